This is an optimization exercise on Yosys and OpenROAD, whose aim is a short achievable clock period and few clock cycles, not a production implementation. RTL that was checked went through simulation tests only; none was proved equivalent to the original. Order is by start time. A run may have started before the one above it ended, and the first run may already hold edits. The series may have gaps, and a smaller design here may also do less where the tests do not look. The RTL of runs 2, 3, 7 to 10, 17 and 20 was laid out without a check of its function. The clock cells of runs 7 to 20 come from the design's own scripts or RTL, not from TritonCTS. The clock port is modelled as an ideal driver, which makes a skipped or thinned clock tree look cheaper than it is; a real chip needs a root buffer or a tree. Power figures rest on the tool's default switching activity, not on a simulated workload.

### run.sh
#!/bin/bash
# synth_recipe.tcl (not shown) runs the flow's synth.tcl, then flattens the netlist and writes it again
# the make line also repeats each setting of config.mk as NAME=value (left out here)
make -C /OpenROAD-flow-scripts/flow DESIGN_CONFIG=/design/flow/config.mk WORK_HOME=/design/flow/orfs CLKGATE_MAP_FILE= SYNTH_SCRIPT=/design/flow/synth_recipe.tcl finish
### config.mk
export PLATFORM = sky130hd
export DESIGN_NAME = mover
export DESIGN_NICKNAME = mover
export VERILOG_FILES = /design/flow/design.v
export SDC_FILE = /design/flow/constraint.sdc
export NUM_CORES = 4
export LEC_CHECK = 0
export CAP_MARGIN = 20
export CORE_AREA = 6 6 234 234
export DIE_AREA = 0 0 240 240
export SLEW_MARGIN = 20
### constraint.sdc
create_clock -name core_clock -period 5.0 [get_ports {ACLK}]
set_input_delay 1.0000 -clock core_clock [delete_from_list [all_inputs] [get_ports {ACLK}]]
set_output_delay 1.0000 -clock core_clock [all_outputs]
set_load 0.01 [all_outputs]
### design.v
module mover(
    input MOVE_START,
    input[7:0] MOVE_NUM,
    input[31:0] SOURCE_ADDR,
    input[31:0] DEST_ADDR,
    output MOVE_DONE,
    output reg RD_START,
    output reg [31:0] RD_ADDR,
    input[127:0] RD_DATA,
    input RD_DONE,
    output reg WR_START,
    output reg [31:0] WR_ADDR,
    output reg [127:0] WR_DATA,
    input WR_DONE,
    input ACLK,
    input ARESETN
);
    localparam [2:0] IDLE       = 3'd0;
    localparam [2:0] READ_CMD   = 3'd1;
    localparam [2:0] READ_WAIT  = 3'd2;
    localparam [2:0] WRITE_CMD  = 3'd3;
    localparam [2:0] WRITE_WAIT = 3'd4;
    localparam [2:0] DONE       = 3'd5;
    reg [2:0] current_state, next_state;
    reg [7:0] move_cnt;
    reg [127:0] data_buffer;
    always @(posedge ACLK or negedge ARESETN) begin
        if (!ARESETN) begin
            current_state <= IDLE;
        end else begin
            current_state <= next_state;
        end
    end
    always @(*) begin
        case (current_state)
            IDLE: begin
                if (MOVE_START)
                    next_state = READ_CMD;
                else
                    next_state = IDLE;
            end
            READ_CMD: begin
                next_state = READ_WAIT;
            end
            READ_WAIT: begin
                if (RD_DONE)
                    next_state = WRITE_CMD;
                else
                    next_state = READ_WAIT;
            end
            WRITE_CMD: begin
                next_state = WRITE_WAIT;
            end
            WRITE_WAIT: begin
                if (WR_DONE) begin
                    if (move_cnt == MOVE_NUM - 1)
                        next_state = DONE;
                    else
                        next_state = READ_CMD;
                end else begin
                    next_state = WRITE_WAIT;
                end
            end
            DONE: begin
                next_state = IDLE;
            end
            default: next_state = IDLE;
        endcase
    end
    always @(posedge ACLK or negedge ARESETN) begin
        if (!ARESETN) begin
            RD_START    <= 1'b0;
            RD_ADDR     <= 32'd0;
            WR_START    <= 1'b0;
            WR_ADDR     <= 32'd0;
            WR_DATA     <= 128'd0;
            move_cnt    <= 8'd0;
            data_buffer <= 128'd0;
        end else begin
            RD_START <= 1'b0;
            WR_START <= 1'b0;
            case (current_state)
                IDLE: begin
                    move_cnt <= 8'd0;
                    if (MOVE_START) begin
                        RD_ADDR <= SOURCE_ADDR;
                        WR_ADDR <= DEST_ADDR;
                    end
                end
                READ_CMD: begin
                    RD_START <= 1'b1;
                end
                READ_WAIT: begin
                    if (RD_DONE) begin
                        data_buffer <= RD_DATA;  
                    end
                end
                WRITE_CMD: begin
                    WR_START <= 1'b1;
                    WR_DATA  <= data_buffer;
                end
                WRITE_WAIT: begin
                    if (WR_DONE) begin
                        if (move_cnt < MOVE_NUM - 1) begin
                            move_cnt <= move_cnt + 1'b1;
                            RD_ADDR  <= RD_ADDR + 32'd16;
                            WR_ADDR  <= WR_ADDR + 32'd16;
                        end
                    end
                end
                DONE: begin
                end
            endcase
        end
    end
    assign MOVE_DONE = (current_state == DONE);
endmodule
==> results.cfg, run 1 <==
[status]
status = finished clean

[place]
routabilityCongestion = 0.822
dp_hpwl_um = 32400
portBuffers = 399
place_ws_ps = 679

[clocking]
root_buffer = clkbuf_16
cts_hold_buf = 0
cts.sinks = 333
cts.repair.resized = 0
clk_latency_ps = 560
htreeDepth = 2
numCtsBuffers = 41
cts_tree = done
cts_setup_buffers = 0
path_clk_slew_ps = 60
clockBufferDepth = 3

[logic_synthesis]
synth_edf_count = 0
ys.flop_type = dfrtp_1
synthAdderAreaFrac = 0.0105
synth_async_sr_flop_share = 1.00
ys_ff_latch = 333
synth_compound_area_frac = 0.0982
netlist_instances = 1384
synth_top_cells_by_area = dfrtp_1 (58%), nand2_1 (12%), mux2_2 (11%), a21oi_1 (2.7%), o21ai_0 (1.9%)
synth_most_common_cell = nand2_1
yosysUniqueCellTypes = 54
synth_top_family_by_area = simple AND/OR/NAND/NOR gates
postSynthAreaPerCell_sq_um = 10.3
yosys.area.top_type = dfrtp_1
syn_area_sq_um = 14300
synth-simple-area-share = 0.167
synth.net_count = 1601
yosys.area_share.xor_xnor = 0.00491
synth_top_cell_area_share = 0.584
ys_seq_area_frac = 0.584
synthTopCellsByCount = nand2_1 (443), dfrtp_1 (333), mux2_2 (136), a21oi_1 (76), o21ai_0 (54)
ys_warn_count = 1
synthMuxAreaShare = 0.107

[global_routing]
grt_first_pass_wirelength_um = 71100
grt_overflow_total = 0
grt_max_degree = 119
track_usage = 0.154
grt_pass1_vias = 12200
antenna_found_initial = 8

[worst_setup_path]
cp-start-kind = primary input
required_ps = 5430
r2r_slack_ps = 2140
worstPathMaxFanout = 24
cp.arrival_ps = 4260
worstSetupEndpointType = flip-flop
critPathKind = in2reg

[floorplan]
start_util = 0.278
die_y_um = 240
io_pins = 400
die_w_um = 240
core-area_sq_um = 51300
die_area_sq_um = 57600
num_rows = 83

[min_path]
hp-class = reg2reg

[detailed_routing]
drt_iter0_drc = 724
viasPerCell = 4.77
post_drt_wl_per_cell_um = 18.7
dr.pass1.iters = 8
vias = 11800
drc = 0
postRouteAntennaNets = 0
drt_wl_total_um = 46300

[power]
pwr-share-clk = 0.238
power_density_nw_per_um2 = 652
power.internal_w = 0.00865
swShare = 0.352
combPwrFrac = 0.391
p_sw_w = 0.00471
pwr-share-seq = 0.371
vdd_drop_max_mv = 0.368
total_power_w = 0.0134
power_leakage_nw = 8.80

[sta]
finalSetupViolCount = 0
fmax_mhz = 261
maxSlewViolCount = 0
final.setup.tns_ps = 0
rsz0062_at_grt = no
holdWs_ps = 457
clock_skew_ps = 20.3
layout_setup_ws_ps = 1170
finalCritPeriodShare = 0.766
tightest_slew_ps = 920
finalHoldViolations = 0
relSlewSlack = 0.387
fin_crit_ps = 3830

[run]
max_cap_viol_count = 0

[finish]
drive_above_1_share = 0.136
finalNetCount = 1983
fin_util = 0.400
syn2layout_area_growth_pct = 43.5
==> cells by family after synthesis <==
logic type | Yosys count
AOI/OAI and AO/OA | 232
xor gates and xnor gates | 8
adders and majority gates | 12
buffers and inverters | 93
DFF | 333
muxes | 136
and+or+nand+nor | 570
==> area by class of cell <==
cell class	count	area, sq um
diodes	2	5.00
clock buffers	61	1240
clock inverters	14	231
fillers	4983	30800
inverters	15	58.8
multi-input cells	958	5570
flip-flops and latches	333	8330
well taps	680	851
repair buffers	417	4210
==> per-layer routing <==
metal	global-route usage	routed length, um	up-vias
met5	0	64	-
met4	0.0394	868	10
met3	0.0650	4910	70
met2	0.255	22000	454
met1	0.186	18400	5786
li1	-	-	5518
==> critical path, cell delays in order <==
cell             delay (ps)
clkdlybuf4s50_1         490
inv_1                    80
ha_1                    240
nand3_1                 160
xor2_1                  180
ha_1                    270
o21ai_1                 200
o21ai_1                 130
a2111oi_4               400
or2_1                   200
buf_4                   290
nand2_2                 210
o41ai_1                 410
==> sequential cells by signal, summed over array words and instances, names as in the netlist <==
register,flops
move_cnt,8
RD_ADDR,32
data_buffer,128
WR_ADDR,32
current_state,3
WR_DATA,128
RD_START,1
WR_START,1
==> power groups by stage <==
stage	Sequential (W)	Clock (W)	Combinational (W)
after floorplan	0.00506	0	0.00250
after global placement	0.00492	0	0.00521
after detailed placement	0.00498	0	0.00531
after CTS	0.00496	0.00330	0.00533
after global routing	0.00513	0.00339	0.00573
final	0.00496	0.00318	0.00522
==> cell usage in the layout (no fill, tap or decap), types with 6 or more instances in the layout <==
cell / instances
buf_12: 6
mux2_2: 136
nand2_1: 443
nand4_1: 14
a21oi_1: 76
clkbuf_8: 12
dfrtp_1: 333
clkdlybuf4s50_1: 398
and4_1: 9
a31oi_1: 35
o21ai_0: 54
ha_1: 12
nand3_1: 32
inv_1: 14
nor2_1: 26
or3_1: 6
buf_4: 12
clkbuf_16: 42
o22ai_1: 21
clkbuf_1: 7
o31ai_1: 8
==> per-stage QoR <==
step / std cells / cell area (sq um)
6_report: 2480 / 20500
5_1_grt: 2479 / 20500
4_1_cts: 2478 / 20500
3_5_place_dp: 2403 / 19000
3_3_place_gp: 2403 / 19000
2_1_floorplan: 1384 / 14300
==> final timing paths <==
| path | startpoint | to | depth (start not counted) |
|---|---|---|---|
| setup / recovery | MOVE_NUM[0] | WR_ADDR[23]$_DFFE_PN0P_ | 13 |
| hold / removal | data_buffer[83]$_DFFE_PN0P_ | WR_DATA[83]$_DFFE_PN0P_ | 2 |
| setup reg to reg | move_cnt[5]$_DFFE_PN0P_ | WR_ADDR[23]$_DFFE_PN0P_ | 8 |
| hold reg to reg | data_buffer[83]$_DFFE_PN0P_ | WR_DATA[83]$_DFFE_PN0P_ | 2 |
| max in group asynchronous | ARESETN | RD_ADDR[27]$_DFFE_PN0P_ | 2 |
| min in group asynchronous | ARESETN | data_buffer[0]$_DFFE_PN0P_ | 1 |
Testbench counts, summed over its fixed seeds: cycles 200,146.
==> run 2, diff against run 1 <==
==> design.v (replaced) <==
module mover(
    input MOVE_START,
    input[7:0] MOVE_NUM,
    input[31:0] SOURCE_ADDR,
    input[31:0] DEST_ADDR,
    output MOVE_DONE,
    output reg RD_START,
    output reg [31:0] RD_ADDR,
    input[127:0] RD_DATA,
    input RD_DONE,
    output reg WR_START,
    output reg [31:0] WR_ADDR,
    output reg [127:0] WR_DATA,
    input WR_DONE,
    input ACLK,
    input ARESETN
);
    localparam integer CAP = 4;
    localparam integer N   = CAP + 1;
    reg [127:0] mem [0:N-1];
    reg [N-1:0] wsel;           
    reg [N-1:0] rsel;           
    reg         nonempty;       
    reg [7:0]   occ;            
    reg [7:0]   rd_left;        
    reg         rd_wait;        
    reg         wr_wait;        
    reg [7:0]   wr_left;        
    reg         wr_last;        
    reg         done_r;
    assign MOVE_DONE = done_r;
    reg [127:0] head;
    integer i;
    always @(*) begin
        head = 128'd0;
        for (i = 0; i < N; i = i + 1)
            head = head | (mem[i] & {128{rsel[i]}});
    end
    wire rd_free  = ~RD_START & (~rd_wait | RD_DONE);
    wire wr_free  = ~WR_START & (~wr_wait | WR_DONE);
    wire [7:0] rd_left_now = rd_left - {7'd0, RD_START};
    wire [7:0] occ_now     = occ + {7'd0, RD_START} - {7'd0, WR_START};
    wire rd_go = MOVE_START | (rd_free & (rd_left_now != 8'd0) & (occ_now < CAP));
    wire wr_go = wr_free & (nonempty | RD_DONE);
    always @(posedge ACLK) begin
        for (i = 0; i < N; i = i + 1)
            if (wsel[i]) mem[i] <= RD_DATA;
        WR_DATA <= nonempty ? head : RD_DATA;
    end
    always @(posedge ACLK or negedge ARESETN) begin
        if (!ARESETN) begin
            RD_START <= 1'b0;
            WR_START <= 1'b0;
            done_r   <= 1'b0;
            wsel     <= {{(N-1){1'b0}}, 1'b1};
            rsel     <= {{(N-1){1'b0}}, 1'b1};
            nonempty <= 1'b0;
            occ      <= 8'd0;
            rd_left  <= 8'd0;
            rd_wait  <= 1'b0;
            wr_wait  <= 1'b0;
            wr_left  <= 8'd0;
            wr_last  <= 1'b0;
        end else begin
            RD_START <= rd_go;
            WR_START <= wr_go;
            done_r   <= WR_DONE & wr_last;
            rd_wait  <= RD_START | (rd_wait & ~RD_DONE);
            wr_wait  <= WR_START | (wr_wait & ~WR_DONE);
            occ      <= occ_now;
            rd_left  <= MOVE_START ? MOVE_NUM : rd_left_now;
            if (MOVE_START) begin
                wr_left <= MOVE_NUM;
                wr_last <= (MOVE_NUM == 8'd1);
            end else if (WR_DONE) begin
                wr_left <= wr_left - 8'd1;
                wr_last <= (wr_left == 8'd2);
            end
            if (RD_DONE) wsel <= {wsel[N-2:0], wsel[N-1]};
            if (wr_go)   rsel <= {rsel[N-2:0], rsel[N-1]};
            if (RD_DONE & ~wr_go)
                nonempty <= 1'b1;
            else if (wr_go & ~RD_DONE)
                nonempty <= (wsel != {rsel[N-2:0], rsel[N-1]});
        end
    end
    always @(posedge ACLK) begin
        if (MOVE_START) begin
            RD_ADDR <= SOURCE_ADDR;
            WR_ADDR <= DEST_ADDR;
        end else begin
            if (RD_START) RD_ADDR[31:4] <= RD_ADDR[31:4] + 28'd1;
            if (WR_START) WR_ADDR[31:4] <= WR_ADDR[31:4] + 28'd1;
        end
    end
endmodule
--- a/config.mk
+++ b/config.mk
@@ -10,2 +10,3 @@
 export DIE_AREA = 0 0 240 240
+export SETUP_SLACK_MARGIN = 3.2
 export SLEW_MARGIN = 20
==> run 2 against run 1 <==
Against the previous run:
- combinational power is 39% higher
- routed wire length is 85% higher
- largest power group is now sequential cells
- first-iteration DRC count grew to 3.1 times the previous value
- sequential power is 120% higher
- flip-flop and latch count is 540 higher
==> results.cfg, run 2 <==
[sta]
final.setup.tns_ps = 0
fmax_mhz = 376
clock_skew_ps = 23.9
rsz0062_at_grt = yes
finalCritPeriodShare = 0.531
maxSlewViolCount = 0
fin_crit_ps = 2660
finalSetupViolCount = 0
tightest_slew_ps = 947
finalHoldViolations = 0
relSlewSlack = 0.368

[clocking]
cts_hold_buf = 0
clk_latency_ps = 640
path_clk_slew_ps = 60
htreeDepth = 3
root_buffer = clkbuf_16
numCtsBuffers = 85
clockBufferDepth = 3
cts_tree = done
cts.sinks = 873

[global_routing]
grt_pass1_vias = 20200
grt_overflow_total = 0
grt_max_degree = 103
grt_first_pass_wirelength_um = 123000
antenna_found_initial = 15
track_usage = 0.280

[power]
power_density_nw_per_um2 = 602
power_leakage_nw = 14.4
vdd_drop_max_mv = 0.445

[detailed_routing]
viasPerCell = 6.27
drt_wl_total_um = 85700
vias = 20300
highest_layer = met5
met3_length_um = 8370
postRouteAntennaNets = 0
dr.pass1.iters = 9
drc = 0
drt-met1-wl_um = 31900
wl_met2_um = 43300
drt_iter0_drc = 2275
post_drt_wl_per_cell_um = 26.5

[logic_synthesis]
postSynthAreaPerCell_sq_um = 16.1
synth_async_sr_flop_share = 0.0470
ys_ff_latch = 873
synthAdderAreaFrac = 0.00659
synth_top_family_by_area = compound AO/OA/AOI/OAI gates
synthMuxAreaShare = 0.00457
synthTopCellsByCount = edfxtp_1 (704), nor2_1 (156), a222oi_1 (129)
ys_warn_count = 2
synth_compound_area_frac = 0.114
synth_most_common_cell = edfxtp_1
yosysUniqueCellTypes = 62
yosys.area.top_type = edfxtp_1
ys_seq_area_frac = 0.785
synth_top_cells_by_area = edfxtp_1 (67%), dfxtp_1 (8.1%), a222oi_1 (4.1%), dfrtp_1 (3.1%), a22oi_1 (3.0%)
syn_area_sq_um = 31500
yosys.area_share.xor_xnor = 0.0200
synth-simple-area-share = 0.0496
synth.net_count = 2178
synth_top_cell_area_share = 0.671
netlist_instances = 1957
ys.flop_type = edfxtp_1
synth_edf_count = 704

[worst_setup_path]
required_ps = 5510
worstSetupEndpointType = flip-flop
worstPathMaxFanout = 2
cp-start-kind = flip-flop
cp.arrival_ps = 3170
critPathKind = reg2reg

[finish]
fin_util = 0.802
reg_top3 = mem x640, WR_DATA x128
final_cell_mix = edfxtp_1 (704), clkdlybuf4s50_1 (200), buf_6 (160), nor2_1 (151), a222oi_1 (129)
regMostFlops = mem
final_common_cell = edfxtp_1
largest_register_ffs = 640
finalNetCount = 2696
syn2layout_area_growth_pct = 30.6
fillers = 2768
drive_above_1_share = 0.281

[min_path]
hp-class = reg2reg

[floorplan]
die_y_um = 240
start_util = 0.614
die_w_um = 240
die_area_sq_um = 57600
io_pins = 400
num_rows = 83
core-area_sq_um = 51300

[place]
portBuffers = 399
routabilityCongestion = 0.829
dp_hpwl_um = 42100

[status]
status = finished clean

[run]
max_cap_viol_count = 0
==> run 2: cell types whose count changed after synthesis, sizes merged, moves of 125 or more <==
cell	before	now
dfrtp	333	39
edfxtp	0	704
nor2	30	156
mux2	136	11
a222oi	0	129
a22oi	0	128
nand2	444	89
dfxtp	0	128
==> run 2: final cells by class <==
cell class	instances	area, sq um	area share
multi-input cells	924	6840	0.166
flip-flops and latches	873	24900	0.606
inverters	36	138	0.00334
clock buffers	121	2420	0.0589
clock inverters	37	415	0.0101
well taps	680	851	0.0207
repair buffers	555	5550	0.135
diodes	6	15.0	0.000365
==> run 2: kinds of logic after synthesis <==
group,count (synthesis)
xor gates and xnor gates,72
and+or+nand+nor,340
buffers and inverters,162
adders and majority gates,16
AOI/OAI and AO/OA,481
DFF,873
muxes,13
==> run 2: timing repair <==
| item | 4_1_cts | 5_1_grt |
|---|---|---|
| pin swaps | 18 | 47 |
| buffers inserted | 96 | 43 |
| resized for setup | 1081 | 146 |
| gates cloned | 1 | 3 |
| endpoints found under the setup margin | 854 | 331 |
==> run 2: per-layer routing <==
layer	global-route usage	vias to the layer above
met5	0	-
met4	0.0742	18
met3	0.0683	147
met2	0.470	1028
met1	0.372	10200
li1	-	8902
==> run 2: critical path, stage by stage, from the launching register on <==
cell,delay (ps)
dfrtp_1,390
inv_2,80
ha_4,210
inv_4,50
ha_4,130
inv_2,40
fa_2,370
xnor2_2,160
or3b_4,410
nor4b_4,270
o2111ai_2,130
o41ai_2,320
==> run 2: report_power, final <==
part           total (W)  leakage (nW)  switching [W]  internal (W)
logic            0.00725          4.89        0.00404       0.00321
registers         0.0111          8.09        0.00102        0.0101
clock network    0.00640          1.39        0.00268       0.00372
total             0.0248          14.4        0.00774        0.0170
==> run 2: path summary, 6_finish.rpt <==
path	from	endpoint	slack, ps	cells after the start
min in group asynchronous	ARESETN	rd_left[5]$_DFF_PN0_	520	1
max reg2reg	occ[0]$_DFF_PN0_	RD_START$_DFF_PN0_	2340	11
max in group asynchronous	ARESETN	rsel[2]$_DFFE_PN0P_	3770	1
max	occ[0]$_DFF_PN0_	RD_START$_DFF_PN0_	2340	11
min	wr_last$_DFFE_PN0P_	done_r$_DFF_PN0_	490	1
min reg2reg	wr_last$_DFFE_PN0P_	done_r$_DFF_PN0_	490	1
==> run 2: per-stage QoR <==
step / hold WS, ps / cell area [sq um] / cells / setup slack [ps] / total power, W
finish: 492 / 41200 / 3232 / 2340 / 0.0248
global route: 535 / 41100 / 3230 / 2310 / 0.0258
CTS: 495 / 40200 / 3180 / 2460 / 0.0242
detailed placement: 479 / 36300 / 2925 / 1750 / 0.0171
global placement: 474 / 36300 / 2925 / 1740 / 0.0169
floorplan: 448 / 31800 / 1957 / 2460 / 0.0140
==> run 3, diff against run 2 <==
==> design.v (replaced) <==
module mover(
    input MOVE_START,
    input[7:0] MOVE_NUM,
    input[31:0] SOURCE_ADDR,
    input[31:0] DEST_ADDR,
    output MOVE_DONE,
    output reg RD_START,
    output reg [31:0] RD_ADDR,
    input[127:0] RD_DATA,
    input RD_DONE,
    output reg WR_START,
    output reg [31:0] WR_ADDR,
    output reg [127:0] WR_DATA,
    input WR_DONE,
    input ACLK,
    input ARESETN
);
    localparam integer CAP = 4;
    localparam integer N   = CAP;
    reg [127:0] mem [0:N-1];
    reg [N-1:0] wsel;           
    reg [N-1:0] rsel;           
    reg [2:0]   cnt;            
    reg         nonempty;       
    reg [2:0]   occ;            
    reg [7:0]   rd_left;        
    reg         rd_left_nz;     
    reg         rd_ok;          
    reg         rd_busy;        
    reg         wr_busy;        
    reg [7:0]   wr_left;        
    reg         wr_last;        
    reg         wr_first;       
    reg         done_r;
    reg [31:4]  rd_addr_q;      
    reg [31:4]  wr_addr_q;      
    assign MOVE_DONE = done_r;
    reg [127:0] head;
    integer i;
    always @(*) begin
        head = 128'd0;
        for (i = 0; i < N; i = i + 1)
            head = head | (mem[i] & {128{rsel[i]}});
    end
    wire rd_go = MOVE_START | (rd_ok & (~rd_busy | RD_DONE));
    wire wr_go = (~wr_busy | WR_DONE) & (nonempty | RD_DONE);
    wire [2:0] occ_nx = occ + {2'd0, rd_go} - {2'd0, wr_go};
    wire [2:0] cnt_nx = cnt + {2'd0, RD_DONE} - {2'd0, wr_go};
    wire [7:0] rd_left_nx = MOVE_START ? MOVE_NUM - 8'd1 : rd_left - {7'd0, rd_go};
    always @(posedge ACLK) begin
        for (i = 0; i < N; i = i + 1)
            if (wsel[i] & RD_DONE) mem[i] <= RD_DATA;
        WR_DATA <= nonempty ? head : RD_DATA;
    end
    always @(posedge ACLK or negedge ARESETN) begin
        if (!ARESETN) begin
            RD_START   <= 1'b0;
            WR_START   <= 1'b0;
            done_r     <= 1'b0;
            wsel       <= {{(N-1){1'b0}}, 1'b1};
            rsel       <= {{(N-1){1'b0}}, 1'b1};
            cnt        <= 3'd0;
            nonempty   <= 1'b0;
            occ        <= 3'd0;
            rd_left    <= 8'd0;
            rd_left_nz <= 1'b0;
            rd_ok      <= 1'b0;
            rd_busy    <= 1'b0;
            wr_busy    <= 1'b0;
            wr_left    <= 8'd0;
            wr_last    <= 1'b0;
            wr_first   <= 1'b0;
            rd_addr_q  <= 28'd0;
            wr_addr_q  <= 28'd0;
        end else begin
            RD_START   <= rd_go;
            WR_START   <= wr_go;
            done_r     <= WR_DONE & wr_last;
            rd_busy    <= rd_go | (rd_busy & ~RD_DONE);
            wr_busy    <= wr_go | (wr_busy & ~WR_DONE);
            occ        <= occ_nx;
            cnt        <= cnt_nx;
            nonempty   <= (cnt_nx != 3'd0);
            rd_left    <= rd_left_nx;
            rd_left_nz <= (rd_left_nx != 8'd0);
            rd_ok      <= rd_left_nz & ((occ < CAP) | wr_go);
            if (MOVE_START) begin
                wr_left <= MOVE_NUM;
                wr_last <= (MOVE_NUM == 8'd1);
            end else if (WR_DONE) begin
                wr_left <= wr_left - 8'd1;
                wr_last <= (wr_left == 8'd2);
            end
            if (RD_DONE) wsel <= {wsel[N-2:0], wsel[N-1]};
            if (wr_go)   rsel <= {rsel[N-2:0], rsel[N-1]};
            if (MOVE_START)
                rd_addr_q <= SOURCE_ADDR[31:4];
            else if (rd_go)
                rd_addr_q <= rd_addr_q + 28'd1;
            if (MOVE_START)
                wr_first <= 1'b1;
            else if (wr_go)
                wr_first <= 1'b0;
            if (MOVE_START)
                wr_addr_q <= DEST_ADDR[31:4];
            else if (wr_go & ~wr_first)
                wr_addr_q <= wr_addr_q + 28'd1;
        end
    end
    always @(posedge ACLK) begin
        if (MOVE_START) begin
            RD_ADDR <= SOURCE_ADDR;
            WR_ADDR <= DEST_ADDR;
        end else begin
            if (rd_go) RD_ADDR[31:4] <= rd_addr_q + 28'd1;
            if (wr_go & ~wr_first) WR_ADDR[31:4] <= wr_addr_q + 28'd1;
        end
    end
endmodule
--- a/config.mk
+++ b/config.mk
@@ -10,3 +10,3 @@
 export DIE_AREA = 0 0 240 240
-export SETUP_SLACK_MARGIN = 3.2
+export SETUP_SLACK_MARGIN = 3.3
 export SLEW_MARGIN = 20
==> run 3 against run 2 <==
Against the previous run:
- still clean
- via count is 2.3% lower
- worst hold slack worse by 140 ps
- synthesized area shrank 5.5%
- setup slack gained 110 ps
- routed wire length shrank 1.6%
- fmax grew 4.4%
- sequential share of layout area down 4.8 points
- first-iteration DRC count down 13%
- register-to-register slack gained 320 ps
- critical path depth grew 3
- largest cell class unchanged
==> results.cfg, run 3 <==
[status]
status = finished clean

[clocking]
clk_latency_ps = 630
cts_tree = done
path_clk_slew_ps = 60
clockBufferDepth = 3
cts.sinks = 800
root_buffer = clkbuf_16
numCtsBuffers = 80
htreeDepth = 3
cts_hold_buf = 0

[detailed_routing]
vias = 19800
drt_iter0_drc = 1982
drc = 0
drt_wl_total_um = 84400
met3_length_um = 6880
postRouteAntennaNets = 0
post_drt_wl_per_cell_um = 25.9
viasPerCell = 6.07
dr.pass1.iters = 7
drt-met1-wl_um = 32300
wl_met2_um = 42200
highest_layer = met5

[finish]
final_cell_mix = edfxtp_1 (576), a22oi_1 (256), clkdlybuf4s50_1 (197), nor2_1 (145), buf_6 (145)
regMostFlops = mem
drive_above_1_share = 0.334
finalNetCount = 2731
largest_register_ffs = 512
reg_top3 = mem x512, WR_DATA x128
final_common_cell = edfxtp_1
syn2layout_area_growth_pct = 35.3

[sta]
final.setup.tns_ps = 0
clock_skew_ps = 24.9
finalSetupViolCount = 0
maxSlewViolCount = 0
fin_crit_ps = 2550
relSlewSlack = 0.605
tightest_slew_ps = 593
finalHoldViolations = 0
finalCritPeriodShare = 0.509
rsz0062_at_grt = yes
layout_setup_ws_ps = 2450
fmax_mhz = 393

[run]
max_cap_viol_count = 0

[logic_synthesis]
netlist_instances = 1953
synth_top_cells_by_area = edfxtp_1 (58%), dfxtp_1 (8.6%), dfrtp_1 (7.9%), a22oi_1 (6.5%), mux2_2 (3.3%)
synth_edf_count = 576
yosys.area.top_type = edfxtp_1
ys_warn_count = 2
synth_async_sr_flop_share = 0.120
synth_most_common_cell = edfxtp_1
synthTopCellsByCount = edfxtp_1 (576), a22oi_1 (256), nor2_1 (151), a31oi_1 (133), dfxtp_1 (128)
yosysUniqueCellTypes = 56
synth.net_count = 2173
ys.flop_type = edfxtp_1
synth_top_cell_area_share = 0.581
ys_ff_latch = 800
postSynthAreaPerCell_sq_um = 15.2
syn_area_sq_um = 29800
ys_seq_area_frac = 0.748

[global_routing]
grt_max_degree = 94
grt_overflow_total = 0
track_usage = 0.257
grt_pass1_vias = 19100
antenna_found_initial = 15
grt_first_pass_wirelength_um = 114000

[floorplan]
start_util = 0.580
die_y_um = 240
io_pins = 400
die_w_um = 240
core-area_sq_um = 51300
num_rows = 83
die_area_sq_um = 57600

[place]
place_ws_ps = 894
portBuffers = 399
dp_hpwl_um = 43200
routabilityCongestion = 0.810

[power]
power_density_nw_per_um2 = 406
vdd_drop_max_mv = 0.345
power_leakage_nw = 14.3

[worst_setup_path]
worstPathMaxFanout = 3
cp-start-kind = primary input
r2r_start = rd_busy$_DFF_PN0_
r2r-end = rd_left_nz$_DFF_PN0_
cp.arrival_ps = 3040
r2r_cells = 10
required_ps = 5490
cp-startpoint = RD_DONE
r2r_slack_ps = 2660
worstSetupEndpointType = flip-flop
critPathKind = in2reg

[min_path]
hp-class = in2async
-- run 3: changes by cell type in the layout (fill, tap and decap cells not counted), moves of 19 or more --
cell      previous run  this run
a222oi_1           129         0
a22oi_1            128       256
buf_2               67        86
dfrtp_1             29        67
dfrtp_2              1        23
edfxtp_1           704       576
mux2_2               9        34
mux2_4               2        53
nand2_1             85        47
nand4_1              6        31
o21ai_0             33         5
-- run 3: stage by stage --
step / util / instances / area [sq um] / hold WS (ps) / total power (W)
4_1_cts: 0.748 / 3150 / 38400 / 457 / 0.0161
5_1_grt: 0.785 / 3261 / 40300 / 367 / 0.0169
3_5_place_dp: 0.679 / 2936 / 34800 / 449 / 0.0102
3_3_place_gp: 0.679 / 2936 / 34800 / 444 / 0.0101
6_report: 0.785 / 3263 / 40300 / 347 / 0.0163
2_1_floorplan: - / 1953 / 30400 / 427 / 0.00900
-- run 3: routing by layer --
metal / GRT usage / vias to the layer above
li1: - / 8699
met1: 0.338 / 10000
met2: 0.424 / 900
met3: 0.0601 / 178
met4: 0.0900 / 12
met5: 0 / -
-- run 3: area by class of cell --
class | count | area (sq um)
clock inverters | 29 | 238
well taps | 680 | 851
flip-flops and latches | 800 | 22500
repair buffers | 582 | 6090
repair inverters | 1 | 8.76
diodes | 9 | 22.5
inverters | 24 | 103
clock buffers | 116 | 2300
fillers | 2873 | 11000
multi-input cells | 1022 | 8220
-- run 3: repair_timing --
action	CTS	global route
gates cloned	7	34
setup buffers	62	70
pin swaps	54	60
setup endpoints to repair	1021	855
resized for setup	1123	182
-- run 3: cell families (layout without fill, tap and decap cells) --
| kind of cell | count (synthesis) | after routing | synth area share |
|---|---|---|---|
| multiplexers | 93 | 93 | 0.0349 |
| buffers and inverters | 145 | 752 | 0.0196 |
| AND/OR/NAND/NOR | 355 | 368 | 0.0573 |
| AO/OA/AOI/OAI | 441 | 442 | 0.103 |
| adder cells (fa/ha/maj) | 15 | 15 | 0.00681 |
| flip-flops | 800 | 800 | 0.748 |
| other | 0 | 9 | 0 |
| XOR/XNOR | 104 | 104 | 0.0306 |
-- run 3: report_power, final --
group          switching (W)  leakage (nW)  internal [W]
sequential          0.000385          7.43       0.00766
clock                0.00247          1.25       0.00332
combinational        0.00122          5.60       0.00130
-- run 3: worst max-delay path: stages --
cell and delay, ps:
buf_6 100, buf_6 110, buf_4 130, buf_12 120, o21ai_4 140, inv_2 70, ha_4 210, inv_2 60
ha_4 110, inv_2 30, fa_2 340, xnor2_2 160, xnor2_2 140, or3_1 310
-- run 3: worst max path at each step --
stage	end	slack, ps	cells past startpoint
after global routing	nonempty$_DFF_PN0_	2420	14
after CTS	nonempty$_DFF_PN0_	2500	13
final	nonempty$_DFF_PN0_	2450	14
after global placement	rd_left_nz$_DFF_PN0_	970	11
after floorplan	rd_left_nz$_DFF_PN0_	1960	11
after detailed placement	rd_left_nz$_DFF_PN0_	890	11
==> run 4, diff against run 3 <==
--- a/design.v
+++ b/design.v
@@ -25,2 +25,3 @@
     reg [2:0]   occ;            
+    reg         occ_lt_cap;     
     reg [7:0]   rd_left;        
@@ -46,5 +47,24 @@
     wire wr_go = (~wr_busy | WR_DONE) & (nonempty | RD_DONE);
-    wire [2:0] occ_nx = occ + {2'd0, rd_go} - {2'd0, wr_go};
-    wire [2:0] cnt_nx = cnt + {2'd0, RD_DONE} - {2'd0, wr_go};
-    wire [7:0] rd_left_nx = MOVE_START ? MOVE_NUM - 8'd1 : rd_left - {7'd0, rd_go};
+    reg [2:0] occ_nx;
+    reg       occ_lt_cap_nx;
+    always @(*) begin
+        case ({rd_go, wr_go})
+            2'b10:   begin occ_nx = occ + 3'd1; occ_lt_cap_nx = (occ < CAP - 1); end
+            2'b01:   begin occ_nx = occ - 3'd1; occ_lt_cap_nx = 1'b1; end
+            default: begin occ_nx = occ;        occ_lt_cap_nx = occ_lt_cap; end
+        endcase
+    end
+    reg [2:0] cnt_nx;
+    reg       nonempty_nx;
+    always @(*) begin
+        case ({RD_DONE, wr_go})
+            2'b10:   begin cnt_nx = cnt + 3'd1; nonempty_nx = 1'b1; end
+            2'b01:   begin cnt_nx = cnt - 3'd1; nonempty_nx = (cnt != 3'd1); end
+            default: begin cnt_nx = cnt;        nonempty_nx = nonempty; end
+        endcase
+    end
+    wire [7:0]  rd_left_m1 = rd_left - 8'd1;
+    wire [7:0]  wr_left_m1 = wr_left - 8'd1;
+    wire [31:4] rd_addr_p1 = rd_addr_q + 28'd1;
+    wire [31:4] wr_addr_p1 = wr_addr_q + 28'd1;
     always @(posedge ACLK) begin
@@ -64,2 +84,3 @@
             occ        <= 3'd0;
+            occ_lt_cap <= 1'b1;
             rd_left    <= 8'd0;
@@ -81,7 +102,13 @@
             occ        <= occ_nx;
+            occ_lt_cap <= occ_lt_cap_nx;
             cnt        <= cnt_nx;
-            nonempty   <= (cnt_nx != 3'd0);
-            rd_left    <= rd_left_nx;
-            rd_left_nz <= (rd_left_nx != 8'd0);
-            rd_ok      <= rd_left_nz & ((occ < CAP) | wr_go);
+            nonempty   <= nonempty_nx;
+            if (MOVE_START) begin
+                rd_left    <= MOVE_NUM - 8'd1;
+                rd_left_nz <= (MOVE_NUM != 8'd1);
+            end else if (rd_go) begin
+                rd_left    <= rd_left_m1;
+                rd_left_nz <= (rd_left != 8'd1);
+            end
+            rd_ok      <= rd_left_nz & (occ_lt_cap | wr_go);
             if (MOVE_START) begin
@@ -90,3 +117,3 @@
             end else if (WR_DONE) begin
-                wr_left <= wr_left - 8'd1;
+                wr_left <= wr_left_m1;
                 wr_last <= (wr_left == 8'd2);
@@ -98,3 +125,3 @@
             else if (rd_go)
-                rd_addr_q <= rd_addr_q + 28'd1;
+                rd_addr_q <= rd_addr_p1;
             if (MOVE_START)
@@ -106,3 +133,3 @@
             else if (wr_go & ~wr_first)
-                wr_addr_q <= wr_addr_q + 28'd1;
+                wr_addr_q <= wr_addr_p1;
         end
@@ -114,4 +141,4 @@
         end else begin
-            if (rd_go) RD_ADDR[31:4] <= rd_addr_q + 28'd1;
-            if (wr_go & ~wr_first) WR_ADDR[31:4] <= wr_addr_q + 28'd1;
+            if (rd_go) RD_ADDR[31:4] <= rd_addr_p1;
+            if (wr_go & ~wr_first) WR_ADDR[31:4] <= wr_addr_p1;
         end
==> run 4 against run 3 <==
Against the previous run:
- register-to-register slack better by 240 ps
- final cell count is 0.67% higher
- count of clock-buffer cells in the layout is 5 lower
- non-clock buffer count is 23 lower
- flip-flop and latch count is 1 higher
- die area stayed put
- first-iteration DRC count is 8.1% lower
- via count is 0.41% lower
- critical endpoint is now WR_ADDR[13]
==> results.cfg, run 4 <==
[worst_setup_path]
worstSetupEndpointType = primary output
max_stage_delay_ps = 410
cp-start-kind = flip-flop
crit_family = flip-flops
crit_slowest_cell = edfxtp_1
required_ps = 4000
critPathKind = reg2out
worstPathCellList = buf_2
crit_buf_inv = 1
cp.arrival_ps = 1190
worstPathMaxFanout = 1

[status]
status = finished clean

[detailed_routing]
viasPerCell = 6.01
drc = 0
postRouteAntennaNets = 0
dr.pass1.iters = 5
post_drt_wl_per_cell_um = 24.7
drt_wl_total_um = 81100
drt_iter0_drc = 1821
vias = 19700

[sta]
relSlewSlack = 0.485
tightest_slew_ps = 772
finalCritPeriodShare = 0.437
finalHoldViolations = 0
finalSetupViolCount = 0
clock_skew_ps = 24.7
maxSlewViolCount = 0
rsz0062_at_grt = yes
final.setup.tns_ps = 0
layout_setup_ws_ps = 2810
fmax_mhz = 457
fin_crit_ps = 2190

[logic_synthesis]
netlist_instances = 1995
ys_seq_area_frac = 0.743
yosys.area.top_type = edfxtp_1
synth.net_count = 2214
synth_top_cell_area_share = 0.577
ys.flop_type = edfxtp_1
syn_area_sq_um = 30000
synth_edf_count = 576
yosysUniqueCellTypes = 54
ys_warn_count = 2
synth_top_cells_by_area = edfxtp_1 (58%), dfxtp_1 (8.5%), dfrtp_1 (7.8%), a22oi_1 (6.4%), mux2_2 (2.7%)
synth_async_sr_flop_share = 0.121
synth_most_common_cell = edfxtp_1
synthTopCellsByCount = edfxtp_1 (576), a22oi_1 (256), nor2_1 (161), a31oi_1 (128), dfxtp_1 (128)
ys_ff_latch = 801
postSynthAreaPerCell_sq_um = 15.0

[clocking]
clockBufferDepth = 3
path_clk_slew_ps = 60
numCtsBuffers = 80
cts_hold_buf = 0
cts.sinks = 801
clk_latency_ps = 620
htreeDepth = 3
cts_tree = done
root_buffer = clkbuf_16

[global_routing]
track_usage = 0.268
grt_overflow_total = 0
grt_pass1_vias = 19800
antenna_found_initial = 20
grt_max_degree = 228
grt_first_pass_wirelength_um = 118000

[power]
power_density_nw_per_um2 = 400
power_leakage_nw = 14.1
power.internal_w = 0.0122
pwr-share-clk = 0.377
p_sw_w = 0.00381
pwr-share-seq = 0.492
vdd_drop_max_mv = 0.334
swShare = 0.239
combPwrFrac = 0.132

[floorplan]
io_pins = 400
die_area_sq_um = 57600
die_w_um = 240
num_rows = 83
core-area_sq_um = 51300
die_y_um = 240
start_util = 0.584

[finish]
finalNetCount = 2745
final_cell_mix = edfxtp_1 (576), a22oi_1 (256), clkdlybuf4s50_1 (194), buf_6 (168), nor2_1 (147)
syn2layout_area_growth_pct = 33.3
regMostFlops = mem
largest_register_ffs = 512
final_common_cell = edfxtp_1
drive_above_1_share = 0.335
reg_top3 = mem x512, WR_DATA x128
fillers = 2955

[min_path]
hp-class = in2async

[place]
dp_hpwl_um = 43400
routabilityCongestion = 0.848
portBuffers = 399
place_ws_ps = 1440

[run]
max_cap_viol_count = 0
run 4: cell count changes after synthesis, moves of 7 or more:
| cell | change |
|---|---|
| or3_1 | -7 |
| nor2b_1 | +10 |
| buf_2 | -9 |
| nor2_1 | +10 |
| nand2_1 | +14 |
| mux2_2 | -15 |
| clkbuf_1 | +7 |
| o21a_1 | +17 |
run 4: area by class of cell:
cell class	count	area, sq um	share of cell area
diodes	13	32.5	0.000814
clock buffers	111	2280	0.0571
clock inverters	37	393	0.00983
inverters	22	86.3	0.00216
multi-input cells	1062	8230	0.206
flip-flops and latches	801	22500	0.563
well taps	680	851	0.0213
repair buffers	559	5600	0.140
run 4: cells by family (layout without fill, tap and decap cells):
group / Yosys count / after routing / share of synthesized area
fa+ha+maj: 14 / 14 / 0.00609
mux: 81 / 81 / 0.0302
simple gates: 394 / 406 / 0.0646
buf+inv: 144 / 729 / 0.0186
xor+xnor: 107 / 107 / 0.0313
other cells: 0 / 13 / 0
compound gates: 454 / 454 / 0.106
flops: 801 / 801 / 0.743
run 4: power groups by stage:
stage | Clock (W) | Sequential (W) | Combinational [W]
after floorplan | 0 | 0.00795 | 0.000736
after global placement | 0 | 0.00792 | 0.00169
after detailed placement | 0 | 0.00792 | 0.00173
after CTS | 0.00609 | 0.00782 | 0.00192
after global routing | 0.00638 | 0.00788 | 0.00224
final | 0.00601 | 0.00785 | 0.00211
run 4: routing by layer:
metal / track usage / vias up / routed length [um]
met5: 0 / - / 103
met4: 0.0858 / 16 / 2110
met3: 0.0729 / 164 / 6940
met2: 0.443 / 841 / 40500
met1: 0.348 / 9922 / 31400
li1: - / 8788 / -
run 4: final timing paths:
path,from,to,slack (ps),cells past startpoint
max in group asynchronous,ARESETN,wr_addr_q[18]$_DFFE_PN0P_,3570,2
min in group core_clock,occ_lt_cap$_DFFE_PN1P_,occ_lt_cap$_DFFE_PN1P_,470,2
hold / removal,ARESETN,RD_START$_DFF_PN0_,380,1
setup / recovery,WR_ADDR[13]$_DFFE_PP_,WR_ADDR[13],2810,1
hold reg to reg,occ_lt_cap$_DFFE_PN1P_,occ_lt_cap$_DFFE_PN1P_,470,2
setup reg to reg,rd_addr_q[5]$_DFFE_PN0P_,rd_addr_q[22]$_DFFE_PN0P_,2900,10
run 4: through the flow:
stage / cells / utilization / total power, W / cell area, sq um / hold WS (ps)
after detailed placement: 2980 / 0.682 / 0.00965 / 35000 / 457
after global placement: 2980 / 0.682 / 0.00961 / 35000 / 457
after CTS: 3243 / 0.762 / 0.0158 / 39100 / 466
after floorplan: 1995 / - / 0.00869 / 30600 / 439
final: 3285 / 0.779 / 0.0160 / 40000 / 376
after global routing: 3280 / 0.779 / 0.0165 / 39900 / 398
run 4: timing repair:
item | 4_1_cts | 5_1_grt
resized for setup | 1192 | 137
pin swaps | 87 | 64
setup buffers | 101 | 25
setup endpoints to repair | 1034 | 423
gates cloned | 14 | 4
Testbench counts for the RTL of run 4, summed over its fixed seeds: cycles 78,189.
==> run 5, diff against run 4 <==
--- a/config.mk
+++ b/config.mk
@@ -10,3 +10,2 @@
 export DIE_AREA = 0 0 240 240
-export SETUP_SLACK_MARGIN = 3.3
 export SLEW_MARGIN = 20
==> run 5 against run 4 <==
Against the previous run:
- still clean
- final cell count decreased by 4.3%
- via count is 6.4% lower
- sequential share of layout area grew 3.5 points
- critical path depth grew 9
- synthesized area is the same
- die area unchanged
- critical path type is now in2reg
- critical endpoint is now occ[2]$_DFFE_PN0P_
==> results.cfg, run 5 <==
[worst_setup_path]
worstPathMaxFanout = 24
cp-start-kind = primary input
crit_buf_inv = 2
cp.arrival_ps = 3950
max_stage_delay_ps = 560
worstPathCellList = clkdlybuf4s50_1 > nand2b_1 > and2_1 > nor2_2 > ha_1 > inv_1 > fa_1 > xor2_1 > nor2_1 > xor2_1
worstSetupEndpointType = flip-flop
crit_path_frequent_cell = xor2_1
critPathKind = in2reg
required_ps = 5540
crit_family = simple AND/OR/NAND/NOR gates
crit_slowest_cell = clkdlybuf4s50_1

[detailed_routing]
drc = 0
drt_iter0_drc = 1449
postRouteAntennaNets = 0
vias = 18500
post_drt_wl_per_cell_um = 22.8
viasPerCell = 5.87
drt_wl_total_um = 71600
dr.pass1.iters = 5

[min_path]
hp-class = reg2reg

[floorplan]
io_pins = 400
core-area_sq_um = 51300
num_rows = 83
die_y_um = 240
die_w_um = 240
start_util = 0.584
die_area_sq_um = 57600

[place]
portBuffers = 399
dp_hpwl_um = 43500
routabilityCongestion = 0.857

[clocking]
clk_latency_ps = 620
cts.repair.resized = 0
cts.sinks = 801
cts_hold_buf = 0
path_clk_slew_ps = 60
cts_tree = done
cts_setup_buffers = 0
numCtsBuffers = 81
root_buffer = clkbuf_16
htreeDepth = 3
clockBufferDepth = 3

[power]
p_sw_w = 0.00353
swShare = 0.230
combPwrFrac = 0.107
pwr-share-clk = 0.383
pwr-share-seq = 0.510
power_leakage_nw = 12.4
power_density_nw_per_um2 = 411
power.internal_w = 0.0118
vdd_drop_max_mv = 0.345

[sta]
finalSetupViolCount = 0
rsz0062_at_grt = no
relSlewSlack = 0.260
clock_skew_ps = 21.2
fmax_mhz = 293
tightest_slew_ps = 1110
maxSlewViolCount = 0
finalHoldViolations = 0
fin_crit_ps = 3410
finalCritPeriodShare = 0.682
final.setup.tns_ps = 0
holdWs_ps = 468

[global_routing]
track_usage = 0.244
grt_pass1_vias = 19000
grt_first_pass_wirelength_um = 110000
antenna_found_initial = 22
grt_max_degree = 101
grt_overflow_total = 0

[finish]
regMostFlops = mem
largest_register_ffs = 512
fin_util = 0.728
reg_top3 = mem x512, WR_DATA x128
syn2layout_area_growth_pct = 24.5
finalNetCount = 2601
drive_above_1_share = 0.0952
final_cell_mix = edfxtp_1 (576), clkdlybuf4s50_1 (397), a22oi_1 (256), nor2_1 (161)
final_common_cell = edfxtp_1

[status]
status = finished clean

[logic_synthesis]
synth_top_cell_area_share = 0.577
netlist_instances = 1995
synth_top_cells_by_area = edfxtp_1 (58%), dfxtp_1 (8.5%), dfrtp_1 (7.8%), a22oi_1 (6.4%), mux2_2 (2.7%)
syn_area_sq_um = 30000
yosys.area.top_type = edfxtp_1
ys_ff_latch = 801
yosysUniqueCellTypes = 54
synth_most_common_cell = edfxtp_1
synthTopCellsByCount = edfxtp_1 (576), a22oi_1 (256), nor2_1 (161), a31oi_1 (128), dfxtp_1 (128)
ys_seq_area_frac = 0.743
postSynthAreaPerCell_sq_um = 15.0
synth_async_sr_flop_share = 0.121
ys_warn_count = 2
synth.net_count = 2214
synth_edf_count = 576
ys.flop_type = edfxtp_1

[run]
max_cap_viol_count = 0
## run 5: path summary, 6_finish.rpt
path	startpoint	to	slack (ps)	cells past startpoint
worst max-delay path	RD_DONE	occ[2]$_DFFE_PN0P_	1590	10
worst min-delay path	cnt[2]$_DFFE_PN0P_	cnt[2]$_DFFE_PN0P_	470	1
worst max register to register	nonempty$_DFFE_PN0P_	wr_addr_q[6]$_DFFE_PN0P_	1910	5
worst min register to register	cnt[2]$_DFFE_PN0P_	cnt[2]$_DFFE_PN0P_	470	1
max in group asynchronous	ARESETN	wr_addr_q[19]$_DFFE_PN0P_	3420	2
min in group asynchronous	ARESETN	RD_START$_DFF_PN0_	480	1
## run 5: cell type report
class | instances | area [sq um]
Antenna cell | 16 | 40.0
Multi-Input combinational cell | 1050 | 7160
Timing Repair Buffer | 426 | 4280
Clock inverter | 27 | 339
Inverter | 22 | 82.6
Sequential cell | 801 | 22300
Fill cell | 3353 | 14000
Clock buffer | 122 | 2270
Tap cell | 680 | 851
## run 5: cells by family after synthesis
group                      after synthesis  share of synthesized area
DFF                                    801                      0.743
AOI/OAI and AO/OA                      454                      0.106
and+or+nand+nor                        394                     0.0646
buffers and inverters                  144                     0.0186
xor gates and xnor gates               107                     0.0313
muxes                                   81                     0.0302
adders and majority gates               14                    0.00609
## run 5: power by group through the flow
stage	sequential (W)	combinational, W	clock [W]
final	0.00782	0.00164	0.00588
after global routing	0.00786	0.00178	0.00628
after CTS	0.00782	0.00166	0.00599
after detailed placement	0.00795	0.00165	0
after global placement	0.00795	0.00161	0
after floorplan	0.00795	0.000663	0
## run 5: stage by stage
stage          worst slack [ps]  cells  cell area, sq um  power (W)
2_1_floorplan               548   1995             30000    0.00861
3_3_place_gp               1080   2979             34700    0.00956
3_5_place_dp                999   2979             34700    0.00960
4_1_cts                    1640   3128             37300     0.0155
5_1_grt                    1400   3137             37300     0.0159
6_report                   1590   3144             37300     0.0153
## run 5: routing by layer
metal,up-vias,GRT usage,wire length (um),share of wire
li1,8491,-,-,-
met1,9251,0.323,28800,0.40
met2,570,0.397,35500,0.50
met3,134,0.0638,5220,0.073
met4,14,0.0855,2030,0.028
met5,-,0,82,0.0011
==> run 6, diff against run 5 <==
==> flow/run.sh (new file) <==
#!/bin/bash
# Layout: the standard flow (standard.sh), except that the clock tree is
# built by flow/clocktree.tcl, which ORFS's CTS step sources before its own
# clock_tree_synthesis call (PRE_CTS_TCL) and which stands in for it.
set -euo pipefail
export PRE_CTS_TCL="$PWD/flow/clocktree.tcl"
bash standard.sh finish > standard.log 2>&1
==> flow/clocktree.tcl (new file) <==
# Clock tree for this design, built here in place of TritonCTS: the clock
# port drives a few inverters, each of which drives a group of leaf
# inverters, each of which drives the clock pins of a group of nearby
# registers. Two inverting levels, so the registers see the clock's own
# polarity; groups are made by recursive bisection of the register
# positions, so every register sits behind the same two cells.
if {![info exists ::ctree_l1]} { set ::ctree_l1 4 }
if {![info exists ::ctree_l2]} { set ::ctree_l2 32 }
if {![info exists ::ctree_l1_cell]} { set ::ctree_l1_cell sky130_fd_sc_hd__clkinv_16 }
if {![info exists ::ctree_l2_cell]} { set ::ctree_l2_cell sky130_fd_sc_hd__clkinv_8 }

proc ctree_split {items n} {
  # items: list of {x y iterm}; returns n groups (n a power of two)
  if {$n <= 1} { return [list $items] }
  set xs {}; set ys {}
  foreach it $items { lappend xs [lindex $it 0]; lappend ys [lindex $it 1] }
  set xs [lsort -integer $xs]; set ys [lsort -integer $ys]
  set dx [expr {[lindex $xs end] - [lindex $xs 0]}]
  set dy [expr {[lindex $ys end] - [lindex $ys 0]}]
  set k [expr {$dx >= $dy ? 0 : 1}]
  set sorted [lsort -integer -index $k $items]
  set h [expr {[llength $sorted] / 2}]
  set a [lrange $sorted 0 [expr {$h - 1}]]
  set b [lrange $sorted $h end]
  return [concat [ctree_split $a [expr {$n / 2}]] [ctree_split $b [expr {$n / 2}]]]
}

proc ctree_center {items} {
  set sx 0; set sy 0
  foreach it $items { set sx [expr {$sx + [lindex $it 0]}]; set sy [expr {$sy + [lindex $it 1]}] }
  set n [llength $items]
  return [list [expr {$sx / $n}] [expr {$sy / $n}]]
}

proc ctree_place {inst xy} {
  set m [$inst getMaster]
  set x [expr {[lindex $xy 0] - [$m getWidth] / 2}]
  set y [expr {[lindex $xy 1] - [$m getHeight] / 2}]
  $inst setLocation $x $y
  $inst setPlacementStatus PLACED
}

proc ctree_build {} {
  set db [ord::get_db]
  set block [ord::get_db_block]
  set clk_port [$block findBTerm ACLK]
  set clk_net [$clk_port getNet]
  set items {}
  foreach it [$clk_net getITerms] {
    set bb [[$it getInst] getBBox]
    lappend items [list [expr {([$bb xMin] + [$bb xMax]) / 2}] [expr {([$bb yMin] + [$bb yMax]) / 2}] $it]
  }
  puts "ctree: [llength $items] clock pins, $::ctree_l1 x [expr {$::ctree_l2 / $::ctree_l1}] leaf groups"
  set m1 [$db findMaster $::ctree_l1_cell]
  set m2 [$db findMaster $::ctree_l2_cell]
  set per [expr {$::ctree_l2 / $::ctree_l1}]
  set top [ctree_split $items $::ctree_l1]
  set j 0
  foreach g1 $top {
    set i1 [odb::dbInst_create $block $m1 "ctree_l1_$j"]
    set n1 [odb::dbNet_create $block "ctree_n1_$j"]
    $n1 setSigType CLOCK
    [$i1 findITerm A] connect $clk_net
    [$i1 findITerm Y] connect $n1
    set leaves [ctree_split $g1 $per]
    set centers {}
    set i 0
    foreach g2 $leaves {
      set name "${j}_$i"
      set i2 [odb::dbInst_create $block $m2 "ctree_l2_$name"]
      set n2 [odb::dbNet_create $block "ctree_n2_$name"]
      $n2 setSigType CLOCK
      [$i2 findITerm A] connect $n1
      [$i2 findITerm Y] connect $n2
      foreach it $g2 {
        set t [lindex $it 2]
        $t disconnect
        $t connect $n2
      }
      set c [ctree_center $g2]
      ctree_place $i2 $c
      lappend centers [list [lindex $c 0] [lindex $c 1] {}]
      incr i
    }
    ctree_place $i1 [ctree_center $centers]
    incr j
  }
}

ctree_build
set_propagated_clock [all_clocks]
# the tree above stands in for TritonCTS
proc clock_tree_synthesis {args} { puts "clock_tree_synthesis skipped: tree built by PRE_CTS_TCL" }
==> standard.sh (new file) <==
#!/bin/bash
# synth_recipe.tcl (not shown) runs the flow's synth.tcl, then flattens the netlist and writes it again
# the make line also repeats each setting of config.mk as NAME=value (left out here)
make -C /OpenROAD-flow-scripts/flow DESIGN_CONFIG=/design/flow/config.mk WORK_HOME=/design/flow/orfs CLKGATE_MAP_FILE= SYNTH_SCRIPT=/design/flow/synth_recipe.tcl "${@:-finish}"
--- a/config.mk
+++ b/config.mk
@@ -10,2 +10,3 @@
 export DIE_AREA = 0 0 240 240
+export SETUP_SLACK_MARGIN = 3.3
 export SLEW_MARGIN = 20
removed: run.sh
==> run 6 against run 5 <==
Against the previous run:
- the run now fails in clock tree synthesis (4_1_cts)
- synthesized cell count stayed put
- synthesized area unchanged
==> results.cfg, run 6 <==
[logic_synthesis]
yosys.area.top_type = edfxtp_1
synth_edf_count = 576
synth_async_sr_flop_share = 0.121
ys.flop_type = edfxtp_1
ys_warn_count = 2
postSynthAreaPerCell_sq_um = 15.0
ys_ff_latch = 801
synth_top_cell_area_share = 0.577
synth_most_common_cell = edfxtp_1
ys_seq_area_frac = 0.743
syn_area_sq_um = 30000
synth.net_count = 2214
netlist_instances = 1995
yosysUniqueCellTypes = 54
synth_top_cells_by_area = edfxtp_1 (58%), dfxtp_1 (8.5%), dfrtp_1 (7.8%), a22oi_1 (6.4%), mux2_2 (2.7%)
synthTopCellsByCount = edfxtp_1 (576), a22oi_1 (256), nor2_1 (161), a31oi_1 (128), dfxtp_1 (128)

[place]
routabilityCongestion = 0.848
dpl_cell_area_sq_um = 35000
placed_cells = 2980
dp_hpwl_um = 43400
portBuffers = 399

[floorplan]
start_util = 0.584
io_pins = 400
num_rows = 83
die_y_um = 240
die_w_um = 240

[status]
error = [ERROR DPL-0038] Utilization greater than 100%, impossible to legalize
status = aborted with a tool error
haltStage = clock tree synthesis (4_1_cts)

[clocking]
cts.repair.resized = 1585
cts_setup_buffers = 202
cts_hold_buf = 0
[run 6: cell counts after synthesis]
No cell type changed its count.
[run 6: power groups by stage]
| stage | sequential, W | clock (W) | combinational, W |
|---|---|---|---|
| floorplan | 0.00795 | 0 | 0.000736 |
| global placement | 0.00792 | 0 | 0.00169 |
| detailed placement | 0.00792 | 0 | 0.00173 |
[run 6: worst max-delay path by stage]
| stage | endpoint | slack, ps |
|---|---|---|
| floorplan | occ[2]$_DFFE_PN0P_ | 2400 |
| global placement | RD_ADDR[26]$_DFFE_PP_ | 1530 |
| detailed placement | RD_ADDR[25]$_DFFE_PP_ | 1440 |
[run 6: cells by family after synthesis]
group / count (synthesis) / share of synthesized area
compound gates: 454 / 0.106
xor+xnor: 107 / 0.0313
fa+ha+maj: 14 / 0.00609
buf+inv: 144 / 0.0186
flops: 801 / 0.743
mux: 81 / 0.0302
simple gates: 394 / 0.0646
[run 6: stage by stage]
stage / setup slack, ps / total power, W
floorplan: 2400 / 0.00869
global placement: 1530 / 0.00961
detailed placement: 1440 / 0.00965
==> run 7, diff against run 6 <==
==> design.v (replaced) <==
module mover(
    input MOVE_START,
    input[7:0] MOVE_NUM,
    input[31:0] SOURCE_ADDR,
    input[31:0] DEST_ADDR,
    output MOVE_DONE,
    output reg RD_START,
    output reg [31:0] RD_ADDR,
    input[127:0] RD_DATA,
    input RD_DONE,
    output reg WR_START,
    output reg [31:0] WR_ADDR,
    output reg [127:0] WR_DATA,
    input WR_DONE,
    input ACLK,
    input ARESETN
);
    localparam integer CAP = 4;
    reg [127:0]   mem [0:CAP-1];
    reg [CAP-1:0] wsel;         
    reg [CAP-1:0] rsel;         
    reg [CAP-1:0] cnt;          
    reg [CAP-1:0] occ;          
    reg [7:0]     rd_left;      
    reg           rd_left_nz;   
    reg           rd_ok;        
    reg           rd_busy;      
    reg           wr_busy;      
    reg [7:0]     wr_left;      
    reg           wr_last;      
    reg           wr_done_d;    
    reg           rd_req;       
    reg           wr_req;       
    reg           done_r;
    reg [31:4]    rd_addr_q;    
    reg [31:4]    wr_addr_q;    
    assign MOVE_DONE = done_r;
    reg [127:0] head;
    integer i;
    always @(*) begin
        head = 128'd0;
        for (i = 0; i < CAP; i = i + 1)
            head = head | (mem[i] & {128{rsel[i]}});
    end
    wire nonempty = cnt[0];
    wire full     = cnt[CAP-1];
    wire rd_go = MOVE_START | (rd_ok & (~rd_busy | RD_DONE));
    wire wr_go = (~wr_busy | WR_DONE) & (nonempty | RD_DONE);
    wire [7:0]  wr_left_m1 = wr_left - 8'd1;
    wire [31:4] rd_addr_p1 = rd_addr_q + 28'd1;
    wire [31:4] wr_addr_p1 = wr_addr_q + 28'd1;
    always @(posedge ACLK) begin
        for (i = 0; i < CAP; i = i + 1)
            if (wsel[i] & ~full) mem[i] <= RD_DATA;
        WR_DATA <= nonempty ? head : RD_DATA;
    end
    always @(posedge ACLK or negedge ARESETN) begin
        if (!ARESETN) begin
            RD_START   <= 1'b0;
            WR_START   <= 1'b0;
            done_r     <= 1'b0;
            wsel       <= {{(CAP-1){1'b0}}, 1'b1};
            rsel       <= {{(CAP-1){1'b0}}, 1'b1};
            cnt        <= {CAP{1'b0}};
            occ        <= {CAP{1'b0}};
            rd_left    <= 8'd0;
            rd_left_nz <= 1'b0;
            rd_ok      <= 1'b0;
            rd_busy    <= 1'b0;
            wr_busy    <= 1'b0;
            wr_left    <= 8'd0;
            wr_last    <= 1'b0;
            wr_done_d  <= 1'b0;
            rd_addr_q  <= 28'd0;
            wr_addr_q  <= 28'd0;
        end else begin
            RD_START   <= rd_go;
            WR_START   <= wr_go;
            done_r     <= WR_DONE & wr_last;
            rd_busy    <= rd_go | (rd_busy & ~RD_DONE);
            wr_busy    <= wr_go | (wr_busy & ~WR_DONE);
            if (rd_go & ~wr_go)
                occ <= {occ[CAP-2:0], 1'b1};
            else if (wr_go & ~rd_go)
                occ <= {1'b0, occ[CAP-1:1]};
            if (RD_DONE & ~wr_go)
                cnt <= {cnt[CAP-2:0], 1'b1};
            else if (wr_go & ~RD_DONE)
                cnt <= {1'b0, cnt[CAP-1:1]};
            if (RD_DONE) wsel <= {wsel[CAP-2:0], wsel[CAP-1]};
            if (wr_go)   rsel <= {rsel[CAP-2:0], rsel[CAP-1]};
            if (MOVE_START) begin
                rd_left    <= MOVE_NUM - 8'd1;
                rd_left_nz <= (MOVE_NUM != 8'd1);
            end else if (rd_go) begin
                rd_left    <= rd_left - 8'd1;
                rd_left_nz <= (rd_left != 8'd1);
            end
            rd_ok      <= rd_left_nz & (~occ[CAP-1] | wr_go);
            wr_done_d  <= WR_DONE;
            if (MOVE_START) begin
                wr_left <= MOVE_NUM;
                wr_last <= (MOVE_NUM == 8'd1);
            end else if (wr_done_d) begin
                wr_left <= wr_left_m1;
                wr_last <= (wr_left == 8'd2);
            end
            if (MOVE_START)
                rd_addr_q <= SOURCE_ADDR[31:4];
            else if (rd_req)
                rd_addr_q <= rd_addr_p1;
            if (MOVE_START)
                wr_addr_q <= DEST_ADDR[31:4];
            else if (wr_req)
                wr_addr_q <= wr_addr_p1;
        end
    end
    always @(posedge ACLK) begin
        rd_req <= rd_go;
        wr_req <= wr_go;
    end
    always @(posedge ACLK) begin
        if (MOVE_START) begin
            RD_ADDR <= SOURCE_ADDR;
            WR_ADDR <= DEST_ADDR;
        end else begin
            if (rd_req) RD_ADDR[31:4] <= rd_addr_p1;
            if (wr_req) WR_ADDR[31:4] <= wr_addr_p1;
        end
    end
endmodule
--- a/flow/clocktree.tcl
+++ b/flow/clocktree.tcl
@@ -52,2 +52,3 @@
   }
+  $clk_net setSigType CLOCK
   puts "ctree: [llength $items] clock pins, $::ctree_l1 x [expr {$::ctree_l2 / $::ctree_l1}] leaf groups"
@@ -90,2 +91,10 @@
 ctree_build
+# the resizer must leave the tree as built
+foreach inst [[ord::get_db_block] getInsts] {
+  if {[string match ctree_* [$inst getName]]} { $inst setDoNotTouch 1 }
+}
+foreach net [[ord::get_db_block] getNets] {
+  if {[string match ctree_* [$net getName]]} { $net setDoNotTouch 1 }
+}
+[[[ord::get_db_block] findBTerm ACLK] getNet] setDoNotTouch 1
 set_propagated_clock [all_clocks]
--- a/config.mk
+++ b/config.mk
@@ -8,4 +8,4 @@
 export CAP_MARGIN = 20
-export CORE_AREA = 6 6 234 234
-export DIE_AREA = 0 0 240 240
+export CORE_AREA = 6 6 254 254
+export DIE_AREA = 0 0 260 260
 export SETUP_SLACK_MARGIN = 3.3
==> run 7 against run 6 <==
Against the previous run:
- now clean on timing, DRC and antenna
- synthesized cell count up 2.8%
- synthesized area up 0.40%
==> results.cfg, run 7 <==
[status]
status = finished clean

[power]
combPwrFrac = 0.250
power_density_nw_per_um2 = 371
total_power_w = 0.0146
pwr-share-clk = 0.170
swShare = 0.308
power_leakage_nw = 13.6
p_sw_w = 0.00451
power.internal_w = 0.0101
vdd_drop_max_mv = 0.226
pwr-share-seq = 0.580

[finish]
drive_above_1_share = 0.341
instances_no_fill = 3378
syn2layout_area_growth_pct = 31.2
register_area_sq_um = 22600
regMostFlops = mem
largest_register_ffs = 512
reg_top3 = mem x512, WR_DATA x128
final_cell_mix = edfxtp_1 (576), a22oi_1 (256), clkdlybuf4s50_1 (178), buf_6 (167), nor2_1 (162)
finalNetCount = 2803
multi_input_area_sq_um = 8740
final_common_cell = edfxtp_1
fillers = 4289

[sta]
fmax_mhz = 451
relSlewSlack = 0.616
finalSetupViolCount = 0
maxSlewViolCount = 0
clock_skew_ps = 28.1
finalCritPeriodShare = 0.443
rsz0062_at_grt = yes
holdWs_ps = 507
final.setup.tns_ps = 0
tightest_slew_ps = 576
finalHoldViolations = 0
fin_crit_ps = 2220
layout_setup_ws_ps = 2780

[logic_synthesis]
synth_async_sr_flop_share = 0.121
netlist_instances = 2051
ys_ff_latch = 803
yosys.area.top_type = edfxtp_1
synth_top_cells_by_area = edfxtp_1 (57%), dfxtp_1 (8.6%), dfrtp_1 (7.9%), a22oi_1 (6.4%), a31oi_1 (2.9%)
synth_top_cell_area_share = 0.575
synth_edf_count = 576
ys.flop_type = edfxtp_1
yosysUniqueCellTypes = 53
synthTopCellsByCount = edfxtp_1 (576), a22oi_1 (256), nor2_1 (179), a31oi_1 (140), dfxtp_1 (130)
syn_area_sq_um = 30100
synth.net_count = 2266
postSynthAreaPerCell_sq_um = 14.7
ys_seq_area_frac = 0.742
synth_most_common_cell = edfxtp_1
ys_warn_count = 2

[floorplan]
die_w_um = 260
num_rows = 90
core-area_sq_um = 60600
die_y_um = 260
die_area_sq_um = 67600
io_pins = 400
start_util = 0.497

[clocking]
cts_hold_buf = 0
path_clk_slew_ps = 100
clk_latency_ps = 260

[place]
dp_hpwl_um = 45100
portBuffers = 399
placed_cells = 3112
routabilityCongestion = 0.879
place_ws_ps = 1910

[detailed_routing]
postRouteAntennaNets = 0
drt_wl_total_um = 89600
drt_iter0_drc = 1567
viasPerCell = 6.07
vias = 20500
dr.pass1.iters = 5
post_drt_wl_per_cell_um = 26.5
drc = 0

[global_routing]
grt_first_pass_wirelength_um = 127000
global_route.usage.met1 = 0.323
track_usage = 0.243
grt_util_met3 = 0.0575
grt_max_degree = 89
grt-busiest-layer = met2
grt_overflow_total = 0
use_met2 = 0.412
antenna_found_initial = 20
grt_pass1_vias = 20100

[worst_setup_path]
critPathKind = in2reg
worstPathMaxFanout = 2
cp.arrival_ps = 2410
required_ps = 5190
worstSetupEndpointType = flip-flop
cp-start-kind = primary input

[run]
max_cap_viol_count = 0

[min_path]
hp-class = reg2reg
run 7: changes by cell type after synthesis, moves of 11 or more:
cell / change
a311oi_1: +13
mux2_2: -16
nor3_1: +20
o21a_1: -15
xnor2_1: -30
nor4_1: +21
nand3_1: -11
a31oi_1: +12
nor2_1: +18
a211oi_1: +22
run 7: logic make-up after synthesis:
| logic type | share of synthesized area |
|---|---|
| muxes | 0.0239 |
| buffers and inverters | 0.0205 |
| xor gates and xnor gates | 0.0195 |
| AOI/OAI and AO/OA | 0.117 |
| DFF | 0.742 |
| and+or+nand+nor | 0.0731 |
| adders and majority gates | 0.00416 |
run 7: worst paths after layout:
kind	startpoint	endpoint	slack (ps)	cells after the start
worst max-delay path	MOVE_NUM[4]	rd_left[7]$_DFFE_PN0P_	2780	5
min in group asynchronous	ARESETN	rd_addr_q[26]$_DFFE_PN0P_	680	1
worst min-delay path	occ[3]$_DFFE_PN0P_	rd_ok$_DFF_PN0_	510	1
worst max register to register	rd_addr_q[23]$_DFFE_PN0P_	RD_ADDR[31]$_DFFE_PP_	3030	4
max in group asynchronous	ARESETN	rd_addr_q[5]$_DFFE_PN0P_	3580	2
worst min register to register	occ[3]$_DFFE_PN0P_	rd_ok$_DFF_PN0_	510	1
run 7: power by group through the flow:
| stage | registers, W | logic [W] | clock network [W] |
|---|---|---|---|
| 6_report | 0.00849 | 0.00366 | 0.00249 |
| 5_1_grt | 0.00855 | 0.00390 | 0.00280 |
| 4_1_cts | 0.00846 | 0.00339 | 0.00256 |
| 3_5_place_dp | 0.00850 | 0.00303 | 0 |
| 3_3_place_gp | 0.00850 | 0.00300 | 0 |
| 2_1_floorplan | 0.00854 | 0.00110 | 0 |
run 7: area by class of cell:
class | instances | area share
sequential | 803 | 0.571
timing repair inverter | 7 | 0.00276
inverter | 53 | 0.0183
tap | 782 | 0.0248
timing repair buffer | 627 | 0.161
multi-input combinational | 1096 | 0.221
antenna | 10 | 0.000634
run 7: per-stage QoR:
step | cell area (sq um) | util
3_3_place_gp | 35000 | 0.578
5_1_grt | 39500 | 0.652
2_1_floorplan | 30600 | -
6_report | 39500 | 0.652
3_5_place_dp | 35000 | 0.578
4_1_cts | 38000 | 0.627
run 7: metal layers:
metal	part of all wire	wire length (um)	up-vias
met4	0.027	2430	20
met5	0.0015	137	-
met2	0.50	44400	841
met1	0.39	35300	10400
met3	0.083	7400	191
li1	-	-	9064
run 7: repair_timing:
item / CTS / global route
gates cloned: 23 / 2
endpoints found under the setup margin: 1072 / 425
gates resized for setup: 1327 / 201
pin swaps: 88 / 87
setup buffers: 123 / 72
run 7: worst max-delay path, cell delays in order:
cell      delay [ps]
buf_8             90
or4_4            540
or4_4            430
xor2_1           160
o211ai_1         180
==> run 8, diff against run 7 <==
--- a/config.mk
+++ b/config.mk
@@ -8,5 +8,6 @@
 export CAP_MARGIN = 20
-export CORE_AREA = 6 6 254 254
-export DIE_AREA = 0 0 260 260
+export CORE_AREA = 6 6 234 234
+export DIE_AREA = 0 0 240 240
 export SETUP_SLACK_MARGIN = 3.3
 export SLEW_MARGIN = 20
+export TNS_END_PERCENT = 10
==> run 8 against run 7 <==
Against the previous run:
- design area decreased by 3.3%
- worst hold slack improved by 0.72 ps
- flip-flop and latch count unchanged
- routed wire length decreased by 6.5%
==> results.cfg, run 8 <==
[finish]
syn2layout_area_growth_pct = 26.9
final_common_cell = edfxtp_1
drive_above_1_share = 0.183
finalNetCount = 2749
regMostFlops = mem
reg_top3 = mem x512, WR_DATA x128
instances_no_fill = 3221
final_cell_mix = edfxtp_1 (576), clkdlybuf4s50_1 (317), a22oi_1 (256), nor2_1 (168), a31oi_1 (139)
largest_register_ffs = 512
fin_area_sq_um = 38200

[sta]
fin_crit_ps = 2190
tightest_slew_ps = 783
layout_setup_ws_ps = 2810
clock_skew_ps = 30.3
finalCritPeriodShare = 0.438
finalHoldViolations = 0
final.setup.tns_ps = 0
finalSetupViolCount = 0
maxSlewViolCount = 0
rsz0062_at_grt = yes
relSlewSlack = 0.478
fmax_mhz = 457

[logic_synthesis]
ys_seq_area_frac = 0.742
synth_most_common_cell = edfxtp_1
synthTopCellsByCount = edfxtp_1 (576), a22oi_1 (256), nor2_1 (179), a31oi_1 (140), dfxtp_1 (130)
synth_async_sr_flop_share = 0.121
yosys.area.top_type = edfxtp_1
synth_top_cells_by_area = edfxtp_1 (57%), dfxtp_1 (8.6%), dfrtp_1 (7.9%), a22oi_1 (6.4%), a31oi_1 (2.9%)
synth_edf_count = 576
ys.flop_type = edfxtp_1
synth.net_count = 2266
ys_ff_latch = 803
netlist_instances = 2051
synth_top_cell_area_share = 0.575
ys_warn_count = 2
postSynthAreaPerCell_sq_um = 14.7
syn_area_sq_um = 30100
yosysUniqueCellTypes = 53

[worst_setup_path]
worstSetupEndpointType = flip-flop
required_ps = 5180
worstPathMaxFanout = 2
critPathKind = in2reg
cp.arrival_ps = 2370
cp-start-kind = primary input

[floorplan]
die_y_um = 240
die_area_sq_um = 57600
die_w_um = 240
io_pins = 400
start_util = 0.587
num_rows = 83
core-area_sq_um = 51300

[run]
max_cap_viol_count = 0

[global_routing]
grt_overflow_total = 0
track_usage = 0.258
grt_max_degree = 98
antenna_found_initial = 14
grt_pass1_vias = 19600
grt_first_pass_wirelength_um = 117000

[detailed_routing]
dr.pass1.iters = 6
drc = 0
postRouteAntennaNets = 0
viasPerCell = 6.32
drt_wl_total_um = 83800
drt_iter0_drc = 2092
post_drt_wl_per_cell_um = 26.0
vias = 20300

[status]
status = finished clean

[place]
place_ws_ps = 2040
dp_hpwl_um = 45000
placed_cells = 3016
routabilityCongestion = 0.854
portBuffers = 399
dpl_cell_area_sq_um = 34700

[clocking]
path_clk_slew_ps = 100
clk_latency_ps = 260

[min_path]
hp-class = reg2reg

[power]
vdd_drop_max_mv = 0.226
total_power_w = 0.0143
power_leakage_nw = 13.0
power_density_nw_per_um2 = 373
[run 8: cell counts after synthesis]
Identical to the previous run, type by type.
[run 8: through the flow]
step	util	hold WS, ps
after floorplan	-	447
after global placement	0.676	472
after detailed placement	0.676	477
after CTS	0.712	517
after global routing	0.744	544
final	0.744	507
[run 8: kinds of logic after synthesis]
| family | synth area share |
|---|---|
| adders and majority gates | 0.00416 |
| AOI/OAI and AO/OA | 0.117 |
| buffers and inverters | 0.0205 |
| DFF | 0.742 |
| muxes | 0.0239 |
| and+or+nand+nor | 0.0731 |
| xor gates and xnor gates | 0.0195 |
[run 8: path summary, 6_finish.rpt]
kind	slack, ps	startpoint	cells past startpoint	endpoint
hold / removal	510	occ[3]$_DFFE_PN0P_	1	rd_ok$_DFF_PN0_
hold reg to reg	510	occ[3]$_DFFE_PN0P_	1	rd_ok$_DFF_PN0_
max in group asynchronous	3330	ARESETN	2	wsel[0]$_DFFE_PN1P_
setup reg to reg	2910	rd_addr_q[26]$_DFFE_PN0P_	4	RD_ADDR[31]$_DFFE_PP_
min in group asynchronous	760	ARESETN	1	wr_addr_q[8]$_DFFE_PN0P_
setup / recovery	2810	MOVE_NUM[5]	5	rd_left[7]$_DFFE_PN0P_
[run 8: area by class of cell]
| type | count | area, sq um |
|---|---|---|
| inverters | 53 | 721 |
| repair buffers | 581 | 6200 |
| well taps | 680 | 851 |
| fillers | 3204 | 13100 |
| flip-flops and latches | 803 | 22400 |
| diodes | 9 | 22.5 |
| multi-input cells | 1095 | 7990 |
[run 8: power by group]
group | internal, W | switching, W | leakage (nW)
sequential | 0.00787 | 0.000435 | 7.45
combinational | 0.00178 | 0.00174 | 5.32
clock | 0.000325 | 0.00212 | 0.266
[run 8: routing by layer]
| layer | GRT usage | up-vias | wire length [um] | part of all wire |
|---|---|---|---|---|
| met5 | 0 | - | 92 | 0.0011 |
| met4 | 0.0520 | 14 | 2500 | 0.030 |
| met3 | 0.0627 | 180 | 7740 | 0.092 |
| met2 | 0.429 | 952 | 41000 | 0.49 |
| met1 | 0.353 | 10200 | 32400 | 0.39 |
| li1 | - | 8957 | - | - |
[run 8: critical path, stage by stage]
cell,delay [ps]
buf_8,90
or4_4,530
or4_4,430
xor2_1,160
o211ai_1,160
[run 8: what timing repair did]
item                                    CTS  global route
setup buffers                            47            96
hold buffers                              0             0
resized for setup                       144           287
endpoints found under the setup margin  519           842
pin swaps                                20            57
gates cloned                             13             4
==> run 9, diff against run 8 <==
--- a/design.v
+++ b/design.v
@@ -24,3 +24,3 @@
     reg [7:0]     rd_left;      
-    reg           rd_left_nz;   
+    reg           rd_first;     
     reg           rd_ok;        
@@ -29,3 +29,2 @@
     reg [7:0]     wr_left;      
-    reg           wr_last;      
     reg           wr_done_d;    
@@ -48,5 +47,17 @@
     wire wr_go = (~wr_busy | WR_DONE) & (nonempty | RD_DONE);
-    wire [7:0]  wr_left_m1 = wr_left - 8'd1;
-    wire [31:4] rd_addr_p1 = rd_addr_q + 28'd1;
-    wire [31:4] wr_addr_p1 = wr_addr_q + 28'd1;
+    function [27:0] inc28(input [27:0] a);
+        integer k;
+        reg c;
+        begin
+            c = 1'b1;
+            for (k = 0; k < 28; k = k + 1) begin
+                inc28[k] = a[k] ^ c;
+                c = c & a[k];
+            end
+        end
+    endfunction
+    wire [31:4] rd_addr_p1 = inc28(rd_addr_q);
+    wire [31:4] wr_addr_p1 = inc28(wr_addr_q);
+    wire rd_more = rd_first ? (rd_left[7:1] != 7'd0) : (rd_left != 8'd0);
+    wire wr_last = (wr_left == 8'd1);
     always @(posedge ACLK) begin
@@ -66,3 +77,3 @@
             rd_left    <= 8'd0;
-            rd_left_nz <= 1'b0;
+            rd_first   <= 1'b0;
             rd_ok      <= 1'b0;
@@ -71,3 +82,2 @@
             wr_left    <= 8'd0;
-            wr_last    <= 1'b0;
             wr_done_d  <= 1'b0;
@@ -91,18 +101,13 @@
             if (wr_go)   rsel <= {rsel[CAP-2:0], rsel[CAP-1]};
-            if (MOVE_START) begin
-                rd_left    <= MOVE_NUM - 8'd1;
-                rd_left_nz <= (MOVE_NUM != 8'd1);
-            end else if (rd_go) begin
-                rd_left    <= rd_left - 8'd1;
-                rd_left_nz <= (rd_left != 8'd1);
-            end
-            rd_ok      <= rd_left_nz & (~occ[CAP-1] | wr_go);
+            rd_first   <= MOVE_START;
+            if (MOVE_START)
+                rd_left <= MOVE_NUM;
+            else if (rd_go | rd_first)
+                rd_left <= rd_left - 8'd1;
+            rd_ok      <= rd_more & (~occ[CAP-1] | wr_go);
             wr_done_d  <= WR_DONE;
-            if (MOVE_START) begin
+            if (MOVE_START)
                 wr_left <= MOVE_NUM;
-                wr_last <= (MOVE_NUM == 8'd1);
-            end else if (wr_done_d) begin
-                wr_left <= wr_left_m1;
-                wr_last <= (wr_left == 8'd2);
-            end
+            else if (wr_done_d)
+                wr_left <= wr_left - 8'd1;
             if (MOVE_START)
--- a/config.mk
+++ b/config.mk
@@ -12,2 +12 @@
 export SLEW_MARGIN = 20
-export TNS_END_PERCENT = 10
==> run 9 against run 8 <==
Against the previous run:
- now fails the layout checks on setup timing
- combinational power fell by 1%
- flip-flop and latch count down 1
- final cell count down 13%
- register-to-register slack got worse by 3100 ps
- via count is 17% lower
- global-route usage shrank 2.5 points
- largest cell class unchanged
- largest power group unchanged
==> results.cfg, run 9 <==
[logic_synthesis]
synth_async_sr_flop_share = 0.120
synth.net_count = 1988
synth_most_common_cell = edfxtp_1
syn_area_sq_um = 28900
synth_edf_count = 576
synthTopCellsByCount = edfxtp_1 (576), a22oi_1 (256), nor2_1 (135), dfxtp_1 (130), a31oi_1 (128)
yosysUniqueCellTypes = 46
ys_ff_latch = 802
synth_top_cell_area_share = 0.599
netlist_instances = 1726
yosys.area.top_type = edfxtp_1
ys.flop_type = edfxtp_1
synth_top_cells_by_area = edfxtp_1 (60%), dfxtp_1 (9.0%), dfrtp_1 (8.1%), a22oi_1 (6.7%), mux2_2 (3.8%)
ys_warn_count = 2
postSynthAreaPerCell_sq_um = 16.7
ys_seq_area_frac = 0.773

[worst_setup_path]
cp.arrival_ps = 5320
critPathKind = reg2reg
worstPathMaxFanout = 2
crit_slowest_cell = dfrtp_1
required_ps = 5150
cp-start-kind = flip-flop
worstSetupEndpointType = flip-flop
max_stage_delay_ps = 400
crit_path_frequent_cell = ha_4

[sta]
fin_crit_ps = 5160
clock_skew_ps = 21.3
relSlewSlack = 0.551
finalCritPeriodShare = 1.03
finalHoldViolations = 0
fmax_mhz = 194
finalSetupViolCount = 6
tightest_slew_ps = 673
layout_setup_ws_ps = -163
final.setup.tns_ps = -431
rsz0062_at_grt = yes
maxSlewViolCount = 0

[floorplan]
core-area_sq_um = 51300
die_y_um = 240
die_area_sq_um = 57600
io_pins = 400
start_util = 0.563
num_rows = 83
die_w_um = 240

[global_routing]
antenna_found_initial = 14
grt_overflow_total = 0
grt_pass1_vias = 16800
grt_max_degree = 114
track_usage = 0.233
grt_first_pass_wirelength_um = 104000

[finish]
reg_top3 = mem x512, WR_DATA x128
fin_util = 0.704
final_cell_mix = edfxtp_1 (576), a22oi_1 (256), clkdlybuf4s50_1 (197), nor2_1 (135), buf_6 (131)
syn2layout_area_growth_pct = 25.0
largest_register_ffs = 512
final_common_cell = edfxtp_1
regMostFlops = mem
finalNetCount = 2392
drive_above_1_share = 0.294
instances_no_fill = 2816

[power]
power_density_nw_per_um2 = 403
power_leakage_nw = 12.5
vdd_drop_max_mv = 0.235

[status]
status = complete, but fails checks
so.violations = setup timing

[detailed_routing]
drt_iter0_drc = 1162
dr.pass1.iters = 5
viasPerCell = 5.98
post_drt_wl_per_cell_um = 25.7
drt_wl_total_um = 72200
drc = 0
vias = 16800
postRouteAntennaNets = 0

[min_path]
hp-class = reg2reg

[clocking]
path_clk_slew_ps = 100
clk_latency_ps = 260

[place]
dp_hpwl_um = 38700
placed_cells = 2722
portBuffers = 399
routabilityCongestion = 0.771

[run]
max_cap_viol_count = 0
-- run 9: changes by cell type after synthesis, moves of 19 or more --
cell,previous run,this run
nand2_1,72,40
a211oi_1,26,0
nand3_1,25,2
xnor2_1,46,6
mux2_2,56,98
ha_1,10,57
nor3_1,38,5
nor2_1,179,135
nand4_1,26,0
clkbuf_1,108,50
nor4_1,29,2
buf_2,16,35
-- run 9: final timing paths --
path                       slack, ps  cells past startpoint                     start                        end
max                             -160                     28  rd_addr_q[4]$_DFFE_PN0P_  rd_addr_q[30]$_DFFE_PN0P_
min                              460                      1    wr_left[7]$_DFFE_PN0P_           done_r$_DFF_PN0_
max reg2reg                     -160                     28  rd_addr_q[4]$_DFFE_PN0P_  rd_addr_q[30]$_DFFE_PN0P_
min reg2reg                      460                      1    wr_left[7]$_DFFE_PN0P_           done_r$_DFF_PN0_
max in group asynchronous       3480                      2                   ARESETN        wsel[0]$_DFFE_PN1P_
min in group asynchronous        710                      1                   ARESETN     wr_left[3]$_DFFE_PN0P_
-- run 9: where the power goes --
part	leakage (nW)	internal, W	total, W	switching (W)
sequential	7.49	0.00805	0.00864	0.000591
clock	0.266	0.000324	0.00241	0.00209
combinational	4.71	0.00188	0.00348	0.00160
total	12.5	0.0102	0.0145	0.00428
-- run 9: logic make-up after synthesis --
logic type,count (synthesis),share of synthesized area
and+or+nand+nor,208,0.0307
xor gates and xnor gates,12,0.00364
adders and majority gates,57,0.0247
DFF,802,0.773
AOI/OAI and AO/OA,418,0.102
muxes,120,0.0490
buffers and inverters,109,0.0169
-- run 9: what timing repair did --
item / 4_1_cts / 5_1_grt
pin swaps: 58 / 7
endpoints found under the setup margin: 939 / 664
hold buffers: 0 / 0
cloned: 5 / 8
resized for setup: 373 / 651
buffers inserted: 21 / 16
-- run 9: worst max-delay path: cells and delay by family, from the launching register on --
| kind | cells | cell delay, ps |
|---|---|---|
| adder cells (fa/ha/maj) | 26 | 4110 |
| flip-flops | 1 | 400 |
| multiplexers | 2 | 520 |
-- run 9: layer usage --
layer | up-vias | track usage | routed length (um)
li1 | 7550 | - | -
met1 | 8626 | 0.333 | 30100
met2 | 571 | 0.384 | 35600
met3 | 85 | 0.0387 | 5060
met4 | 12 | 0.0454 | 1410
met5 | - | 0 | 82
-- run 9: through the flow --
stage               instance area (sq um)  hold slack, ps  setup WS, ps  total power [W]
finish                              36100             459          -163           0.0145
global route                        36100             491          -240           0.0152
CTS                                 35600             466          -169           0.0145
detailed placement                  34300             451          -225           0.0118
global placement                    34300             447          -166           0.0118
floorplan                           29800             427         -82.5          0.00988
-- run 9: final cells by class --
type                    instances  area (sq um)
repair buffers                466          4830
flip-flops and latches        802         22500
well taps                     680           851
multi-input cells             818          7250
diodes                          8          20.0
inverters                      42           663
fillers                      3368         15200
==> run 10, diff against run 9 <==
--- a/config.mk
+++ b/config.mk
@@ -8,4 +8,4 @@
 export CAP_MARGIN = 20
-export CORE_AREA = 6 6 234 234
-export DIE_AREA = 0 0 240 240
+export CORE_AREA = 6 6 254 254
+export DIE_AREA = 0 0 260 260
 export SETUP_SLACK_MARGIN = 3.3
==> run 10 against run 9 <==
Against the previous run:
- clock power grew 2%
- power hardly changed
- combinational power up 1%
- flip-flop and latch count did not move
- highest routed layer unchanged
- sequential share of layout area decreased by 1.0 points
- first-iteration DRC count down 1.9%
- register-to-register slack is essentially flat
- still fails the layout checks on setup timing
- fmax hardly changed
==> results.cfg, run 10 <==
[logic_synthesis]
synth_async_sr_flop_share = 0.120
synth.net_count = 1988
synth_edf_count = 576
synth_top_cells_by_area = edfxtp_1 (60%), dfxtp_1 (9.0%), dfrtp_1 (8.1%), a22oi_1 (6.7%), mux2_2 (3.8%)
ys.flop_type = edfxtp_1
ys_ff_latch = 802
ys_warn_count = 2
yosysUniqueCellTypes = 46
synth_top_cell_area_share = 0.599
ys_seq_area_frac = 0.773
yosys.area.top_type = edfxtp_1
netlist_instances = 1726
synth_most_common_cell = edfxtp_1
syn_area_sq_um = 28900
synthTopCellsByCount = edfxtp_1 (576), a22oi_1 (256), nor2_1 (135), dfxtp_1 (130), a31oi_1 (128)
postSynthAreaPerCell_sq_um = 16.7

[sta]
maxSlewViolCount = 0
layout_setup_ws_ps = -158
relSlewSlack = 0.479
tightest_slew_ps = 782
fmax_mhz = 194
rsz0062_at_grt = yes
holdWs_ps = 480
fin_crit_ps = 5160
clock_skew_ps = 26.2
finalHoldViolations = 0
finalSetupViolCount = 7
finalCritPeriodShare = 1.03

[finish]
syn2layout_area_growth_pct = 27.1
drive_above_1_share = 0.301
fin_util = 0.606
instances_no_fill = 2939
final_common_cell = edfxtp_1
reg_top3 = mem x512, WR_DATA x128
regMostFlops = mem
finalNetCount = 2414
largest_register_ffs = 512
final_cell_mix = edfxtp_1 (576), a22oi_1 (256), clkdlybuf4s50_1 (191), buf_6 (153), nor2_1 (135)
fillers = 4510

[global_routing]
track_usage = 0.205
grt_pass1_vias = 16800
grt_first_pass_wirelength_um = 108000
use_met2 = 0.342
grt_util_met3 = 0.0491
global_route.usage.met1 = 0.282
grt_max_degree = 170
antenna_found_initial = 21
grt_overflow_total = 0
grt-busiest-layer = met2

[clocking]
clk_latency_ps = 260
cts_hold_buf = 0
path_clk_slew_ps = 100

[place]
portBuffers = 399
placed_cells = 2827
place_ws_ps = -225
routabilityCongestion = 0.747
dp_hpwl_um = 40700

[floorplan]
die_area_sq_um = 67600
die_y_um = 260
io_pins = 400
die_w_um = 260
num_rows = 90
start_util = 0.476
core-area_sq_um = 60600

[detailed_routing]
drt_iter0_drc = 1140
drc = 0
dr.pass1.iters = 5
vias = 16700
postRouteAntennaNets = 0
post_drt_wl_per_cell_um = 25.4
drt_wl_total_um = 74500
viasPerCell = 5.69

[power]
combPwrFrac = 0.243
power.internal_w = 0.0103
power_density_nw_per_um2 = 396
pwr-share-seq = 0.588
p_sw_w = 0.00425
swShare = 0.293
vdd_drop_max_mv = 0.284
power_leakage_nw = 12.7
pwr-share-clk = 0.169

[worst_setup_path]
max_stage_delay_ps = 400
cp-start-kind = flip-flop
required_ps = 5170
crit_path_frequent_cell = ha_4
critPathKind = reg2reg
crit_buf_inv = 0
cp.arrival_ps = 5320
worstSetupEndpointType = flip-flop
crit_family = adder cells
worstPathMaxFanout = 2
crit_slowest_cell = dfrtp_1

[status]
status = complete, but fails checks
so.violations = setup timing

[min_path]
hp-class = reg2reg

[run]
max_cap_viol_count = 0
run 10: cell count changes in the layout (fill, tap and decap cells not counted), sizes merged:
cell | previous run | this run
buf | 219 | 251
clkbuf | 46 | 32
clkdlybuf4s50 | 197 | 191
bufbuf | 1 | 6
dlymetal6s2s | 3 | 7
dlygate4sd2 | 0 | 2
diode | 8 | 7
nor2b | 6 | 5
run 10: metal layers:
layer,vias up,share of wire
met5,-,0.0023
met4,26,0.016
li1,7583,-
met2,430,0.49
met1,8592,0.43
met3,92,0.065
run 10: kinds of logic after synthesis:
logic type	after synthesis	synth area share
adder cells (fa/ha/maj)	57	0.0247
multiplexers	120	0.0490
flip-flops	802	0.773
XOR/XNOR	12	0.00364
AO/OA/AOI/OAI	418	0.102
AND/OR/NAND/NOR	208	0.0307
buffers and inverters	109	0.0169
run 10: final timing paths:
check,start,endpoint,slack [ps],depth (start not counted)
max,rd_addr_q[4]$_DFFE_PN0P_,rd_addr_q[30]$_DFFE_PN0P_,-160,28
min,wr_left[7]$_DFFE_PN0P_,done_r$_DFF_PN0_,480,1
max reg2reg,rd_addr_q[4]$_DFFE_PN0P_,rd_addr_q[30]$_DFFE_PN0P_,-160,28
min reg2reg,wr_left[7]$_DFFE_PN0P_,done_r$_DFF_PN0_,480,1
max in group asynchronous,ARESETN,wr_addr_q[16]$_DFFE_PN0P_,3500,2
min in group asynchronous,ARESETN,rd_addr_q[27]$_DFFE_PN0P_,720,1
run 10: worst reg2reg max path: cells and delay by family, from the launching register on:
kind | cells | cell delay [ps]
adders and majority gates | 26 | 4100
DFF | 1 | 400
muxes | 2 | 520
run 10: final cells by class:
type / count / area, sq um / area share
diodes: 7 / 17.5 / 0.000477
multi-input cells: 817 / 7210 / 0.197
inverters: 42 / 663 / 0.0181
well taps: 782 / 978 / 0.0267
repair buffers: 489 / 5360 / 0.146
flip-flops and latches: 802 / 22500 / 0.612
run 10: stage by stage:
stage | setup TNS, ps | area, sq um | total power [W]
6_report | -471 | 36700 | 0.0145
5_1_grt | -1200 | 36700 | 0.0152
4_1_cts | -523 | 36000 | 0.0144
3_5_place_dp | -1140 | 34400 | 0.0119
3_3_place_gp | -842 | 34400 | 0.0118
2_1_floorplan | -165 | 29800 | 0.00988
run 10: timing repair:
action / 4_1_cts / 5_1_grt
cloned: 11 / 10
endpoints found under the setup margin: 988 / 558
buffers inserted: 19 / 29
pin swaps: 57 / 4
resized for setup: 378 / 710
run 10: power groups by stage:
stage          combinational, W  sequential (W)  clock, W
3_3_place_gp            0.00336         0.00847         0
3_5_place_dp            0.00337         0.00848         0
5_1_grt                 0.00380         0.00864   0.00279
6_report                0.00353         0.00855   0.00245
4_1_cts                 0.00347         0.00841   0.00255
2_1_floorplan           0.00116         0.00871         0
==> run 11, diff against run 10 <==
==> design.v (replaced) <==
module mover(
    input MOVE_START,
    input[7:0] MOVE_NUM,
    input[31:0] SOURCE_ADDR,
    input[31:0] DEST_ADDR,
    output MOVE_DONE,
    output reg RD_START,
    output reg [31:0] RD_ADDR,
    input[127:0] RD_DATA,
    input RD_DONE,
    output reg WR_START,
    output reg [31:0] WR_ADDR,
    output reg [127:0] WR_DATA,
    input WR_DONE,
    input ACLK,
    input ARESETN
);
    localparam integer CAP = 4;
    reg [127:0]   mem [0:CAP-1];
    reg [CAP-1:0] wsel;         
    reg [CAP-1:0] rsel;         
    reg [CAP-1:0] cnt;          
    reg [CAP-1:0] occ;          
    reg [7:0]     rd_left;      
    reg           rd_lz;        
    reg           rd_hz;        
    reg           rd_first;     
    reg           rd_ok;        
    reg           rd_busy;      
    reg           wr_busy;      
    reg [7:0]     wr_left;      
    reg           wr_lz;        
    reg           wr_hz;        
    reg           wr_done_d;    
    reg           done_r;
    reg [31:0]    rd_addr_q;    
    reg [31:0]    wr_addr_q;    
    reg           rd_req;       
    reg           wr_req;       
    reg           rd_req_d;     
    reg           wr_req_d;     
    reg           rd_cy;        
    reg           wr_cy;
    assign MOVE_DONE = done_r;
    reg [127:0] head;
    integer i;
    always @(*) begin
        head = 128'd0;
        for (i = 0; i < CAP; i = i + 1)
            head = head | (mem[i] & {128{rsel[i]}});
    end
    wire nonempty = cnt[0];
    wire full     = cnt[CAP-1];
    wire rd_go = MOVE_START | (rd_ok & (~rd_busy | RD_DONE));
    wire wr_go = (~wr_busy | WR_DONE) & (nonempty | RD_DONE);
    wire [3:0] rd_lo_m1 = rd_left[3:0] - 4'd1;
    wire [3:0] rd_hi_m1 = rd_left[7:4] - 4'd1;
    wire [3:0] wr_lo_m1 = wr_left[3:0] - 4'd1;
    wire [3:0] wr_hi_m1 = wr_left[7:4] - 4'd1;
    wire rd_more = rd_first ? (~rd_hz | (rd_left[3:1] != 3'd0)) : ~(rd_hz & rd_lz);
    wire wr_last = wr_hz & (wr_left[3:0] == 4'd1);
    reg [31:0] rd_addr_nx, wr_addr_nx;
    always @(*) begin
        rd_addr_nx = rd_addr_q;
        if (MOVE_START)
            rd_addr_nx = SOURCE_ADDR;
        else if (rd_req)
            rd_addr_nx[17:4] = rd_addr_q[17:4] + 14'd1;
        else if (rd_req_d)
            rd_addr_nx[31:18] = rd_addr_q[31:18] + {13'd0, rd_cy};
        wr_addr_nx = wr_addr_q;
        if (rd_first)
            wr_addr_nx = DEST_ADDR;
        else if (wr_req)
            wr_addr_nx[17:4] = wr_addr_q[17:4] + 14'd1;
        else if (wr_req_d)
            wr_addr_nx[31:18] = wr_addr_q[31:18] + {13'd0, wr_cy};
    end
    always @(posedge ACLK) begin
        for (i = 0; i < CAP; i = i + 1)
            if (wsel[i] & ~full) mem[i] <= RD_DATA;
        WR_DATA <= nonempty ? head : RD_DATA;
    end
    always @(posedge ACLK or negedge ARESETN) begin
        if (!ARESETN) begin
            RD_START  <= 1'b0;
            WR_START  <= 1'b0;
            done_r    <= 1'b0;
            wsel      <= {{(CAP-1){1'b0}}, 1'b1};
            rsel      <= {{(CAP-1){1'b0}}, 1'b1};
            cnt       <= {CAP{1'b0}};
            occ       <= {CAP{1'b0}};
            rd_left   <= 8'd0;
            rd_lz     <= 1'b1;
            rd_hz     <= 1'b1;
            rd_first  <= 1'b0;
            rd_ok     <= 1'b0;
            rd_busy   <= 1'b0;
            wr_busy   <= 1'b0;
            wr_left   <= 8'd0;
            wr_lz     <= 1'b1;
            wr_hz     <= 1'b1;
            wr_done_d <= 1'b0;
            rd_addr_q <= 32'd0;
            wr_addr_q <= 32'd0;
        end else begin
            RD_START  <= rd_go;
            WR_START  <= wr_go;
            done_r    <= WR_DONE & wr_last;
            rd_busy   <= rd_go | (rd_busy & ~RD_DONE);
            wr_busy   <= wr_go | (wr_busy & ~WR_DONE);
            if (rd_go & ~wr_go)
                occ <= {occ[CAP-2:0], 1'b1};
            else if (wr_go & ~rd_go)
                occ <= {1'b0, occ[CAP-1:1]};
            if (RD_DONE & ~wr_go)
                cnt <= {cnt[CAP-2:0], 1'b1};
            else if (wr_go & ~RD_DONE)
                cnt <= {1'b0, cnt[CAP-1:1]};
            if (RD_DONE) wsel <= {wsel[CAP-2:0], wsel[CAP-1]};
            if (wr_go)   rsel <= {rsel[CAP-2:0], rsel[CAP-1]};
            rd_first  <= MOVE_START;
            if (MOVE_START) begin
                rd_left <= MOVE_NUM;
                rd_lz   <= (MOVE_NUM[3:0] == 4'd0);
                rd_hz   <= (MOVE_NUM[7:4] == 4'd0);
            end else if (rd_go | rd_first) begin
                rd_left[3:0] <= rd_lo_m1;
                rd_lz        <= (rd_left[3:0] == 4'd1);
                if (rd_lz) begin
                    rd_left[7:4] <= rd_hi_m1;
                    rd_hz        <= (rd_left[7:4] == 4'd1);
                end
            end
            rd_ok     <= rd_more & (~occ[CAP-1] | wr_go);
            wr_done_d <= WR_DONE;
            if (rd_first) begin
                wr_left <= MOVE_NUM;
                wr_lz   <= (MOVE_NUM[3:0] == 4'd0);
                wr_hz   <= (MOVE_NUM[7:4] == 4'd0);
            end else if (wr_done_d) begin
                wr_left[3:0] <= wr_lo_m1;
                wr_lz        <= (wr_left[3:0] == 4'd1);
                if (wr_lz) begin
                    wr_left[7:4] <= wr_hi_m1;
                    wr_hz        <= (wr_left[7:4] == 4'd1);
                end
            end
            rd_addr_q <= rd_addr_nx;
            wr_addr_q <= wr_addr_nx;
        end
    end
    always @(posedge ACLK) begin
        rd_req   <= rd_go;
        wr_req   <= wr_go;
        rd_req_d <= rd_req;
        wr_req_d <= wr_req;
        if (rd_req) rd_cy <= &rd_addr_q[17:4];
        if (wr_req) wr_cy <= &wr_addr_q[17:4];
        RD_ADDR  <= rd_addr_nx;
        WR_ADDR  <= wr_addr_nx;
    end
endmodule
==> run 11 against run 10 <==
Against the previous run:
- the run now finishes clean
- clock skew down 5.9 ps
- sequential power down 2%
- synthesized cell count up 8.9%
- critical path type is now in2reg
- fmax rose to 2.8 times the previous value
- core utilization down 2.7 points
- register-to-register slack better by 3500 ps
- global-route usage up 0.75 points
- via count up 3.6%
- combinational power down 13%
==> results.cfg, run 11 <==
[logic_synthesis]
ys.flop_type = edfxtp_1
synthAdderAreaFrac = 0.00705
synth_top_family_by_area = compound AO/OA/AOI/OAI gates
yosys.area_share.xor_xnor = 0.0154
synth-simple-area-share = 0.0552
netlist_instances = 1879
synth_most_common_cell = edfxtp_1
synth.net_count = 2100
ys_ff_latch = 818
yosys.area.top_type = edfxtp_1
synth_compound_area_frac = 0.116
yosysUniqueCellTypes = 49
synth_async_sr_flop_share = 0.132
synth_top_cell_area_share = 0.544
synthTopCellsByCount = edfxtp_1 (514), a22oi_1 (257), dfxtp_1 (196), nor2_1 (150), a31oi_1 (137)
ys_warn_count = 2
synth_edf_count = 514
ys_seq_area_frac = 0.777
synth_top_cells_by_area = edfxtp_1 (54%), dfxtp_1 (14%), dfrtp_1 (9.0%), a22oi_1 (6.8%), a31oi_1 (3.0%)
syn_area_sq_um = 28400
postSynthAreaPerCell_sq_um = 15.1
synthMuxAreaShare = 0.0112

[finish]
finalNetCount = 2496
fillers = 4804
final_cell_mix = edfxtp_1 (514), a22oi_1 (257), clkdlybuf4s50_1 (190), buf_6 (163), nor2_1 (147)
instances_no_fill = 3062
drive_above_1_share = 0.232
final_common_cell = edfxtp_1
largest_register_ffs = 512
reg_top3 = mem x512, WR_DATA x128
regMostFlops = mem
syn2layout_area_growth_pct = 23.6

[global_routing]
grt_first_pass_wirelength_um = 112000
antenna_found_initial = 15
track_usage = 0.212
grt_max_degree = 89
grt_overflow_total = 0
grt_pass1_vias = 17600

[detailed_routing]
wl_met2_um = 36700
drt-met1-wl_um = 31700
highest_layer = met5
post_drt_wl_per_cell_um = 24.7
dr.pass1.iters = 6
drt_wl_total_um = 75600
postRouteAntennaNets = 0
viasPerCell = 5.66
drc = 0
drt_iter0_drc = 1246
vias = 17300
met3_length_um = 5830

[floorplan]
io_pins = 400
die_w_um = 260
start_util = 0.469
num_rows = 90
core-area_sq_um = 60600
die_y_um = 260
die_area_sq_um = 67600

[sta]
maxSlewViolCount = 0
holdWs_ps = 465
fmax_mhz = 547
clock_skew_ps = 20.3
finalHoldViolations = 0
tightest_slew_ps = 571
relSlewSlack = 0.620
layout_setup_ws_ps = 3170
rsz0062_at_grt = yes
finalSetupViolCount = 0
fin_crit_ps = 1830
final.setup.tns_ps = 0
finalCritPeriodShare = 0.365

[worst_setup_path]
worstPathCellList = buf_12 > buf_12 > o21ai_4 > ha_4 > mux2i_2 > o21ai_1
crit_buf_inv = 2
cp-start-kind = primary input
worstSetupEndpointType = flip-flop
crit_slowest_cell = o21ai_4
crit_path_frequent_cell = buf_12
cp.arrival_ps = 1980
required_ps = 5150
critPathKind = in2reg
crit_family = compound AO/OA/AOI/OAI gates
max_stage_delay_ps = 240
worstPathMaxFanout = 4

[place]
dp_hpwl_um = 41400
placed_cells = 2976
place_ws_ps = 2090
portBuffers = 399
routabilityCongestion = 0.781

[power]
power_density_nw_per_um2 = 397
total_power_w = 0.0139
vdd_drop_max_mv = 0.218
power_leakage_nw = 11.8

[status]
status = finished clean

[run]
max_cap_viol_count = 0

[clocking]
clk_latency_ps = 260
path_clk_slew_ps = 100

[min_path]
hp-class = reg2reg
run 11: cell type report:
| class | instances | area (sq um) | share of cell area |
|---|---|---|---|
| timing repair buffer | 465 | 4980 | 0.142 |
| tap | 782 | 978 | 0.0279 |
| multi-input combinational | 932 | 6100 | 0.174 |
| sequential | 818 | 22300 | 0.635 |
| antenna | 7 | 17.5 | 0.000499 |
| inverter | 58 | 723 | 0.0206 |
run 11: kinds of logic after synthesis:
| family | Yosys count |
|---|---|
| adders and majority gates | 16 |
| DFF | 818 |
| and+or+nand+nor | 351 |
| AOI/OAI and AO/OA | 485 |
| muxes | 30 |
| xor gates and xnor gates | 50 |
| buffers and inverters | 129 |
run 11: where the power goes:
part | switching (W) | internal (W)
sequential | 0.000433 | 0.00795
combinational | 0.00155 | 0.00152
clock | 0.00213 | 0.000325
run 11: worst reg2reg max path, stage by stage, from the launching register on:
cell and delay, ps:
dfrtp_1 560, nor2b_4 360, buf_6 380
run 11: path summary, 6_finish.rpt:
check / startpoint / to / slack (ps) / cells past startpoint
min in group asynchronous: ARESETN / wr_addr_q[23]$_DFF_PN0_ / 700 / 1
max in group asynchronous: ARESETN / rd_addr_q[9]$_DFF_PN0_ / 3520 / 2
setup / recovery: RD_DONE / occ[1]$_DFFE_PN0P_ / 3170 / 6
setup reg to reg: cnt[3]$_DFFE_PN0P_ / mem[3][126]$_DFFE_PP_ / 3330 / 2
hold reg to reg: wr_req$_DFF_P_ / wr_req_d$_DFF_P_ / 470 / 0
hold / removal: wr_req$_DFF_P_ / wr_req_d$_DFF_P_ / 470 / 0
run 11: layer usage:
metal | vias to the layer above | global-route usage
met5 | - | 0
met4 | 16 | 0.0308
met3 | 81 | 0.0541
met2 | 496 | 0.355
met1 | 8774 | 0.290
li1 | 7958 | -
run 11: repair_timing:
| action | in CTS | in global routing |
|---|---|---|
| setup endpoints to repair | 853 | 363 |
| hold buffers | 0 | 0 |
| setup buffers | 29 | 6 |
| cloned | 7 | 1 |
| pin swaps | 13 | 20 |
| resized for setup | 1171 | 90 |
run 11: metrics by stage:
stage | cell area, sq um | utilization
4_1_cts | 34700 | 0.572
3_5_place_dp | 33200 | 0.549
5_1_grt | 35100 | 0.579
3_3_place_gp | 33200 | 0.549
2_1_floorplan | 28500 | -
6_report | 35100 | 0.579
Testbench counts for the RTL of run 11, summed over its fixed seeds: cycles 78,189.
==> run 12, diff against run 11 <==
--- a/flow/clocktree.tcl
+++ b/flow/clocktree.tcl
@@ -91,2 +91,4 @@
 ctree_build
+# power pins of the new cells, as the floorplan's rules connect every cell's
+global_connect
 # the resizer must leave the tree as built
==> run 12 against run 11 <==
Against the previous run:
- global-route usage stayed put
- combinational power hardly changed
- largest cell class unchanged
- sequential power hardly changed
- routed wire length stayed put
- worst hold slack stayed put
- final cell count stayed put
- design area stayed put
- critical path depth stayed put
- clock power hardly changed
- synthesized area stayed put
- largest power group unchanged
- flip-flop and latch count stayed put
- sequential share of layout area stayed put
==> results.cfg, run 12 <==
[status]
status = finished clean

[logic_synthesis]
yosysUniqueCellTypes = 49
synth_edf_count = 514
ys.flop_type = edfxtp_1
yosys.area.top_type = edfxtp_1
postSynthAreaPerCell_sq_um = 15.1
netlist_instances = 1879
synth_most_common_cell = edfxtp_1
synth_top_cell_area_share = 0.544
synth.net_count = 2100
synth_top_cells_by_area = edfxtp_1 (54%), dfxtp_1 (14%), dfrtp_1 (9.0%), a22oi_1 (6.8%), a31oi_1 (3.0%)
ys_ff_latch = 818
ys_seq_area_frac = 0.777
synth_async_sr_flop_share = 0.132
synthTopCellsByCount = edfxtp_1 (514), a22oi_1 (257), dfxtp_1 (196), nor2_1 (150), a31oi_1 (137)
syn_area_sq_um = 28400
ys_warn_count = 2

[power]
pwr-share-seq = 0.603
power_leakage_nw = 11.8
vdd_drop_max_mv = 0.308
power_density_nw_per_um2 = 397
combPwrFrac = 0.221
power.internal_w = 0.00980
total_power_w = 0.0139
pwr-share-clk = 0.177
swShare = 0.296
p_sw_w = 0.00411

[detailed_routing]
drt_wl_total_um = 75600
drc = 0
viasPerCell = 5.66
dr.pass1.iters = 6
post_drt_wl_per_cell_um = 24.7
postRouteAntennaNets = 0
vias = 17300
drt_iter0_drc = 1245

[floorplan]
die_area_sq_um = 67600
io_pins = 400
start_util = 0.469
num_rows = 90
core-area_sq_um = 60600
die_w_um = 260
die_y_um = 260

[finish]
drive_above_1_share = 0.232
largest_register_ffs = 512
syn2layout_area_growth_pct = 23.6
finalNetCount = 2496
final_cell_mix = edfxtp_1 (514), a22oi_1 (257), clkdlybuf4s50_1 (190), buf_6 (163), nor2_1 (147)
fin_util = 0.579
reg_top3 = mem x512, WR_DATA x128
fin_area_sq_um = 35100
multi_input_area_sq_um = 6100
final_common_cell = edfxtp_1
regMostFlops = mem
register_area_sq_um = 22300
fillers = 4804

[sta]
tightest_slew_ps = 571
maxSlewViolCount = 0
fin_crit_ps = 1830
clock_skew_ps = 20.3
finalCritPeriodShare = 0.365
fmax_mhz = 547
relSlewSlack = 0.620
finalHoldViolations = 0
layout_setup_ws_ps = 3170
finalSetupViolCount = 0
rsz0062_at_grt = yes
final.setup.tns_ps = 0

[worst_setup_path]
worstPathMaxFanout = 4
cp.arrival_ps = 1980
cp-start-kind = primary input
worstSetupEndpointType = flip-flop
critPathKind = in2reg
required_ps = 5150

[global_routing]
grt_max_degree = 89
grt_first_pass_wirelength_um = 112000
antenna_found_initial = 15
track_usage = 0.212
use_met2 = 0.355
grt_util_met3 = 0.0541
grt_pass1_vias = 17600
grt_overflow_total = 0
global_route.usage.met1 = 0.290
grt-busiest-layer = met2

[run]
max_cap_viol_count = 0

[place]
routabilityCongestion = 0.781
dp_hpwl_um = 41400
dpl_cell_area_sq_um = 33200
place_ws_ps = 2090
portBuffers = 399

[clocking]
path_clk_slew_ps = 100
clk_latency_ps = 260

[min_path]
hp-class = reg2reg
## run 12: cell counts in the layout (fill, tap and decap cells not counted)
No cell type changed its count.
## run 12: layout make-up
class / count / share of cell area
Sequential cell: 818 / 0.635
Tap cell: 782 / 0.0279
Multi-Input combinational cell: 932 / 0.174
Antenna cell: 7 / 0.000499
Inverter: 58 / 0.0206
Timing Repair Buffer: 465 / 0.142
## run 12: path summary, 6_finish.rpt
| check | startpoint | to | slack, ps | cells past startpoint |
|---|---|---|---|---|
| max | RD_DONE | occ[1]$_DFFE_PN0P_ | 3170 | 6 |
| min reg2reg | wr_req$_DFF_P_ | wr_req_d$_DFF_P_ | 470 | 0 |
| min | wr_req$_DFF_P_ | wr_req_d$_DFF_P_ | 470 | 0 |
| min in group asynchronous | ARESETN | wr_addr_q[23]$_DFF_PN0_ | 700 | 1 |
| max reg2reg | cnt[3]$_DFFE_PN0P_ | mem[3][126]$_DFFE_PP_ | 3330 | 2 |
| max in group asynchronous | ARESETN | rd_addr_q[9]$_DFF_PN0_ | 3520 | 2 |
## run 12: kinds of logic (layout without fill, tap and decap cells)
logic type | after synthesis | in the layout | share of synthesized area
xor+xnor | 50 | 50 | 0.0154
flops | 818 | 818 | 0.777
mux | 30 | 30 | 0.0112
fa+ha+maj | 16 | 16 | 0.00705
buf+inv | 129 | 523 | 0.0182
simple gates | 351 | 351 | 0.0552
compound gates | 485 | 485 | 0.116
other cells | 0 | 7 | 0
## run 12: power by group through the flow
| stage | logic (W) | registers (W) | clock network, W |
|---|---|---|---|
| 2_1_floorplan | 0.000862 | 0.00851 | 0 |
| 3_3_place_gp | 0.00276 | 0.00842 | 0 |
| 3_5_place_dp | 0.00277 | 0.00842 | 0 |
| 4_1_cts | 0.00297 | 0.00838 | 0.00257 |
| 5_1_grt | 0.00330 | 0.00846 | 0.00280 |
| 6_report | 0.00307 | 0.00839 | 0.00246 |
## run 12: stage by stage
stage,instances,hold slack [ps]
floorplan,1879,369
global placement,2976,473
detailed placement,2976,480
CTS,3048,488
global route,3057,484
finish,3062,465
## run 12: critical path, cell delays in order
cell and delay, ps:
buf_12 100, buf_12 110, o21ai_4 240, ha_4 210, mux2i_2 230, o21ai_1 80
## run 12: routing by layer
metal / routed length [um] / vias to the layer above
met5: 109 / -
met4: 1260 / 16
met3: 5830 / 81
met2: 36700 / 496
met1: 31700 / 8774
li1: - / 7958
## run 12: what timing repair did
action | CTS | global route
setup endpoints to repair | 853 | 363
gates cloned | 7 | 1
hold endpoints to repair | 0 | 0
setup buffers | 29 | 6
gates resized for setup | 1171 | 90
hold buffers | 0 | 0
pin swaps | 13 | 20
==> run 13, diff against run 12 <==
--- a/design.v
+++ b/design.v
@@ -34,2 +34,4 @@
     reg           wr_done_d;    
+    reg           rd_req_n;     
+    reg           wr_req_n;     
     reg           done_r;
@@ -37,4 +39,2 @@
     reg [31:0]    wr_addr_q;    
-    reg           rd_req;       
-    reg           wr_req;       
     reg           rd_req_d;     
@@ -44,2 +44,4 @@
     assign MOVE_DONE = done_r;
+    wire rd_req = ~rd_req_n;
+    wire wr_req = ~wr_req_n;
     reg [127:0] head;
@@ -53,4 +55,9 @@
     wire full     = cnt[CAP-1];
-    wire rd_go = MOVE_START | (rd_ok & (~rd_busy | RD_DONE));
-    wire wr_go = (~wr_busy | WR_DONE) & (nonempty | RD_DONE);
+    wire wr_free  = ~wr_busy | WR_DONE;
+    wire rd_go    = MOVE_START | (rd_ok & (~rd_busy | RD_DONE));
+    wire wr_go    = wr_free & (nonempty | RD_DONE);
+    wire cnt_up   = RD_DONE & ~wr_free;
+    wire cnt_dn   = ~RD_DONE & wr_free & nonempty;
+    wire occ_room = (rd_req & ~wr_req) ? ~occ[CAP-2] :
+                    (wr_req & ~rd_req) ? 1'b1 : ~occ[CAP-1];
     wire [3:0] rd_lo_m1 = rd_left[3:0] - 4'd1;
@@ -59,4 +66,4 @@
     wire [3:0] wr_hi_m1 = wr_left[7:4] - 4'd1;
-    wire rd_more = rd_first ? (~rd_hz | (rd_left[3:1] != 3'd0)) : ~(rd_hz & rd_lz);
-    wire wr_last = wr_hz & (wr_left[3:0] == 4'd1);
+    wire rd_more  = rd_req ? (~rd_hz | (rd_left[3:1] != 3'd0)) : ~(rd_hz & rd_lz);
+    wire wr_last  = wr_hz & (wr_left[3:0] == 4'd1);
     reg [31:0] rd_addr_nx, wr_addr_nx;
@@ -87,2 +94,4 @@
             WR_START  <= 1'b0;
+            rd_req_n  <= 1'b1;
+            wr_req_n  <= 1'b1;
             done_r    <= 1'b0;
@@ -108,2 +117,4 @@
             WR_START  <= wr_go;
+            rd_req_n  <= ~rd_go;
+            wr_req_n  <= ~wr_go;
             done_r    <= WR_DONE & wr_last;
@@ -111,9 +122,9 @@
             wr_busy   <= wr_go | (wr_busy & ~WR_DONE);
-            if (rd_go & ~wr_go)
+            if (rd_req & ~wr_req)
                 occ <= {occ[CAP-2:0], 1'b1};
-            else if (wr_go & ~rd_go)
+            else if (wr_req & ~rd_req)
                 occ <= {1'b0, occ[CAP-1:1]};
-            if (RD_DONE & ~wr_go)
+            if (cnt_up)
                 cnt <= {cnt[CAP-2:0], 1'b1};
-            else if (wr_go & ~RD_DONE)
+            else if (cnt_dn)
                 cnt <= {1'b0, cnt[CAP-1:1]};
@@ -126,3 +137,3 @@
                 rd_hz   <= (MOVE_NUM[7:4] == 4'd0);
-            end else if (rd_go | rd_first) begin
+            end else if (rd_req) begin
                 rd_left[3:0] <= rd_lo_m1;
@@ -134,3 +145,3 @@
             end
-            rd_ok     <= rd_more & (~occ[CAP-1] | wr_go);
+            rd_ok     <= rd_more & (occ_room | wr_go);
             wr_done_d <= WR_DONE;
@@ -153,4 +164,2 @@
     always @(posedge ACLK) begin
-        rd_req   <= rd_go;
-        wr_req   <= wr_go;
         rd_req_d <= rd_req;
==> run 13 against run 12 <==
Against the previous run:
- power shrank 11%
- critical path type is now reg2out
- clock power about the same
- largest power group unchanged
- combinational power down 38%
- first-iteration DRC count fell by 2.2%
- highest routed layer unchanged
- routed wire length down 3.1%
- still clean
- core utilization about the same
- die area unchanged
==> results.cfg, run 13 <==
[detailed_routing]
dr.pass1.iters = 5
vias = 17000
post_drt_wl_per_cell_um = 24.1
met3_length_um = 4790
postRouteAntennaNets = 0
drt_wl_total_um = 73300
drt-met1-wl_um = 30900
drc = 0
highest_layer = met5
viasPerCell = 5.60
wl_met2_um = 36000
drt_iter0_drc = 1217

[sta]
final.setup.tns_ps = 0
clock_skew_ps = 24.5
holdWs_ps = 439
layout_setup_ws_ps = 3190
fmax_mhz = 551
relSlewSlack = 0.590
maxSlewViolCount = 0
rsz0062_at_grt = yes
tightest_slew_ps = 615
finalHoldViolations = 0
fin_crit_ps = 1810
finalCritPeriodShare = 0.363
finalSetupViolCount = 0

[finish]
finalNetCount = 2474
fin_area_sq_um = 35100
syn2layout_area_growth_pct = 22.7
register_area_sq_um = 22300
reg_top3 = mem x512, WR_DATA x128
instances_no_fill = 3041
final_cell_mix = edfxtp_1 (514), a22oi_1 (257), clkdlybuf4s50_1 (190), buf_6 (171), dfxtp_2 (161)
largest_register_ffs = 512
multi_input_area_sq_um = 6230
final_common_cell = edfxtp_1
regMostFlops = mem
fillers = 4714
drive_above_1_share = 0.241

[worst_setup_path]
crit_slowest_cell = dfrtp_1
crit_family = flip-flops
worstPathMaxFanout = 1
critPathKind = reg2out
max_stage_delay_ps = 410
cp-start-kind = flip-flop
worstPathCellList = buf_6
crit_buf_inv = 1
cp.arrival_ps = 810
worstSetupEndpointType = primary output
required_ps = 4000

[floorplan]
die_y_um = 260
die_area_sq_um = 67600
start_util = 0.472
die_w_um = 260
num_rows = 90
io_pins = 400
core-area_sq_um = 60600

[place]
placed_cells = 2964
routabilityCongestion = 0.781
place_ws_ps = 2380
portBuffers = 399
dpl_cell_area_sq_um = 33500
dp_hpwl_um = 40900

[logic_synthesis]
ys_warn_count = 2
ys.flop_type = edfxtp_1
synthTopCellsByCount = edfxtp_1 (514), a22oi_1 (257), dfxtp_1 (194), nor2_1 (146), a31oi_1 (128)
synth_edf_count = 514
synth_top_cell_area_share = 0.540
synth_async_sr_flop_share = 0.134
yosysUniqueCellTypes = 55
postSynthAreaPerCell_sq_um = 15.3
synth_top_cells_by_area = edfxtp_1 (54%), dfxtp_1 (14%), dfrtp_1 (8.9%), a22oi_1 (6.7%), a31oi_1 (2.8%)
netlist_instances = 1871
ys_seq_area_frac = 0.772
ys_ff_latch = 818
syn_area_sq_um = 28600
yosys.area.top_type = edfxtp_1
synth.net_count = 2092
synth_most_common_cell = edfxtp_1

[status]
status = finished clean

[min_path]
hp-class = reg2reg

[clocking]
clk_latency_ps = 260
path_clk_slew_ps = 100
cts_hold_buf = 0

[global_routing]
grt_overflow_total = 0
grt_first_pass_wirelength_um = 109000
grt_max_degree = 95
antenna_found_initial = 23
track_usage = 0.206
grt_pass1_vias = 17400

[run]
max_cap_viol_count = 0

[power]
power_density_nw_per_um2 = 351
power_leakage_nw = 11.9
vdd_drop_max_mv = 0.272
## run 13: kinds of logic (layout without fill, tap and decap cells)
family | count (synthesis) | in the layout | share of synthesized area
compound gates | 473 | 473 | 0.112
xor+xnor | 59 | 59 | 0.0181
fa+ha+maj | 16 | 16 | 0.00700
buf+inv | 132 | 512 | 0.0189
flops | 818 | 818 | 0.772
mux | 38 | 38 | 0.0146
other cells | 0 | 8 | 0
simple gates | 335 | 335 | 0.0572
## run 13: repair_timing
action	CTS	global route
pin swaps	7	7
gates cloned	2	0
endpoints found under the setup margin	806	326
buffers inserted	22	9
resized for setup	1135	116
## run 13: layer usage
metal | vias to the layer above | global-route usage
li1 | 7877 | -
met1 | 8572 | 0.281
met2 | 469 | 0.346
met3 | 99 | 0.0445
met4 | 24 | 0.0370
met5 | - | 0
## run 13: where the power goes
part           switching (W)  internal (W)
Sequential          0.000307       0.00765
Clock                0.00215      0.000325
Combinational       0.000912      0.000973
## run 13: cell type report
cell class,count,share of cell area
Antenna cell,8,0.000571
Inverter,60,0.0208
Multi-Input combinational cell,921,0.178
Sequential cell,818,0.636
Tap cell,782,0.0279
Timing Repair Buffer,452,0.137
## run 13: final timing paths
check                              startpoint                       to  slack (ps)  cells past startpoint
max reg2reg                rd_req_n$_DFF_PN1_  rd_addr_q[28]$_DFF_PN0_        3280                      5
max                        RD_START$_DFF_PN0_                 RD_START        3190                      1
min                           rd_ok$_DFF_PN0_       rd_req_n$_DFF_PN1_         440                      1
max in group asynchronous             ARESETN   rd_addr_q[3]$_DFF_PN0_        3500                      2
min reg2reg                   rd_ok$_DFF_PN0_       rd_req_n$_DFF_PN1_         440                      1
min in group asynchronous             ARESETN  wr_addr_q[28]$_DFF_PN0_         740                      1
## run 13: through the flow
step	utilization	total power [W]
final	0.579	0.0123
after global routing	0.579	0.0129
after CTS	0.570	0.0123
after detailed placement	0.552	0.00980
after global placement	0.552	0.00978
after floorplan	-	0.00866
Testbench counts for the RTL of run 13, summed over its fixed seeds: cycles 78,189.
==> run 14, diff against run 13 <==
==> flow/run.sh (replaced) <==
#!/bin/bash
# Layout: the standard flow (standard.sh), except at CTS: ORFS's CTS step
# sources flow/clocktree.tcl before its own clock_tree_synthesis call
# (PRE_CTS_TCL). That script moves each output port's buffer and register
# next to the port (flow/iomove.tcl), then builds the clock tree in place of
# TritonCTS.
set -euo pipefail
export PRE_CTS_TCL="$PWD/flow/clocktree.tcl"
bash standard.sh finish > standard.log 2>&1
--- a/flow/clocktree.tcl
+++ b/flow/clocktree.tcl
@@ -90,2 +90,3 @@
 
+source [file join [file dirname $::env(PRE_CTS_TCL)] iomove.tcl]
 ctree_build
==> flow/iomove.tcl (new file) <==
# Output ports: move each port's buffer to the port and the register that
# drives it next to the buffer, so the clock-to-output path has short wires.
proc io_center {bb} {
  return [list [expr {([$bb xMin] + [$bb xMax]) / 2}] [expr {([$bb yMin] + [$bb yMax]) / 2}]]
}
proc io_driver {net} {
  foreach it [$net getITerms] {
    if {[$it isOutputSignal]} { return [$it getInst] }
  }
  return ""
}
proc io_put {inst x y} {
  set m [$inst getMaster]
  set core [[ord::get_db_block] getCoreArea]
  set w [$m getWidth]; set h [$m getHeight]
  set x [expr {$x - $w / 2}]; set y [expr {$y - $h / 2}]
  set x [expr {max([$core xMin], min([$core xMax] - $w, $x))}]
  set y [expr {max([$core yMin], min([$core yMax] - $h, $y))}]
  $inst setLocation $x $y
  $inst setPlacementStatus PLACED
}
proc io_move_outputs {} {
  set block [ord::get_db_block]
  set core [$block getCoreArea]
  set moved 0
  foreach bt [$block getBTerms] {
    if {[$bt getIoType] != "OUTPUT"} { continue }
    set buf [io_driver [$bt getNet]]
    if {$buf eq ""} { continue }
    set in [$buf findITerm A]
    if {$in eq "NULL" || [$in getNet] eq "NULL"} { continue }
    set reg [io_driver [$in getNet]]
    if {$reg eq "" || ![[$reg getMaster] isSequential]} { continue }
    lassign [io_center [$bt getBBox]] px py
    # inward direction from the nearest die edge
    set dx 0; set dy 0
    if {$px <= [$core xMin]} { set dx 1 } elseif {$px >= [$core xMax]} { set dx -1 } elseif {$py <= [$core yMin]} { set dy 1 } else { set dy -1 }
    set step 4000
    io_put $buf [expr {$px + $dx * $step}] [expr {$py + $dy * $step}]
    io_put $reg [expr {$px + $dx * 3 * $step}] [expr {$py + $dy * 3 * $step}]
    incr moved
  }
  puts "iomove: moved $moved output buffers and registers"
}
io_move_outputs
==> run 14 against run 13 <==
Against the previous run:
- largest power group unchanged
- sequential share of layout area decreased by 0.71 points
- synthesized cell count unchanged
- first-iteration DRC count increased by 8.7%
- still clean on timing, DRC and antenna
- routed wire length increased by 5.0%
- fmax increased by 2.1%
- via count increased by 1.8%
==> results.cfg, run 14 <==
[detailed_routing]
dr.pass1.iters = 5
drt_wl_total_um = 77000
vias = 17300
drt_iter0_drc = 1323
post_drt_wl_per_cell_um = 25.2
drc = 0
viasPerCell = 5.68
postRouteAntennaNets = 0

[finish]
final_common_cell = edfxtp_1
reg_top3 = mem x512, WR_DATA x128
drive_above_1_share = 0.260
finalNetCount = 2483
fillers = 4543
regMostFlops = mem
syn2layout_area_growth_pct = 24.0
final_cell_mix = edfxtp_1 (514), a22oi_1 (257), clkdlybuf4s50_1 (160), buf_6 (159), dfxtp_2 (148)
largest_register_ffs = 512

[sta]
maxSlewViolCount = 0
finalSetupViolCount = 0
finalHoldViolations = 0
clock_skew_ps = 22.1
tightest_slew_ps = 646
fin_crit_ps = 1780
fmax_mhz = 562
relSlewSlack = 0.569
final.setup.tns_ps = 0
finalCritPeriodShare = 0.356
rsz0062_at_grt = yes

[global_routing]
grt_util_met3 = 0.0377
use_met2 = 0.362
track_usage = 0.215
grt_overflow_total = 0
grt_pass1_vias = 17800
grt_first_pass_wirelength_um = 114000
global_route.usage.met1 = 0.299
grt-busiest-layer = met2
grt_max_degree = 95
antenna_found_initial = 38

[place]
portBuffers = 399
routabilityCongestion = 0.781
dp_hpwl_um = 40900

[worst_setup_path]
worstPathCellList = buf_2
max_stage_delay_ps = 380
r2r_cells = 5
cp-start-kind = flip-flop
r2r-end = wr_addr_q[29]$_DFF_PN0_
worstSetupEndpointType = primary output
required_ps = 4000
crit_family = flip-flops
r2r_slack_ps = 3280
critPathKind = reg2out
worstPathMaxFanout = 1
crit_buf_inv = 1
crit_slowest_cell = dfrtp_1
r2r_start = wr_req_n$_DFF_PN1_
cp.arrival_ps = 780

[power]
pwr-share-clk = 0.201
vdd_drop_max_mv = 0.323
p_sw_w = 0.00349
pwr-share-seq = 0.640
power_leakage_nw = 12.2
power.internal_w = 0.00896
total_power_w = 0.0124
power_density_nw_per_um2 = 351
combPwrFrac = 0.159
swShare = 0.280

[logic_synthesis]
ys.flop_type = edfxtp_1
postSynthAreaPerCell_sq_um = 15.3
ys_ff_latch = 818
synth_edf_count = 514
synth_top_cell_area_share = 0.540
syn_area_sq_um = 28600
ys_seq_area_frac = 0.772
synth-simple-area-share = 0.0572
synthMuxAreaShare = 0.0146
ys_warn_count = 2
yosysUniqueCellTypes = 55
yosys.area_share.xor_xnor = 0.0181
synth_compound_area_frac = 0.112
netlist_instances = 1871
synth_async_sr_flop_share = 0.134
synth_most_common_cell = edfxtp_1
synthTopCellsByCount = edfxtp_1 (514), a22oi_1 (257), dfxtp_1 (194), nor2_1 (146), a31oi_1 (128)
synth_top_cells_by_area = edfxtp_1 (54%), dfxtp_1 (14%), dfrtp_1 (8.9%), a22oi_1 (6.7%), a31oi_1 (2.8%)
synth.net_count = 2092
synth_top_family_by_area = compound AO/OA/AOI/OAI gates
synthAdderAreaFrac = 0.00700
yosys.area.top_type = edfxtp_1

[floorplan]
core-area_sq_um = 60600
die_w_um = 260
start_util = 0.472
die_area_sq_um = 67600
num_rows = 90
io_pins = 400
die_y_um = 260

[status]
status = finished clean

[min_path]
hp-class = reg2reg
hold_end = rd_req_n$_DFF_PN1_
hold_path_depth = 1
min_from = rd_ok$_DFF_PN0_

[clocking]
clk_latency_ps = 260
path_clk_slew_ps = 110

[run]
max_cap_viol_count = 0
-- run 14: cell counts after synthesis --
No cell type changed its count.
-- run 14: logic make-up (layout without fill, tap and decap cells) --
logic type | after synthesis | count (layout)
other cells | 0 | 14
xor+xnor | 59 | 59
fa+ha+maj | 16 | 16
mux | 38 | 38
buf+inv | 132 | 521
flops | 818 | 818
simple gates | 335 | 335
compound gates | 473 | 473
-- run 14: per-layer routing --
layer	share of wire	up-vias	wire length (um)
met4	0.019	28	1430
met2	0.49	521	38000
met3	0.065	117	5000
met5	0.0025	-	193
li1	-	7908	-
met1	0.42	8770	32300
-- run 14: through the flow --
step | area, sq um | hold WS (ps) | worst slack (ps) | cells | util
after floorplan | 28700 | 394 | 2120 | 1871 | -
after global placement | 33500 | 433 | 2380 | 2964 | 0.552
after detailed placement | 33500 | 418 | 2380 | 2964 | 0.552
after CTS | 34800 | 437 | 3200 | 3038 | 0.574
after global routing | 35400 | 434 | 3180 | 3050 | 0.585
final | 35500 | 415 | 3220 | 3056 | 0.585
-- run 14: timing repair --
| action | 4_1_cts | 5_1_grt |
|---|---|---|
| endpoints found under the setup margin | 807 | 293 |
| pin swaps | 8 | 8 |
| buffers inserted | 36 | 3 |
| hold buffers | 0 | 0 |
| cloned | 2 | 1 |
| resized for setup | 1107 | 149 |
-- run 14: power by group through the flow --
stage	registers, W	logic, W	clock network [W]
floorplan	0.00808	0.000587	0
global placement	0.00804	0.00174	0
detailed placement	0.00804	0.00176	0
CTS	0.00792	0.00187	0.00258
global route	0.00800	0.00212	0.00285
finish	0.00796	0.00198	0.00250
-- run 14: how the worst max path moves through the flow --
stage | from | to | slack (ps) | cells past startpoint
5_1_grt | RD_START$_DFF_PN0_ | RD_START | 3180 | 1
4_1_cts | RD_DATA[127] | WR_DATA[127]$_DFF_P_ | 3200 | 3
6_report | done_r$_DFF_PN0_ | MOVE_DONE | 3220 | 1
3_3_place_gp | MOVE_START | rd_addr_q[2]$_DFF_PN0_ | 2380 | 3
2_1_floorplan | wsel[0]$_DFFE_PN1P_ | mem[0][0]$_DFFE_PP_ | 2120 | 1
3_5_place_dp | MOVE_START | rd_addr_q[1]$_DFF_PN0_ | 2380 | 3
-- run 14: area by class of cell --
| type | instances | area [sq um] | share of cell area |
|---|---|---|---|
| inverter | 60 | 731 | 0.0206 |
| sequential | 818 | 22300 | 0.629 |
| tap | 782 | 978 | 0.0276 |
| antenna | 14 | 35.0 | 0.000988 |
| timing repair buffer | 461 | 4850 | 0.137 |
| multi-input combinational | 921 | 6570 | 0.185 |
==> run 15, diff against run 14 <==
--- a/flow/clocktree.tcl
+++ b/flow/clocktree.tcl
@@ -102,2 +102,4 @@
 [[[ord::get_db_block] findBTerm ACLK] getNet] setDoNotTouch 1
+# and the output buffers sized in iomove.tcl
+foreach inst $::io_keep { $inst setDoNotTouch 1 }
 set_propagated_clock [all_clocks]
--- a/flow/iomove.tcl
+++ b/flow/iomove.tcl
@@ -21,2 +21,3 @@
 }
+set ::io_keep {}
 proc io_move_outputs {} {
@@ -38,2 +39,8 @@
     set step 4000
+    # the reset registers are slower, so their buffers get a size that
+    # loads them little and drives the port well
+    if {[string match *dfrtp* [[$reg getMaster] getName]] && [lsearch {sky130_fd_sc_hd__buf_1 sky130_fd_sc_hd__buf_2} [[$buf getMaster] getName]] >= 0} {
+      $buf swapMaster [[ord::get_db] findMaster sky130_fd_sc_hd__buf_4]
+      lappend ::io_keep $buf
+    }
     io_put $buf [expr {$px + $dx * $step}] [expr {$py + $dy * $step}]
==> run 15 against run 14 <==
Against the previous run:
- still clean on timing, DRC and antenna
- via count is the same
- fmax is the same
- setup slack is the same
- clock skew is the same
- clock power is essentially flat
- flip-flop and latch count is the same
- critical path depth is the same
- first-iteration DRC count is the same
- final cell count is the same
- combinational power is essentially flat
- critical path type unchanged
- largest cell class unchanged
- largest power group unchanged
- highest routed layer unchanged
==> results.cfg, run 15 <==
[sta]
tightest_slew_ps = 646
fmax_mhz = 562
holdWs_ps = 415
final.setup.tns_ps = 0
finalSetupViolCount = 0
rsz0062_at_grt = yes
fin_crit_ps = 1780
finalHoldViolations = 0
clock_skew_ps = 22.1
finalCritPeriodShare = 0.356
relSlewSlack = 0.569
maxSlewViolCount = 0

[logic_synthesis]
synthMuxAreaShare = 0.0146
yosys.area_share.xor_xnor = 0.0181
synth_top_cell_area_share = 0.540
synth_compound_area_frac = 0.112
synth_top_cells_by_area = edfxtp_1 (54%), dfxtp_1 (14%), dfrtp_1 (8.9%), a22oi_1 (6.7%), a31oi_1 (2.8%)
synth_top_family_by_area = compound AO/OA/AOI/OAI gates
postSynthAreaPerCell_sq_um = 15.3
ys.flop_type = edfxtp_1
yosysUniqueCellTypes = 55
ys_seq_area_frac = 0.772
synthAdderAreaFrac = 0.00700
synth.net_count = 2092
ys_ff_latch = 818
ys_warn_count = 2
synthTopCellsByCount = edfxtp_1 (514), a22oi_1 (257), dfxtp_1 (194), nor2_1 (146), a31oi_1 (128)
synth-simple-area-share = 0.0572
synth_edf_count = 514
yosys.area.top_type = edfxtp_1
syn_area_sq_um = 28600
netlist_instances = 1871
synth_most_common_cell = edfxtp_1
synth_async_sr_flop_share = 0.134

[power]
power_density_nw_per_um2 = 351
total_power_w = 0.0124
vdd_drop_max_mv = 0.323
power_leakage_nw = 12.2

[worst_setup_path]
worstPathCellList = buf_2
crit_family = flip-flops
worstSetupEndpointType = primary output
required_ps = 4000
cp-start-kind = flip-flop
critPathKind = reg2out
max_stage_delay_ps = 380
crit_slowest_cell = dfrtp_1
worstPathMaxFanout = 1
crit_buf_inv = 1
cp.arrival_ps = 780

[min_path]
hp-class = reg2reg

[global_routing]
grt_max_degree = 95
grt_pass1_vias = 17800
grt_overflow_total = 0
grt_first_pass_wirelength_um = 114000
antenna_found_initial = 38
track_usage = 0.215

[place]
portBuffers = 399
dp_hpwl_um = 40900
dpl_cell_area_sq_um = 33500
routabilityCongestion = 0.781

[floorplan]
io_pins = 400
num_rows = 90
die_area_sq_um = 67600
die_w_um = 260
die_y_um = 260
start_util = 0.472
core-area_sq_um = 60600

[detailed_routing]
viasPerCell = 5.68
vias = 17300
postRouteAntennaNets = 0
post_drt_wl_per_cell_um = 25.2
drt_iter0_drc = 1323
dr.pass1.iters = 5
drc = 0
drt_wl_total_um = 77000

[finish]
fin_util = 0.585
fillers = 4543
regMostFlops = mem
syn2layout_area_growth_pct = 24.0
reg_top3 = mem x512, WR_DATA x128
multi_input_area_sq_um = 6570
fin_area_sq_um = 35500
register_area_sq_um = 22300
final_cell_mix = edfxtp_1 (514), a22oi_1 (257), clkdlybuf4s50_1 (160), buf_6 (159), dfxtp_2 (148)
largest_register_ffs = 512
final_common_cell = edfxtp_1
drive_above_1_share = 0.260
finalNetCount = 2483

[status]
status = finished clean

[clocking]
clk_latency_ps = 260
path_clk_slew_ps = 110

[run]
max_cap_viol_count = 0
[run 15: cell counts in the layout (fill, tap and decap cells not counted)]
Identical to the previous run, type by type.
[run 15: final cells by class]
type / instances / area share
multi-input combinational: 921 / 0.185
tap: 782 / 0.0276
antenna: 14 / 0.000988
timing repair buffer: 461 / 0.137
sequential: 818 / 0.629
inverter: 60 / 0.0206
[run 15: what timing repair did]
item | CTS | global route
hold buffers | 0 | 0
setup buffers | 36 | 3
gates cloned | 2 | 1
gates resized for setup | 1107 | 149
pin swaps | 8 | 8
endpoints found under the setup margin | 807 | 293
[run 15: path summary, 6_finish.rpt]
path	start	slack [ps]	to	cells after the start
max in group asynchronous	ARESETN	3520	rd_addr_q[2]$_DFF_PN0_	2
worst max-delay path	done_r$_DFF_PN0_	3220	MOVE_DONE	1
worst max register to register	wr_req_n$_DFF_PN1_	3280	wr_addr_q[29]$_DFF_PN0_	5
worst min-delay path	rd_ok$_DFF_PN0_	420	rd_req_n$_DFF_PN1_	1
min in group asynchronous	ARESETN	700	done_r$_DFF_PN0_	1
worst min register to register	rd_ok$_DFF_PN0_	420	rd_req_n$_DFF_PN1_	1
[run 15: cell families after synthesis]
group                      Yosys count
and+or+nand+nor                    335
buffers and inverters              132
DFF                                818
xor gates and xnor gates            59
adders and majority gates           16
muxes                               38
AOI/OAI and AO/OA                  473
[run 15: metrics by stage]
stage	setup WS, ps	instances
detailed placement	2380	2964
floorplan	2120	1871
global placement	2380	2964
finish	3220	3056
global route	3180	3050
CTS	3200	3038
[run 15: power breakdown]
part | internal, W | leakage, nW | switching, W
registers | 0.00765 | 7.58 | 0.000309
clock network | 0.000326 | 0.266 | 0.00218
logic | 0.000980 | 4.31 | 0.00100
[run 15: metal layers]
metal	part of all wire	global-route usage
met1	0.42	0.299
met5	0.0025	0
met4	0.019	0.0414
met2	0.49	0.362
met3	0.065	0.0377
==> run 16, diff against run 15 <==
--- a/flow/iomove.tcl
+++ b/flow/iomove.tcl
@@ -41,3 +41,3 @@
     # loads them little and drives the port well
-    if {[string match *dfrtp* [[$reg getMaster] getName]] && [lsearch {sky130_fd_sc_hd__buf_1 sky130_fd_sc_hd__buf_2} [[$buf getMaster] getName]] >= 0} {
+    if {[string match *dfrtp* [[$reg getMaster] getName]]} {
       $buf swapMaster [[ord::get_db] findMaster sky130_fd_sc_hd__buf_4]
==> run 16 against run 15 <==
Against the previous run:
- largest cell class unchanged
- routed wire length up 0.37%
- critical path type unchanged
- via count up 0.48%
- design area up 0.11%
- register-to-register slack about the same
- still clean on timing, DRC and antenna
==> results.cfg, run 16 <==
[status]
status = finished clean

[min_path]
hp-class = reg2reg
hold_end = rd_req_n$_DFF_PN1_
hold_path_depth = 1
min_from = rd_ok$_DFF_PN0_

[finish]
final_cell_mix = edfxtp_1 (514), a22oi_1 (257), clkdlybuf4s50_1 (160), buf_6 (160), dfxtp_2 (150)
regMostFlops = mem
largest_register_ffs = 512
finalNetCount = 2485
fillers = 4534
final_common_cell = edfxtp_1
reg_top3 = mem x512, WR_DATA x128
drive_above_1_share = 0.262
syn2layout_area_growth_pct = 24.1
instances_no_fill = 3057
fin_util = 0.586

[logic_synthesis]
netlist_instances = 1871
synthMuxAreaShare = 0.0146
ys_seq_area_frac = 0.772
syn_area_sq_um = 28600
synthTopCellsByCount = edfxtp_1 (514), a22oi_1 (257), dfxtp_1 (194), nor2_1 (146), a31oi_1 (128)
synth-simple-area-share = 0.0572
synth_most_common_cell = edfxtp_1
synth_top_family_by_area = compound AO/OA/AOI/OAI gates
synth_top_cell_area_share = 0.540
postSynthAreaPerCell_sq_um = 15.3
ys_ff_latch = 818
synth.net_count = 2092
synth_async_sr_flop_share = 0.134
synth_compound_area_frac = 0.112
yosys.area.top_type = edfxtp_1
synth_edf_count = 514
ys.flop_type = edfxtp_1
yosysUniqueCellTypes = 55
synth_top_cells_by_area = edfxtp_1 (54%), dfxtp_1 (14%), dfrtp_1 (8.9%), a22oi_1 (6.7%), a31oi_1 (2.8%)
ys_warn_count = 2
yosys.area_share.xor_xnor = 0.0181
synthAdderAreaFrac = 0.00700

[worst_setup_path]
cp.arrival_ps = 790
required_ps = 4000
worstSetupEndpointType = primary output
max_stage_delay_ps = 390
crit_buf_inv = 1
r2r_cells = 5
critPathKind = reg2out
crit_family = flip-flops
r2r_start = wr_req_n$_DFF_PN1_
r2r-end = wr_addr_q[29]$_DFF_PN0_
worstPathCellList = buf_4
crit_slowest_cell = dfrtp_1
r2r_slack_ps = 3280
cp-start-kind = flip-flop
worstPathMaxFanout = 1

[clocking]
cts_hold_buf = 0
clk_latency_ps = 260
path_clk_slew_ps = 110

[global_routing]
grt_overflow_total = 0
track_usage = 0.216
grt_first_pass_wirelength_um = 114000
grt_max_degree = 95
grt_pass1_vias = 17800
antenna_found_initial = 38

[sta]
fin_crit_ps = 1790
fmax_mhz = 557
relSlewSlack = 0.566
finalCritPeriodShare = 0.359
final.setup.tns_ps = 0
tightest_slew_ps = 651
rsz0062_at_grt = yes
finalHoldViolations = 0
finalSetupViolCount = 0
clock_skew_ps = 20.9
maxSlewViolCount = 0

[detailed_routing]
drt_wl_total_um = 77200
dr.pass1.iters = 6
vias = 17400
viasPerCell = 5.70
drt_iter0_drc = 1357
postRouteAntennaNets = 0
drc = 0
post_drt_wl_per_cell_um = 25.3

[place]
dp_hpwl_um = 40900
portBuffers = 399
routabilityCongestion = 0.781
placed_cells = 2964

[floorplan]
die_area_sq_um = 67600
io_pins = 400
die_y_um = 260
die_w_um = 260
num_rows = 90
start_util = 0.472
core-area_sq_um = 60600

[power]
total_power_w = 0.0125
power_density_nw_per_um2 = 351
power_leakage_nw = 12.2
vdd_drop_max_mv = 0.324

[run]
max_cap_viol_count = 0
## run 16: power breakdown
group          internal (W)  switching (W)
registers           0.00765       0.000311
logic              0.000982        0.00101
clock network      0.000326        0.00218
total               0.00896        0.00349
## run 16: kinds of logic (layout without fill, tap and decap cells)
kind of cell	after synthesis	count (layout)
AOI/OAI and AO/OA	473	473
buffers and inverters	132	523
adders and majority gates	16	16
xor gates and xnor gates	59	59
other	0	13
DFF	818	818
and+or+nand+nor	335	335
muxes	38	38
## run 16: cell type report
class                      count  area (sq um)  share of cell area
sequential                   818         22300               0.628
antenna                       13          32.5            0.000917
tap                          782           978              0.0276
multi-input combinational    921          6580               0.185
timing repair buffer         463          4880               0.137
inverter                      60           731              0.0206
## run 16: worst max path at each step
stage	startpoint	endpoint	slack, ps	cells after the start
6_report	done_r$_DFF_PN0_	MOVE_DONE	3210	1
3_3_place_gp	MOVE_START	rd_addr_q[2]$_DFF_PN0_	2380	3
5_1_grt	RD_START$_DFF_PN0_	RD_START	3160	1
3_5_place_dp	MOVE_START	rd_addr_q[1]$_DFF_PN0_	2380	3
4_1_cts	done_r$_DFF_PN0_	MOVE_DONE	3200	1
2_1_floorplan	wsel[0]$_DFFE_PN1P_	mem[0][0]$_DFFE_PP_	2120	1
## run 16: what timing repair did
| action | CTS | global route |
|---|---|---|
| pin swaps | 8 | 12 |
| cloned | 2 | 1 |
| setup endpoints to repair | 809 | 294 |
| gates resized for setup | 1096 | 152 |
| setup buffers | 36 | 5 |
## run 16: stage by stage
stage | cell area, sq um | hold WS (ps) | worst slack, ps
final | 35500 | 435 | 3210
after floorplan | 28700 | 394 | 2120
after detailed placement | 33500 | 418 | 2380
after CTS | 34800 | 437 | 3200
after global routing | 35500 | 461 | 3160
after global placement | 33500 | 433 | 2380
## run 16: metal layers
layer | wire length (um) | global-route usage | share of wire | vias to the layer above
met1 | 32600 | 0.300 | 0.42 | 8854
met4 | 1490 | 0.0398 | 0.019 | 28
met5 | 194 | 0 | 0.0025 | -
met3 | 4760 | 0.0376 | 0.062 | 121
met2 | 38200 | 0.363 | 0.49 | 516
li1 | - | - | - | 7909
==> run 17, diff against run 16 <==
--- a/design.v
+++ b/design.v
@@ -39,2 +39,4 @@
     reg [31:0]    wr_addr_q;    
+    reg           rd_req_a;     
+    reg           wr_req_a;     
     reg           rd_req_d;     
@@ -73,3 +75,3 @@
             rd_addr_nx = SOURCE_ADDR;
-        else if (rd_req)
+        else if (rd_req_a)
             rd_addr_nx[17:4] = rd_addr_q[17:4] + 14'd1;
@@ -80,3 +82,3 @@
             wr_addr_nx = DEST_ADDR;
-        else if (wr_req)
+        else if (wr_req_a)
             wr_addr_nx[17:4] = wr_addr_q[17:4] + 14'd1;
@@ -164,6 +166,8 @@
     always @(posedge ACLK) begin
-        rd_req_d <= rd_req;
-        wr_req_d <= wr_req;
-        if (rd_req) rd_cy <= &rd_addr_q[17:4];
-        if (wr_req) wr_cy <= &wr_addr_q[17:4];
+        rd_req_a <= rd_go;
+        wr_req_a <= wr_go;
+        rd_req_d <= rd_req_a;
+        wr_req_d <= wr_req_a;
+        if (rd_req_a) rd_cy <= &rd_addr_q[17:4];
+        if (wr_req_a) wr_cy <= &wr_addr_q[17:4];
         RD_ADDR  <= rd_addr_nx;
--- a/flow/clocktree.tcl
+++ b/flow/clocktree.tcl
@@ -102,4 +102,2 @@
 [[[ord::get_db_block] findBTerm ACLK] getNet] setDoNotTouch 1
-# and the output buffers sized in iomove.tcl
-foreach inst $::io_keep { $inst setDoNotTouch 1 }
 set_propagated_clock [all_clocks]
--- a/flow/iomove.tcl
+++ b/flow/iomove.tcl
@@ -21,3 +21,2 @@
 }
-set ::io_keep {}
 proc io_move_outputs {} {
@@ -39,8 +38,2 @@
     set step 4000
-    # the reset registers are slower, so their buffers get a size that
-    # loads them little and drives the port well
-    if {[string match *dfrtp* [[$reg getMaster] getName]]} {
-      $buf swapMaster [[ord::get_db] findMaster sky130_fd_sc_hd__buf_4]
-      lappend ::io_keep $buf
-    }
     io_put $buf [expr {$px + $dx * $step}] [expr {$py + $dy * $step}]
==> run 17 against run 16 <==
Against the previous run:
- largest power group unchanged
- critical path type unchanged
- critical endpoint unchanged
- routed wire length down 2.9%
- largest cell class unchanged
- register-to-register slack better by 50 ps
- sequential power about the same
==> results.cfg, run 17 <==
[finish]
fin_util = 0.582
finalNetCount = 2471
regMostFlops = mem
final_common_cell = edfxtp_1
reg_top3 = mem x512, WR_DATA x128
drive_above_1_share = 0.249
syn2layout_area_growth_pct = 23.8
largest_register_ffs = 512
final_cell_mix = edfxtp_1 (514), a22oi_1 (257), clkdlybuf4s50_1 (151), buf_6 (143), dfxtp_2 (141)

[detailed_routing]
highest_layer = met5
postRouteAntennaNets = 0
viasPerCell = 5.66
post_drt_wl_per_cell_um = 24.7
drt_iter0_drc = 1355
drt_wl_total_um = 75000
wl_met2_um = 37800
met3_length_um = 4220
drt-met1-wl_um = 31600
drc = 0
vias = 17200
dr.pass1.iters = 7

[place]
dp_hpwl_um = 41000
place_ws_ps = 2390
routabilityCongestion = 0.800
portBuffers = 399

[worst_setup_path]
worstPathMaxFanout = 1
cp.arrival_ps = 810
cp-start-kind = flip-flop
max_stage_delay_ps = 410
worstSetupEndpointType = primary output
critPathKind = reg2out
worstPathCellList = buf_6
r2r_start = wsel[0]$_DFFE_PN1P_
crit_buf_inv = 1
cp-startpoint = done_r$_DFF_PN0_
required_ps = 4000
crit_family = flip-flops
crit_slowest_cell = dfrtp_1

[logic_synthesis]
ys_warn_count = 2
synth_top_cells_by_area = edfxtp_1 (54%), dfxtp_1 (14%), dfrtp_1 (9.0%), a22oi_1 (6.8%), a31oi_1 (2.8%)
ys.flop_type = edfxtp_1
yosysUniqueCellTypes = 51
synth_edf_count = 514
ys_seq_area_frac = 0.777
synthTopCellsByCount = edfxtp_1 (514), a22oi_1 (257), dfxtp_1 (196), nor2_1 (138), a31oi_1 (128)
yosys.area.top_type = edfxtp_1
ys_ff_latch = 820
synth.net_count = 2081
synth_top_cell_area_share = 0.542
netlist_instances = 1860
syn_area_sq_um = 28500
synth_async_sr_flop_share = 0.134
synth_most_common_cell = edfxtp_1
postSynthAreaPerCell_sq_um = 15.3

[floorplan]
core-area_sq_um = 60600
die_w_um = 260
die_y_um = 260
io_pins = 400
start_util = 0.470
die_area_sq_um = 67600
num_rows = 90

[min_path]
min_from = rd_ok$_DFF_PN0_
hp-class = reg2reg

[sta]
fmax_mhz = 552
tightest_slew_ps = 774
maxSlewViolCount = 0
rsz0062_at_grt = yes
layout_setup_ws_ps = 3190
finalHoldViolations = 0
relSlewSlack = 0.482
final.setup.tns_ps = 0
finalSetupViolCount = 0
fin_crit_ps = 1810
finalCritPeriodShare = 0.362
clock_skew_ps = 24.5

[global_routing]
antenna_found_initial = 28
grt_max_degree = 79
grt_pass1_vias = 17600
grt_overflow_total = 0
track_usage = 0.212
grt_first_pass_wirelength_um = 112000

[clocking]
cts_hold_buf = 0
path_clk_slew_ps = 100
clk_latency_ps = 260

[power]
power_density_nw_per_um2 = 350
vdd_drop_max_mv = 0.306
power_leakage_nw = 12.1

[status]
status = finished clean

[run]
max_cap_viol_count = 0
[run 17: cell types whose count changed in the layout (fill, tap and decap cells not counted), moves of 11 or more]
cell / before / now
dlymetal6s2s_1: 18 / 32
dfxtp_1: 44 / 55
o21ai_0: 34 / 57
buf_2: 44 / 57
o21ai_1: 29 / 11
buf_6: 160 / 143
[run 17: area by class of cell]
type	instances	area, sq um
repair buffers	458	4870
well taps	782	978
multi-input cells	916	6340
fillers	4569	25300
flip-flops and latches	820	22300
inverters	54	708
diodes	11	27.5
[run 17: worst paths after layout]
check / to / slack, ps / cells after the start
setup / recovery: MOVE_DONE / 3190 / 1
hold / removal: rd_req_n$_DFF_PN1_ / 430 / 1
setup reg to reg: mem[0][126]$_DFFE_PP_ / 3330 / 1
hold reg to reg: rd_req_n$_DFF_PN1_ / 430 / 1
max in group asynchronous: rsel[2]$_DFFE_PN0N_ / 3490 / 2
min in group asynchronous: rd_addr_q[2]$_DFF_PN0_ / 670 / 1
[run 17: per-stage QoR]
stage	instance area [sq um]	instances	total power, W	hold slack, ps
2_1_floorplan	28600	1860	0.00866	369
3_3_place_gp	33300	2957	0.00977	451
3_5_place_dp	33300	2957	0.00979	447
4_1_cts	34500	3015	0.0123	461
5_1_grt	35200	3033	0.0128	449
6_report	35300	3041	0.0123	428
[run 17: metal layers]
layer  vias to the layer above  track usage
li1                       7874            -
met1                      8756        0.295
met2                       469        0.366
met3                        96       0.0317
met4                        24       0.0273
met5                         -            0
[run 17: kinds of logic after synthesis]
family | share of synthesized area
AO/OA/AOI/OAI | 0.113
XOR/XNOR | 0.0185
adder cells (fa/ha/maj) | 0.00703
buffers and inverters | 0.0178
flip-flops | 0.777
multiplexers | 0.0142
AND/OR/NAND/NOR | 0.0529
[run 17: what timing repair did]
| action | CTS | global route |
|---|---|---|
| setup buffers | 18 | 13 |
| gates resized for setup | 1073 | 174 |
| setup endpoints to repair | 891 | 531 |
| pin swaps | 5 | 4 |
| gates cloned | 4 | 2 |
[run 17: power by group]
group	switching (W)	leakage (nW)	internal, W
clock network	0.00215	0.266	0.000325
registers	0.000279	7.59	0.00767
logic	0.000971	4.26	0.000954
==> run 18, diff against run 17 <==
--- a/design.v
+++ b/design.v
@@ -39,4 +39,2 @@
     reg [31:0]    wr_addr_q;    
-    reg           rd_req_a;     
-    reg           wr_req_a;     
     reg           rd_req_d;     
@@ -75,3 +73,3 @@
             rd_addr_nx = SOURCE_ADDR;
-        else if (rd_req_a)
+        else if (rd_req)
             rd_addr_nx[17:4] = rd_addr_q[17:4] + 14'd1;
@@ -82,3 +80,3 @@
             wr_addr_nx = DEST_ADDR;
-        else if (wr_req_a)
+        else if (wr_req)
             wr_addr_nx[17:4] = wr_addr_q[17:4] + 14'd1;
@@ -166,8 +164,6 @@
     always @(posedge ACLK) begin
-        rd_req_a <= rd_go;
-        wr_req_a <= wr_go;
-        rd_req_d <= rd_req_a;
-        wr_req_d <= wr_req_a;
-        if (rd_req_a) rd_cy <= &rd_addr_q[17:4];
-        if (wr_req_a) wr_cy <= &wr_addr_q[17:4];
+        rd_req_d <= rd_req;
+        wr_req_d <= wr_req;
+        if (rd_req) rd_cy <= &rd_addr_q[17:4];
+        if (wr_req) wr_cy <= &wr_addr_q[17:4];
         RD_ADDR  <= rd_addr_nx;
--- a/config.mk
+++ b/config.mk
@@ -8,4 +8,4 @@
 export CAP_MARGIN = 20
-export CORE_AREA = 6 6 254 254
-export DIE_AREA = 0 0 260 260
+export CORE_AREA = 6 6 224 224
+export DIE_AREA = 0 0 230 230
 export SETUP_SLACK_MARGIN = 3.3
==> run 18 against run 17 <==
Against the previous run:
- power is 0.87% higher
- sequential power barely moved
- sequential share of layout area hardly changed
- fmax rose by 1.1%
- synthesized cell count is 0.59% higher
- combinational power is 4% higher
- register-to-register slack got worse by 60 ps
- clock skew up 2.1 ps
- still clean
- setup slack better by 20 ps
- die area decreased by 22%
- clock power hardly changed
- largest power group unchanged
==> results.cfg, run 18 <==
[status]
status = finished clean

[worst_setup_path]
worstPathMaxFanout = 1
max_stage_delay_ps = 390
crit_slowest_cell = dfrtp_1
critPathKind = reg2out
crit_family = flip-flops
worstPathCellList = buf_2
crit_buf_inv = 1
required_ps = 4000
worstSetupEndpointType = primary output
cp-start-kind = flip-flop
cp.arrival_ps = 790

[floorplan]
die_w_um = 230
io_pins = 400
start_util = 0.613
core-area_sq_um = 46700
die_area_sq_um = 52900
num_rows = 79
die_y_um = 230

[sta]
fmax_mhz = 559
relSlewSlack = 0.552
clock_skew_ps = 26.6
finalSetupViolCount = 0
finalHoldViolations = 0
tightest_slew_ps = 673
fin_crit_ps = 1790
finalCritPeriodShare = 0.358
layout_setup_ws_ps = 3210
maxSlewViolCount = 0
rsz0062_at_grt = yes
final.setup.tns_ps = 0

[logic_synthesis]
synth_compound_area_frac = 0.112
postSynthAreaPerCell_sq_um = 15.3
synth.net_count = 2092
yosys.area.top_type = edfxtp_1
synth_top_cells_by_area = edfxtp_1 (54%), dfxtp_1 (14%), dfrtp_1 (8.9%), a22oi_1 (6.7%), a31oi_1 (2.8%)
synth_async_sr_flop_share = 0.134
ys.flop_type = edfxtp_1
ys_ff_latch = 818
synthTopCellsByCount = edfxtp_1 (514), a22oi_1 (257), dfxtp_1 (194), nor2_1 (146), a31oi_1 (128)
ys_seq_area_frac = 0.772
netlist_instances = 1871
yosys.area_share.xor_xnor = 0.0181
ys_warn_count = 2
synth_top_family_by_area = compound AO/OA/AOI/OAI gates
synthAdderAreaFrac = 0.00700
yosysUniqueCellTypes = 55
synth_top_cell_area_share = 0.540
synth_edf_count = 514
synthMuxAreaShare = 0.0146
synth-simple-area-share = 0.0572
synth_most_common_cell = edfxtp_1
syn_area_sq_um = 28600

[power]
total_power_w = 0.0124
power_leakage_nw = 12.2
vdd_drop_max_mv = 0.330
power_density_nw_per_um2 = 353

[detailed_routing]
drt_iter0_drc = 1676
drt_wl_total_um = 75800
drc = 0
post_drt_wl_per_cell_um = 26.5
vias = 18000
dr.pass1.iters = 6
postRouteAntennaNets = 0
viasPerCell = 6.27

[place]
dp_hpwl_um = 38700
portBuffers = 399
place_ws_ps = 2370
placed_cells = 2786
routabilityCongestion = 0.817

[global_routing]
antenna_found_initial = 36
grt_first_pass_wirelength_um = 111000
grt_max_degree = 82
grt_pass1_vias = 18000
grt_overflow_total = 0
track_usage = 0.268

[finish]
largest_register_ffs = 512
final_common_cell = edfxtp_1
reg_top3 = mem x512, WR_DATA x128
regMostFlops = mem
final_cell_mix = edfxtp_1 (514), a22oi_1 (257), buf_6 (169), dfxtp_2 (159), clkdlybuf4s50_1 (150)
instances_no_fill = 2866
drive_above_1_share = 0.261
syn2layout_area_growth_pct = 23.3
finalNetCount = 2468

[run]
max_cap_viol_count = 0

[clocking]
path_clk_slew_ps = 100
cts_hold_buf = 0
clk_latency_ps = 260

[min_path]
hp-class = reg2reg
run 18: changes by cell type after synthesis, moves of 7 or more:
cell	previous run	this run
nor2_1	138	146
clkbuf_1	82	65
o21ai_0	68	39
nor4_1	15	6
buf_2	14	26
nor4_2	1	10
o21ai_1	1	28
buf_1	8	15
run 18: metal layers:
layer  up-vias  track usage  share of wire
li1       7894            -              -
met1      9083        0.361           0.38
met2       819        0.454           0.50
met3       154       0.0547          0.086
met4        28       0.0634          0.027
met5         -            0         0.0020
run 18: worst paths after layout:
kind                       slack, ps  cells after the start                from                       to
max                             3210                      1  WR_START$_DFF_PN0_                 WR_START
min                              450                      1     rd_ok$_DFF_PN0_       rd_req_n$_DFF_PN1_
max reg2reg                     3270                      4  rd_req_n$_DFF_PN1_  rd_addr_q[28]$_DFF_PN0_
min reg2reg                      450                      1     rd_ok$_DFF_PN0_       rd_req_n$_DFF_PN1_
max in group asynchronous       3460                      2             ARESETN  wr_addr_q[10]$_DFF_PN0_
min in group asynchronous        740                      1             ARESETN  rd_addr_q[24]$_DFF_PN0_
run 18: metrics by stage:
step | area (sq um) | utilization | hold WS (ps)
3_3_place_gp | 33200 | 0.711 | 450
3_5_place_dp | 33200 | 0.711 | 443
2_1_floorplan | 28700 | - | 394
4_1_cts | 34500 | 0.740 | 456
5_1_grt | 35200 | 0.755 | 466
6_report | 35300 | 0.756 | 448
run 18: logic make-up (layout without fill, tap and decap cells):
| logic type | after synthesis | in the layout |
|---|---|---|
| and+or+nand+nor | 335 | 335 |
| buffers and inverters | 132 | 506 |
| DFF | 818 | 818 |
| other | 0 | 14 |
| adders and majority gates | 16 | 16 |
| AOI/OAI and AO/OA | 473 | 473 |
| muxes | 38 | 38 |
| xor gates and xnor gates | 59 | 59 |
run 18: power breakdown:
part / leakage [nW] / total (W) / switching, W / internal, W
clock: 0.266 / 0.00247 / 0.00214 / 0.000325
sequential: 7.58 / 0.00797 / 0.000315 / 0.00766
combinational: 4.31 / 0.00201 / 0.00101 / 0.000993
total: 12.2 / 0.0124 / 0.00347 / 0.00897
run 18: area by class of cell:
cell class	count	area [sq um]
antenna	14	35.0
fill	2722	11400
inverter	60	731
multi-input combinational	921	6590
sequential	818	22300
tap	607	759
timing repair buffer	446	4830
run 18: repair_timing:
action                      CTS  global route
pin swaps                     7             9
resized for setup          1130           164
setup endpoints to repair   973           332
setup buffers                20             4
gates cloned                  5             1
Testbench counts for the RTL of run 18, summed over its fixed seeds: cycles 78,189.
==> run 19, diff against run 18 <==
--- a/config.mk
+++ b/config.mk
@@ -8,4 +8,4 @@
 export CAP_MARGIN = 20
-export CORE_AREA = 6 6 224 224
-export DIE_AREA = 0 0 230 230
+export CORE_AREA = 6 6 244 244
+export DIE_AREA = 0 0 250 250
 export SETUP_SLACK_MARGIN = 3.3
==> run 19 against run 18 <==
Against the previous run:
- global-route usage fell by 3.8 points
- die area grew 18%
- sequential share of layout area fell by 0.67 points
- largest cell class unchanged
- clock skew decreased by 8.4 ps
- highest routed layer unchanged
- core utilization shrank 11 points
- synthesized cell count did not move
- worst hold slack got worse by 32 ps
- fmax up 0.39%
- first-iteration DRC count shrank 34%
==> results.cfg, run 19 <==
[status]
status = finished clean

[logic_synthesis]
yosysUniqueCellTypes = 55
ys_ff_latch = 818
synth_async_sr_flop_share = 0.134
yosys.area.top_type = edfxtp_1
netlist_instances = 1871
postSynthAreaPerCell_sq_um = 15.3
synth_most_common_cell = edfxtp_1
synthTopCellsByCount = edfxtp_1 (514), a22oi_1 (257), dfxtp_1 (194), nor2_1 (146), a31oi_1 (128)
synth_edf_count = 514
synth.net_count = 2092
synth_top_cells_by_area = edfxtp_1 (54%), dfxtp_1 (14%), dfrtp_1 (8.9%), a22oi_1 (6.7%), a31oi_1 (2.8%)
syn_area_sq_um = 28600
synth_top_cell_area_share = 0.540
ys_warn_count = 2
ys_seq_area_frac = 0.772
ys.flop_type = edfxtp_1

[worst_setup_path]
crit_buf_inv = 1
cp-start-kind = flip-flop
r2r-end = mem[1][106]$_DFFE_PP_
r2r_cells = 4
max_stage_delay_ps = 380
worstPathMaxFanout = 1
worstPathCellList = buf_2
cp-startpoint = WR_START$_DFF_PN0_
critPathKind = reg2out
required_ps = 4000
cp.arrival_ps = 780
crit_slowest_cell = dfrtp_1
worstSetupEndpointType = primary output
crit_family = flip-flops
r2r_slack_ps = 3320
r2r_start = cnt[3]$_DFFE_PN0P_

[finish]
finalNetCount = 2487
final_common_cell = edfxtp_1
regMostFlops = mem
reg_top3 = mem x512, WR_DATA x128
largest_register_ffs = 512
drive_above_1_share = 0.258
fin_area_sq_um = 35600
syn2layout_area_growth_pct = 24.5
final_cell_mix = edfxtp_1 (514), a22oi_1 (257), clkdlybuf4s50_1 (159), buf_6 (148), nor2_1 (146)

[global_routing]
antenna_found_initial = 37
track_usage = 0.230
grt_first_pass_wirelength_um = 113000
grt_overflow_total = 0
grt_pass1_vias = 17900
grt_max_degree = 97

[place]
portBuffers = 399
dpl_cell_area_sq_um = 33400
place_ws_ps = 2430
dp_hpwl_um = 40800
routabilityCongestion = 0.803

[sta]
finalCritPeriodShare = 0.357
finalSetupViolCount = 0
rsz0062_at_grt = yes
relSlewSlack = 0.499
tightest_slew_ps = 751
layout_setup_ws_ps = 3220
finalHoldViolations = 0
clock_skew_ps = 18.2
final.setup.tns_ps = 0
fmax_mhz = 561
maxSlewViolCount = 0
fin_crit_ps = 1780

[power]
combPwrFrac = 0.157
power.internal_w = 0.00893
vdd_drop_max_mv = 0.267
power_leakage_nw = 12.2
p_sw_w = 0.00346
swShare = 0.279
pwr-share-clk = 0.201
pwr-share-seq = 0.642
power_density_nw_per_um2 = 348

[detailed_routing]
drc = 0
vias = 17500
drt_wl_total_um = 77300
post_drt_wl_per_cell_um = 25.6
viasPerCell = 5.79
drt_iter0_drc = 1107
postRouteAntennaNets = 0
dr.pass1.iters = 5

[run]
max_cap_viol_count = 0

[clocking]
clk_latency_ps = 260
path_clk_slew_ps = 100

[floorplan]
core-area_sq_um = 55500
die_y_um = 250
die_area_sq_um = 62500
num_rows = 86
start_util = 0.515
die_w_um = 250
io_pins = 400

[min_path]
hold_path_depth = 1
min_from = rd_ok$_DFF_PN0_
hold_end = rd_req_n$_DFF_PN1_
hp-class = reg2reg
## run 19: final cells by class
class                      instances  area, sq um
antenna                           13         32.5
fill                            4040        19900
inverter                          60          731
multi-input combinational        923         6590
sequential                       818        22300
tap                              748          936
timing repair buffer             463         5020
## run 19: worst max path at each step
| stage | end | slack [ps] | cells past startpoint |
|---|---|---|---|
| 6_report | WR_START | 3220 | 1 |
| 5_1_grt | WR_START | 3190 | 1 |
| 4_1_cts | RD_START | 3200 | 1 |
| 3_5_place_dp | rsel[3]$_DFFE_PN0N_ | 2430 | 3 |
| 3_3_place_gp | rd_addr_q[1]$_DFF_PN0_ | 2510 | 3 |
| 2_1_floorplan | mem[0][0]$_DFFE_PP_ | 2120 | 1 |
## run 19: cell families (layout without fill, tap and decap cells)
family / after synthesis / count (layout) / synth area share
compound gates: 473 / 473 / 0.112
xor+xnor: 59 / 59 / 0.0181
fa+ha+maj: 16 / 16 / 0.00700
buf+inv: 132 / 523 / 0.0189
flops: 818 / 818 / 0.772
mux: 38 / 38 / 0.0146
other cells: 0 / 13 / 0
simple gates: 335 / 337 / 0.0572
## run 19: power groups by stage
stage                     Combinational [W]  Sequential, W  Clock, W
after global routing                0.00209        0.00798   0.00282
after detailed placement            0.00177        0.00803         0
final                               0.00194        0.00795   0.00249
after floorplan                    0.000587        0.00808         0
after CTS                           0.00185        0.00791   0.00257
after global placement              0.00174        0.00804         0
## run 19: metal layers
layer | routed length, um | vias to the layer above | GRT usage
met1 | 32500 | 8938 | 0.317
met4 | 2080 | 22 | 0.0539
met3 | 4400 | 128 | 0.0397
li1 | - | 7914 | -
met2 | 38200 | 509 | 0.386
met5 | 147 | - | 0
## run 19: metrics by stage
stage | util | total power (W) | cells | hold slack [ps]
global placement | 0.602 | 0.00978 | 2931 | 425
detailed placement | 0.602 | 0.00980 | 2931 | 427
global route | 0.641 | 0.0129 | 3020 | 448
finish | 0.641 | 0.0124 | 3025 | 416
floorplan | - | 0.00866 | 1871 | 394
CTS | 0.628 | 0.0123 | 3004 | 423
## run 19: timing repair
action / 4_1_cts / 5_1_grt
cloned: 8 / 5
hold buffers: 0 / 0
setup buffers: 29 / 3
setup endpoints to repair: 887 / 397
pin swaps: 6 / 1
resized for setup: 1111 / 135
==> run 20, diff against run 19 <==
--- a/design.v
+++ b/design.v
@@ -17,3 +17,3 @@
 );
-    localparam integer CAP = 4;
+    localparam integer CAP = 5;
     reg [127:0]   mem [0:CAP-1];
--- a/config.mk
+++ b/config.mk
@@ -8,4 +8,4 @@
 export CAP_MARGIN = 20
-export CORE_AREA = 6 6 244 244
-export DIE_AREA = 0 0 250 250
+export CORE_AREA = 6 6 254 254
+export DIE_AREA = 0 0 260 260
 export SETUP_SLACK_MARGIN = 3.3
==> run 20 against run 19 <==
Against the previous run:
- power up 15%
- critical path depth unchanged
- clock power is 9.2% higher
- synthesized cell count is 8.4% higher
- register-to-register slack worse by 100 ps
- global-route usage grew 1.1 points
- highest routed layer unchanged
- design area grew 13%
- critical endpoint is now MOVE_DONE
- synthesized area increased by 15%
- still clean
- die area increased by 8.2%
- sequential share of layout area rose by 2.6 points
==> results.cfg, run 20 <==
[detailed_routing]
post_drt_wl_per_cell_um = 27.0
postRouteAntennaNets = 0
vias = 19600
drt_iter0_drc = 1946
dr.pass1.iters = 6
drt_wl_total_um = 86900
viasPerCell = 6.08
drc = 0

[status]
status = finished clean

[logic_synthesis]
synth_top_cells_by_area = edfxtp_1 (58%), dfxtp_1 (12%), dfrtp_1 (8.0%), a222oi_1 (3.9%), a22oi_1 (2.9%)
ys_ff_latch = 950
ys_warn_count = 2
postSynthAreaPerCell_sq_um = 16.3
netlist_instances = 2029
synth.net_count = 2250
ys.flop_type = edfxtp_1
synth_top_cell_area_share = 0.584
synth_async_sr_flop_share = 0.120
yosys.area.top_type = edfxtp_1
synth_edf_count = 642
syn_area_sq_um = 33000
yosysUniqueCellTypes = 55
ys_seq_area_frac = 0.789
synthTopCellsByCount = edfxtp_1 (642), dfxtp_1 (194), nor2_1 (147), a22oi_1 (129), a31oi_1 (129)
synth_most_common_cell = edfxtp_1

[finish]
final_cell_mix = edfxtp_1 (642), buf_6 (155), nor2_1 (147), dfxtp_2 (145), clkdlybuf4s50_1 (139)
regMostFlops = mem
fin_area_sq_um = 40300
drive_above_1_share = 0.253
reg_top3 = mem x640, WR_DATA x128
largest_register_ffs = 640
syn2layout_area_growth_pct = 22.0
instances_no_fill = 3219
finalNetCount = 2642
multi_input_area_sq_um = 7050
register_area_sq_um = 26200
final_common_cell = edfxtp_1
fillers = 4102

[worst_setup_path]
cp.arrival_ps = 790
crit_buf_inv = 1
crit_slowest_cell = dfrtp_1
worstPathMaxFanout = 1
cp-start-kind = flip-flop
crit_family = flip-flops
critPathKind = reg2out
worstPathCellList = buf_2
worstSetupEndpointType = primary output
required_ps = 4000
max_stage_delay_ps = 390

[floorplan]
die_y_um = 260
die_w_um = 260
io_pins = 400
die_area_sq_um = 67600
core-area_sq_um = 60600
start_util = 0.545
num_rows = 90

[sta]
finalSetupViolCount = 0
finalCritPeriodShare = 0.359
clock_skew_ps = 28.0
tightest_slew_ps = 750
maxSlewViolCount = 0
rsz0062_at_grt = yes
fin_crit_ps = 1790
finalHoldViolations = 0
final.setup.tns_ps = 0
relSlewSlack = 0.500
fmax_mhz = 558

[power]
power_leakage_nw = 13.8
power_density_nw_per_um2 = 353
vdd_drop_max_mv = 0.273
total_power_w = 0.0142

[place]
dp_hpwl_um = 45100
placed_cells = 3111
portBuffers = 399
dpl_cell_area_sq_um = 37800
routabilityCongestion = 0.784

[global_routing]
grt_overflow_total = 0
track_usage = 0.241
antenna_found_initial = 39
grt_first_pass_wirelength_um = 126000
grt_pass1_vias = 19800
grt_max_degree = 96

[run]
max_cap_viol_count = 0

[clocking]
clk_latency_ps = 280
path_clk_slew_ps = 110
cts_hold_buf = 0

[min_path]
hp-class = reg2reg
run 20: area by class of cell:
cell class	instances	area share
sequential	950	0.652
antenna	18	0.00112
tap	782	0.0243
inverter	59	0.0181
timing repair buffer	478	0.130
multi-input combinational	932	0.175
run 20: cells by family (layout without fill, tap and decap cells):
| logic type | after synthesis | in the layout | share of synthesized area |
|---|---|---|---|
| AOI/OAI and AO/OA | 475 | 475 | 0.108 |
| xor gates and xnor gates | 59 | 59 | 0.0157 |
| adders and majority gates | 16 | 16 | 0.00607 |
| buffers and inverters | 148 | 537 | 0.0179 |
| DFF | 950 | 950 | 0.789 |
| muxes | 40 | 40 | 0.0133 |
| other | 0 | 18 | 0 |
| and+or+nand+nor | 341 | 342 | 0.0506 |
run 20: stage by stage:
step                setup WS, ps  hold WS (ps)   util
detailed placement          2280           442  0.624
CTS                         3180           460  0.649
finish                      3210           459  0.664
floorplan                   2120           394      -
global placement            2350           437  0.624
global route                3150           466  0.664
run 20: repair_timing:
action | CTS | global route
buffers inserted | 26 | 16
pin swaps | 9 | 20
gates resized for setup | 1153 | 163
gates cloned | 4 | 8
endpoints found under the setup margin | 708 | 560
run 20: path summary, 6_finish.rpt:
path / startpoint / end / slack [ps] / cells after the start
min in group asynchronous: ARESETN / rd_addr_q[26]$_DFF_PN0_ / 660 / 1
hold reg to reg: rd_ok$_DFF_PN0_ / rd_req_n$_DFF_PN1_ / 460 / 1
max in group asynchronous: ARESETN / wr_hz$_DFFE_PN1P_ / 3480 / 2
setup / recovery: done_r$_DFF_PN0_ / MOVE_DONE / 3210 / 1
hold / removal: rd_ok$_DFF_PN0_ / rd_req_n$_DFF_PN1_ / 460 / 1
setup reg to reg: cnt[4]$_DFFE_PN0P_ / mem[0][69]$_DFFE_PP_ / 3220 / 3
run 20: routing by layer:
| metal | global-route usage | wire length, um | part of all wire |
|---|---|---|---|
| met2 | 0.408 | 43600 | 0.50 |
| met4 | 0.0525 | 1930 | 0.022 |
| met1 | 0.329 | 34800 | 0.40 |
| met5 | 0 | 171 | 0.0020 |
| met3 | 0.0462 | 6360 | 0.073 |
run 20: power breakdown:
| group | internal, W | total, W | leakage [nW] | switching, W |
|---|---|---|---|---|
| clock network | 0.000329 | 0.00272 | 0.266 | 0.00240 |
| registers | 0.00892 | 0.00925 | 8.78 | 0.000333 |
| logic | 0.00108 | 0.00222 | 4.73 | 0.00114 |

## what the ideal ports hide
In the flow no input, the clock included, has a driving cell. The finished layouts below were timed again as built, in two steps.
Step 1 sets driving cells, clkbuf_16 on the clock port and buf_2 on the other inputs (assumed; they add their load-dependent delay and slew).
Step 2 moves the port delays by t, midway between the first and last clock arrival at a register: inputs arrive t later, outputs are due t later. That takes back most of the time a late clock gives input paths.
Slacks: ideal / step 1 / step 2; pairs: ideal / step 1.
run	shift t [ns]	slack for setup (ns)	worst hold slack (ns)	worst setup path after step 2	pins driven straight from the clock port
run 1	0.599	1.169 / 1.191 / 0.592	0.457 / 0.457 / 0.457	input to register	1
run 2	0.692	2.343 / 2.343 / 2.173	0.492 / 0.492 / 0.492	input to register	1
run 3	0.681	2.455 / 2.449 / 1.768	0.347 / 0.336 / 0.489	input to register	1
run 4	0.669	2.814 / 2.754 / 2.329	0.376 / 0.358 / 0.468	input to register	1
run 5	0.675	1.590 / 1.589 / 0.913	0.468 / 0.449 / 0.468	input to register	1
run 7	0.510	2.783 / 2.852 / 2.481	0.507 / 0.480 / 0.507	input to register	4
run 8	0.502	2.812 / 2.571 / 2.518	0.507 / 0.508 / 0.508	input to register	4
run 9	0.497	-0.163 / -0.164 / -0.164	0.459 / 0.459 / 0.459	register to register	4
run 10	0.506	-0.158 / -0.158 / -0.158	0.480 / 0.481 / 0.481	register to register	4
run 11	0.502	3.173 / 2.943 / 2.852	0.465 / 0.466 / 0.466	input to register	4
run 12	0.502	3.173 / 2.943 / 2.852	0.465 / 0.466 / 0.466	input to register	4
run 13	0.502	3.186 / 2.934 / 3.025	0.439 / 0.439 / 0.439	input to register	4
run 14	0.522	3.222 / 2.953 / 2.911	0.415 / 0.416 / 0.416	input to register	4
run 15	0.522	3.222 / 2.953 / 2.911	0.415 / 0.416 / 0.416	input to register	4
run 16	0.524	3.205 / 2.936 / 2.900	0.435 / 0.435 / 0.435	input to register	4
run 17	0.510	3.190 / 2.937 / 2.934	0.428 / 0.428 / 0.428	input to register	4
run 18	0.508	3.210 / 2.952 / 2.933	0.448 / 0.449 / 0.449	input to register	4
run 19	0.510	3.217 / 2.963 / 2.960	0.416 / 0.416 / 0.416	input to register	4
run 20	0.532	3.206 / 2.940 / 2.949	0.459 / 0.446 / 0.460	input to register	4
For run 3, which loses most, drivers alone change the setup slack by -0.006 ns; drivers and shift together by -0.687 ns.
